This is an optimization exercise on Yosys and OpenROAD, whose aim is small area, a short achievable clock period and few clock cycles per item, not a production implementation.
RTL that was checked went through simulation tests only; none was proved equivalent to the original.
Order is by start time. A run may have started before the one above it ended, and the first run may already hold edits.
Some runs may be left out. An edit can pass the tests and still lose a function that they never use.
No functional check of the RTL was part of runs 1, 3 to 9 and 15.

`config.mk`:
```
export PLATFORM = sky130hd
export DESIGN_NAME = JAM
export DESIGN_NICKNAME = JAM
export VERILOG_FILES = /design/flow/design.v
export SDC_FILE = /design/flow/constraint.sdc
export NUM_CORES = 4
export LEC_CHECK = 0
export CAP_MARGIN = 20
export CORE_MARGIN = 2
export CORE_UTILIZATION = 40
export SLEW_MARGIN = 20
```
`design.v`:
```
module JAM (
input CLK,
input RST,
output reg [2:0] W,
output reg [2:0] J,
input [6:0] Cost,
output reg [3:0] MatchCount,
output reg [9:0] MinCost,
output reg Valid );
reg [2:0] n_state;
reg [2:0] c_state;
reg [2:0] max_index;
reg [2:0] max;
reg [2:0] sortlist [0:7];
reg directions [0:7];
reg sortable;
reg [2:0] list_index;
reg [9:0] cost_sum;
reg [9:0] cost_min;
parameter IDLE          = 3'd0,
          CAL_COST      = 3'd1,
          MIN_CONFIRM   = 3'd2,
          MOVE          = 3'd3,
          FIN           = 3'd4
;
always@(posedge CLK or posedge RST) begin
    if (RST) c_state <= IDLE;
    else c_state <= n_state;
end
always@(*) begin
    case(c_state)
        IDLE : n_state = CAL_COST;
        CAL_COST : n_state = (W == 3'd7) ? MIN_CONFIRM : c_state;
        MIN_CONFIRM : n_state = MOVE;
        MOVE : n_state = (sortable == 1'b0) ? FIN : CAL_COST;
        default : n_state = c_state;
    endcase
end
always @(posedge CLK or posedge RST) begin
    if(RST) list_index <= 3'd0;
    else if(n_state == CAL_COST) list_index <= list_index + 3'd1;
    else list_index <= 3'd0;
end
always @(posedge CLK or posedge RST) begin
    if(RST)begin
        sortlist[0] <= 3'd0;
        sortlist[1] <= 3'd1;
        sortlist[2] <= 3'd2;
        sortlist[3] <= 3'd3;
        sortlist[4] <= 3'd4;
        sortlist[5] <= 3'd5;
        sortlist[6] <= 3'd6;
        sortlist[7] <= 3'd7;
    end
    else if(c_state == MOVE && sortable == 1'b1)begin
        if(directions[sortlist[max_index]] == 1'b0)begin
            sortlist[max_index] <= sortlist[max_index-1];
            sortlist[max_index-1] <= sortlist[max_index];
        end
        else if(directions[sortlist[max_index]] == 1'b1)begin
            sortlist[max_index] <= sortlist[max_index+1];
            sortlist[max_index+1] <= sortlist[max_index];
        end
    end
end
always @(posedge CLK or posedge RST) begin
    if(RST)begin
        directions[0] <= 1'b0;
        directions[1] <= 1'b0;
        directions[2] <= 1'b0;
        directions[3] <= 1'b0;
        directions[4] <= 1'b0;
        directions[5] <= 1'b0;
        directions[6] <= 1'b0;
        directions[7] <= 1'b0;
    end
    else if(c_state == MOVE && sortable == 1'b1)begin
        directions[sortlist[0]] <= (sortlist[max_index] < sortlist[0]) ? ~directions[sortlist[0]] : directions[sortlist[0]];
        directions[sortlist[1]] <= (sortlist[max_index] < sortlist[1]) ? ~directions[sortlist[1]] : directions[sortlist[1]];
        directions[sortlist[2]] <= (sortlist[max_index] < sortlist[2]) ? ~directions[sortlist[2]] : directions[sortlist[2]];
        directions[sortlist[3]] <= (sortlist[max_index] < sortlist[3]) ? ~directions[sortlist[3]] : directions[sortlist[3]];
        directions[sortlist[4]] <= (sortlist[max_index] < sortlist[4]) ? ~directions[sortlist[4]] : directions[sortlist[4]];
        directions[sortlist[5]] <= (sortlist[max_index] < sortlist[5]) ? ~directions[sortlist[5]] : directions[sortlist[5]];
        directions[sortlist[6]] <= (sortlist[max_index] < sortlist[6]) ? ~directions[sortlist[6]] : directions[sortlist[6]];
        directions[sortlist[7]] <= (sortlist[max_index] < sortlist[7]) ? ~directions[sortlist[7]] : directions[sortlist[7]];
    end
end
always @(*) begin
    begin
        max_index = 3'd0;
        max = 3'd0;
        if(max < sortlist[0] && (directions[sortlist[0]] == 1'b1 && sortlist[0] > sortlist[1]))begin
            max = sortlist[0];
            max_index = 3'd0;
        end
        if(max < sortlist[1] &&((directions[sortlist[1]] == 1'b0 && sortlist[1] > sortlist[0])||(directions[sortlist[1]] == 1'b1 && sortlist[1] > sortlist[2])))begin
            max = sortlist[1];
            max_index = 3'd1;
        end
        if(max < sortlist[2] &&((directions[sortlist[2]] == 1'b0 && sortlist[2] > sortlist[1])||(directions[sortlist[2]] == 1'b1 && sortlist[2] > sortlist[3])))begin
            max = sortlist[2];
            max_index = 3'd2;
        end
        if(max < sortlist[3] &&((directions[sortlist[3]] == 1'b0 && sortlist[3] > sortlist[2])||(directions[sortlist[3]] == 1'b1 && sortlist[3] > sortlist[4])))begin
            max = sortlist[3];
            max_index = 3'd3;
        end
        if(max < sortlist[4] &&((directions[sortlist[4]] == 1'b0 && sortlist[4] > sortlist[3])||(directions[sortlist[4]] == 1'b1 && sortlist[4] > sortlist[5])))begin
            max = sortlist[4];
            max_index = 3'd4;
        end
        if(max < sortlist[5] &&((directions[sortlist[5]] == 1'b0 && sortlist[5] > sortlist[4])||(directions[sortlist[5]] == 1'b1 && sortlist[5] > sortlist[6])))begin
            max = sortlist[5];
            max_index = 3'd5;
        end
        if(max < sortlist[6] &&((directions[sortlist[6]] == 1'b0 && sortlist[6] > sortlist[5])||(directions[sortlist[6]] == 1'b1 && sortlist[6] > sortlist[7])))begin
            max = sortlist[6];
            max_index = 3'd6;
        end
        if(max < sortlist[7] &&((directions[sortlist[7]] == 1'b0 && sortlist[7] > sortlist[6])))begin
            max = sortlist[7];
            max_index = 3'd7;
        end
    end
end
always @(*) begin
    sortable = 1'b0;
    sortable = ( directions[sortlist[0]] == 1'b1 && sortlist[0] > sortlist[1]) ? 1'b1 : sortable;
    sortable = ((directions[sortlist[1]] == 1'b0 && sortlist[1] > sortlist[0])||(directions[sortlist[1]] == 1'b1 && sortlist[1] > sortlist[2])) ? 1'b1 : sortable;
    sortable = ((directions[sortlist[2]] == 1'b0 && sortlist[2] > sortlist[1])||(directions[sortlist[2]] == 1'b1 && sortlist[2] > sortlist[3])) ? 1'b1 : sortable;
    sortable = ((directions[sortlist[3]] == 1'b0 && sortlist[3] > sortlist[2])||(directions[sortlist[3]] == 1'b1 && sortlist[3] > sortlist[4])) ? 1'b1 : sortable;
    sortable = ((directions[sortlist[4]] == 1'b0 && sortlist[4] > sortlist[3])||(directions[sortlist[4]] == 1'b1 && sortlist[4] > sortlist[5])) ? 1'b1 : sortable;
    sortable = ((directions[sortlist[5]] == 1'b0 && sortlist[5] > sortlist[4])||(directions[sortlist[5]] == 1'b1 && sortlist[5] > sortlist[6])) ? 1'b1 : sortable;
    sortable = ((directions[sortlist[6]] == 1'b0 && sortlist[6] > sortlist[5])||(directions[sortlist[6]] == 1'b1 && sortlist[6] > sortlist[7])) ? 1'b1 : sortable;
    sortable = ( directions[sortlist[7]] == 1'b0 && sortlist[7] > sortlist[6]) ? 1'b1 : sortable;
end
always @(posedge CLK or posedge RST) begin
    if(RST) W <= 3'd0;
    else if(c_state == CAL_COST) W <= list_index;
end
always @(*) begin
    J = sortlist[W];
end
always @(posedge CLK or posedge RST) begin
    if(RST) cost_sum <= 10'd0;
    else if(c_state == CAL_COST) cost_sum <= cost_sum + Cost;
    else cost_sum <= 10'd0;
end
always @(posedge CLK or posedge RST) begin
    if(RST) cost_min <= 10'd1023;
    else if(c_state == MIN_CONFIRM) cost_min <= (cost_min > cost_sum) ? cost_sum : cost_min;
end
always @(posedge CLK or posedge RST) begin
    if(RST) MinCost <= 10'd0;
    else if(c_state == FIN) MinCost <= cost_min;
end
always @(posedge CLK or posedge RST) begin
    if(RST) MatchCount <= 4'd0;
    else if(c_state == MIN_CONFIRM)begin
        if(cost_min > cost_sum) MatchCount <= 4'd1;
        else if(cost_min == cost_sum) MatchCount <= MatchCount + 4'd1;
    end
end
always @(posedge CLK or posedge RST) begin
    if(RST) Valid <= 1'b0;
    else if(c_state == FIN) Valid <= 1'b1;
end
endmodule
```
`run.sh`:
```
#!/bin/bash
# synth_recipe.tcl (not shown) runs the flow's synth.tcl, then flattens the netlist and writes it again
# the make line also repeats each setting of config.mk as NAME=value (left out here)
make -C /OpenROAD-flow-scripts/flow DESIGN_CONFIG=/design/flow/config.mk WORK_HOME=/design/flow/orfs CLKGATE_MAP_FILE= SYNTH_SCRIPT=/design/flow/synth_recipe.tcl finish
```
`constraint.sdc`:
```
create_clock -name core_clock -period 16.0 [get_ports {CLK}]
set_input_delay 3.2000 -clock core_clock [delete_from_list [all_inputs] [get_ports {CLK}]]
set_output_delay 3.2000 -clock core_clock [all_outputs]
set_load 0.01 [all_outputs]
```
==> results of run 1 <==
-- Yosys cell counts, drive strengths merged, types with 16 or more instances --
| master | number | area share [%] |
|---|---|---|
| a211oi | 22 | 1.9 |
| a21o | 16 | 1.4 |
| a21oi | 52 | 2.9 |
| a31oi | 18 | 1.3 |
| buf | 29 | 1.7 |
| clkbuf | 32 | 1.4 |
| dfrtp | 54 | 15 |
| dfstp | 22 | 6.5 |
| ha | 71 | 10 |
| inv | 48 | 2.0 |
| mux2 | 32 | 4.2 |
| mux2i | 70 | 7.9 |
| nand2 | 85 | 3.6 |
| nand2b | 26 | 1.8 |
| nand3 | 40 | 2.4 |
| nor2 | 82 | 3.5 |
| nor2b | 22 | 1.5 |
| nor3 | 45 | 2.5 |
| o21ai | 67 | 3.9 |
-- cells in the final DEF (no fill, tap or decap), drive strengths merged, types with 15 or more instances in the layout --
| cell | instances |
|---|---|
| a211oi | 22 |
| a21o | 16 |
| a21oi | 52 |
| a222oi | 15 |
| a31oi | 18 |
| buf | 37 |
| clkdlybuf4s50 | 29 |
| dfrtp | 54 |
| dfstp | 22 |
| ha | 71 |
| inv | 47 |
| mux2 | 32 |
| mux2i | 70 |
| nand2 | 85 |
| nand2b | 26 |
| nand3 | 40 |
| nor2 | 82 |
| nor2b | 22 |
| nor3 | 45 |
| o21ai | 67 |
-- per-layer routing --
layer	up-vias	part of all wire, %	track usage [%]
met5	-	0	0
met4	0	5.2	15.3
met3	133	10	7.06
met2	549	42	43.3
met1	4408	42	38.3
li1	4153	-	-
-- state kept, by name (all words and copies together) (netlist names) --
register and cells:
cost_sum 10, MinCost 10, directions 8, c_state 3
list_index 3, W 3, sortlist 24, cost_min 10
MatchCount 4, Valid 1
-- worst max-delay path: cells and delay by family (launching register included) --
kind / cells / cell delay [ns]
and+or+nand+nor: 18 / 3.38
muxes: 5 / 1.58
adders and majority gates: 9 / 2.71
DFF: 1 / 0.56
AOI/OAI and AO/OA: 29 / 6.18
xor gates and xnor gates: 1 / 0.26
buffers and inverters: 2 / 0.35
-- repair_timing --
item                                    4_1_cts  5_1_grt
pin swaps                                     0        3
cloned                                        0        0
buffers inserted                              2        4
hold buffers                                  0        0
gates resized for setup                       1       19
endpoints found under the setup margin        4       32
-- worst paths after layout --
check,cells past startpoint,from,to
setup / recovery,64,sortlist[0][0]$_DFFE_PP0P_,directions[2]$_DFFE_PP0P_
hold / removal,1,Valid$_DFFE_PP0N_,Valid$_DFFE_PP0N_
setup reg to reg,64,sortlist[0][0]$_DFFE_PP0P_,directions[2]$_DFFE_PP0P_
hold reg to reg,1,Valid$_DFFE_PP0N_,Valid$_DFFE_PP0N_
max in group asynchronous,3,RST,sortlist[0][2]$_DFFE_PP0P_
min in group asynchronous,2,RST,sortlist[2][0]$_DFFE_PP0P_
-- through the flow --
step | setup slack (ns) | setup TNS [ns] | cell area, µm²
2_1_floorplan | 1.24 | 0 | 8890
3_3_place_gp | 0.174 | 0 | 9490
3_5_place_dp | -0.0353 | -0.0470 | 9490
4_1_cts | 0.137 | 0 | 9840
5_1_grt | 0.0482 | 0 | 9950
6_report | 0.844 | 0 | 9950
-- kinds of logic after synthesis --
kind of cell	after synthesis	synth area share (%)
fa+ha+maj	72	10.2
buf+inv	110	5.11
simple gates	390	22.6
mux	104	12.6
compound gates	313	26.0
xor+xnor	18	1.77
flops	76	21.7
-- final cells by class --
class / instances / area, µm² / area share, %
clock buffer: 11 / 243 / 2.44
clock inverter: 5 / 83.8 / 0.843
inverter: 49 / 189 / 1.90
multi-input combinational: 897 / 6580 / 66.2
sequential: 76 / 1930 / 19.4
tap: 280 / 350 / 3.52
timing repair buffer: 66 / 568 / 5.71
==> results.py, run 1 <==
metrics = {
    "timing": {
        "period_needed_ns": 15.16,
        "fin_crit_sh_pct": 94.7,
        "hold_ws_ns": 0.465,
        "rsz0062_at_grt": "no",
        "fmax_mhz": 66.0,
        "skew_ns": 0.00952,
        "setup_viol": 0,
        "slew_viol_final": 0,
        "hold_viol": 0,
        "tightest_slew_ns": 1.03,
        "slew_headroom_pct": 31.0,
    },
    "clock_network": {
        "clkTransAtPathRegs_ns": 0.07,
        "cts_buffers": 9,
        "cts_tree": "built",
        "cts_root_buf": "clkbuf_16",
        "clk_path_buf_depth": 2,
        "cts.sinks": 76,
        "clk_latency_ns": 0.35,
        "htree_levels": 3,
    },
    "global_route": {
        "grt_pass1_vias": 8829,
        "overflow": 0,
        "grt_max_degree": 66,
        "antenna_found_initial": 0,
        "grt_usage_pct": 28.8,
        "grt_pass1_wl_um": 52200,
    },
    "finish": {
        "drive_above_1_share_pct": 13.8,
        "fillers": 2181,
        "post-route-util_pct": 45.6,
        "layout.nets": 1180,
        "stdcell_count": 1384,
        "area_delta_synth_final_pct": 11.9,
        "n_antenna_cell": 0,
    },
    "yosys": {
        "synth_area_per_cell_um2": 8.21,
        "synth-async-reset-ratio_pct": 100,
        "netlist_area_um2": 8890,
        "synth_edf_count": 0,
        "synthCells": 1083,
        "netlist-cell-type-count": 99,
        "ys.flop_type": "dfrtp_1",
        "yosysWarnings": 3,
        "ys_seq_elements": 76,
        "ys_seq_area_share_pct": 21.7,
    },
    "critical_path": {
        "required_ns": 16.24,
        "cpMostUsedCell": "ha_1",
        "endpoint_kind": "flip-flop",
        "worst_setup_path_start_kind": "flip-flop",
        "r2r_slack_ns": 0.84,
        "worstSetupPathType": "flip-flop to flip-flop",
        "arrival_ns": 15.39,
        "crit_slowest_cell": "dfrtp_2",
        "cpPeakStageDelay_ns": 0.56,
        "path_max_fanout": 16,
    },
    "floorplan": {
        "core_um2": 21800,
        "rows": 54,
        "die_h_um": 153,
        "initial_core_util_pct": 40.7,
        "die-width_um": 153,
        "ioPinCount": 30,
        "dieArea_um2": 23400,
    },
    "run_status": {
        "outcome": "complete, no violations",
    },
    "placed_design": {
        "dpl.hpwl_um": 24700,
        "dp_cells": 1362,
        "io_buffers": 29,
        "gp_congestion": 1.01,
    },
    "detailed_routing": {
        "drt_first_pass_iters": 5,
        "wl_per_cell_um": 25.2,
        "ant_nets": 0,
        "drc": 0,
        "drtIter0Drc": 1114,
        "vias": 9243,
        "wl_um": 34800,
        "vias_per_cell": 6.68,
    },
    "job": {
        "drv_cap": 0,
    },
    "min_path": {
        "hold_class": "flip-flop to flip-flop",
    },
}
Power of run 1 is not shown: the default activity estimate is doubtful for this run.
==> inputs of run 2 (changes only) <==
==> design.v (replaced) <==
module JAM (
input CLK,
input RST,
output reg [2:0] W,
output reg [2:0] J,
input [6:0] Cost,
output reg [3:0] MatchCount,
output reg [9:0] MinCost,
output reg Valid );
localparam [6:0] LAST = 7'd73;
reg [6:0] step;
reg [2:0] yr, xr;           
reg [1:0] sF, sG;           
reg [111:0] Fm, Gm;         
reg [9:0] rom;              
always @(*) begin
    case (step)
        7'd0: rom = {3'd1, 3'd5, 2'd1, 2'd1};
        7'd1: rom = {3'd2, 3'd6, 2'd2, 2'd2};
        7'd2: rom = {3'd3, 3'd7, 2'd3, 2'd3};
        7'd3: rom = {3'd4, 3'd0, 2'd0, 2'd0};
        7'd4: rom = {3'd0, 3'd1, 2'd1, 2'd0};
        7'd5: rom = {3'd1, 3'd2, 2'd2, 2'd0};
        7'd6: rom = {3'd2, 3'd3, 2'd3, 2'd0};
        7'd7: rom = {3'd5, 3'd0, 2'd1, 2'd1};
        7'd8: rom = {3'd0, 3'd1, 2'd2, 2'd1};
        7'd9: rom = {3'd3, 3'd0, 2'd2, 2'd0};
        7'd10: rom = {3'd0, 3'd2, 2'd3, 2'd0};
        7'd11: rom = {3'd1, 3'd0, 2'd3, 2'd1};
        7'd12: rom = {3'd0, 3'd3, 2'd2, 2'd1};
        7'd13: rom = {3'd2, 3'd4, 2'd0, 2'd0};
        7'd14: rom = {3'd3, 3'd0, 2'd2, 2'd1};
        7'd15: rom = {3'd0, 3'd1, 2'd3, 2'd1};
        7'd16: rom = {3'd1, 3'd2, 2'd0, 2'd1};
        7'd17: rom = {3'd6, 3'd0, 2'd3, 2'd2};
        7'd18: rom = {3'd0, 3'd1, 2'd0, 2'd2};
        7'd19: rom = {3'd2, 3'd0, 2'd0, 2'd1};
        7'd20: rom = {3'd4, 3'd2, 2'd0, 2'd0};
        7'd21: rom = {3'd0, 3'd3, 2'd2, 2'd1};
        7'd22: rom = {3'd1, 3'd0, 2'd2, 2'd2};
        7'd23: rom = {3'd2, 3'd1, 2'd2, 2'd0};
        7'd24: rom = {3'd0, 3'd4, 2'd0, 2'd2};
        7'd25: rom = {3'd1, 3'd0, 2'd0, 2'd0};
        7'd26: rom = {3'd0, 3'd2, 2'd2, 2'd0};
        7'd27: rom = {3'd2, 3'd5, 2'd1, 2'd0};
        7'd28: rom = {3'd3, 3'd0, 2'd2, 2'd1};
        7'd29: rom = {3'd0, 3'd1, 2'd0, 2'd1};
        7'd30: rom = {3'd1, 3'd2, 2'd1, 2'd1};
        7'd31: rom = {3'd4, 3'd0, 2'd0, 2'd2};
        7'd32: rom = {3'd0, 3'd1, 2'd1, 2'd2};
        7'd33: rom = {3'd2, 3'd0, 2'd1, 2'd1};
        7'd34: rom = {3'd0, 3'd3, 2'd2, 2'd1};
        7'd35: rom = {3'd1, 3'd0, 2'd2, 2'd2};
        7'd36: rom = {3'd0, 3'd2, 2'd1, 2'd2};
        7'd37: rom = {3'd7, 3'd0, 2'd1, 2'd3};
        7'd38: rom = {3'd0, 3'd1, 2'd2, 2'd3};
        7'd39: rom = {3'd2, 3'd0, 2'd2, 2'd2};
        7'd40: rom = {3'd3, 3'd2, 2'd2, 2'd1};
        7'd41: rom = {3'd5, 3'd3, 2'd2, 2'd0};
        7'd42: rom = {3'd0, 3'd4, 2'd0, 2'd2};
        7'd43: rom = {3'd1, 3'd0, 2'd0, 2'd3};
        7'd44: rom = {3'd2, 3'd1, 2'd0, 2'd1};
        7'd45: rom = {3'd3, 3'd2, 2'd0, 2'd0};
        7'd46: rom = {3'd0, 3'd5, 2'd2, 2'd3};
        7'd47: rom = {3'd1, 3'd0, 2'd2, 2'd1};
        7'd48: rom = {3'd2, 3'd1, 2'd2, 2'd0};
        7'd49: rom = {3'd0, 3'd3, 2'd0, 2'd1};
        7'd50: rom = {3'd1, 3'd0, 2'd0, 2'd0};
        7'd51: rom = {3'd0, 3'd2, 2'd2, 2'd0};
        7'd52: rom = {3'd2, 3'd6, 2'd3, 2'd0};
        7'd53: rom = {3'd3, 3'd0, 2'd2, 2'd1};
        7'd54: rom = {3'd0, 3'd1, 2'd0, 2'd1};
        7'd55: rom = {3'd1, 3'd2, 2'd3, 2'd1};
        7'd56: rom = {3'd4, 3'd0, 2'd0, 2'd2};
        7'd57: rom = {3'd0, 3'd1, 2'd3, 2'd2};
        7'd58: rom = {3'd2, 3'd0, 2'd3, 2'd1};
        7'd59: rom = {3'd0, 3'd3, 2'd2, 2'd1};
        7'd60: rom = {3'd1, 3'd0, 2'd2, 2'd2};
        7'd61: rom = {3'd0, 3'd2, 2'd3, 2'd2};
        7'd62: rom = {3'd5, 3'd0, 2'd3, 2'd3};
        7'd63: rom = {3'd0, 3'd1, 2'd2, 2'd3};
        7'd64: rom = {3'd2, 3'd0, 2'd2, 2'd2};
        7'd65: rom = {3'd3, 3'd2, 2'd2, 2'd1};
        7'd66: rom = {3'd0, 3'd4, 2'd0, 2'd2};
        7'd67: rom = {3'd1, 3'd0, 2'd0, 2'd3};
        7'd68: rom = {3'd2, 3'd1, 2'd0, 2'd1};
        7'd69: rom = {3'd0, 3'd3, 2'd2, 2'd3};
        7'd70: rom = {3'd1, 3'd0, 2'd2, 2'd1};
        7'd71: rom = {3'd0, 3'd2, 2'd0, 2'd1};
        default: rom = 10'd0;
    endcase
end
always @(posedge CLK or posedge RST) begin
    if (RST) begin
        W <= 3'd0;
        J <= 3'd0;
        step <= 7'd0;
        yr <= 3'd0;
        xr <= 3'd4;
        sF <= 2'd0;
        sG <= 2'd0;
    end else begin
        W <= W + 3'd1;
        if (W == 3'd3) J <= xr;
        if (W == 3'd7) begin
            J <= rom[9:7];
            {yr, xr, sF, sG} <= rom;
            if (!Valid) step <= step + 7'd1;
        end
    end
end
integer s, r;
always @(posedge CLK) begin
    for (s = 0; s < 4; s = s + 1)
        for (r = 0; r < 4; r = r + 1) begin
            if (!W[2] && sF == s && W[1:0] == r) Fm[(s*4+r)*7 +: 7] <= Cost;
            if ( W[2] && sG == s && W[1:0] == r) Gm[(s*4+r)*7 +: 7] <= Cost;
        end
end
wire [111:0] M = W[2] ? Fm : Gm;
wire [1:0] pt = W[1:0];
wire [27:0] cA = M[27:0];
wire [27:0] cB = (pt == 2'd0) ? M[55:28] : (pt == 2'd1) ? M[83:56] : M[111:84];
wire [27:0] cC = (pt == 2'd0) ? M[83:56] : M[55:28];
wire [27:0] cD = (pt == 2'd2) ? M[83:56] : M[111:84];
function [8:0] pmin;        
    input [6:0] a0, b1, b0, a1;
    reg [7:0] u, v;
    begin
        u = a0 + b1;
        v = b0 + a1;
        pmin = {u == v, (u < v) ? u : v};
    end
endfunction
reg [8:0] q01ab, q23cd, q01cd, q23ab;
always @(posedge CLK) begin
    q01ab <= pmin(cA[6:0],   cB[13:7],  cB[6:0],   cA[13:7]);
    q23cd <= pmin(cC[20:14], cD[27:21], cD[20:14], cC[27:21]);
    q01cd <= pmin(cC[6:0],   cD[13:7],  cD[6:0],   cC[13:7]);
    q23ab <= pmin(cA[20:14], cB[27:21], cB[20:14], cA[27:21]);
end
wire [8:0] v1 = q01ab[7:0] + q23cd[7:0];
wire [8:0] v2 = q01cd[7:0] + q23ab[7:0];
wire [3:0] c1 = (q01ab[8] & q23cd[8]) ? 4'd4 : (q01ab[8] | q23cd[8]) ? 4'd2 : 4'd1;
wire [3:0] c2 = (q01cd[8] & q23ab[8]) ? 4'd4 : (q01cd[8] | q23ab[8]) ? 4'd2 : 4'd1;
reg [8:0] pv;
reg [3:0] pc;
always @(posedge CLK) begin
    pv <= (v1 < v2) ? v1 : v2;
    pc <= (v1 < v2) ? c1 : (v2 < v1) ? c2 : c1 + c2;
end
reg [8:0] acc, fs;
reg [3:0] accc, fsc;
always @(posedge CLK) begin
    if (W == 3'd6 || W == 3'd2) begin
        acc <= pv;
        accc <= pc;
    end else if (pv < acc) begin
        acc <= pv;
        accc <= pc;
    end else if (pv == acc) begin
        accc <= accc + pc;
    end
    if (W == 3'd1) begin
        fs <= acc;
        fsc <= accc;
    end
end
wire [9:0] tot = fs + acc;
wire [7:0] cprod = fsc * accc;
always @(posedge CLK or posedge RST) begin
    if (RST) begin
        MinCost <= 10'h3ff;
        MatchCount <= 4'd0;
        Valid <= 1'b0;
    end else if (W == 3'd5 && step >= 7'd4 && !Valid) begin
        if (tot < MinCost) begin
            MinCost <= tot;
            MatchCount <= cprod[3:0];
        end else if (tot == MinCost) begin
            MatchCount <= MatchCount + cprod[3:0];
        end
        if (step == LAST) Valid <= 1'b1;
    end
end
endmodule
==> results.py, run 2 <==
metrics = {
    "clock_network": {
        "cts_buffers": 40,
        "clkTransAtPathRegs_ns": 0.06,
        "cts.sinks": 334,
        "cts_root_buf": "clkbuf_16",
        "clk_latency_ns": 0.59,
        "clk_path_buf_depth": 3,
        "cts_hold_buf": 0,
        "post_cts_buffers": 0,
        "htree_levels": 2,
        "cts-resized-gates": 0,
        "cts_tree": "built",
    },
    "detailed_routing": {
        "drc": 0,
        "drtIter0Drc": 829,
        "ant_nets": 0,
        "wl_per_cell_um": 20.1,
        "drt_first_pass_iters": 5,
        "vias": 12620,
        "vias_per_cell": 5.46,
        "wl_um": 46400,
    },
    "timing": {
        "hold_ws_ns": 0.435,
        "period_needed_ns": 5.74,
        "hold_viol": 0,
        "tightest_slew_ns": 1.04,
        "setup_viol": 0,
        "fin_crit_sh_pct": 35.9,
        "skew_ns": 0.0450,
        "layout_setup_ws_ns": 10.26,
        "slew_headroom_pct": 29.9,
        "slew_viol_final": 0,
        "rsz0062_at_grt": "no",
        "fmax_mhz": 174,
        "tns_ns": 0,
    },
    "placed_design": {
        "dpl.hpwl_um": 33200,
        "gp_congestion": 0.899,
        "dp_slack_ns": 10.24,
        "io_buffers": 29,
    },
    "floorplan": {
        "dieArea_um2": 51600,
        "rows": 81,
        "core_um2": 49100,
        "ioPinCount": 30,
        "die-width_um": 227,
        "die_h_um": 227,
        "initial_core_util_pct": 40.6,
    },
    "global_route": {
        "antenna_found_initial": 1,
        "grt_pass1_wl_um": 73100,
        "overflow": 0,
        "grt_max_degree": 76,
        "grt_usage_pct": 18.6,
        "grt_pass1_vias": 13006,
    },
    "finish": {
        "layout.nets": 1816,
        "final_common_cell": "edfxtp_1",
        "fillers": 4424,
        "regArea_um2": 9380,
        "mostFrequentLayoutCells": "250 x edfxtp_1, 177 x ha_1, 131 x inv_1, 96 x a21oi_1, 95 x nor2_1",
        "area_delta_synth_final_pct": 11.8,
        "drive_above_1_share_pct": 15.9,
        "reg_top3": "Fm: 112 flops, Gm: 112 flops, MinCost: 10 flops",
        "multi_input_area_um2": 9760,
    },
    "critical_path": {
        "path_max_fanout": 52,
        "arrival_ns": 6.19,
        "crit_buf_inv": 2,
        "cp_cell_sequence": "buf_4 > mux4_2 > nor2_1 > a21oi_1 > ha_1 > inv_1 > fa_1 > nor2b_1 > o21a_1 > o21ai_0 > a21oi_1 > a2111oi_1 > ha_1 > nand4_1 > o21ai_2 > mux2_2",
        "cpPeakStageDelay_ns": 1.00,
        "crit_slowest_cell": "dfrtp_4",
        "required_ns": 16.45,
        "critical-path-top-delay-family": "compound AO/OA/AOI/OAI gates",
        "endpoint_kind": "flip-flop",
        "worstSetupPathType": "flip-flop to flip-flop",
        "worst_setup_path_start_kind": "flip-flop",
    },
    "yosys": {
        "ys.flop_type": "edfxtp_1",
        "synth_area_per_cell_um2": 12.6,
        "synth_common_cells": "250 x edfxtp_1, 179 x ha_1, 132 x inv_1",
        "synth_top_cell_by_area": "edfxtp_1",
        "synth_top_area_share_pct": 37.7,
        "synthCells": 1584,
        "synth_edf_count": 250,
        "ys_seq_area_share_pct": 47.1,
        "synth-async-reset-ratio_pct": 10.5,
        "netlist_area_um2": 19900,
        "synth_area_leaders": "edfxtp_1 38%, ha_1 11%, mux4_2 10%",
        "netlist-cell-type-count": 71,
        "synth.most_common_cell": "edfxtp_1",
        "ys_seq_elements": 334,
        "yosysWarnings": 1,
    },
    "run_status": {
        "outcome": "complete, no violations",
    },
    "min_path": {
        "hold_class": "flip-flop to flip-flop",
    },
    "job": {
        "drv_cap": 0,
    },
}
[run 2: cells by family after synthesis]
kind of cell	share of synthesized area [%]
xor+xnor	2.84
fa+ha+maj	12.7
mux	16.5
simple gates	7.13
compound gates	9.85
flops	47.1
buf+inv	3.88
[run 2: layout make-up]
type,count,area share [%]
Multi-Input combinational cell,1057,43.9
Sequential cell,334,42.1
Clock buffer,46,4.60
Tap cell,664,3.73
Inverter,134,2.26
Timing Repair Buffer,47,1.89
Clock inverter,28,1.51
Antenna cell,1,0.0112
[run 2: worst paths after layout]
kind	startpoint	endpoint	slack [ns]	cells past startpoint
worst max-delay path	W[2]$_DFF_PP0_	q23ab[0]$_DFF_P_	10.26	16
worst min-delay path	pv[4]$_DFF_P_	acc[4]$_DFFE_PP_	0.44	0
worst max register to register	W[2]$_DFF_PP0_	q23ab[0]$_DFF_P_	10.26	16
worst min register to register	pv[4]$_DFF_P_	acc[4]$_DFFE_PP_	0.44	0
max in group asynchronous	RST	W[2]$_DFF_PP0_	12.50	3
min in group asynchronous	RST	W[2]$_DFF_PP0_	3.08	3
[run 2: routing by layer]
layer / track usage (%) / routed length, µm / vias up
met5: 0 / 0 / -
met4: 6.75 / 1480 / 0
met3: 3.27 / 2500 / 84
met2: 31.4 / 22100 / 325
met1: 24.1 / 20400 / 6205
li1: - / - / 6006
[run 2: metrics by stage]
step | area (µm²) | cells | util [%]
6_report | 22300 | 2311 | 45.4
3_3_place_gp | 20900 | 2236 | 42.6
5_1_grt | 22300 | 2310 | 45.4
3_5_place_dp | 20900 | 2236 | 42.6
4_1_cts | 22300 | 2310 | 45.4
2_1_floorplan | 19900 | 1584 | -
Testbench counts for the RTL of run 2, summed over its fixed seeds: cycles 10,620, tables 18.
Power of run 2 is not shown: the default activity estimate is doubtful for this run.
==> inputs of run 3 (changes only) <==
--- a/design.v
+++ b/design.v
@@ -90,9 +90,14 @@
         default: rom = 10'd0;
     endcase
 end
+reg [2:0] ph;
+wire [2:0] phn = ph + 3'd1;
+wire [1:0] sn = (ph == 3'd7) ? rom[3:2] : phn[2] ? sG : sF;
+wire [1:0] rn = sn - phn[1:0] - 2'd1;
 always @(posedge CLK or posedge RST) begin
     if (RST) begin
-        W <= 3'd0;
+        ph <= 3'd0;
+        W <= 3'd3;
         J <= 3'd0;
         step <= 7'd0;
         yr <= 3'd0;
@@ -100,29 +105,30 @@
         sF <= 2'd0;
         sG <= 2'd0;
     end else begin
-        W <= W + 3'd1;
-        if (W == 3'd3) J <= xr;
-        if (W == 3'd7) begin
+        ph <= phn;
+        W <= {phn[2], rn};
+        if (ph == 3'd3) J <= xr;
+        if (ph == 3'd7) begin
             J <= rom[9:7];
             {yr, xr, sF, sG} <= rom;
             if (!Valid) step <= step + 7'd1;
         end
     end
 end
-integer s, r;
+integer r, k;
 always @(posedge CLK) begin
-    for (s = 0; s < 4; s = s + 1)
-        for (r = 0; r < 4; r = r + 1) begin
-            if (!W[2] && sF == s && W[1:0] == r) Fm[(s*4+r)*7 +: 7] <= Cost;
-            if ( W[2] && sG == s && W[1:0] == r) Gm[(s*4+r)*7 +: 7] <= Cost;
+    for (r = 0; r < 4; r = r + 1)
+        for (k = 0; k < 4; k = k + 1) begin
+            Fm[(k*4+r)*7 +: 7] <= (k == r && !W[2] && W[1:0] == r) ? Cost : Fm[(((k+1)%4)*4+r)*7 +: 7];
+            Gm[(k*4+r)*7 +: 7] <= (k == r &&  W[2] && W[1:0] == r) ? Cost : Gm[(((k+1)%4)*4+r)*7 +: 7];
         end
 end
-wire [111:0] M = W[2] ? Fm : Gm;
-wire [1:0] pt = W[1:0];
+wire [111:0] M = ph[2] ? Fm : Gm;
+wire swap = (ph[1:0] == 2'd2);
 wire [27:0] cA = M[27:0];
-wire [27:0] cB = (pt == 2'd0) ? M[55:28] : (pt == 2'd1) ? M[83:56] : M[111:84];
-wire [27:0] cC = (pt == 2'd0) ? M[83:56] : M[55:28];
-wire [27:0] cD = (pt == 2'd2) ? M[83:56] : M[111:84];
+wire [27:0] cB = swap ? M[83:56] : M[55:28];
+wire [27:0] cC = swap ? M[55:28] : M[83:56];
+wire [27:0] cD = M[111:84];
 function [8:0] pmin;        
     input [6:0] a0, b1, b0, a1;
     reg [7:0] u, v;
@@ -152,7 +158,7 @@
 reg [8:0] acc, fs;
 reg [3:0] accc, fsc;
 always @(posedge CLK) begin
-    if (W == 3'd6 || W == 3'd2) begin
+    if (ph == 3'd6 || ph == 3'd2) begin
         acc <= pv;
         accc <= pc;
     end else if (pv < acc) begin
@@ -161,7 +167,7 @@
     end else if (pv == acc) begin
         accc <= accc + pc;
     end
-    if (W == 3'd1) begin
+    if (ph == 3'd1) begin
         fs <= acc;
         fsc <= accc;
     end
@@ -173,7 +179,7 @@
         MinCost <= 10'h3ff;
         MatchCount <= 4'd0;
         Valid <= 1'b0;
-    end else if (W == 3'd5 && step >= 7'd4 && !Valid) begin
+    end else if (ph == 3'd5 && step >= 7'd4 && !Valid) begin
         if (tot < MinCost) begin
             MinCost <= tot;
             MatchCount <= cprod[3:0];
==> results.py, run 3 <==
metrics = {
    "detailed_routing": {
        "drc": 0,
        "drtIter0Drc": 684,
        "route.met3.wl_um": 1680,
        "met2_length_um": 17100,
        "routed.top_layer": "met4",
        "vias": 11084,
        "m1WireLength_um": 17700,
        "drt_first_pass_iters": 5,
        "vias_per_cell": 5.30,
        "ant_nets": 0,
        "wl_per_cell_um": 17.9,
        "wl_um": 37400,
    },
    "finish": {
        "reg_top3": "Fm: 112 flops, Gm: 112 flops, MinCost: 10 flops",
        "n_antenna_cell": 0,
        "layout.nets": 1728,
        "final_common_cell": "dfxtp_1",
        "fin_area_um2": 19100,
        "drive_above_1_share_pct": 18.8,
        "post-route-util_pct": 45.5,
        "area_delta_synth_final_pct": 12.2,
        "mostFrequentLayoutCells": "273 x dfxtp_1, 177 x ha_1, 127 x mux2_2, 110 x inv_1, 105 x a21oi_1",
    },
    "placed_design": {
        "dpl.hpwl_um": 27300,
        "postPlaceCellArea_um2": 17800,
        "io_buffers": 29,
        "gp_congestion": 0.880,
    },
    "critical_path": {
        "worst_setup_path_start_kind": "flip-flop",
        "crit_slowest_cell": "dfrtp_4",
        "cpPeakStageDelay_ns": 0.99,
        "critical-path-top-delay-family": "flip-flops",
        "path_max_fanout": 58,
        "required_ns": 12.80,
        "crit_buf_inv": 1,
        "cp_cell_sequence": "clkdlybuf4s50_1",
        "endpoint_kind": "primary output",
        "worstSetupPathType": "flip-flop to primary output",
        "arrival_ns": 2.31,
    },
    "yosys": {
        "synth_area_leaders": "dfxtp_1 32%, ha_1 13%, mux2_2 8.4%",
        "synth-simple-area-share_pct": 6.68,
        "ys_seq_elements": 336,
        "synth_compound_area_share_pct": 10.3,
        "synth_edf_count": 26,
        "synth_top_area_share_pct": 32.1,
        "synth-async-reset-ratio_pct": 11.0,
        "synth_top_family_by_area": "multiplexers",
        "synth_area_per_cell_um2": 11.4,
        "synth.most_common_cell": "dfxtp_1",
        "ys.flop_type": "dfxtp_1",
        "netlist-cell-type-count": 64,
        "synth_top_cell_by_area": "dfxtp_1",
        "yosysWarnings": 1,
        "synthCells": 1501,
        "ys_seq_area_share_pct": 42.2,
        "synth_xor_area_share_pct": 4.04,
        "synth_fa_ha_area_share_pct": 14.7,
        "synth_mux_area_share_pct": 17.8,
        "synth_common_cells": "273 x dfxtp_1, 178 x ha_1, 127 x mux2_2",
        "netlist_area_um2": 17000,
    },
    "clock_network": {
        "cts_root_buf": "clkbuf_16",
        "cts-resized-gates": 0,
        "clkTransAtPathRegs_ns": 0.06,
        "cts.sinks": 336,
        "post_cts_buffers": 0,
        "clk_path_buf_depth": 3,
        "cts_tree": "built",
        "cts_buffers": 38,
        "clk_latency_ns": 0.56,
        "cts_hold_buf": 0,
        "htree_levels": 2,
    },
    "timing": {
        "tightest_slew_ns": 0.922,
        "fin_crit_sh_pct": 34.4,
        "skew_ns": 0.0326,
        "period_needed_ns": 5.51,
        "slew_viol_final": 0,
        "rsz0062_at_grt": "no",
        "hold_viol": 0,
        "tns_ns": 0,
        "setup_viol": 0,
        "slew_headroom_pct": 38.5,
        "fmax_mhz": 182,
    },
    "min_path": {
        "hold_class": "flip-flop to flip-flop",
    },
    "global_route": {
        "grt_usage_pct": 17.3,
        "grt_pass1_vias": 11224,
        "grt_pass1_wl_um": 60600,
        "overflow": 0,
        "antenna_found_initial": 1,
        "grt_max_degree": 59,
    },
    "floorplan": {
        "dieArea_um2": 44300,
        "die_h_um": 210,
        "rows": 75,
        "ioPinCount": 30,
        "initial_core_util_pct": 40.5,
        "die-width_um": 210,
        "core_um2": 42000,
    },
    "run_status": {
        "outcome": "complete, no violations",
    },
    "job": {
        "drv_cap": 0,
    },
}
## run 3: cell types whose count changed after synthesis, sizes merged, moves of 13 or more
| cell | change |
|---|---|
| dfxtp | +224 |
| edfxtp | -224 |
| mux2 | +69 |
| nor2 | -47 |
| mux2i | -35 |
| mux4 | -30 |
| inv | -22 |
| nand2 | +22 |
| and2 | -19 |
| xor2 | +13 |
## run 3: metrics by stage
stage | worst slack [ns] | hold WS, ns | instances
finish | 10.49 | 0.340 | 2091
global route | 10.22 | 0.349 | 2091
CTS | 10.42 | 0.343 | 2091
detailed placement | 10.62 | 0.331 | 2026
global placement | 10.66 | 0.329 | 2025
floorplan | 11.68 | 0.326 | 1501
## run 3: path summary, 6_finish.rpt
check	from	end	slack [ns]	cells past startpoint
max reg2reg	W[2]$_DFF_PP0_	q01cd[2]$_DFF_P_	10.65	15
min	Gm[7]$_DFF_P_	Gm[91]$_DFF_P_	0.34	0
min in group asynchronous	RST	J[2]$_DFFE_PP0P_	3.08	3
max in group asynchronous	RST	W[2]$_DFF_PP0_	12.53	3
max	W[2]$_DFF_PP0_	W[2]	10.49	1
min reg2reg	Gm[7]$_DFF_P_	Gm[91]$_DFF_P_	0.34	0
## run 3: final cells by class
| cell class | instances | area [µm²] |
|---|---|---|
| Clock buffer | 48 | 1090 |
| Clock inverter | 17 | 193 |
| Fill cell | 3855 | 22900 |
| Inverter | 112 | 420 |
| Multi-Input combinational cell | 995 | 9140 |
| Sequential cell | 336 | 7190 |
| Tap cell | 539 | 674 |
| Timing Repair Buffer | 44 | 403 |
## run 3: routing by layer
metal  vias to the layer above  GRT usage [%]
met3                        62           2.89
met2                       223           28.2
met1                      5375           23.6
li1                       5424              -
met5                         -              0
met4                         0           5.44
## run 3: cells by family (layout without fill, tap and decap cells)
family | after synthesis | in the layout
flops | 336 | 336
mux | 214 | 214
compound gates | 286 | 286
xor+xnor | 77 | 77
fa+ha+maj | 192 | 192
simple gates | 226 | 226
buf+inv | 170 | 221
Power of run 3 is not shown: the default activity estimate is doubtful for this run.
==> inputs of run 4 (changes only) <==
--- a/design.v
+++ b/design.v
@@ -91,6 +91,9 @@
     endcase
 end
 reg [2:0] ph;
+reg [3:0] ldF, ldG;           
+reg selA, selB, selC, selD;   
+reg swB, swC;                 
 wire [2:0] phn = ph + 3'd1;
 wire [1:0] sn = (ph == 3'd7) ? rom[3:2] : phn[2] ? sG : sF;
 wire [1:0] rn = sn - phn[1:0] - 2'd1;
@@ -98,6 +101,14 @@
     if (RST) begin
         ph <= 3'd0;
         W <= 3'd3;
+        ldF <= 4'd8;
+        ldG <= 4'd0;
+        selA <= 1'b0;
+        selB <= 1'b0;
+        selC <= 1'b0;
+        selD <= 1'b0;
+        swB <= 1'b0;
+        swC <= 1'b0;
         J <= 3'd0;
         step <= 7'd0;
         yr <= 3'd0;
@@ -107,6 +118,14 @@
     end else begin
         ph <= phn;
         W <= {phn[2], rn};
+        ldF <= phn[2] ? 4'd0 : (4'd1 << rn);
+        ldG <= phn[2] ? (4'd1 << rn) : 4'd0;
+        selA <= phn[2];
+        selB <= phn[2] & (phn[1:0] != 2'd3);
+        selC <= (phn >= 3'd3) & (phn <= 3'd6);
+        selD <= (phn >= 3'd3);
+        swB <= (phn[1:0] == 2'd2);
+        swC <= phn[1];
         if (ph == 3'd3) J <= xr;
         if (ph == 3'd7) begin
             J <= rom[9:7];
@@ -119,16 +138,14 @@
 always @(posedge CLK) begin
     for (r = 0; r < 4; r = r + 1)
         for (k = 0; k < 4; k = k + 1) begin
-            Fm[(k*4+r)*7 +: 7] <= (k == r && !W[2] && W[1:0] == r) ? Cost : Fm[(((k+1)%4)*4+r)*7 +: 7];
-            Gm[(k*4+r)*7 +: 7] <= (k == r &&  W[2] && W[1:0] == r) ? Cost : Gm[(((k+1)%4)*4+r)*7 +: 7];
+            Fm[(k*4+r)*7 +: 7] <= (k == r && ldF[r]) ? Cost : Fm[(((k+1)%4)*4+r)*7 +: 7];
+            Gm[(k*4+r)*7 +: 7] <= (k == r && ldG[r]) ? Cost : Gm[(((k+1)%4)*4+r)*7 +: 7];
         end
 end
-wire [111:0] M = ph[2] ? Fm : Gm;
-wire swap = (ph[1:0] == 2'd2);
-wire [27:0] cA = M[27:0];
-wire [27:0] cB = swap ? M[83:56] : M[55:28];
-wire [27:0] cC = swap ? M[55:28] : M[83:56];
-wire [27:0] cD = M[111:84];
+wire [27:0] cA = selA ? Fm[27:0] : Gm[27:0];
+wire [27:0] cB = selB ? (swB ? Fm[83:56] : Fm[55:28]) : (swB ? Gm[83:56] : Gm[55:28]);
+wire [27:0] cC = selC ? (swC ? Fm[55:28] : Fm[83:56]) : (swC ? Gm[55:28] : Gm[83:56]);
+wire [27:0] cD = selD ? Fm[111:84] : Gm[111:84];
 function [8:0] pmin;        
     input [6:0] a0, b1, b0, a1;
     reg [7:0] u, v;
==> results.py, run 4 <==
metrics = {
    "run_status": {
        "outcome": "complete, no violations",
    },
    "timing": {
        "skew_ns": 0.0219,
        "slew_viol_final": 0,
        "slew_headroom_pct": 40.0,
        "setup_viol": 0,
        "fin_crit_sh_pct": 33.8,
        "tightest_slew_ns": 0.897,
        "rsz0062_at_grt": "no",
        "hold_viol": 0,
        "tns_ns": 0,
        "period_needed_ns": 5.41,
        "fmax_mhz": 185,
        "hold_ws_ns": 0.345,
    },
    "global_route": {
        "gr-usage-met3_pct": 2.57,
        "grt_max_degree": 51,
        "antenna_found_initial": 0,
        "met2_usage_pct": 28.3,
        "overflow": 0,
        "grt_usage_pct": 17.7,
        "grt.busiest_layer": "met2",
        "grt_pass1_vias": 11784,
        "grt_pass1_wl_um": 65200,
        "gr-usage-met1_pct": 25.0,
    },
    "yosys": {
        "synth-async-reset-ratio_pct": 14.1,
        "ys_seq_area_share_pct": 41.8,
        "ys.flop_type": "dfxtp_1",
        "netlist_area_um2": 17900,
        "synth_edf_count": 26,
        "ys_seq_elements": 348,
        "synth_top_cell_by_area": "dfxtp_1",
        "yosysWarnings": 1,
        "synth_area_leaders": "dfxtp_1 31%, ha_1 13%, mux2_2 8.6%",
        "netlist-cell-type-count": 73,
        "synth_top_area_share_pct": 30.5,
        "synthCells": 1596,
        "synth_area_per_cell_um2": 11.2,
        "synth.most_common_cell": "dfxtp_1",
        "synth_common_cells": "273 x dfxtp_1, 179 x ha_1, 143 x inv_1",
    },
    "min_path": {
        "hold_class": "flip-flop to flip-flop",
    },
    "finish": {
        "fillers": 4006,
        "mostFrequentLayoutCells": "273 x dfxtp_1, 179 x ha_1, 142 x inv_1, 137 x mux2_2, 70 x nor2_1",
        "reg_top3": "Fm: 112 flops, Gm: 112 flops, MinCost: 10 flops",
        "layout.nets": 1818,
        "drive_above_1_share_pct": 18.8,
        "stdcell_count": 2238,
        "n_antenna_cell": 0,
        "final_common_cell": "dfxtp_1",
        "area_delta_synth_final_pct": 12.1,
    },
    "critical_path": {
        "worstSetupPathType": "flip-flop to primary output",
        "endpoint_kind": "primary output",
        "cpPeakStageDelay_ns": 0.63,
        "path_max_fanout": 23,
        "required_ns": 12.80,
        "worst_setup_path_start_kind": "flip-flop",
        "cp_cell_sequence": "buf_4 > clkdlybuf4s50_1",
        "arrival_ns": 2.21,
        "crit_slowest_cell": "clkdlybuf4s50_1",
    },
    "clock_network": {
        "post_cts_buffers": 0,
        "cts-resized-gates": 0,
        "cts_root_buf": "clkbuf_16",
        "cts_buffers": 39,
        "cts_hold_buf": 0,
        "htree_levels": 2,
        "clk_latency_ns": 0.54,
        "clkTransAtPathRegs_ns": 0.06,
        "clk_path_buf_depth": 3,
        "cts.sinks": 348,
        "cts_tree": "built",
    },
    "floorplan": {
        "rows": 77,
        "ioPinCount": 30,
        "die_h_um": 216,
        "core_um2": 44200,
        "dieArea_um2": 46500,
        "initial_core_util_pct": 40.5,
        "die-width_um": 216,
    },
    "detailed_routing": {
        "vias": 11800,
        "drc": 0,
        "drt_first_pass_iters": 5,
        "wl_per_cell_um": 18.4,
        "wl_um": 41100,
        "drtIter0Drc": 845,
        "ant_nets": 0,
        "vias_per_cell": 5.27,
    },
    "placed_design": {
        "dp_cells": 2167,
        "gp_congestion": 0.832,
        "io_buffers": 29,
        "dpl.hpwl_um": 29800,
    },
    "job": {
        "drv_cap": 0,
    },
}
run 4: cell count changes in the layout (fill, tap and decap cells not counted), sizes merged, moves of 12 or more:
cell / change
a21oi: -40
inv: +32
mux2i: +25
nand2: -12
nand2b: -12
nor2: +22
nor2b: +12
run 4: cell type report:
type	instances	area, µm²	share of cell area (%)
clock buffers	59	1160	5.79
clock inverters	12	133	0.661
inverters	143	537	2.67
multi-input cells	1044	9630	48.0
flip-flops and latches	348	7500	37.3
well taps	592	741	3.69
repair buffers	40	373	1.86
run 4: worst max-delay path, delay by kind of cell, from the launching register on:
family / cells / cell delay (ns)
buffers and inverters: 2 / 1.09
flip-flops: 1 / 0.56
run 4: stage by stage:
stage,setup WS (ns),area (µm²),utilization [%]
5_1_grt,10.53,20100,45.4
4_1_cts,10.57,20100,45.4
6_report,10.59,20100,45.4
2_1_floorplan,11.53,17900,-
3_3_place_gp,11.16,18800,42.5
3_5_place_dp,11.13,18800,42.5
run 4: logic make-up (layout without fill, tap and decap cells):
family / after synthesis / count (layout) / synth area share, %
mux: 249 / 249 / 19.0
xor+xnor: 62 / 62 / 3.11
flops: 348 / 348 / 41.8
compound gates: 282 / 282 / 10.4
buf+inv: 204 / 254 / 4.43
fa+ha+maj: 193 / 193 / 14.1
simple gates: 258 / 258 / 7.25
run 4: final timing paths:
path	from	cells past startpoint	end	slack [ns]
min in group asynchronous	RST	3	MatchCount[0]$_DFFE_PP0P_	3.18
max in group asynchronous	RST	3	selB$_DFF_PP0_	12.35
setup reg to reg	selC$_DFF_PP0_	15	q23cd[4]$_DFF_P_	11.07
setup / recovery	W[2]$_DFF_PP0_	2	W[2]	10.59
hold / removal	Gm[108]$_DFF_P_	0	Gm[80]$_DFF_P_	0.35
hold reg to reg	Gm[108]$_DFF_P_	0	Gm[80]$_DFF_P_	0.35
run 4: routing by layer:
metal | share of wire, % | wire length, µm
met1 | 49 | 20000
met2 | 45 | 18700
met3 | 3.7 | 1540
met4 | 2.2 | 915
met5 | 0 | 0
Power of run 4 is not shown: the default activity estimate is doubtful for this run.
==> inputs of run 5 (changes only) <==
--- a/design.v
+++ b/design.v
@@ -8,6 +8,7 @@
 output reg [9:0] MinCost,
 output reg Valid );
 localparam [6:0] LAST = 7'd73;
+reg [2:0] ph;
 reg [6:0] step;
 reg [2:0] yr, xr;           
 reg [1:0] sF, sG;           
@@ -87,51 +88,38 @@
         7'd69: rom = {3'd0, 3'd3, 2'd2, 2'd3};
         7'd70: rom = {3'd1, 3'd0, 2'd2, 2'd1};
         7'd71: rom = {3'd0, 3'd2, 2'd0, 2'd1};
-        default: rom = 10'd0;
+        default: rom = {3'd0, 3'd4, 2'd0, 2'd0};
     endcase
 end
-reg [2:0] ph;
-reg [3:0] ldF, ldG;           
-reg selA, selB, selC, selD;   
-reg swB, swC;                 
 wire [2:0] phn = ph + 3'd1;
 wire [1:0] sn = (ph == 3'd7) ? rom[3:2] : phn[2] ? sG : sF;
 wire [1:0] rn = sn - phn[1:0] - 2'd1;
+reg [3:0] ldF, ldG;         
+reg selA, selB, selC, selD;  
+reg swB, swC;               
 always @(posedge CLK or posedge RST) begin
     if (RST) begin
-        ph <= 3'd0;
-        W <= 3'd3;
-        ldF <= 4'd8;
-        ldG <= 4'd0;
-        selA <= 1'b0;
-        selB <= 1'b0;
-        selC <= 1'b0;
-        selD <= 1'b0;
-        swB <= 1'b0;
-        swC <= 1'b0;
-        J <= 3'd0;
-        step <= 7'd0;
-        yr <= 3'd0;
-        xr <= 3'd4;
-        sF <= 2'd0;
-        sG <= 2'd0;
+        ph <= 3'd7;
+        step <= 7'h7f;
     end else begin
         ph <= phn;
-        W <= {phn[2], rn};
-        ldF <= phn[2] ? 4'd0 : (4'd1 << rn);
-        ldG <= phn[2] ? (4'd1 << rn) : 4'd0;
-        selA <= phn[2];
-        selB <= phn[2] & (phn[1:0] != 2'd3);
-        selC <= (phn >= 3'd3) & (phn <= 3'd6);
-        selD <= (phn >= 3'd3);
-        swB <= (phn[1:0] == 2'd2);
-        swC <= phn[1];
-        if (ph == 3'd3) J <= xr;
-        if (ph == 3'd7) begin
-            J <= rom[9:7];
-            {yr, xr, sF, sG} <= rom;
-            if (!Valid) step <= step + 7'd1;
-        end
+        if (ph == 3'd7 && !Valid) step <= step + 7'd1;
+    end
+end
+always @(posedge CLK) begin
+    W <= {phn[2], rn};
+    ldF <= phn[2] ? 4'd0 : (4'd1 << rn);
+    ldG <= phn[2] ? (4'd1 << rn) : 4'd0;
+    selA <= (phn <= 3'd2);
+    selB <= (phn >= 3'd4) & (phn <= 3'd6);
+    selC <= (phn >= 3'd3) & (phn <= 3'd6);
+    selD <= (phn >= 3'd3);
+    swB <= (phn[1:0] == 2'd2);
+    swC <= phn[1];
+    if (ph == 3'd3) J <= xr;
+    if (ph == 3'd7) begin
+        J <= rom[9:7];
+        {yr, xr, sF, sG} <= rom;
     end
 end
 integer r, k;
@@ -142,7 +130,7 @@
             Gm[(k*4+r)*7 +: 7] <= (k == r && ldG[r]) ? Cost : Gm[(((k+1)%4)*4+r)*7 +: 7];
         end
 end
-wire [27:0] cA = selA ? Fm[27:0] : Gm[27:0];
+wire [27:0] cA = selA ? Gm[27:0] : Fm[27:0];
 wire [27:0] cB = selB ? (swB ? Fm[83:56] : Fm[55:28]) : (swB ? Gm[83:56] : Gm[55:28]);
 wire [27:0] cC = selC ? (swC ? Fm[55:28] : Fm[83:56]) : (swC ? Gm[55:28] : Gm[83:56]);
 wire [27:0] cD = selD ? Fm[111:84] : Gm[111:84];
@@ -191,19 +179,19 @@
 end
 wire [9:0] tot = fs + acc;
 wire [7:0] cprod = fsc * accc;
-always @(posedge CLK or posedge RST) begin
-    if (RST) begin
-        MinCost <= 10'h3ff;
-        MatchCount <= 4'd0;
-        Valid <= 1'b0;
-    end else if (ph == 3'd5 && step >= 7'd4 && !Valid) begin
-        if (tot < MinCost) begin
+wire merge = (ph == 3'd5) && (step >= 7'd4) && (step <= LAST) && !Valid;
+always @(posedge CLK) begin
+    if (merge) begin
+        if (step == 7'd4 || tot < MinCost) begin
             MinCost <= tot;
             MatchCount <= cprod[3:0];
         end else if (tot == MinCost) begin
             MatchCount <= MatchCount + cprod[3:0];
         end
-        if (step == LAST) Valid <= 1'b1;
     end
 end
+always @(posedge CLK or posedge RST) begin
+    if (RST) Valid <= 1'b0;
+    else if (merge && step == LAST) Valid <= 1'b1;
+end
 endmodule
==> results.py, run 5 <==
metrics = {
    "finish": {
        "n_antenna_cell": 0,
        "layout.nets": 1741,
        "area_delta_synth_final_pct": 11.6,
        "mostFrequentLayoutCells": "286 x dfxtp_1, 179 x ha_1, 128 x mux2_2, 112 x inv_1, 89 x a21oi_1",
        "drive_above_1_share_pct": 18.0,
        "fillers": 3984,
        "regArea_um2": 7600,
        "reg_top3": "Fm: 112 flops, Gm: 112 flops, MinCost: 10 flops",
        "final_common_cell": "dfxtp_1",
        "multi_input_area_um2": 9250,
    },
    "detailed_routing": {
        "vias": 11321,
        "wl_per_cell_um": 18.9,
        "drtIter0Drc": 758,
        "drt_first_pass_iters": 5,
        "ant_nets": 0,
        "wl_um": 40600,
        "drc": 0,
        "vias_per_cell": 5.26,
    },
    "global_route": {
        "grt_pass1_wl_um": 64800,
        "antenna_found_initial": 0,
        "overflow": 0,
        "grt_max_degree": 49,
        "grt_usage_pct": 18.4,
        "grt_pass1_vias": 11615,
    },
    "yosys": {
        "ys_seq_elements": 351,
        "synthCells": 1520,
        "synth_common_cells": "290 x dfxtp_1, 179 x ha_1, 128 x mux2_2",
        "ys.flop_type": "dfxtp_1",
        "synth_top_area_share_pct": 33.1,
        "synth_area_leaders": "dfxtp_1 33%, ha_1 13%, edfxtp_1 8.6%",
        "yosysWarnings": 1,
        "netlist_area_um2": 17500,
        "synth_top_cell_by_area": "dfxtp_1",
        "synth_area_per_cell_um2": 11.5,
        "synth_edf_count": 50,
        "netlist-cell-type-count": 71,
        "synth-async-reset-ratio_pct": 3.13,
        "ys_seq_area_share_pct": 43.3,
        "synth.most_common_cell": "dfxtp_1",
    },
    "placed_design": {
        "gp_congestion": 0.862,
        "io_buffers": 29,
        "dpl.hpwl_um": 29000,
    },
    "critical_path": {
        "startpoint": "Valid$_DFFE_PP0P_",
        "endpoint_kind": "primary output",
        "cpPeakStageDelay_ns": 0.57,
        "arrival_ns": 1.53,
        "worstSetupPathType": "flip-flop to primary output",
        "crit_slowest_cell": "clkdlybuf4s50_1",
        "worst_setup_path_start_kind": "flip-flop",
        "reg2reg_from": "selC$_DFF_P_",
        "critical-path-top-delay-family": "buffers and inverters",
        "path_max_fanout": 5,
        "crit_buf_inv": 1,
        "required_ns": 12.80,
        "cp_cell_sequence": "clkdlybuf4s50_1",
    },
    "floorplan": {
        "die_h_um": 213,
        "dieArea_um2": 45500,
        "initial_core_util_pct": 40.6,
        "ioPinCount": 30,
        "rows": 76,
        "die-width_um": 213,
        "core_um2": 43200,
    },
    "job": {
        "drv_cap": 0,
    },
    "timing": {
        "fin_crit_sh_pct": 29.5,
        "hold_viol": 0,
        "tightest_slew_ns": 0.994,
        "period_needed_ns": 4.73,
        "tns_ns": 0,
        "skew_ns": 0.0187,
        "slew_headroom_pct": 32.9,
        "setup_viol": 0,
        "rsz0062_at_grt": "no",
        "fmax_mhz": 212,
        "slew_viol_final": 0,
    },
    "min_path": {
        "hp-start": "Gm[17]$_DFF_P_",
        "hold_class": "flip-flop to flip-flop",
    },
    "clock_network": {
        "htree_levels": 2,
        "clk_path_buf_depth": 3,
        "cts_hold_buf": 0,
        "clkTransAtPathRegs_ns": 0.06,
        "cts_root_buf": "clkbuf_16",
        "cts_buffers": 38,
        "cts_tree": "built",
        "clk_latency_ns": 0.54,
        "post_cts_buffers": 0,
        "cts.sinks": 351,
        "cts-resized-gates": 0,
    },
    "run_status": {
        "outcome": "complete, no violations",
    },
}
run 5: cell count changes after synthesis, sizes merged, moves of 10 or more:
cell / delta
dfrtp: -34
buf: +11
inv: -30
clkbuf: -16
mux2i: -18
dfxtp: +17
edfxtp: +24
a21oi: +24
o21a: -10
xnor2: +11
run 5: area by class of cell:
| class | instances | area share [%] |
|---|---|---|
| Tap cell | 585 | 3.74 |
| Timing Repair Buffer | 35 | 1.71 |
| Multi-Input combinational cell | 1000 | 47.3 |
| Clock buffer | 53 | 5.57 |
| Clock inverter | 15 | 0.640 |
| Inverter | 113 | 2.17 |
| Sequential cell | 351 | 38.9 |
run 5: final timing paths:
check / to / cells past startpoint / slack, ns
max: Valid / 1 / 11.27
min: Gm[101]$_DFF_P_ / 0 / 0.34
max reg2reg: q23cd[0]$_DFF_P_ / 15 / 11.42
min reg2reg: Gm[101]$_DFF_P_ / 0 / 0.34
max in group asynchronous: step[0]$_DFFE_PP1P_ / 2 / 12.62
min in group asynchronous: Valid$_DFFE_PP0P_ / 2 / 3.02
run 5: routing by layer:
metal	vias up	track usage (%)	part of all wire [%]
met5	-	0	0
met4	0	4.17	1.8
met3	56	2.87	4.0
met2	221	30.3	46
met1	5506	25.5	48
li1	5538	-	-
run 5: cells by family (layout without fill, tap and decap cells):
kind of cell / after synthesis / in the layout / share of synthesized area, %
compound gates: 271 / 271 / 9.76
buf+inv: 169 / 216 / 3.89
xor+xnor: 73 / 73 / 3.76
mux: 224 / 224 / 18.1
simple gates: 239 / 239 / 6.78
flops: 351 / 351 / 43.3
fa+ha+maj: 193 / 193 / 14.4
run 5: metrics by stage:
step | setup WS, ns | hold slack (ns) | util, % | cell area (µm²) | cells
floorplan | 11.87 | 0.326 | - | 17500 | 1520
global placement | 11.48 | 0.328 | 42.5 | 18300 | 2084
detailed placement | 11.48 | 0.331 | 42.5 | 18300 | 2084
CTS | 11.25 | 0.343 | 45.3 | 19600 | 2152
global route | 11.16 | 0.348 | 45.3 | 19600 | 2152
finish | 11.27 | 0.341 | 45.3 | 19600 | 2152
Power of run 5 is not shown: the default activity estimate is doubtful for this run.
==> inputs of run 6 (changes only) <==
--- a/config.mk
+++ b/config.mk
@@ -7,5 +7,6 @@
 export LEC_CHECK = 0
 export CAP_MARGIN = 20
 export CORE_MARGIN = 2
-export CORE_UTILIZATION = 40
+export CORE_UTILIZATION = 60
+export CTS_BUF_LIST = sky130_fd_sc_hd__clkbuf_4 sky130_fd_sc_hd__clkbuf_8
 export SLEW_MARGIN = 20
==> results.py, run 6 <==
metrics = {
    "yosys": {
        "synth.most_common_cell": "dfxtp_1",
        "synth_top_family_by_area": "multiplexers",
        "synth_compound_area_share_pct": 9.76,
        "netlist_area_um2": 17500,
        "synth_fa_ha_area_share_pct": 14.4,
        "synth-simple-area-share_pct": 6.78,
        "yosysWarnings": 1,
        "synth-async-reset-ratio_pct": 3.13,
        "synth_common_cells": "290 x dfxtp_1, 179 x ha_1, 128 x mux2_2",
        "ys.flop_type": "dfxtp_1",
        "ys_seq_elements": 351,
        "synth_top_area_share_pct": 33.1,
        "synth_xor_area_share_pct": 3.76,
        "ys_seq_area_share_pct": 43.3,
        "synthCells": 1520,
        "synth_area_leaders": "dfxtp_1 33%, ha_1 13%, edfxtp_1 8.6%",
        "synth_area_per_cell_um2": 11.5,
        "synth_mux_area_share_pct": 18.1,
        "netlist-cell-type-count": 71,
        "synth_top_cell_by_area": "dfxtp_1",
        "synth_edf_count": 50,
    },
    "finish": {
        "multi_input_area_um2": 9260,
        "reg_top3": "Fm: 112 flops, Gm: 112 flops, MinCost: 10 flops",
        "stdcell_count": 1984,
        "n_antenna_cell": 0,
        "post-route-util_pct": 67.2,
        "layout.nets": 1757,
        "mostFrequentLayoutCells": "286 x dfxtp_1, 179 x ha_1, 128 x mux2_2, 112 x inv_1, 89 x a21oi_1",
        "final_common_cell": "dfxtp_1",
        "fillers": 2235,
        "area_delta_synth_final_pct": 10.1,
        "regArea_um2": 7600,
        "drive_above_1_share_pct": 20.2,
    },
    "critical_path": {
        "path_max_fanout": 5,
        "worstSetupPathType": "flip-flop to primary output",
        "crit_buf_inv": 1,
        "rr_worst_depth": 16,
        "timing.rr.end": "q23ab[0]$_DFF_P_",
        "worst_setup_path_start_kind": "flip-flop",
        "endpoint_kind": "primary output",
        "arrival_ns": 1.57,
        "reg2reg_from": "swB$_DFF_P_",
        "crit_slowest_cell": "clkdlybuf4s50_1",
        "r2r_slack_ns": 11.51,
        "required_ns": 12.80,
        "cp_cell_sequence": "clkdlybuf4s50_1",
        "cpPeakStageDelay_ns": 0.56,
        "critical-path-top-delay-family": "buffers and inverters",
    },
    "detailed_routing": {
        "drt_first_pass_iters": 5,
        "wl_per_cell_um": 19.4,
        "drc": 0,
        "vias_per_cell": 5.76,
        "vias": 11421,
        "ant_nets": 0,
        "wl_um": 38600,
        "drtIter0Drc": 707,
    },
    "clock_network": {
        "cts.sinks": 351,
        "clk_latency_ns": 0.59,
        "cts-resized-gates": 0,
        "cts_buffers": 54,
        "post_cts_buffers": 0,
        "cts_root_buf": "clkbuf_8",
        "clkTransAtPathRegs_ns": 0.06,
        "clk_path_buf_depth": 3,
        "cts_hold_buf": 0,
        "cts_tree": "built",
        "htree_levels": 2,
    },
    "floorplan": {
        "dieArea_um2": 30600,
        "die_h_um": 175,
        "initial_core_util_pct": 61.0,
        "ioPinCount": 30,
        "die-width_um": 175,
        "rows": 62,
        "core_um2": 28700,
    },
    "global_route": {
        "grt_pass1_vias": 11447,
        "grt_pass1_wl_um": 61300,
        "grt_max_degree": 49,
        "grt_usage_pct": 25.6,
        "antenna_found_initial": 0,
        "overflow": 0,
    },
    "min_path": {
        "hold-path-endpoint": "Gm[79]$_DFF_P_",
        "hp-start": "Gm[107]$_DFF_P_",
        "hold_class": "flip-flop to flip-flop",
        "min_path_cells": 0,
    },
    "placed_design": {
        "gp_congestion": 0.885,
        "io_buffers": 29,
        "dpl.hpwl_um": 27900,
        "dp_cells": 1883,
    },
    "timing": {
        "slew_headroom_pct": 40.2,
        "slew_viol_final": 0,
        "tightest_slew_ns": 0.898,
        "rsz0062_at_grt": "no",
        "setup_viol": 0,
        "period_needed_ns": 4.77,
        "fin_crit_sh_pct": 29.8,
        "fmax_mhz": 210,
        "hold_viol": 0,
        "skew_ns": 0.0194,
        "tns_ns": 0,
    },
    "run_status": {
        "outcome": "complete, no violations",
    },
    "job": {
        "drv_cap": 0,
    },
}
-- run 6: logic make-up (layout without fill, tap and decap cells) --
family,after synthesis,count (layout)
multiplexers,224,224
XOR/XNOR,73,73
AO/OA/AOI/OAI,271,271
buffers and inverters,169,249
AND/OR/NAND/NOR,239,239
flip-flops,351,351
adder cells (fa/ha/maj),193,193
-- run 6: layer usage --
layer | vias to the layer above | wire length (µm) | track usage (%)
met5 | - | 0 | 0
met4 | 0 | 1190 | 8.65
met3 | 72 | 1870 | 3.85
met2 | 262 | 17900 | 42.2
met1 | 5517 | 17600 | 34.8
li1 | 5570 | - | -
-- run 6: how the worst max path moves through the flow --
stage / startpoint / end / slack (ns) / depth (start not counted)
global route: Valid$_DFFE_PP0P_ / Valid / 11.16 / 1
CTS: Valid$_DFFE_PP0P_ / Valid / 11.22 / 1
global placement: swC$_DFF_P_ / q23cd[3]$_DFF_P_ / 11.61 / 15
finish: Valid$_DFFE_PP0P_ / Valid / 11.23 / 1
floorplan: selC$_DFF_P_ / q01cd[0]$_DFF_P_ / 11.87 / 18
detailed placement: selB$_DFF_P_ / q23ab[0]$_DFF_P_ / 11.54 / 16
-- run 6: final cells by class --
type / count / area share [%]
multi-input combinational: 1000 / 48.0
sequential: 351 / 39.4
clock buffer: 76 / 5.10
tap: 384 / 2.49
inverter: 113 / 2.20
timing repair buffer: 35 / 1.74
clock inverter: 25 / 1.10
-- run 6: through the flow --
stage	setup WS [ns]	hold WS, ns	instance area, µm²
after floorplan	11.87	0.326	17500
after global placement	11.61	0.329	18100
after detailed placement	11.54	0.332	18100
after CTS	11.22	0.344	19300
after global routing	11.16	0.351	19300
final	11.23	0.344	19300
Power of run 6 is not shown: the default activity estimate is doubtful for this run.
==> inputs of run 7 (changes only) <==
==> flow/run.sh (new file) <==
#!/bin/bash
# Standard layout, with repair_timing aiming for more setup slack than the
# clock period needs (the SDC and the clock period are the design's).
set -euo pipefail
bash standard.sh SETUP_SLACK_MARGIN=11.5 finish > standard_make.log 2>&1
==> standard.sh (new file) <==
#!/bin/bash
# synth_recipe.tcl (not shown) runs the flow's synth.tcl, then flattens the netlist and writes it again
# the make line also repeats each setting of config.mk as NAME=value (left out here)
make -C /OpenROAD-flow-scripts/flow DESIGN_CONFIG=/design/flow/config.mk WORK_HOME=/design/flow/orfs CLKGATE_MAP_FILE= SYNTH_SCRIPT=/design/flow/synth_recipe.tcl "${@:-finish}"
--- a/config.mk
+++ b/config.mk
@@ -7,6 +7,5 @@
 export LEC_CHECK = 0
 export CAP_MARGIN = 20
 export CORE_MARGIN = 2
-export CORE_UTILIZATION = 60
-export CTS_BUF_LIST = sky130_fd_sc_hd__clkbuf_4 sky130_fd_sc_hd__clkbuf_8
+export CORE_UTILIZATION = 40
 export SLEW_MARGIN = 20
removed: run.sh
==> results.py, run 7 <==
metrics = {
    "yosys": {
        "synth_common_cells": "290 x dfxtp_1, 179 x ha_1, 128 x mux2_2",
        "synth_top_area_share_pct": 33.1,
        "yosysWarnings": 1,
        "netlist-cell-type-count": 71,
        "synth-async-reset-ratio_pct": 3.13,
        "synth_top_cell_by_area": "dfxtp_1",
        "synth_edf_count": 50,
        "ys_seq_elements": 351,
        "synth.most_common_cell": "dfxtp_1",
        "synth_area_per_cell_um2": 11.5,
        "ys.flop_type": "dfxtp_1",
        "netlist_area_um2": 17500,
        "ys_seq_area_share_pct": 43.3,
        "synth_area_leaders": "dfxtp_1 33%, ha_1 13%, edfxtp_1 8.6%",
        "synthCells": 1520,
    },
    "critical_path": {
        "crit_buf_inv": 1,
        "cp_cell_sequence": "dlygate4sd2_1",
        "worstSetupPathType": "flip-flop to primary output",
        "r2r_slack_ns": 11.74,
        "cpPeakStageDelay_ns": 0.41,
        "worst_setup_path_start_kind": "flip-flop",
        "reg2reg_from": "selC$_DFF_P_",
        "arrival_ns": 1.23,
        "critical-path-top-delay-family": "flip-flops",
        "crit_slowest_cell": "edfxtp_1",
        "path_max_fanout": 2,
        "timing.rr.end": "q23cd[0]$_DFF_P_",
        "required_ns": 12.80,
        "rr_worst_depth": 15,
        "endpoint_kind": "primary output",
    },
    "detailed_routing": {
        "drc": 0,
        "wl_um": 40800,
        "drtIter0Drc": 767,
        "wl_per_cell_um": 18.9,
        "ant_nets": 0,
        "vias_per_cell": 5.26,
        "vias": 11327,
        "drt_first_pass_iters": 5,
    },
    "floorplan": {
        "die_h_um": 213,
        "dieArea_um2": 45500,
        "rows": 76,
        "ioPinCount": 30,
        "die-width_um": 213,
        "core_um2": 43200,
        "initial_core_util_pct": 40.6,
    },
    "timing": {
        "slew_headroom_pct": 32.9,
        "setup_viol": 0,
        "hold_viol": 0,
        "period_needed_ns": 4.43,
        "fin_crit_sh_pct": 27.7,
        "tns_ns": 0,
        "fmax_mhz": 226,
        "skew_ns": 0.0188,
        "rsz0062_at_grt": "yes",
        "slew_viol_final": 0,
        "tightest_slew_ns": 0.994,
    },
    "clock_network": {
        "cts_tree": "built",
        "htree_levels": 2,
        "clk_path_buf_depth": 3,
        "cts_buffers": 38,
        "cts_hold_buf": 0,
        "clkTransAtPathRegs_ns": 0.06,
        "cts.sinks": 351,
        "cts_root_buf": "clkbuf_16",
        "clk_latency_ns": 0.54,
    },
    "run_status": {
        "outcome": "complete, no violations",
    },
    "finish": {
        "n_antenna_cell": 0,
        "reg_top3": "Fm: 112 flops, Gm: 112 flops, MinCost: 10 flops",
        "mostFrequentLayoutCells": "286 x dfxtp_1, 179 x ha_1, 128 x mux2_2, 112 x inv_1, 89 x a21oi_1",
        "area_delta_synth_final_pct": 11.7,
        "final_common_cell": "dfxtp_1",
        "drive_above_1_share_pct": 18.4,
        "post-route-util_pct": 45.4,
        "layout.nets": 1743,
    },
    "global_route": {
        "grt_pass1_vias": 11627,
        "overflow": 0,
        "grt_max_degree": 49,
        "antenna_found_initial": 0,
        "grt_usage_pct": 18.4,
        "grt_pass1_wl_um": 64800,
    },
    "placed_design": {
        "io_buffers": 29,
        "gp_congestion": 0.862,
        "dpl.hpwl_um": 29000,
    },
    "job": {
        "drv_cap": 0,
    },
    "min_path": {
        "hp-start": "Gm[17]$_DFF_P_",
        "hold_class": "flip-flop to flip-flop",
        "min_path_cells": 0,
        "hold-path-endpoint": "Gm[101]$_DFF_P_",
    },
}
==> run 7: cell counts after synthesis <==
No cell type changed its count.
==> run 7: cells by family after synthesis <==
group	after synthesis	share of synthesized area (%)
and+or+nand+nor	239	6.78
DFF	351	43.3
adders and majority gates	193	14.4
muxes	224	18.1
AOI/OAI and AO/OA	271	9.76
buffers and inverters	169	3.89
xor gates and xnor gates	73	3.76
==> run 7: routing by layer <==
metal | global-route usage, % | up-vias | wire, µm
li1 | - | 5545 | -
met1 | 25.5 | 5507 | 19600
met2 | 30.1 | 217 | 18600
met3 | 2.93 | 58 | 1680
met4 | 4.55 | 0 | 893
met5 | 0 | - | 0
==> run 7: how the worst max path moves through the flow <==
stage	start	endpoint	depth (start not counted)
floorplan	selC$_DFF_P_	q01cd[0]$_DFF_P_	18
global placement	selC$_DFF_P_	q23cd[0]$_DFF_P_	15
detailed placement	selC$_DFF_P_	q23cd[0]$_DFF_P_	15
CTS	Valid$_DFFE_PP0P_	Valid	1
global route	selC$_DFF_P_	q23cd[0]$_DFF_P_	15
finish	MinCost[7]$_DFFE_PP_	MinCost[7]	1
==> run 7: timing repair <==
action | in CTS | in global routing
hold endpoints to repair | 0 | 0
buffers inserted | 1 | 1
resized for setup | 22 | 11
setup endpoints to repair | 27 | 34
==> run 7: layout make-up <==
type / instances / area [µm²]
Tap cell: 585 / 732
Sequential cell: 351 / 7600
Inverter: 113 / 424
Clock buffer: 53 / 1090
Clock inverter: 15 / 125
Multi-Input combinational cell: 1000 / 9260
Timing Repair Buffer: 37 / 352
Fill cell: 3990 / 23600
==> run 7: through the flow <==
step,cell area [µm²],hold WS (ns),worst slack (ns),std cells
after floorplan,17500,0.326,11.87,1520
after global placement,18300,0.328,11.48,2084
after detailed placement,18300,0.331,11.48,2084
after CTS,19500,0.343,11.37,2153
after global routing,19600,0.348,11.48,2154
final,19600,0.341,11.57,2154
Power of run 7 is not shown: the default activity estimate is doubtful for this run.
==> inputs of run 8 (changes only) <==
==> flow/run.sh (replaced) <==
#!/bin/bash
# Standard layout, with repair_timing aiming for more setup slack than the
# clock period needs (the SDC and the clock period are the design's), and
# plain buffers on the ports.
set -euo pipefail
bash standard.sh SETUP_SLACK_MARGIN=11.8 "BUFFER_PORTS_ARGS=-buffer_cell sky130_fd_sc_hd__buf_2" finish > standard_make.log 2>&1
==> results.py, run 8 <==
metrics = {
    "run_status": {
        "outcome": "complete, no violations",
    },
    "floorplan": {
        "die-width_um": 213,
        "rows": 76,
        "ioPinCount": 30,
        "die_h_um": 213,
        "core_um2": 43200,
        "dieArea_um2": 45500,
        "initial_core_util_pct": 40.6,
    },
    "critical_path": {
        "crit_buf_inv": 1,
        "cpPeakStageDelay_ns": 0.41,
        "endpoint_kind": "primary output",
        "r2r_slack_ns": 12.01,
        "arrival_ns": 1.11,
        "worst_setup_path_start_kind": "flip-flop",
        "cp_cell_sequence": "buf_6",
        "critical-path-top-delay-family": "flip-flops",
        "worstSetupPathType": "flip-flop to primary output",
        "crit_slowest_cell": "edfxtp_1",
        "path_max_fanout": 2,
        "required_ns": 12.80,
    },
    "global_route": {
        "met2_usage_pct": 28.7,
        "gr-usage-met1_pct": 25.5,
        "antenna_found_initial": 0,
        "grt_pass1_wl_um": 64000,
        "overflow": 0,
        "gr-usage-met3_pct": 2.77,
        "grt_usage_pct": 18.3,
        "grt_max_degree": 49,
        "grt.busiest_layer": "met2",
        "grt_pass1_vias": 11573,
    },
    "detailed_routing": {
        "wl_per_cell_um": 18.7,
        "ant_nets": 0,
        "vias": 11444,
        "drtIter0Drc": 625,
        "vias_per_cell": 5.25,
        "wl_um": 40800,
        "drt_first_pass_iters": 7,
        "drc": 0,
    },
    "placed_design": {
        "io_buffers": 29,
        "gp_congestion": 0.846,
        "dp_slack_ns": 11.47,
        "dpl.hpwl_um": 29000,
        "postPlaceCellArea_um2": 18200,
    },
    "finish": {
        "mostFrequentLayoutCells": "285 x dfxtp_1, 179 x ha_1, 128 x mux2_2, 112 x inv_1, 86 x a21oi_1",
        "n_antenna_cell": 0,
        "reg_top3": "Fm: 112 flops, Gm: 112 flops, MinCost: 10 flops",
        "drive_above_1_share_pct": 22.3,
        "area_delta_synth_final_pct": 13.3,
        "fin_area_um2": 19900,
        "final_common_cell": "dfxtp_1",
        "layout.nets": 1769,
    },
    "clock_network": {
        "cts.sinks": 351,
        "htree_levels": 2,
        "clk_path_buf_depth": 3,
        "cts_hold_buf": 0,
        "cts_buffers": 38,
        "cts_root_buf": "clkbuf_16",
        "cts_tree": "built",
        "clkTransAtPathRegs_ns": 0.06,
        "clk_latency_ns": 0.56,
    },
    "yosys": {
        "synth_area_per_cell_um2": 11.5,
        "synth_common_cells": "290 x dfxtp_1, 179 x ha_1, 128 x mux2_2",
        "synth_top_cell_by_area": "dfxtp_1",
        "synth_top_area_share_pct": 33.1,
        "netlist_area_um2": 17500,
        "ys_seq_area_share_pct": 43.3,
        "ys_seq_elements": 351,
        "synth_area_leaders": "dfxtp_1 33%, ha_1 13%, edfxtp_1 8.6%",
        "synth_edf_count": 50,
        "yosysWarnings": 1,
        "synth.most_common_cell": "dfxtp_1",
        "ys.flop_type": "dfxtp_1",
        "netlist-cell-type-count": 71,
        "synthCells": 1520,
        "synth-async-reset-ratio_pct": 3.13,
    },
    "timing": {
        "hold_ws_ns": 0.343,
        "slew_headroom_pct": 33.0,
        "hold_viol": 0,
        "tns_ns": 0,
        "rsz0062_at_grt": "yes",
        "slew_viol_final": 0,
        "tightest_slew_ns": 0.992,
        "layout_setup_ws_ns": 11.69,
        "period_needed_ns": 4.31,
        "fmax_mhz": 232,
        "skew_ns": 0.0302,
        "setup_viol": 0,
        "fin_crit_sh_pct": 26.9,
    },
    "min_path": {
        "hold_class": "flip-flop to flip-flop",
    },
    "job": {
        "drv_cap": 0,
    },
}
[run 8: cell counts after synthesis]
No cell type changed its count.
[run 8: path summary, 6_finish.rpt]
check,from,to,depth (start not counted)
max reg2reg,selA$_DFF_P_,q23ab[0]$_DFF_P_,16
min in group asynchronous,RST,Valid$_DFFE_PP0P_,2
max in group asynchronous,RST,step[5]$_DFFE_PP1P_,2
max,MinCost[3]$_DFFE_PP_,MinCost[3],1
min reg2reg,Fm[5]$_DFF_P_,Fm[89]$_DFF_P_,0
min,Fm[5]$_DFF_P_,Fm[89]$_DFF_P_,0
[run 8: what timing repair did]
action | CTS | global route
buffers inserted | 13 | 13
resized for setup | 14 | 18
hold endpoints to repair | 0 | 0
pin swaps | 0 | 0
setup endpoints to repair | 44 | 72
gates cloned | 0 | 2
[run 8: through the flow]
stage / instances / util [%]
5_1_grt: 2180 / 46.0
6_report: 2180 / 46.0
4_1_cts: 2165 / 45.5
3_3_place_gp: 2084 / 42.1
3_5_place_dp: 2084 / 42.1
2_1_floorplan: 1520 / -
[run 8: metal layers]
| layer | share of wire (%) | wire, µm | vias to the layer above |
|---|---|---|---|
| li1 | - | - | 5587 |
| met3 | 4.4 | 1800 | 67 |
| met1 | 48 | 19400 | 5540 |
| met2 | 45 | 18300 | 250 |
| met5 | 0 | 0 | - |
| met4 | 3.1 | 1270 | 0 |
[run 8: area by class of cell]
class	count	area [µm²]
clock buffers	49	1100
flip-flops and latches	351	7610
multi-input cells	1000	9290
well taps	585	732
inverters	113	424
clock inverters	19	204
fillers	3996	23300
repair buffers	63	505
[run 8: kinds of logic (layout without fill, tap and decap cells)]
group | after synthesis | in the layout | share of synthesized area, %
AO/OA/AOI/OAI | 271 | 271 | 9.76
XOR/XNOR | 73 | 73 | 3.76
adder cells (fa/ha/maj) | 193 | 193 | 14.4
buffers and inverters | 169 | 244 | 3.89
flip-flops | 351 | 351 | 43.3
multiplexers | 224 | 224 | 18.1
AND/OR/NAND/NOR | 239 | 239 | 6.78
Power of run 8 is not shown: the default activity estimate is doubtful for this run.
==> inputs of run 9 (changes only) <==
--- a/config.mk
+++ b/config.mk
@@ -8,4 +8,6 @@
 export CAP_MARGIN = 20
 export CORE_MARGIN = 2
 export CORE_UTILIZATION = 40
+export CTS_CLUSTER_DIAMETER = 80
+export CTS_CLUSTER_SIZE = 40
 export SLEW_MARGIN = 20
==> results.py, run 9 <==
metrics = {
    "yosys": {
        "netlist-cell-type-count": 71,
        "synth.most_common_cell": "dfxtp_1",
        "synth-async-reset-ratio_pct": 3.13,
        "synth_edf_count": 50,
        "synth_area_leaders": "dfxtp_1 33%, ha_1 13%, edfxtp_1 8.6%",
        "synth_common_cells": "290 x dfxtp_1, 179 x ha_1, 128 x mux2_2",
        "yosysWarnings": 1,
        "synth_top_cell_by_area": "dfxtp_1",
        "synth_top_area_share_pct": 33.1,
        "ys_seq_elements": 351,
        "synthCells": 1520,
        "ys_seq_area_share_pct": 43.3,
        "synth_area_per_cell_um2": 11.5,
        "netlist_area_um2": 17500,
        "ys.flop_type": "dfxtp_1",
    },
    "clock_network": {
        "cts_buffers": 20,
        "clk_path_buf_depth": 3,
        "cts_tree": "built",
        "clkTransAtPathRegs_ns": 0.10,
        "clk_latency_ns": 0.57,
        "cts.sinks": 351,
        "htree_levels": 1,
        "cts_root_buf": "clkbuf_16",
    },
    "global_route": {
        "grt_max_degree": 49,
        "antenna_found_initial": 0,
        "overflow": 0,
        "grt_usage_pct": 17.9,
        "grt_pass1_vias": 11346,
        "grt_pass1_wl_um": 63400,
    },
    "finish": {
        "reg_top3": "Fm: 112 flops, Gm: 112 flops, MinCost: 10 flops",
        "n_antenna_cell": 0,
        "area_delta_synth_final_pct": 10.6,
        "final_common_cell": "dfxtp_1",
        "drive_above_1_share_pct": 21.3,
        "mostFrequentLayoutCells": "285 x dfxtp_1, 179 x ha_1, 128 x mux2_2, 112 x inv_1, 85 x a21oi_1",
        "layout.nets": 1758,
    },
    "critical_path": {
        "worst_setup_path_start_kind": "flip-flop",
        "rr_worst_depth": 15,
        "cp_cell_sequence": "buf_6",
        "crit_buf_inv": 1,
        "crit_cells": 1,
        "path_max_fanout": 2,
        "required_ns": 12.80,
        "endpoint_kind": "primary output",
        "arrival_ns": 1.11,
        "cpPeakStageDelay_ns": 0.43,
        "critical-path-top-delay-family": "flip-flops",
        "crit_slowest_cell": "edfxtp_1",
        "worstSetupPathType": "flip-flop to primary output",
    },
    "min_path": {
        "hold_class": "flip-flop to flip-flop",
        "min_path_cells": 0,
    },
    "floorplan": {
        "die_h_um": 213,
        "initial_core_util_pct": 40.6,
        "rows": 76,
        "core_um2": 43200,
        "dieArea_um2": 45500,
        "ioPinCount": 30,
        "die-width_um": 213,
    },
    "placed_design": {
        "gp_congestion": 0.846,
        "io_buffers": 29,
        "dpl.hpwl_um": 29000,
    },
    "timing": {
        "fin_crit_sh_pct": 26.9,
        "rsz0062_at_grt": "yes",
        "tns_ns": 0,
        "fmax_mhz": 232,
        "setup_viol": 0,
        "skew_ns": 0.0379,
        "tightest_slew_ns": 0.987,
        "slew_viol_final": 0,
        "hold_viol": 0,
        "period_needed_ns": 4.31,
        "slew_headroom_pct": 33.3,
    },
    "detailed_routing": {
        "drt_first_pass_iters": 5,
        "wl_per_cell_um": 18.7,
        "drtIter0Drc": 660,
        "vias": 11366,
        "ant_nets": 0,
        "drc": 0,
        "wl_um": 40200,
        "vias_per_cell": 5.27,
    },
    "job": {
        "drv_cap": 0,
    },
    "run_status": {
        "outcome": "complete, no violations",
    },
}
## run 9: layout make-up
cell class	count	area, µm²
fillers	4022	23800
inverters	113	424
repair buffers	70	562
flip-flops and latches	351	7610
well taps	585	732
clock inverters	14	221
multi-input cells	1000	9290
clock buffers	22	539
## run 9: cells by family (layout without fill, tap and decap cells)
kind of cell               Yosys count  count (layout)  share of synthesized area (%)
AOI/OAI and AO/OA                  271             271                           9.76
xor gates and xnor gates            73              73                           3.76
adders and majority gates          193             193                           14.4
buffers and inverters              169             219                           3.89
DFF                                351             351                           43.3
muxes                              224             224                           18.1
and+or+nand+nor                    239             239                           6.78
## run 9: worst paths after layout
check                                     startpoint  slack, ns             endpoint
min in group asynchronous                        RST       2.67    Valid$_DFFE_PP0P_
worst min-delay path                  Fm[97]$_DFF_P_       0.33       Fm[69]$_DFF_P_
worst max-delay path            MinCost[3]$_DFFE_PP_      11.69           MinCost[3]
worst max register to register          selC$_DFF_P_      12.00     q23cd[0]$_DFF_P_
worst min register to register        Fm[97]$_DFF_P_       0.33       Fm[69]$_DFF_P_
max in group asynchronous                        RST      12.98  step[6]$_DFFE_PP1P_
## run 9: repair_timing
item                       CTS  global route
pin swaps                    0             0
cloned                       0             2
setup endpoints to repair   46            74
buffers inserted            13            20
gates resized for setup     16            21
hold buffers                 0             0
## run 9: metal layers
layer,global-route usage (%),wire length [µm]
met4,4.89,1110
met2,28.4,18100
met3,2.19,1480
met5,0,0
met1,25.7,19500
## run 9: stage by stage
| step | utilization, % | setup WS (ns) | hold slack (ns) | cells | instance area (µm²) |
|---|---|---|---|---|---|
| floorplan | - | 11.87 | 0.326 | 1520 | 17500 |
| global placement | 42.1 | 11.54 | 0.327 | 2084 | 18200 |
| detailed placement | 42.1 | 11.47 | 0.332 | 2084 | 18200 |
| CTS | 44.2 | 11.67 | 0.328 | 2133 | 19100 |
| global route | 44.9 | 11.64 | 0.334 | 2155 | 19400 |
| finish | 44.9 | 11.69 | 0.333 | 2155 | 19400 |
Power of run 9 is not shown: the default activity estimate is doubtful for this run.
==> inputs of run 10 (changes only) <==
--- a/design.v
+++ b/design.v
@@ -160,29 +160,28 @@
     pv <= (v1 < v2) ? v1 : v2;
     pc <= (v1 < v2) ? c1 : (v2 < v1) ? c2 : c1 + c2;
 end
-reg [8:0] acc, fs;
-reg [3:0] accc, fsc;
+reg [8:0] acc;
+reg [3:0] accc;
 always @(posedge CLK) begin
-    if (ph == 3'd6 || ph == 3'd2) begin
+    if (ph == 3'd6) begin
         acc <= pv;
         accc <= pc;
-    end else if (pv < acc) begin
-        acc <= pv;
-        accc <= pc;
-    end else if (pv == acc) begin
-        accc <= accc + pc;
-    end
-    if (ph == 3'd1) begin
-        fs <= acc;
-        fsc <= accc;
+    end else if (ph == 3'd7 || ph == 3'd0) begin
+        if (pv < acc) begin
+            acc <= pv;
+            accc <= pc;
+        end else if (pv == acc) begin
+            accc <= accc + pc;
+        end
     end
 end
-wire [9:0] tot = fs + acc;
-wire [7:0] cprod = fsc * accc;
-wire merge = (ph == 3'd5) && (step >= 7'd4) && (step <= LAST) && !Valid;
+wire [9:0] tot = acc + pv;
+wire [7:0] cprod = accc * pc;
+wire merge = (ph >= 3'd2) && (ph <= 3'd4) && (step >= 7'd4) && (step <= LAST) && !Valid;
+wire first = (step == 7'd4) && (ph == 3'd2);
 always @(posedge CLK) begin
     if (merge) begin
-        if (step == 7'd4 || tot < MinCost) begin
+        if (first || tot < MinCost) begin
             MinCost <= tot;
             MatchCount <= cprod[3:0];
         end else if (tot == MinCost) begin
@@ -192,6 +191,6 @@
 end
 always @(posedge CLK or posedge RST) begin
     if (RST) Valid <= 1'b0;
-    else if (merge && step == LAST) Valid <= 1'b1;
+    else if (merge && step == LAST && ph == 3'd4) Valid <= 1'b1;
 end
 endmodule
--- a/config.mk
+++ b/config.mk
@@ -8,6 +8,6 @@
 export CAP_MARGIN = 20
 export CORE_MARGIN = 2
 export CORE_UTILIZATION = 40
-export CTS_CLUSTER_DIAMETER = 80
+export CTS_CLUSTER_DIAMETER = 50
 export CTS_CLUSTER_SIZE = 40
 export SLEW_MARGIN = 20
==> results.py, run 10 <==
metrics = {
    "finish": {
        "area_delta_synth_final_pct": 11.9,
        "layout.nets": 1758,
        "mostFrequentLayoutCells": "285 x dfxtp_1, 179 x ha_1, 122 x inv_1, 119 x mux2_2, 80 x a21oi_1",
        "drive_above_1_share_pct": 21.3,
        "reg_top3": "Fm: 112 flops, Gm: 112 flops, MinCost: 10 flops",
        "final_common_cell": "dfxtp_1",
        "n_antenna_cell": 0,
    },
    "critical_path": {
        "r2r_slack_ns": 11.98,
        "cpPeakStageDelay_ns": 0.40,
        "crit_buf_inv": 1,
        "endpoint_kind": "primary output",
        "arrival_ns": 1.14,
        "critical-path-top-delay-family": "flip-flops",
        "path_max_fanout": 2,
        "cp_cell_sequence": "buf_2",
        "crit_slowest_cell": "edfxtp_1",
        "reg2reg_from": "selA$_DFF_P_",
        "required_ns": 12.80,
        "timing.rr.end": "q01ab[0]$_DFF_P_",
        "rr_worst_depth": 14,
        "worstSetupPathType": "flip-flop to primary output",
        "worst_setup_path_start_kind": "flip-flop",
    },
    "run_status": {
        "outcome": "complete, no violations",
    },
    "yosys": {
        "netlist_area_um2": 17300,
        "netlist-cell-type-count": 83,
        "synth_area_leaders": "dfxtp_1 34%, ha_1 13%, mux2_2 7.7%",
        "synth.most_common_cell": "dfxtp_1",
        "yosysWarnings": 1,
        "synth_area_per_cell_um2": 11.3,
        "ys_seq_elements": 338,
        "synth_top_cell_by_area": "dfxtp_1",
        "ys_seq_area_share_pct": 41.6,
        "synth-async-reset-ratio_pct": 3.25,
        "synth_common_cells": "290 x dfxtp_1, 179 x ha_1, 122 x inv_1",
        "synth_top_area_share_pct": 33.6,
        "ys.flop_type": "dfxtp_1",
        "synthCells": 1525,
        "synth_edf_count": 37,
    },
    "global_route": {
        "antenna_found_initial": 0,
        "grt_pass1_vias": 11372,
        "grt_max_degree": 51,
        "overflow": 0,
        "grt_pass1_wl_um": 63700,
        "grt_usage_pct": 18.1,
    },
    "detailed_routing": {
        "vias_per_cell": 5.29,
        "drtIter0Drc": 773,
        "drc": 0,
        "wl_um": 40500,
        "ant_nets": 0,
        "wl_per_cell_um": 18.7,
        "drt_first_pass_iters": 7,
        "vias": 11457,
    },
    "floorplan": {
        "die_h_um": 212,
        "initial_core_util_pct": 40.3,
        "ioPinCount": 30,
        "rows": 76,
        "die-width_um": 212,
        "dieArea_um2": 44900,
        "core_um2": 42900,
    },
    "clock_network": {
        "cts_hold_buf": 0,
        "cts_tree": "built",
        "cts_buffers": 31,
        "clk_latency_ns": 0.59,
        "cts.sinks": 338,
        "cts_root_buf": "clkbuf_16",
        "clkTransAtPathRegs_ns": 0.08,
        "htree_levels": 1,
        "clk_path_buf_depth": 3,
    },
    "min_path": {
        "hold_class": "flip-flop to flip-flop",
        "min_path_cells": 0,
        "hold-path-endpoint": "Fm[85]$_DFF_P_",
        "hp-start": "Fm[1]$_DFF_P_",
    },
    "job": {
        "drv_cap": 0,
    },
    "timing": {
        "tns_ns": 0,
        "tightest_slew_ns": 0.856,
        "slew_headroom_pct": 42.9,
        "setup_viol": 0,
        "slew_viol_final": 0,
        "rsz0062_at_grt": "yes",
        "period_needed_ns": 4.34,
        "skew_ns": 0.0262,
        "fin_crit_sh_pct": 27.1,
        "layout_setup_ws_ns": 11.66,
        "fmax_mhz": 231,
        "hold_viol": 0,
    },
    "placed_design": {
        "dpl.hpwl_um": 29200,
        "gp_congestion": 0.881,
        "dp_slack_ns": 11.31,
        "io_buffers": 29,
    },
}
run 10: changes by cell type after synthesis, moves of 8 or more:
| cell | change |
|---|---|
| nand2_1 | -8 |
| mux2_2 | -9 |
| nor3_1 | +14 |
| inv_1 | +10 |
| a211oi_1 | -8 |
| o21ai_0 | -9 |
| edfxtp_1 | -13 |
| nor2_1 | -12 |
| a31oi_1 | -10 |
run 10: timing repair:
| action | in CTS | in global routing |
|---|---|---|
| resized for setup | 18 | 17 |
| setup endpoints to repair | 62 | 65 |
| buffers inserted | 12 | 3 |
| gates cloned | 0 | 2 |
| pin swaps | 2 | 2 |
run 10: logic make-up (layout without fill, tap and decap cells):
family,after synthesis,count (layout),share of synthesized area [%]
flops,338,338,41.6
buf+inv,179,234,4.29
xor+xnor,77,77,3.90
compound gates,280,280,10.7
simple gates,240,240,7.22
fa+ha+maj,193,193,14.6
mux,218,218,17.7
run 10: worst max path at each step:
| stage | from | slack, ns | depth (start not counted) | endpoint |
|---|---|---|---|---|
| final | MatchCount[0]$_DFFE_PP_ | 11.66 | 1 | MatchCount[0] |
| after detailed placement | selC$_DFF_P_ | 11.31 | 14 | q23cd[0]$_DFF_P_ |
| after floorplan | selC$_DFF_P_ | 11.85 | 16 | q01cd[0]$_DFF_P_ |
| after global placement | selC$_DFF_P_ | 11.36 | 14 | q23cd[0]$_DFF_P_ |
| after global routing | MinCost[4]$_DFFE_PP_ | 11.61 | 1 | MinCost[4] |
| after CTS | MatchCount[0]$_DFFE_PP_ | 11.63 | 1 | MatchCount[0] |
run 10: area by class of cell:
cell class	instances	area, µm²
Fill cell	3918	23500
Multi-Input combinational cell	1008	9420
Sequential cell	338	7210
Clock buffer	35	832
Tap cell	585	732
Inverter	124	465
Timing Repair Buffer	53	430
Clock inverter	22	267
run 10: worst reg2reg max path, cell delays in order, from the launching register on:
cell	delay, ns
dfxtp_1	0.33
buf_6	0.35
mux2_2	0.44
ha_1	0.23
fa_1	0.41
a21o_1	0.20
a21oi_2	0.20
o21bai_1	0.08
a21oi_1	0.19
xor2_1	0.21
inv_1	0.06
ha_1	0.31
nand4_1	0.16
o21ai_4	0.36
mux2_2	0.39
run 10: per-stage QoR:
| stage | std cells | utilization, % | hold slack, ns | area, µm² |
|---|---|---|---|---|
| after floorplan | 1525 | - | 0.326 | 17300 |
| after global placement | 2091 | 41.9 | 0.328 | 18000 |
| after detailed placement | 2091 | 41.9 | 0.331 | 18000 |
| after CTS | 2160 | 44.8 | 0.348 | 19200 |
| after global routing | 2165 | 45.1 | 0.352 | 19400 |
| final | 2165 | 45.1 | 0.344 | 19400 |
run 10: layer usage:
| metal | wire, µm | track usage [%] |
|---|---|---|
| met1 | 19600 | 26.1 |
| met2 | 18400 | 29.1 |
| met3 | 1650 | 1.96 |
| met4 | 871 | 4.15 |
| met5 | 0 | 0 |
Testbench counts for the RTL of run 10, summed over its fixed seeds: cycles 10,620, tables 18.
Power of run 10 is not shown: the default activity estimate is doubtful for this run.
==> inputs of run 11 (changes only) <==
--- a/config.mk
+++ b/config.mk
@@ -8,6 +8,6 @@
 export CAP_MARGIN = 20
 export CORE_MARGIN = 2
 export CORE_UTILIZATION = 40
-export CTS_CLUSTER_DIAMETER = 50
-export CTS_CLUSTER_SIZE = 40
+export CTS_CLUSTER_DIAMETER = 60
+export CTS_CLUSTER_SIZE = 30
 export SLEW_MARGIN = 20
==> results.py, run 11 <==
metrics = {
    "timing": {
        "tns_ns": 0,
        "fin_crit_sh_pct": 27.0,
        "tightest_slew_ns": 0.844,
        "setup_viol": 0,
        "period_needed_ns": 4.32,
        "hold_viol": 0,
        "fmax_mhz": 231,
        "hold_ws_ns": 0.347,
        "slew_viol_final": 0,
        "rsz0062_at_grt": "yes",
        "skew_ns": 0.0138,
        "slew_headroom_pct": 43.7,
        "layout_setup_ws_ns": 11.68,
    },
    "critical_path": {
        "critical-path-top-delay-family": "flip-flops",
        "worst_setup_path_start_kind": "flip-flop",
        "rr_worst_depth": 14,
        "crit_cells": 1,
        "arrival_ns": 1.12,
        "crit_buf_inv": 1,
        "crit_slowest_cell": "edfxtp_1",
        "cp_cell_sequence": "buf_2",
        "path_max_fanout": 2,
        "cpPeakStageDelay_ns": 0.40,
        "endpoint_kind": "primary output",
        "worstSetupPathType": "flip-flop to primary output",
        "required_ns": 12.80,
    },
    "clock_network": {
        "clk_path_buf_depth": 3,
        "cts_tree": "built",
        "clkTransAtPathRegs_ns": 0.08,
        "htree_levels": 1,
        "cts_root_buf": "clkbuf_16",
        "cts_buffers": 28,
        "clk_latency_ns": 0.58,
        "cts.sinks": 338,
        "cts_hold_buf": 0,
    },
    "yosys": {
        "synth_common_cells": "290 x dfxtp_1, 179 x ha_1, 122 x inv_1",
        "synth_top_cell_by_area": "dfxtp_1",
        "yosysWarnings": 1,
        "ys.flop_type": "dfxtp_1",
        "synth.most_common_cell": "dfxtp_1",
        "synth_area_leaders": "dfxtp_1 34%, ha_1 13%, mux2_2 7.7%",
        "synth_edf_count": 37,
        "netlist_area_um2": 17300,
        "netlist-cell-type-count": 83,
        "synth_top_area_share_pct": 33.6,
        "synth-async-reset-ratio_pct": 3.25,
        "ys_seq_area_share_pct": 41.6,
        "ys_seq_elements": 338,
        "synthCells": 1525,
        "synth_area_per_cell_um2": 11.3,
    },
    "global_route": {
        "overflow": 0,
        "grt_usage_pct": 18.1,
        "antenna_found_initial": 0,
        "grt_max_degree": 51,
        "grt_pass1_vias": 11373,
        "grt_pass1_wl_um": 63900,
    },
    "floorplan": {
        "ioPinCount": 30,
        "die-width_um": 212,
        "rows": 76,
        "die_h_um": 212,
        "initial_core_util_pct": 40.3,
        "dieArea_um2": 44900,
        "core_um2": 42900,
    },
    "detailed_routing": {
        "drtIter0Drc": 662,
        "wl_per_cell_um": 18.8,
        "wl_um": 40500,
        "vias_per_cell": 5.28,
        "vias": 11409,
        "ant_nets": 0,
        "drt_first_pass_iters": 5,
        "drc": 0,
    },
    "min_path": {
        "min_path_cells": 0,
        "hold_class": "flip-flop to flip-flop",
    },
    "finish": {
        "mostFrequentLayoutCells": "285 x dfxtp_1, 179 x ha_1, 122 x inv_1, 119 x mux2_2, 79 x a21oi_1",
        "reg_top3": "Fm: 112 flops, Gm: 112 flops, MinCost: 10 flops",
        "area_delta_synth_final_pct": 11.7,
        "layout.nets": 1755,
        "n_antenna_cell": 0,
        "fillers": 3917,
        "regArea_um2": 7210,
        "multi_input_area_um2": 9420,
        "final_common_cell": "dfxtp_1",
        "post-route-util_pct": 45.0,
        "drive_above_1_share_pct": 21.0,
    },
    "placed_design": {
        "dp_slack_ns": 11.31,
        "dpl.hpwl_um": 29200,
        "gp_congestion": 0.881,
        "io_buffers": 29,
    },
    "job": {
        "drv_cap": 0,
    },
    "run_status": {
        "outcome": "complete, no violations",
    },
}
## run 11: repair_timing
item,CTS,global route
cloned,0,2
resized for setup,18,18
buffers inserted,12,3
setup endpoints to repair,63,65
pin swaps,2,2
endpoints found under the hold margin,0,0
## run 11: kinds of logic after synthesis
logic type / after synthesis / synth area share [%]
mux: 218 / 17.7
fa+ha+maj: 193 / 14.6
flops: 338 / 41.6
xor+xnor: 77 / 3.90
compound gates: 280 / 10.7
simple gates: 240 / 7.22
buf+inv: 179 / 4.29
## run 11: per-layer routing
layer / routed length (µm) / GRT usage (%) / part of all wire (%)
met1: 19800 / 26.0 / 49
met2: 18500 / 29.4 / 46
met3: 1430 / 1.92 / 3.5
met4: 816 / 4.08 / 2.0
met5: 0 / 0 / 0
## run 11: path summary, 6_finish.rpt
kind / start / endpoint / slack [ns]
worst max-delay path: MatchCount[0]$_DFFE_PP_ / MatchCount[0] / 11.68
worst min-delay path: Fm[93]$_DFF_P_ / Fm[65]$_DFF_P_ / 0.35
worst max register to register: selA$_DFF_P_ / q01ab[0]$_DFF_P_ / 11.95
worst min register to register: Fm[93]$_DFF_P_ / Fm[65]$_DFF_P_ / 0.35
max in group asynchronous: RST / Valid$_DFFE_PP0P_ / 12.95
min in group asynchronous: RST / Valid$_DFFE_PP0P_ / 2.67
## run 11: metrics by stage
step           std cells  instance area (µm²)
4_1_cts             2155                19200
3_3_place_gp        2091                18000
5_1_grt             2160                19300
3_5_place_dp        2091                18000
6_report            2160                19300
2_1_floorplan       1525                17300
## run 11: cell type report
| class | instances | share of cell area, % |
|---|---|---|
| clock buffers | 32 | 3.92 |
| clock inverters | 20 | 1.52 |
| inverters | 124 | 2.41 |
| multi-input cells | 1008 | 48.8 |
| flip-flops and latches | 338 | 37.3 |
| well taps | 585 | 3.79 |
| repair buffers | 53 | 2.24 |
Power of run 11 is not shown: the default activity estimate is doubtful for this run.
==> inputs of run 12 (changes only) <==
==> flow/run.sh (replaced) <==
#!/bin/bash
# Standard layout, with repair_timing aiming for more setup slack than the
# clock period needs (the SDC and the clock period are the design's), and
# plain buffers on the ports.
set -euo pipefail
bash standard.sh SETUP_SLACK_MARGIN=12.2 "BUFFER_PORTS_ARGS=-buffer_cell sky130_fd_sc_hd__buf_2" finish > standard_make.log 2>&1
--- a/config.mk
+++ b/config.mk
@@ -5,6 +5,7 @@
 export SDC_FILE = /design/flow/constraint.sdc
 export NUM_CORES = 4
 export LEC_CHECK = 0
+export ABC_AREA = 1
 export CAP_MARGIN = 20
 export CORE_MARGIN = 2
 export CORE_UTILIZATION = 40
==> results.py, run 12 <==
metrics = {
    "placed_design": {
        "io_buffers": 29,
        "gp_congestion": 0.914,
        "dpl.hpwl_um": 31600,
        "postPlaceCellArea_um2": 17500,
    },
    "detailed_routing": {
        "vias_per_cell": 5.31,
        "wl_per_cell_um": 17.9,
        "vias": 13576,
        "wl_um": 45800,
        "drc": 0,
        "drtIter0Drc": 1145,
        "ant_nets": 0,
        "drt_first_pass_iters": 5,
    },
    "yosys": {
        "ys_seq_area_share_pct": 42.7,
        "netlist_area_um2": 16900,
        "ys_seq_elements": 338,
        "synth_top_area_share_pct": 34.4,
        "synth_edf_count": 37,
        "synthCells": 1960,
        "synth_area_per_cell_um2": 8.61,
        "synth_common_cells": "317 x nand2_1, 290 x dfxtp_1, 245 x o21ai_0",
        "synth_area_leaders": "dfxtp_1 34%, ha_1 13%, o21ai_0 7.3%",
        "ys.flop_type": "dfxtp_1",
        "netlist-cell-type-count": 51,
        "synth-async-reset-ratio_pct": 3.25,
        "synth.most_common_cell": "nand2_1",
        "synth_top_cell_by_area": "dfxtp_1",
        "yosysWarnings": 1,
    },
    "critical_path": {
        "cpPeakStageDelay_ns": 0.42,
        "cp_cell_sequence": "buf_6",
        "arrival_ns": 1.10,
        "required_ns": 12.80,
        "worstSetupPathType": "flip-flop to primary output",
        "endpoint_kind": "primary output",
        "worst_setup_path_start_kind": "flip-flop",
        "crit_buf_inv": 1,
        "path_max_fanout": 2,
        "crit_slowest_cell": "dfrtp_2",
        "critical-path-top-delay-family": "flip-flops",
    },
    "timing": {
        "setup_viol": 0,
        "period_needed_ns": 4.30,
        "fin_crit_sh_pct": 26.9,
        "fmax_mhz": 233,
        "skew_ns": 0.0587,
        "rsz0062_at_grt": "yes",
        "slew_viol_final": 0,
        "hold_viol": 0,
        "slew_headroom_pct": 46.4,
        "tns_ns": 0,
        "tightest_slew_ns": 0.804,
    },
    "floorplan": {
        "die-width_um": 209,
        "dieArea_um2": 43900,
        "initial_core_util_pct": 40.4,
        "core_um2": 41800,
        "rows": 75,
        "die_h_um": 209,
        "ioPinCount": 30,
    },
    "finish": {
        "multi_input_area_um2": 8750,
        "drive_above_1_share_pct": 12.2,
        "reg_top3": "Fm: 112 flops, Gm: 112 flops, MinCost: 10 flops",
        "layout.nets": 2198,
        "mostFrequentLayoutCells": "312 x nand2_1, 284 x dfxtp_1, 237 x o21ai_0, 198 x inv_1, 175 x ha_1",
        "final_common_cell": "nand2_1",
        "fin_area_um2": 19300,
        "area_delta_synth_final_pct": 14.3,
        "fillers": 3953,
        "regArea_um2": 7220,
        "n_antenna_cell": 0,
    },
    "clock_network": {
        "cts_hold_buf": 0,
        "cts.sinks": 338,
        "clkTransAtPathRegs_ns": 0.08,
        "clk_path_buf_depth": 3,
        "cts_tree": "built",
        "cts_root_buf": "clkbuf_16",
        "clk_latency_ns": 0.61,
        "htree_levels": 1,
        "cts_buffers": 28,
    },
    "global_route": {
        "overflow": 0,
        "antenna_found_initial": 0,
        "grt_pass1_vias": 12756,
        "grt_max_degree": 69,
        "grt_pass1_wl_um": 68700,
        "grt_usage_pct": 19.6,
    },
    "run_status": {
        "outcome": "complete, no violations",
    },
    "min_path": {
        "hold_class": "flip-flop to flip-flop",
    },
    "job": {
        "drv_cap": 0,
    },
}
run 12: cell types whose count changed after synthesis, moves of 35 or more:
cell / before / now
mux2_2: 119 / 56
nand2_1: 45 / 317
mux4_2: 57 / 0
inv_1: 122 / 207
nor2_1: 61 / 120
mux2i_1: 38 / 0
a21oi_1: 86 / 162
nand3_1: 10 / 50
o21ai_0: 49 / 245
clkbuf_1: 22 / 57
run 12: final timing paths:
| kind | depth (start not counted) | endpoint | slack, ns | from |
|---|---|---|---|---|
| worst max-delay path | 1 | Valid | 11.70 | Valid$_DFFE_PP0P_ |
| worst min-delay path | 0 | Fm[90]$_DFF_P_ | 0.34 | Fm[6]$_DFF_P_ |
| worst max register to register | 21 | q01cd[2]$_DFF_P_ | 12.32 | selC$_DFF_P_ |
| worst min register to register | 0 | Fm[90]$_DFF_P_ | 0.34 | Fm[6]$_DFF_P_ |
| max in group asynchronous | 2 | step[2]$_DFFE_PP1P_ | 13.00 | RST |
| min in group asynchronous | 2 | Valid$_DFFE_PP0P_ | 2.65 | RST |
run 12: metal layers:
metal  vias to the layer above  GRT usage (%)  part of all wire (%)
met4                         0           3.99                   2.3
met5                         -              0                     0
met3                        73           2.32                   6.0
met1                      6356           27.5                    46
met2                       445           32.7                    46
li1                       6702              -                     -
run 12: final cells by class:
cell class	instances	area share, %
clock buffers	32	3.87
clock inverters	20	1.67
inverters	212	4.47
multi-input cells	1343	45.3
flip-flops and latches	338	37.4
well taps	539	3.49
repair buffers	67	3.46
repair inverters	6	0.253
run 12: cell families (layout without fill, tap and decap cells):
family | count (synthesis) | count (layout) | synth area share (%)
xor+xnor | 70 | 70 | 3.63
compound gates | 492 | 492 | 15.8
fa+ha+maj | 193 | 193 | 14.9
buf+inv | 279 | 337 | 6.34
mux | 56 | 56 | 3.73
simple gates | 532 | 532 | 12.9
flops | 338 | 338 | 42.7
run 12: what timing repair did:
action | CTS | global route
pin swaps | 0 | 9
cloned | 0 | 13
resized for setup | 30 | 67
endpoints found under the setup margin | 57 | 78
buffers inserted | 10 | 14
run 12: metrics by stage:
step	setup slack (ns)	instances	util [%]	hold WS [ns]
floorplan	12.33	1960	-	0.326
global placement	11.55	2468	41.9	0.328
detailed placement	11.46	2468	41.9	0.331
CTS	11.66	2530	44.8	0.342
global route	11.64	2557	46.2	0.339
finish	11.70	2557	46.2	0.338
Power of run 12 is not shown: the default activity estimate is doubtful for this run.
==> inputs of run 13 (changes only) <==
==> flow/run.sh (replaced) <==
#!/bin/bash
# Standard layout, with repair_timing aiming for more setup slack than the
# clock period needs (the SDC and the clock period are the design's), and
# plain buffers on the ports.
set -euo pipefail
bash standard.sh SETUP_SLACK_MARGIN=11.8 "BUFFER_PORTS_ARGS=-buffer_cell sky130_fd_sc_hd__buf_2" finish > standard_make.log 2>&1
--- a/config.mk
+++ b/config.mk
@@ -8,7 +8,7 @@
 export ABC_AREA = 1
 export CAP_MARGIN = 20
 export CORE_MARGIN = 2
-export CORE_UTILIZATION = 40
+export CORE_UTILIZATION = 65
 export CTS_CLUSTER_DIAMETER = 60
 export CTS_CLUSTER_SIZE = 30
 export SLEW_MARGIN = 20
==> results.py, run 13 <==
metrics = {
    "yosys": {
        "synth-async-reset-ratio_pct": 3.25,
        "synth_top_area_share_pct": 34.4,
        "synth.most_common_cell": "nand2_1",
        "synth_common_cells": "317 x nand2_1, 290 x dfxtp_1, 245 x o21ai_0",
        "yosysWarnings": 1,
        "ys.flop_type": "dfxtp_1",
        "netlist-cell-type-count": 51,
        "ys_seq_elements": 338,
        "synthCells": 1960,
        "synth_area_per_cell_um2": 8.61,
        "netlist_area_um2": 16900,
        "synth_edf_count": 37,
        "synth_area_leaders": "dfxtp_1 34%, ha_1 13%, o21ai_0 7.3%",
        "synth_top_cell_by_area": "dfxtp_1",
        "ys_seq_area_share_pct": 42.7,
    },
    "critical_path": {
        "cp-endpoint": "MinCost[5]",
        "cp_cell_sequence": "buf_6",
        "r2r_slack_ns": 12.05,
        "reg2reg_from": "swC$_DFF_P_",
        "critical-path-top-delay-family": "flip-flops",
        "crit_buf_inv": 1,
        "startpoint": "MinCost[5]$_DFFE_PP_",
        "rr_worst_depth": 21,
        "crit_cells": 1,
        "worst_setup_path_start_kind": "flip-flop",
        "arrival_ns": 1.09,
        "path_max_fanout": 2,
        "crit_slowest_cell": "edfxtp_1",
        "timing.rr.end": "q23cd[5]$_DFF_P_",
        "endpoint_kind": "primary output",
        "worstSetupPathType": "flip-flop to primary output",
        "cpPeakStageDelay_ns": 0.42,
        "required_ns": 12.80,
    },
    "detailed_routing": {
        "wl_um": 43700,
        "drtIter0Drc": 1378,
        "drc": 0,
        "wl_per_cell_um": 18.8,
        "vias_per_cell": 5.87,
        "drt_first_pass_iters": 5,
        "ant_nets": 0,
        "vias": 13633,
    },
    "timing": {
        "hold_ws_ns": 0.332,
        "tns_ns": 0,
        "period_needed_ns": 4.29,
        "setup_viol": 0,
        "hold_viol": 0,
        "slew_headroom_pct": 47.5,
        "slew_viol_final": 0,
        "skew_ns": 0.0372,
        "fin_crit_sh_pct": 26.8,
        "fmax_mhz": 233,
        "tightest_slew_ns": 0.786,
        "rsz0062_at_grt": "yes",
    },
    "finish": {
        "area_delta_synth_final_pct": 9.15,
        "reg_top3": "Fm: 112 flops, Gm: 112 flops, MinCost: 10 flops",
        "layout.nets": 2180,
        "multi_input_area_um2": 8620,
        "n_antenna_cell": 0,
        "fillers": 1931,
        "final_common_cell": "nand2_1",
        "drive_above_1_share_pct": 10.0,
        "fin_area_um2": 18400,
        "mostFrequentLayoutCells": "317 x nand2_1, 286 x dfxtp_1, 244 x o21ai_0, 199 x inv_1, 179 x ha_1",
        "regArea_um2": 7220,
    },
    "min_path": {
        "min_path_cells": 0,
        "hold_class": "flip-flop to flip-flop",
    },
    "clock_network": {
        "htree_levels": 1,
        "clk_path_buf_depth": 3,
        "clk_latency_ns": 0.56,
        "cts_buffers": 23,
        "cts_hold_buf": 0,
        "cts_root_buf": "clkbuf_16",
        "cts_tree": "built",
        "clkTransAtPathRegs_ns": 0.10,
        "cts.sinks": 338,
    },
    "global_route": {
        "antenna_found_initial": 0,
        "grt_usage_pct": 32.1,
        "grt_pass1_vias": 12999,
        "grt_pass1_wl_um": 68100,
        "overflow": 0,
        "grt_max_degree": 69,
    },
    "floorplan": {
        "dieArea_um2": 27300,
        "initial_core_util_pct": 66.7,
        "core_um2": 25300,
        "die-width_um": 165,
        "die_h_um": 165,
        "ioPinCount": 30,
        "rows": 58,
    },
    "placed_design": {
        "io_buffers": 29,
        "gp_congestion": 0.944,
        "dpl.hpwl_um": 31200,
        "postPlaceCellArea_um2": 17200,
    },
    "job": {
        "drv_cap": 0,
    },
    "run_status": {
        "outcome": "complete, no violations",
    },
}
[run 13: cell type report]
| cell class | count | share of cell area [%] |
|---|---|---|
| multi-input cells | 1343 | 46.8 |
| clock inverters | 17 | 1.70 |
| repair inverters | 1 | 0.0272 |
| clock buffers | 24 | 3.20 |
| well taps | 330 | 2.24 |
| repair buffers | 59 | 2.35 |
| flip-flops and latches | 338 | 39.2 |
| inverters | 212 | 4.57 |
[run 13: worst min path at each step]
stage / startpoint / endpoint / slack, ns
floorplan: Fm[84]$_DFF_P_ / Fm[56]$_DFF_P_ / 0.33
global placement: Gm[14]$_DFF_P_ / Gm[98]$_DFF_P_ / 0.33
detailed placement: Gm[20]$_DFF_P_ / Gm[104]$_DFF_P_ / 0.33
CTS: Fm[108]$_DFF_P_ / Fm[80]$_DFF_P_ / 0.33
global route: Fm[108]$_DFF_P_ / Fm[80]$_DFF_P_ / 0.32
finish: Fm[108]$_DFF_P_ / Fm[80]$_DFF_P_ / 0.33
[run 13: metal layers]
metal,track usage [%],part of all wire [%],up-vias
li1,-,-,6642
met1,43.3,42,6301
met2,52.5,46,573
met3,4.17,7.4,117
met4,12.8,4.2,0
met5,0,0,-
[run 13: logic make-up (layout without fill, tap and decap cells)]
| kind of cell | after synthesis | after routing | synth area share [%] |
|---|---|---|---|
| AND/OR/NAND/NOR | 532 | 532 | 12.9 |
| AO/OA/AOI/OAI | 492 | 492 | 15.8 |
| flip-flops | 338 | 338 | 42.7 |
| buffers and inverters | 279 | 313 | 6.34 |
| adder cells (fa/ha/maj) | 193 | 193 | 14.9 |
| XOR/XNOR | 70 | 70 | 3.63 |
| multiplexers | 56 | 56 | 3.73 |
[run 13: through the flow]
stage	std cells	setup WS (ns)	utilization (%)
2_1_floorplan	1960	12.33	-
4_1_cts	2309	11.70	71.9
6_report	2324	11.71	72.8
5_1_grt	2324	11.64	72.8
3_5_place_dp	2258	11.59	68.0
3_3_place_gp	2258	11.77	68.0
[run 13: timing repair]
| item | in CTS | in global routing |
|---|---|---|
| setup endpoints to repair | 49 | 51 |
| buffers inserted | 9 | 15 |
| endpoints found under the hold margin | 0 | 0 |
| pin swaps | 0 | 1 |
| resized for setup | 8 | 28 |
| gates cloned | 1 | 0 |
Power of run 13 is not shown: the default activity estimate is doubtful for this run.
==> inputs of run 14 (changes only) <==
--- a/config.mk
+++ b/config.mk
@@ -8,7 +8,7 @@
 export ABC_AREA = 1
 export CAP_MARGIN = 20
 export CORE_MARGIN = 2
-export CORE_UTILIZATION = 65
+export CORE_UTILIZATION = 40
 export CTS_CLUSTER_DIAMETER = 60
 export CTS_CLUSTER_SIZE = 30
 export SLEW_MARGIN = 20
==> results.py, run 14 <==
metrics = {
    "yosys": {
        "synth_area_leaders": "dfxtp_1 34%, ha_1 13%, o21ai_0 7.3%",
        "netlist_area_um2": 16900,
        "yosysWarnings": 1,
        "synth_area_per_cell_um2": 8.61,
        "synth_edf_count": 37,
        "synth.most_common_cell": "nand2_1",
        "ys.flop_type": "dfxtp_1",
        "netlist-cell-type-count": 51,
        "synth_top_area_share_pct": 34.4,
        "synth_common_cells": "317 x nand2_1, 290 x dfxtp_1, 245 x o21ai_0",
        "synthCells": 1960,
        "synth_top_cell_by_area": "dfxtp_1",
        "synth-async-reset-ratio_pct": 3.25,
        "ys_seq_area_share_pct": 42.7,
        "ys_seq_elements": 338,
    },
    "min_path": {
        "hold_class": "flip-flop to flip-flop",
        "min_path_cells": 0,
        "hold-path-endpoint": "Gm[48]$_DFF_P_",
        "hp-start": "Gm[76]$_DFF_P_",
    },
    "floorplan": {
        "ioPinCount": 30,
        "rows": 75,
        "die-width_um": 209,
        "initial_core_util_pct": 40.4,
        "die_h_um": 209,
        "core_um2": 41800,
        "dieArea_um2": 43900,
    },
    "finish": {
        "n_antenna_cell": 0,
        "layout.nets": 2175,
        "mostFrequentLayoutCells": "317 x nand2_1, 285 x dfxtp_1, 244 x o21ai_0, 201 x inv_1, 179 x ha_1",
        "drive_above_1_share_pct": 9.97,
        "area_delta_synth_final_pct": 11.3,
        "final_common_cell": "nand2_1",
        "reg_top3": "Fm: 112 flops, Gm: 112 flops, MinCost: 10 flops",
        "post-route-util_pct": 45.0,
    },
    "detailed_routing": {
        "drtIter0Drc": 1118,
        "drc": 0,
        "vias": 13294,
        "vias_per_cell": 5.25,
        "wl_per_cell_um": 17.0,
        "drt_first_pass_iters": 6,
        "ant_nets": 0,
        "wl_um": 43200,
    },
    "placed_design": {
        "dp_slack_ns": 11.46,
        "dpl.hpwl_um": 31600,
        "io_buffers": 29,
        "gp_congestion": 0.914,
    },
    "critical_path": {
        "endpoint_kind": "primary output",
        "path_max_fanout": 2,
        "crit_slowest_cell": "dfrtp_2",
        "reg2reg_from": "swC$_DFF_P_",
        "worst_setup_path_start_kind": "flip-flop",
        "critical-path-top-delay-family": "flip-flops",
        "r2r_slack_ns": 12.10,
        "crit_buf_inv": 1,
        "arrival_ns": 1.10,
        "required_ns": 12.80,
        "rr_worst_depth": 22,
        "cp_cell_sequence": "buf_6",
        "crit_cells": 1,
        "cpPeakStageDelay_ns": 0.42,
        "worstSetupPathType": "flip-flop to primary output",
        "timing.rr.end": "q01cd[6]$_DFF_P_",
    },
    "run_status": {
        "outcome": "complete, no violations",
    },
    "clock_network": {
        "clk_path_buf_depth": 3,
        "clk_latency_ns": 0.60,
        "cts_buffers": 28,
        "cts_tree": "built",
        "htree_levels": 1,
        "clkTransAtPathRegs_ns": 0.09,
        "cts.sinks": 338,
        "cts_root_buf": "clkbuf_16",
    },
    "timing": {
        "setup_viol": 0,
        "skew_ns": 0.0566,
        "period_needed_ns": 4.30,
        "fmax_mhz": 233,
        "rsz0062_at_grt": "yes",
        "tightest_slew_ns": 0.795,
        "slew_viol_final": 0,
        "layout_setup_ws_ns": 11.70,
        "fin_crit_sh_pct": 26.9,
        "tns_ns": 0,
        "hold_viol": 0,
        "slew_headroom_pct": 47.0,
    },
    "global_route": {
        "gr-usage-met1_pct": 27.5,
        "gr-usage-met3_pct": 2.32,
        "grt_pass1_wl_um": 68800,
        "grt.busiest_layer": "met2",
        "antenna_found_initial": 0,
        "overflow": 0,
        "grt_max_degree": 69,
        "grt_usage_pct": 19.6,
        "grt_pass1_vias": 12722,
        "met2_usage_pct": 32.8,
    },
    "job": {
        "drv_cap": 0,
    },
}
## run 14: changes by cell type in the layout (fill, tap and decap cells not counted), moves of 2 or more
cell,change
clkbuf_16,+7
clkbuf_1,+2
inv_2,-2
buf_8,+2
inv_8,+2
buf_2,+3
buf_4,-12
inv_1,+2
clkinv_2,+2
buf_6,-3
## run 14: worst max path at each step
stage                             endpoint                  from
after CTS                            Valid     Valid$_DFFE_PP0P_
after floorplan           q23ab[1]$_DFF_P_          selA$_DFF_P_
after global placement    q01cd[4]$_DFF_P_           swC$_DFF_P_
after detailed placement  q01cd[6]$_DFF_P_           swC$_DFF_P_
final                                Valid     Valid$_DFFE_PP0P_
after global routing            MinCost[1]  MinCost[1]$_DFFE_PP_
## run 14: kinds of logic (layout without fill, tap and decap cells)
group	Yosys count	after routing	share of synthesized area (%)
AOI/OAI and AO/OA	492	492	15.8
xor gates and xnor gates	70	70	3.63
adders and majority gates	193	193	14.9
buffers and inverters	279	314	6.34
DFF	338	338	42.7
muxes	56	56	3.73
and+or+nand+nor	532	532	12.9
## run 14: per-stage QoR
step                      hold slack, ns  instance area (µm²)  std cells
after floorplan                    0.326                16900       1960
after global placement             0.328                17500       2468
after detailed placement           0.331                17500       2468
after CTS                          0.342                18700       2529
after global routing               0.344                18800       2534
final                              0.341                18800       2534
## run 14: cell type report
cell class / instances / area (µm²)
clock buffer: 32 / 747
clock inverter: 20 / 322
fill: 3984 / 23000
inverter: 212 / 833
multi-input combinational: 1343 / 8620
sequential: 338 / 7220
tap: 539 / 674
timing repair buffer: 50 / 385
## run 14: metal layers
metal	part of all wire (%)	vias to the layer above
li1	-	6650
met1	48	6247
met2	46	349
met3	4.5	48
met4	1.6	0
met5	0	-
## run 14: repair_timing
| item | CTS | global route |
|---|---|---|
| gates resized for setup | 10 | 29 |
| endpoints found under the setup margin | 52 | 52 |
| setup buffers | 9 | 4 |
| cloned | 0 | 1 |
| hold buffers | 0 | 0 |
Power of run 14 is not shown: the default activity estimate is doubtful for this run.
==> inputs of run 15 (changes only) <==
==> design.v (replaced) <==
module JAM (
input CLK,
input RST,
output reg [2:0] W,
output reg [2:0] J,
input [6:0] Cost,
output reg [3:0] MatchCount,
output reg [9:0] MinCost,
output reg Valid );
localparam [6:0] FIRST = 7'd10;
localparam [6:0] LAST = 7'd79;
reg [1:0] ph;
reg [6:0] step;
reg tgt;                    
reg [2:0] exF, exG;         
reg [139:0] Fm, Gm;         
reg [9:0] rom;              
always @(*) begin
    case (step)
        7'd0: rom = {1'b0, 3'd1, 3'd1, 3'd4};
        7'd1: rom = {1'b0, 3'd2, 3'd2, 3'd4};
        7'd2: rom = {1'b0, 3'd3, 3'd3, 3'd4};
        7'd3: rom = {1'b0, 3'd4, 3'd4, 3'd4};
        7'd4: rom = {1'b1, 3'd4, 3'd4, 3'd0};
        7'd5: rom = {1'b1, 3'd5, 3'd4, 3'd1};
        7'd6: rom = {1'b1, 3'd6, 3'd4, 3'd2};
        7'd7: rom = {1'b1, 3'd7, 3'd4, 3'd3};
        7'd8: rom = {1'b1, 3'd0, 3'd4, 3'd4};
        7'd9: rom = {1'b1, 3'd1, 3'd0, 3'd0};
        7'd10: rom = {1'b1, 3'd2, 3'd1, 3'd4};
        7'd11: rom = {1'b1, 3'd3, 3'd2, 3'd0};
        7'd12: rom = {1'b0, 3'd5, 3'd3, 3'd4};
        7'd13: rom = {1'b0, 3'd6, 3'd2, 3'd1};
        7'd14: rom = {1'b0, 3'd7, 3'd3, 3'd2};
        7'd15: rom = {1'b1, 3'd0, 3'd2, 3'd3};
        7'd16: rom = {1'b1, 3'd4, 3'd0, 3'd2};
        7'd17: rom = {1'b1, 3'd1, 3'd4, 3'd3};
        7'd18: rom = {1'b0, 3'd3, 3'd1, 3'd2};
        7'd19: rom = {1'b0, 3'd5, 3'd4, 3'd0};
        7'd20: rom = {1'b0, 3'd2, 3'd1, 3'd1};
        7'd21: rom = {1'b1, 3'd6, 3'd4, 3'd4};
        7'd22: rom = {1'b1, 3'd0, 3'd2, 3'd1};
        7'd23: rom = {1'b1, 3'd7, 3'd0, 3'd4};
        7'd24: rom = {1'b0, 3'd4, 3'd3, 3'd1};
        7'd25: rom = {1'b0, 3'd3, 3'd0, 3'd2};
        7'd26: rom = {1'b0, 3'd1, 3'd3, 3'd0};
        7'd27: rom = {1'b1, 3'd2, 3'd0, 3'd3};
        7'd28: rom = {1'b1, 3'd6, 3'd1, 3'd0};
        7'd29: rom = {1'b1, 3'd5, 3'd2, 3'd3};
        7'd30: rom = {1'b0, 3'd7, 3'd4, 3'd0};
        7'd31: rom = {1'b1, 3'd2, 3'd2, 3'd4};
        7'd32: rom = {1'b1, 3'd3, 3'd1, 3'd0};
        7'd33: rom = {1'b1, 3'd1, 3'd0, 3'd4};
        7'd34: rom = {1'b0, 3'd4, 3'd3, 3'd0};
        7'd35: rom = {1'b1, 3'd2, 3'd0, 3'd2};
        7'd36: rom = {1'b0, 3'd5, 3'd1, 3'd0};
        7'd37: rom = {1'b1, 3'd4, 3'd0, 3'd3};
        7'd38: rom = {1'b0, 3'd1, 3'd3, 3'd0};
        7'd39: rom = {1'b1, 3'd6, 3'd0, 3'd4};
        7'd40: rom = {1'b0, 3'd2, 3'd2, 3'd0};
        7'd41: rom = {1'b1, 3'd1, 3'd0, 3'd2};
        7'd42: rom = {1'b0, 3'd4, 3'd3, 3'd0};
        7'd43: rom = {1'b1, 3'd7, 3'd0, 3'd3};
        7'd44: rom = {1'b1, 3'd5, 3'd4, 3'd0};
        7'd45: rom = {1'b1, 3'd2, 3'd1, 3'd3};
        7'd46: rom = {1'b0, 3'd1, 3'd2, 3'd0};
        7'd47: rom = {1'b1, 3'd3, 3'd1, 3'd2};
        7'd48: rom = {1'b0, 3'd2, 3'd0, 3'd0};
        7'd49: rom = {1'b1, 3'd7, 3'd1, 3'd3};
        7'd50: rom = {1'b0, 3'd6, 3'd4, 3'd0};
        7'd51: rom = {1'b1, 3'd2, 3'd1, 3'd4};
        7'd52: rom = {1'b0, 3'd3, 3'd0, 3'd0};
        7'd53: rom = {1'b1, 3'd1, 3'd1, 3'd2};
        7'd54: rom = {1'b0, 3'd2, 3'd2, 3'd0};
        7'd55: rom = {1'b0, 3'd0, 3'd1, 3'd4};
        7'd56: rom = {1'b1, 3'd3, 3'd2, 3'd1};
        7'd57: rom = {1'b0, 3'd5, 3'd0, 3'd4};
        7'd58: rom = {1'b1, 3'd6, 3'd2, 3'd0};
        7'd59: rom = {1'b0, 3'd7, 3'd4, 3'd4};
        7'd60: rom = {1'b1, 3'd5, 3'd2, 3'd3};
        7'd61: rom = {1'b0, 3'd3, 3'd0, 3'd4};
        7'd62: rom = {1'b1, 3'd4, 3'd2, 3'd1};
        7'd63: rom = {1'b0, 3'd1, 3'd3, 3'd4};
        7'd64: rom = {1'b1, 3'd3, 3'd2, 3'd2};
        7'd65: rom = {1'b0, 3'd5, 3'd0, 3'd4};
        7'd66: rom = {1'b1, 3'd7, 3'd2, 3'd3};
        7'd67: rom = {1'b0, 3'd6, 3'd4, 3'd4};
        7'd68: rom = {1'b1, 3'd5, 3'd2, 3'd0};
        7'd69: rom = {1'b0, 3'd3, 3'd0, 3'd4};
        7'd70: rom = {1'b1, 3'd1, 3'd2, 3'd2};
        7'd71: rom = {1'b0, 3'd5, 3'd3, 3'd4};
        7'd72: rom = {1'b1, 3'd6, 3'd2, 3'd0};
        7'd73: rom = {1'b0, 3'd7, 3'd4, 3'd4};
        7'd74: rom = {1'b0, 3'd4, 3'd2, 3'd3};
        7'd75: rom = {1'b0, 3'd1, 3'd4, 3'd1};
        7'd76: rom = {1'b1, 3'd0, 3'd2, 3'd2};
        7'd77: rom = {1'b0, 3'd0, 3'd1, 3'd1};
        default: rom = {1'b0, 3'd0, 3'd0, 3'd4};
    endcase
end
wire [1:0] phn = ph + 2'd1;
wire endstep = (ph == 2'd3);
wire tgtn = endstep ? rom[9] : tgt;
wire [2:0] exFn = endstep ? rom[5:3] : exF;
wire [2:0] exGn = endstep ? rom[2:0] : exG;
function [10:0] sels;
    input [2:0] e;
    input [1:0] p;
    reg a;
    reg [3:0] b;
    reg [2:0] c, d;
    begin
        a = (e == 3'd0);
        case (p)
            2'd0:    b = (e >= 3'd2) ? 4'b0001 : 4'b0010;
            2'd1:    b = (e >= 3'd3) ? 4'b0010 : 4'b0100;
            default: b = (e == 3'd4) ? 4'b0100 : 4'b1000;
        endcase
        if (p == 2'd0) c = (e >= 3'd3) ? 3'b010 : 3'b100;
        else           c = (e >= 3'd2) ? 3'b001 : 3'b010;
        if (p == 2'd2) d = (e >= 3'd3) ? 3'b001 : 3'b010;
        else           d = (e == 3'd4) ? 3'b010 : 3'b100;
        sels = {a, b, c, d};
    end
endfunction
reg [10:0] sF, sG;
always @(posedge CLK or posedge RST) begin
    if (RST) begin
        ph <= 2'd3;
        step <= 7'h7f;
    end else begin
        ph <= phn;
        if (endstep && !Valid) step <= step + 7'd1;
    end
end
always @(posedge CLK) begin
    W <= {tgtn, phn};
    if (endstep) begin
        J <= rom[8:6];
        tgt <= rom[9];
        exF <= rom[5:3];
        exG <= rom[2:0];
    end
    sF <= sels(exFn, phn);
    sG <= sels(exGn, phn);
end
integer s, r;
always @(posedge CLK) begin
    for (s = 0; s < 5; s = s + 1)
        for (r = 0; r < 4; r = r + 1) begin
            if (!tgt && exF == s && ph == r) Fm[(s*4+r)*7 +: 7] <= Cost;
            if ( tgt && exG == s && ph == r) Gm[(s*4+r)*7 +: 7] <= Cost;
        end
end
function [8:0] pmin;        
    input [6:0] a0, b1, b0, a1;
    reg [7:0] u, v;
    begin
        u = a0 + b1;
        v = b0 + a1;
        pmin = {u == v, (u < v) ? u : v};
    end
endfunction
function [27:0] pick4;      
    input [3:0] o;
    input [139:0] m;
    begin
        pick4 = ({28{o[0]}} & m[55:28]) | ({28{o[1]}} & m[83:56]) |
                ({28{o[2]}} & m[111:84]) | ({28{o[3]}} & m[139:112]);
    end
endfunction
function [111:0] cols;
    input [10:0] q;
    input [139:0] m;
    begin
        cols[27:0]   = q[10] ? m[55:28] : m[27:0];
        cols[55:28]  = pick4(q[9:6], m);
        cols[83:56]  = pick4({1'b0, q[5:3]}, m);
        cols[111:84] = pick4({q[2:0], 1'b0}, m);
    end
endfunction
wire [111:0] uF = cols(sF, Fm);
wire [111:0] uG = cols(sG, Gm);
reg [8:0] qF01ab, qF23cd, qF01cd, qF23ab;
reg [8:0] qG01ab, qG23cd, qG01cd, qG23ab;
always @(posedge CLK) begin
    qF01ab <= pmin(uF[6:0],    uF[41:35],  uF[34:28],  uF[13:7]);
    qF23cd <= pmin(uF[76:70],  uF[111:105], uF[104:98], uF[83:77]);
    qF01cd <= pmin(uF[62:56],  uF[97:91],  uF[90:84],  uF[69:63]);
    qF23ab <= pmin(uF[20:14],  uF[55:49],  uF[48:42],  uF[27:21]);
    qG01ab <= pmin(uG[6:0],    uG[41:35],  uG[34:28],  uG[13:7]);
    qG23cd <= pmin(uG[76:70],  uG[111:105], uG[104:98], uG[83:77]);
    qG01cd <= pmin(uG[62:56],  uG[97:91],  uG[90:84],  uG[69:63]);
    qG23ab <= pmin(uG[20:14],  uG[55:49],  uG[48:42],  uG[27:21]);
end
function [12:0] part;
    input [8:0] q01ab, q23cd, q01cd, q23ab;
    reg [8:0] v1, v2;
    reg [3:0] c1, c2;
    begin
        v1 = q01ab[7:0] + q23cd[7:0];
        v2 = q01cd[7:0] + q23ab[7:0];
        c1 = (q01ab[8] & q23cd[8]) ? 4'd4 : (q01ab[8] | q23cd[8]) ? 4'd2 : 4'd1;
        c2 = (q01cd[8] & q23ab[8]) ? 4'd4 : (q01cd[8] | q23ab[8]) ? 4'd2 : 4'd1;
        part = (v1 < v2) ? {v1, c1} : (v2 < v1) ? {v2, c2} : {v1, c1 + c2};
    end
endfunction
reg [12:0] pF, pG;          
always @(posedge CLK) begin
    pF <= part(qF01ab, qF23cd, qF01cd, qF23ab);
    pG <= part(qG01ab, qG23cd, qG01cd, qG23ab);
end
function [12:0] accum;
    input [12:0] acc, p;
    begin
        if (p[12:4] < acc[12:4]) accum = p;
        else if (p[12:4] == acc[12:4]) accum = {acc[12:4], acc[3:0] + p[3:0]};
        else accum = acc;
    end
endfunction
reg [12:0] aF, aG;
always @(posedge CLK) begin
    aF <= (ph == 2'd2) ? pF : accum(aF, pF);
    aG <= (ph == 2'd2) ? pG : accum(aG, pG);
end
wire [9:0] tot = aF[12:4] + aG[12:4];
wire [7:0] cprod = aF[3:0] * aG[3:0];
wire merge = (ph == 2'd1) && (step >= FIRST) && (step <= LAST) && !Valid;
always @(posedge CLK) begin
    if (merge) begin
        if (step == FIRST || tot < MinCost) begin
            MinCost <= tot;
            MatchCount <= cprod[3:0];
        end else if (tot == MinCost) begin
            MatchCount <= MatchCount + cprod[3:0];
        end
    end
end
always @(posedge CLK or posedge RST) begin
    if (RST) Valid <= 1'b0;
    else if (merge && step == LAST) Valid <= 1'b1;
end
endmodule
--- a/config.mk
+++ b/config.mk
@@ -8,7 +8,7 @@
 export ABC_AREA = 1
 export CAP_MARGIN = 20
 export CORE_MARGIN = 2
-export CORE_UTILIZATION = 40
+export CORE_UTILIZATION = 65
 export CTS_CLUSTER_DIAMETER = 60
 export CTS_CLUSTER_SIZE = 30
 export SLEW_MARGIN = 20
==> results.py, run 15 <==
metrics = {
    "run_status": {
        "outcome": "complete, no violations",
    },
    "yosys": {
        "ys_seq_elements": 462,
        "synth.most_common_cell": "nand2_1",
        "ys.flop_type": "edfxtp_1",
        "netlist-cell-type-count": 47,
        "synth_area_per_cell_um2": 8.54,
        "synth_common_cells": "960 x nand2_1, 377 x inv_1, 324 x edfxtp_1",
        "synthCells": 3376,
        "synth_edf_count": 324,
        "synth-async-reset-ratio_pct": 2.16,
        "synth_top_cell_by_area": "edfxtp_1",
        "netlist_area_um2": 28800,
        "yosysWarnings": 1,
        "synth_area_leaders": "edfxtp_1 34%, ha_1 13%, nand2_1 12%",
        "ys_seq_area_share_pct": 43.5,
        "synth_top_area_share_pct": 33.7,
    },
    "timing": {
        "fmax_mhz": 227,
        "hold_ws_ns": 0.546,
        "fin_crit_sh_pct": 27.5,
        "slew_headroom_pct": 29.4,
        "setup_viol": 0,
        "rsz0062_at_grt": "yes",
        "hold_viol": 0,
        "slew_viol_final": 0,
        "skew_ns": 0.0469,
        "tns_ns": 0,
        "tightest_slew_ns": 1.05,
        "period_needed_ns": 4.41,
    },
    "global_route": {
        "grt_usage_pct": 34.4,
        "grt_pass1_wl_um": 124000,
        "overflow": 0,
        "antenna_found_initial": 2,
        "grt_pass1_vias": 23349,
        "grt_max_degree": 47,
    },
    "placed_design": {
        "dpl.hpwl_um": 57700,
        "io_buffers": 29,
        "gp_congestion": 0.961,
    },
    "finish": {
        "mostFrequentLayoutCells": "960 x nand2_1, 374 x inv_1, 324 x edfxtp_1, 306 x ha_1, 233 x a21oi_1",
        "area_delta_synth_final_pct": 7.54,
        "reg_top3": "Fm: 140 flops, Gm: 140 flops",
        "post-route-util_pct": 70.4,
        "final_common_cell": "nand2_1",
        "n_antenna_cell": 0,
        "drive_above_1_share_pct": 5.97,
        "layout.nets": 3727,
        "fillers": 3430,
    },
    "critical_path": {
        "critical-path-top-delay-family": "flip-flops",
        "worst_setup_path_start_kind": "flip-flop",
        "crit_slowest_cell": "edfxtp_1",
        "required_ns": 12.80,
        "arrival_ns": 1.21,
        "worstSetupPathType": "flip-flop to primary output",
        "endpoint_kind": "primary output",
        "cpPeakStageDelay_ns": 0.44,
        "path_max_fanout": 2,
        "crit_buf_inv": 1,
        "cp_cell_sequence": "buf_6",
    },
    "clock_network": {
        "cts_root_buf": "clkbuf_16",
        "htree_levels": 2,
        "cts.sinks": 462,
        "clkTransAtPathRegs_ns": 0.09,
        "cts_buffers": 38,
        "clk_path_buf_depth": 3,
        "cts_tree": "built",
        "clk_latency_ns": 0.61,
    },
    "floorplan": {
        "rows": 77,
        "ioPinCount": 30,
        "core_um2": 44000,
        "die-width_um": 215,
        "die_h_um": 215,
        "dieArea_um2": 46100,
        "initial_core_util_pct": 65.5,
    },
    "detailed_routing": {
        "drtIter0Drc": 2495,
        "wl_um": 78900,
        "drc": 0,
        "ant_nets": 0,
        "vias_per_cell": 5.95,
        "vias": 23849,
        "wl_per_cell_um": 19.7,
        "drt_first_pass_iters": 6,
    },
    "job": {
        "drv_cap": 0,
    },
    "min_path": {
        "hold_class": "flip-flop to flip-flop",
    },
}
[run 15: cell count changes after synthesis, moves of 48 or more]
cell | previous run | this run
a21oi_1 | 162 | 233
xor2_1 | 41 | 89
nand2_1 | 317 | 960
o21ai_0 | 245 | 174
ha_1 | 179 | 306
edfxtp_1 | 37 | 324
inv_1 | 207 | 377
dfxtp_1 | 290 | 128
nand3_1 | 50 | 203
nor2_1 | 120 | 186
[run 15: logic make-up (layout without fill, tap and decap cells)]
logic type	after synthesis	after routing	synth area share, %
AOI/OAI and AO/OA	505	505	9.80
xor gates and xnor gates	125	125	3.80
adders and majority gates	332	332	15.1
buffers and inverters	487	526	6.50
DFF	462	462	43.5
muxes	21	21	0.820
and+or+nand+nor	1444	1444	20.5
[run 15: per-stage QoR]
stage | area [µm²] | instances | setup WS, ns
4_1_cts | 30900 | 3999 | 11.56
3_3_place_gp | 29400 | 3914 | 11.68
3_5_place_dp | 29400 | 3914 | 11.53
6_report | 31000 | 4007 | 11.59
5_1_grt | 31000 | 4007 | 11.56
2_1_floorplan | 28800 | 3376 | 12.25
[run 15: repair_timing]
item | in CTS | in global routing
buffers inserted | 16 | 8
resized for setup | 3 | 23
hold buffers | 0 | 0
endpoints found under the setup margin | 47 | 64
[run 15: path summary, 6_finish.rpt]
check / start / cells past startpoint / endpoint / slack [ns]
min in group asynchronous: RST / 2 / Valid$_DFFE_PP0P_ / 2.58
hold reg to reg: pF[3]$_SDFF_PN0_ / 1 / aF[3]$_DFFE_PP_ / 0.55
setup reg to reg: sF[4]$_DFF_P_ / 20 / qF23cd[5]$_DFF_P_ / 11.87
max in group asynchronous: RST / 2 / step[1]$_DFFE_PP1P_ / 13.08
hold / removal: pF[3]$_SDFF_PN0_ / 1 / aF[3]$_DFFE_PP_ / 0.55
setup / recovery: W[2]$_DFFE_PP_ / 1 / W[2] / 11.59
[run 15: layout make-up]
cell class	instances	area, µm²	share of cell area (%)
inverters	385	1460	4.70
well taps	592	741	2.39
repair buffers	72	504	1.63
clock buffers	40	980	3.16
multi-input cells	2427	14400	46.5
flip-flops and latches	462	12600	40.5
clock inverters	29	353	1.14
[run 15: metal layers]
metal | vias to the layer above | share of wire, % | global-route usage [%]
li1 | 11369 | - | -
met1 | 11089 | 40 | 44.8
met2 | 1173 | 46 | 56.7
met3 | 216 | 10 | 7.67
met4 | 2 | 3.4 | 12.1
met5 | - | 0.023 | 0
Power of run 15 is not shown: the default activity estimate is doubtful for this run.
==> inputs of run 16 (changes only) <==
--- a/design.v
+++ b/design.v
@@ -12,97 +12,109 @@
 reg [1:0] ph;
 reg [6:0] step;
 reg tgt;                    
-reg [2:0] exF, exG;         
+reg [2:0] xF0, xG0;         
+reg [2:0] lpos;             
 reg [139:0] Fm, Gm;         
 reg [9:0] rom;              
 always @(*) begin
     case (step)
-        7'd0: rom = {1'b0, 3'd1, 3'd1, 3'd4};
-        7'd1: rom = {1'b0, 3'd2, 3'd2, 3'd4};
-        7'd2: rom = {1'b0, 3'd3, 3'd3, 3'd4};
-        7'd3: rom = {1'b0, 3'd4, 3'd4, 3'd4};
+        7'd0: rom = {1'b0, 3'd1, 3'd2, 3'd0};
+        7'd1: rom = {1'b0, 3'd2, 3'd4, 3'd1};
+        7'd2: rom = {1'b0, 3'd3, 3'd1, 3'd2};
+        7'd3: rom = {1'b0, 3'd4, 3'd3, 3'd3};
         7'd4: rom = {1'b1, 3'd4, 3'd4, 3'd0};
-        7'd5: rom = {1'b1, 3'd5, 3'd4, 3'd1};
-        7'd6: rom = {1'b1, 3'd6, 3'd4, 3'd2};
-        7'd7: rom = {1'b1, 3'd7, 3'd4, 3'd3};
-        7'd8: rom = {1'b1, 3'd0, 3'd4, 3'd4};
+        7'd5: rom = {1'b1, 3'd5, 3'd0, 3'd2};
+        7'd6: rom = {1'b1, 3'd6, 3'd1, 3'd4};
+        7'd7: rom = {1'b1, 3'd7, 3'd2, 3'd1};
+        7'd8: rom = {1'b1, 3'd0, 3'd3, 3'd3};
         7'd9: rom = {1'b1, 3'd1, 3'd0, 3'd0};
-        7'd10: rom = {1'b1, 3'd2, 3'd1, 3'd4};
-        7'd11: rom = {1'b1, 3'd3, 3'd2, 3'd0};
-        7'd12: rom = {1'b0, 3'd5, 3'd3, 3'd4};
-        7'd13: rom = {1'b0, 3'd6, 3'd2, 3'd1};
+        7'd10: rom = {1'b1, 3'd2, 3'd2, 3'd0};
+        7'd11: rom = {1'b1, 3'd3, 3'd4, 3'd2};
+        7'd12: rom = {1'b0, 3'd5, 3'd1, 3'd2};
+        7'd13: rom = {1'b0, 3'd6, 3'd1, 3'd0};
         7'd14: rom = {1'b0, 3'd7, 3'd3, 3'd2};
-        7'd15: rom = {1'b1, 3'd0, 3'd2, 3'd3};
-        7'd16: rom = {1'b1, 3'd4, 3'd0, 3'd2};
-        7'd17: rom = {1'b1, 3'd1, 3'd4, 3'd3};
-        7'd18: rom = {1'b0, 3'd3, 3'd1, 3'd2};
+        7'd15: rom = {1'b1, 3'd0, 3'd3, 3'd4};
+        7'd16: rom = {1'b1, 3'd4, 3'd2, 3'd4};
+        7'd17: rom = {1'b1, 3'd1, 3'd2, 3'd1};
+        7'd18: rom = {1'b0, 3'd3, 3'd0, 3'd1};
         7'd19: rom = {1'b0, 3'd5, 3'd4, 3'd0};
-        7'd20: rom = {1'b0, 3'd2, 3'd1, 3'd1};
-        7'd21: rom = {1'b1, 3'd6, 3'd4, 3'd4};
-        7'd22: rom = {1'b1, 3'd0, 3'd2, 3'd1};
-        7'd23: rom = {1'b1, 3'd7, 3'd0, 3'd4};
+        7'd20: rom = {1'b0, 3'd2, 3'd2, 3'd2};
+        7'd21: rom = {1'b1, 3'd6, 3'd1, 3'd1};
+        7'd22: rom = {1'b1, 3'd0, 3'd0, 3'd4};
+        7'd23: rom = {1'b1, 3'd7, 3'd4, 3'd3};
         7'd24: rom = {1'b0, 3'd4, 3'd3, 3'd1};
-        7'd25: rom = {1'b0, 3'd3, 3'd0, 3'd2};
-        7'd26: rom = {1'b0, 3'd1, 3'd3, 3'd0};
-        7'd27: rom = {1'b1, 3'd2, 3'd0, 3'd3};
-        7'd28: rom = {1'b1, 3'd6, 3'd1, 3'd0};
+        7'd25: rom = {1'b0, 3'd3, 3'd1, 3'd3};
+        7'd26: rom = {1'b0, 3'd1, 3'd0, 3'd2};
+        7'd27: rom = {1'b1, 3'd2, 3'd3, 3'd1};
+        7'd28: rom = {1'b1, 3'd6, 3'd0, 3'd4};
         7'd29: rom = {1'b1, 3'd5, 3'd2, 3'd3};
-        7'd30: rom = {1'b0, 3'd7, 3'd4, 3'd0};
-        7'd31: rom = {1'b1, 3'd2, 3'd2, 3'd4};
-        7'd32: rom = {1'b1, 3'd3, 3'd1, 3'd0};
-        7'd33: rom = {1'b1, 3'd1, 3'd0, 3'd4};
+        7'd30: rom = {1'b0, 3'd7, 3'd0, 3'd1};
+        7'd31: rom = {1'b1, 3'd2, 3'd4, 3'd1};
+        7'd32: rom = {1'b1, 3'd3, 3'd4, 3'd3};
+        7'd33: rom = {1'b1, 3'd1, 3'd4, 3'd3};
         7'd34: rom = {1'b0, 3'd4, 3'd3, 3'd0};
-        7'd35: rom = {1'b1, 3'd2, 3'd0, 3'd2};
-        7'd36: rom = {1'b0, 3'd5, 3'd1, 3'd0};
-        7'd37: rom = {1'b1, 3'd4, 3'd0, 3'd3};
-        7'd38: rom = {1'b0, 3'd1, 3'd3, 3'd0};
+        7'd35: rom = {1'b1, 3'd2, 3'd1, 3'd3};
+        7'd36: rom = {1'b0, 3'd5, 3'd3, 3'd2};
+        7'd37: rom = {1'b1, 3'd4, 3'd3, 3'd1};
+        7'd38: rom = {1'b0, 3'd1, 3'd2, 3'd4};
         7'd39: rom = {1'b1, 3'd6, 3'd0, 3'd4};
-        7'd40: rom = {1'b0, 3'd2, 3'd2, 3'd0};
-        7'd41: rom = {1'b1, 3'd1, 3'd0, 3'd2};
-        7'd42: rom = {1'b0, 3'd4, 3'd3, 3'd0};
-        7'd43: rom = {1'b1, 3'd7, 3'd0, 3'd3};
+        7'd40: rom = {1'b0, 3'd2, 3'd3, 3'd1};
+        7'd41: rom = {1'b1, 3'd1, 3'd2, 3'd4};
+        7'd42: rom = {1'b0, 3'd4, 3'd1, 3'd3};
+        7'd43: rom = {1'b1, 3'd7, 3'd4, 3'd2};
         7'd44: rom = {1'b1, 3'd5, 3'd4, 3'd0};
-        7'd45: rom = {1'b1, 3'd2, 3'd1, 3'd3};
-        7'd46: rom = {1'b0, 3'd1, 3'd2, 3'd0};
-        7'd47: rom = {1'b1, 3'd3, 3'd1, 3'd2};
-        7'd48: rom = {1'b0, 3'd2, 3'd0, 3'd0};
+        7'd45: rom = {1'b1, 3'd2, 3'd2, 3'd4};
+        7'd46: rom = {1'b0, 3'd1, 3'd4, 3'd2};
+        7'd47: rom = {1'b1, 3'd3, 3'd4, 3'd0};
+        7'd48: rom = {1'b0, 3'd2, 3'd4, 3'd4};
         7'd49: rom = {1'b1, 3'd7, 3'd1, 3'd3};
-        7'd50: rom = {1'b0, 3'd6, 3'd4, 3'd0};
-        7'd51: rom = {1'b1, 3'd2, 3'd1, 3'd4};
-        7'd52: rom = {1'b0, 3'd3, 3'd0, 3'd0};
-        7'd53: rom = {1'b1, 3'd1, 3'd1, 3'd2};
+        7'd50: rom = {1'b0, 3'd6, 3'd0, 3'd1};
+        7'd51: rom = {1'b1, 3'd2, 3'd3, 3'd1};
+        7'd52: rom = {1'b0, 3'd3, 3'd3, 3'd3};
+        7'd53: rom = {1'b1, 3'd1, 3'd0, 3'd1};
         7'd54: rom = {1'b0, 3'd2, 3'd2, 3'd0};
-        7'd55: rom = {1'b0, 3'd0, 3'd1, 3'd4};
-        7'd56: rom = {1'b1, 3'd3, 3'd2, 3'd1};
-        7'd57: rom = {1'b0, 3'd5, 3'd0, 3'd4};
-        7'd58: rom = {1'b1, 3'd6, 3'd2, 3'd0};
+        7'd55: rom = {1'b0, 3'd0, 3'd2, 3'd0};
+        7'd56: rom = {1'b1, 3'd3, 3'd4, 3'd3};
+        7'd57: rom = {1'b0, 3'd5, 3'd3, 3'd2};
+        7'd58: rom = {1'b1, 3'd6, 3'd1, 3'd4};
         7'd59: rom = {1'b0, 3'd7, 3'd4, 3'd4};
-        7'd60: rom = {1'b1, 3'd5, 3'd2, 3'd3};
-        7'd61: rom = {1'b0, 3'd3, 3'd0, 3'd4};
-        7'd62: rom = {1'b1, 3'd4, 3'd2, 3'd1};
-        7'd63: rom = {1'b0, 3'd1, 3'd3, 3'd4};
+        7'd60: rom = {1'b1, 3'd5, 3'd3, 3'd4};
+        7'd61: rom = {1'b0, 3'd3, 3'd2, 3'd1};
+        7'd62: rom = {1'b1, 3'd4, 3'd0, 3'd4};
+        7'd63: rom = {1'b0, 3'd1, 3'd2, 3'd3};
         7'd64: rom = {1'b1, 3'd3, 3'd2, 3'd2};
-        7'd65: rom = {1'b0, 3'd5, 3'd0, 3'd4};
-        7'd66: rom = {1'b1, 3'd7, 3'd2, 3'd3};
-        7'd67: rom = {1'b0, 3'd6, 3'd4, 3'd4};
-        7'd68: rom = {1'b1, 3'd5, 3'd2, 3'd0};
+        7'd65: rom = {1'b0, 3'd5, 3'd1, 3'd0};
+        7'd66: rom = {1'b1, 3'd7, 3'd4, 3'd0};
+        7'd67: rom = {1'b0, 3'd6, 3'd2, 3'd2};
+        7'd68: rom = {1'b1, 3'd5, 3'd1, 3'd4};
         7'd69: rom = {1'b0, 3'd3, 3'd0, 3'd4};
-        7'd70: rom = {1'b1, 3'd1, 3'd2, 3'd2};
-        7'd71: rom = {1'b0, 3'd5, 3'd3, 3'd4};
-        7'd72: rom = {1'b1, 3'd6, 3'd2, 3'd0};
-        7'd73: rom = {1'b0, 3'd7, 3'd4, 3'd4};
+        7'd70: rom = {1'b1, 3'd1, 3'd3, 3'd3};
+        7'd71: rom = {1'b0, 3'd5, 3'd0, 3'd1};
+        7'd72: rom = {1'b1, 3'd6, 3'd0, 3'd3};
+        7'd73: rom = {1'b0, 3'd7, 3'd3, 3'd3};
         7'd74: rom = {1'b0, 3'd4, 3'd2, 3'd3};
-        7'd75: rom = {1'b0, 3'd1, 3'd4, 3'd1};
-        7'd76: rom = {1'b1, 3'd0, 3'd2, 3'd2};
-        7'd77: rom = {1'b0, 3'd0, 3'd1, 3'd1};
+        7'd75: rom = {1'b0, 3'd1, 3'd0, 3'd2};
+        7'd76: rom = {1'b1, 3'd0, 3'd4, 3'd4};
+        7'd77: rom = {1'b0, 3'd0, 3'd4, 3'd4};
         default: rom = {1'b0, 3'd0, 3'd0, 3'd4};
     endcase
 end
+function [2:0] sub5;        
+    input [2:0] a, b;
+    begin
+        sub5 = (a >= b) ? a - b : a + 3'd5 - b;
+    end
+endfunction
 wire [1:0] phn = ph + 2'd1;
 wire endstep = (ph == 2'd3);
 wire tgtn = endstep ? rom[9] : tgt;
-wire [2:0] exFn = endstep ? rom[5:3] : exF;
-wire [2:0] exGn = endstep ? rom[2:0] : exG;
+wire [2:0] xF0n = endstep ? rom[5:3] : xF0;
+wire [2:0] xG0n = endstep ? rom[2:0] : xG0;
+wire [2:0] mn = tgtn ? xG0n : xF0n;
+wire [2:0] pn = sub5(mn, {1'b0, phn} + 3'd1);    
+wire [1:0] rn = mn[1:0] - phn - 2'd1;            
+wire [2:0] xpFn = sub5(xF0n, {1'b0, phn});       
+wire [2:0] xpGn = sub5(xG0n, {1'b0, phn});
 function [10:0] sels;
     input [2:0] e;
     input [1:0] p;
@@ -123,6 +135,13 @@
         sels = {a, b, c, d};
     end
 endfunction
+function [1:0] qsel;
+    input [2:0] xp;         
+    input [1:0] p;
+    begin
+        qsel = (p == 2'd0) ? 2'd1 : (p == 2'd2 && xp == 3'd4) ? 2'd2 : 2'd0;
+    end
+endfunction
 reg [10:0] sF, sG;
 always @(posedge CLK or posedge RST) begin
     if (RST) begin
@@ -134,22 +153,25 @@
     end
 end
 always @(posedge CLK) begin
-    W <= {tgtn, phn};
+    W <= {tgtn, rn};
+    lpos <= pn;
     if (endstep) begin
         J <= rom[8:6];
         tgt <= rom[9];
-        exF <= rom[5:3];
-        exG <= rom[2:0];
-    end
-    sF <= sels(exFn, phn);
-    sG <= sels(exGn, phn);
-end
-integer s, r;
-always @(posedge CLK) begin
-    for (s = 0; s < 5; s = s + 1)
+        xF0 <= rom[5:3];
+        xG0 <= rom[2:0];
+    end
+    sF <= sels(xpFn, qsel(xpFn, phn));
+    sG <= sels(xpGn, qsel(xpGn, phn));
+end
+integer k, r;
+always @(posedge CLK) begin
+    for (k = 0; k < 5; k = k + 1)
         for (r = 0; r < 4; r = r + 1) begin
-            if (!tgt && exF == s && ph == r) Fm[(s*4+r)*7 +: 7] <= Cost;
-            if ( tgt && exG == s && ph == r) Gm[(s*4+r)*7 +: 7] <= Cost;
+            Fm[(k*4+r)*7 +: 7] <= ((k == r || k == r + 1) && !tgt && W[1:0] == r && lpos == k) ?
+                                  Cost : Fm[(((k+1)%5)*4+r)*7 +: 7];
+            Gm[(k*4+r)*7 +: 7] <= ((k == r || k == r + 1) &&  tgt && W[1:0] == r && lpos == k) ?
+                                  Cost : Gm[(((k+1)%5)*4+r)*7 +: 7];
         end
 end
 function [8:0] pmin;        
--- a/config.mk
+++ b/config.mk
@@ -5,7 +5,6 @@
 export SDC_FILE = /design/flow/constraint.sdc
 export NUM_CORES = 4
 export LEC_CHECK = 0
-export ABC_AREA = 1
 export CAP_MARGIN = 20
 export CORE_MARGIN = 2
 export CORE_UTILIZATION = 65
==> results.py, run 16 <==
metrics = {
    "global_route": {
        "grt_pass1_vias": 21066,
        "grt_usage_pct": 32.3,
        "grt_pass1_wl_um": 113000,
        "overflow": 0,
        "antenna_found_initial": 3,
        "grt_max_degree": 63,
    },
    "finish": {
        "area_delta_synth_final_pct": 9.81,
        "reg_top3": "Fm: 140 flops, Gm: 140 flops",
        "layout.nets": 3177,
        "final_common_cell": "dfxtp_1",
        "n_antenna_cell": 0,
        "mostFrequentLayoutCells": "408 x dfxtp_1, 330 x inv_1, 326 x ha_1, 184 x mux2_2, 140 x a21oi_1",
        "drive_above_1_share_pct": 16.1,
    },
    "detailed_routing": {
        "vias": 21291,
        "drtIter0Drc": 2190,
        "drc": 0,
        "vias_per_cell": 6.31,
        "drt_first_pass_iters": 10,
        "wl_um": 72200,
        "wl_per_cell_um": 21.4,
        "ant_nets": 0,
    },
    "timing": {
        "hold_viol": 0,
        "fin_crit_sh_pct": 27.1,
        "tns_ns": 0,
        "rsz0062_at_grt": "yes",
        "fmax_mhz": 231,
        "slew_viol_final": 0,
        "skew_ns": 0.0254,
        "tightest_slew_ns": 1.17,
        "slew_headroom_pct": 22.0,
        "setup_viol": 0,
        "period_needed_ns": 4.33,
    },
    "critical_path": {
        "reg2reg_from": "sF[10]$_DFF_P_",
        "startpoint": "MinCost[0]$_DFFE_PP_",
        "required_ns": 12.80,
        "path_max_fanout": 2,
        "endpoint_kind": "primary output",
        "crit_slowest_cell": "edfxtp_1",
        "r2r_slack_ns": 11.87,
        "critical-path-top-delay-family": "flip-flops",
        "cp-endpoint": "MinCost[0]",
        "cpPeakStageDelay_ns": 0.40,
        "worst_setup_path_start_kind": "flip-flop",
        "crit_buf_inv": 1,
        "timing.rr.end": "qF23ab[7]$_DFF_P_",
        "crit_cells": 1,
        "rr_worst_depth": 16,
        "worstSetupPathType": "flip-flop to primary output",
        "arrival_ns": 1.13,
        "cp_cell_sequence": "buf_2",
    },
    "clock_network": {
        "htree_levels": 2,
        "clkTransAtPathRegs_ns": 0.08,
        "cts_root_buf": "clkbuf_16",
        "clk_path_buf_depth": 3,
        "cts_tree": "built",
        "cts.sinks": 465,
        "clk_latency_ns": 0.59,
        "cts_hold_buf": 0,
        "cts_buffers": 36,
    },
    "yosys": {
        "ys_seq_elements": 465,
        "synth_edf_count": 43,
        "synth.most_common_cell": "dfxtp_1",
        "ys.flop_type": "dfxtp_1",
        "synthCells": 2780,
        "synth_top_area_share_pct": 30.0,
        "synth_common_cells": "412 x dfxtp_1, 334 x inv_1, 330 x ha_1",
        "synth-async-reset-ratio_pct": 2.15,
        "synth_area_leaders": "dfxtp_1 30%, ha_1 15%, mux2_2 7.6%",
        "synth_top_cell_by_area": "dfxtp_1",
        "netlist-cell-type-count": 97,
        "synth_area_per_cell_um2": 9.89,
        "ys_seq_area_share_pct": 35.7,
        "netlist_area_um2": 27500,
        "yosysWarnings": 1,
    },
    "placed_design": {
        "dpl.hpwl_um": 51800,
        "gp_congestion": 0.920,
        "io_buffers": 29,
    },
    "floorplan": {
        "dieArea_um2": 43900,
        "ioPinCount": 30,
        "die_h_um": 210,
        "core_um2": 41900,
        "initial_core_util_pct": 65.7,
        "die-width_um": 210,
        "rows": 75,
    },
    "min_path": {
        "hold_class": "flip-flop to flip-flop",
    },
    "run_status": {
        "outcome": "complete, no violations",
    },
    "job": {
        "drv_cap": 0,
    },
}
==> run 16: cell count changes after synthesis, moves of 50 or more <==
| cell | change |
|---|---|
| a21o_1 | +70 |
| a21oi_1 | -81 |
| a222oi_1 | +112 |
| a22oi_1 | +119 |
| dfxtp_1 | +284 |
| edfxtp_1 | -281 |
| mux2_2 | +164 |
| mux2i_1 | +62 |
| nand2_1 | -839 |
| nand3_1 | -179 |
| nor2_1 | -94 |
| nor2b_1 | +50 |
| o21ai_0 | -108 |
==> run 16: cells by family after synthesis <==
logic type | share of synthesized area [%]
and+or+nand+nor | 7.77
buffers and inverters | 6.57
xor gates and xnor gates | 4.56
AOI/OAI and AO/OA | 17.8
muxes | 10.5
adders and majority gates | 17.1
DFF | 35.7
other | 0.0136
==> run 16: layout make-up <==
| cell class | count | area [µm²] |
|---|---|---|
| tap | 539 | 674 |
| sequential | 465 | 9820 |
| timing repair buffer | 114 | 898 |
| inverter | 336 | 1270 |
| clock inverter | 26 | 428 |
| multi-input combinational | 1856 | 16200 |
| clock buffer | 38 | 940 |
| fill | 3097 | 11700 |
==> run 16: how the worst min path moves through the flow <==
stage	depth (start not counted)	slack (ns)	end	startpoint
3_5_place_dp	0	0.33	Fm[112]$_DFF_P_	Fm[0]$_DFF_P_
3_3_place_gp	0	0.33	Gm[124]$_DFF_P_	Gm[12]$_DFF_P_
5_1_grt	0	0.34	Fm[114]$_DFF_P_	Fm[2]$_DFF_P_
2_1_floorplan	0	0.33	Fm[112]$_DFF_P_	Fm[0]$_DFF_P_
6_report	0	0.33	Fm[114]$_DFF_P_	Fm[2]$_DFF_P_
4_1_cts	0	0.33	Fm[114]$_DFF_P_	Fm[2]$_DFF_P_
==> run 16: metal layers <==
layer	up-vias	routed length, µm	track usage [%]
met3	173	6170	5.40
li1	10041	-	-
met1	10139	30900	43.6
met2	936	32600	52.4
met5	-	13	0
met4	2	2490	12.0
==> run 16: worst reg2reg max path, delay by kind of cell (launching register included) <==
kind	cells	cell delay, ns
AO/OA/AOI/OAI	9	1.85
XOR/XNOR	1	0.23
adder cells (fa/ha/maj)	2	0.62
buffers and inverters	3	0.50
flip-flops	1	0.41
multiplexers	1	0.41
==> run 16: what timing repair did <==
item                       in CTS  in global routing
gates cloned                    1                  1
pin swaps                       2                 26
gates resized for setup        30                 58
buffers inserted               20                 28
setup endpoints to repair      84                117
==> run 16: metrics by stage <==
| step | hold slack, ns | utilization [%] | setup WS [ns] | std cells | cell area, µm² |
|---|---|---|---|---|---|
| 2_1_floorplan | 0.327 | - | 11.81 | 2781 | 27500 |
| 3_3_place_gp | 0.330 | 67.0 | 11.33 | 3260 | 28000 |
| 3_5_place_dp | 0.333 | 67.0 | 11.23 | 3260 | 28000 |
| 4_1_cts | 0.335 | 71.0 | 11.65 | 3345 | 29700 |
| 5_1_grt | 0.340 | 72.1 | 11.63 | 3374 | 30200 |
| 6_report | 0.334 | 72.1 | 11.67 | 3374 | 30200 |
Testbench counts for the RTL of run 16, summed over its fixed seeds: cycles 5,742, tables 18.
Power of run 16 is not shown: the default activity estimate is doubtful for this run.
==> inputs of run 17 (changes only) <==
--- a/config.mk
+++ b/config.mk
@@ -5,6 +5,7 @@
 export SDC_FILE = /design/flow/constraint.sdc
 export NUM_CORES = 4
 export LEC_CHECK = 0
+export ABC_AREA = 1
 export CAP_MARGIN = 20
 export CORE_MARGIN = 2
 export CORE_UTILIZATION = 65
==> results.py, run 17 <==
metrics = {
    "run_status": {
        "outcome": "complete, no violations",
    },
    "timing": {
        "slew_viol_final": 0,
        "tns_ns": 0,
        "layout_setup_ws_ns": 11.62,
        "skew_ns": 0.0244,
        "setup_viol": 0,
        "hold_viol": 0,
        "hold_ws_ns": 0.346,
        "tightest_slew_ns": 1.07,
        "fmax_mhz": 228,
        "period_needed_ns": 4.38,
        "rsz0062_at_grt": "yes",
        "slew_headroom_pct": 27.7,
        "fin_crit_sh_pct": 27.4,
    },
    "floorplan": {
        "ioPinCount": 30,
        "dieArea_um2": 43900,
        "initial_core_util_pct": 65.6,
        "rows": 75,
        "die_h_um": 210,
        "core_um2": 41900,
        "die-width_um": 210,
    },
    "yosys": {
        "ys.flop_type": "dfxtp_1",
        "synth_xor_area_share_pct": 4.43,
        "ys_seq_elements": 465,
        "synth_edf_count": 43,
        "yosysWarnings": 1,
        "synth_compound_area_share_pct": 12.4,
        "synth.most_common_cell": "nand2_1",
        "synth_mux_area_share_pct": 0.897,
        "synth_top_family_by_area": "simple AND/OR/NAND/NOR gates",
        "netlist_area_um2": 27500,
        "ys_seq_area_share_pct": 35.7,
        "synth_area_per_cell_um2": 7.67,
        "synth-simple-area-share_pct": 21.9,
        "netlist-cell-type-count": 55,
        "synth_fa_ha_area_share_pct": 17.1,
        "synthCells": 3581,
        "synth_common_cells": "1035 x nand2_1, 412 x dfxtp_1, 396 x inv_1",
        "synth_area_leaders": "dfxtp_1 30%, ha_1 15%, nand2_1 14%",
        "synth_top_area_share_pct": 30.0,
        "synth-async-reset-ratio_pct": 2.15,
        "synth_top_cell_by_area": "dfxtp_1",
    },
    "detailed_routing": {
        "drt_first_pass_iters": 6,
        "drtIter0Drc": 1964,
        "drc": 0,
        "vias": 24321,
        "wl_per_cell_um": 18.7,
        "ant_nets": 0,
        "wl_um": 77400,
        "vias_per_cell": 5.86,
    },
    "critical_path": {
        "arrival_ns": 1.18,
        "crit_cells": 1,
        "reg2reg_from": "sG[6]$_DFF_P_",
        "crit_buf_inv": 1,
        "startpoint": "MinCost[7]$_DFFE_PP_",
        "cp_cell_sequence": "buf_2",
        "rr_worst_depth": 18,
        "cp-endpoint": "MinCost[7]",
        "crit_slowest_cell": "edfxtp_1",
        "worst_setup_path_start_kind": "flip-flop",
        "cpPeakStageDelay_ns": 0.42,
        "endpoint_kind": "primary output",
        "timing.rr.end": "qG01ab[3]$_DFF_P_",
        "worstSetupPathType": "flip-flop to primary output",
        "r2r_slack_ns": 12.09,
        "path_max_fanout": 2,
        "critical-path-top-delay-family": "flip-flops",
        "required_ns": 12.80,
    },
    "finish": {
        "area_delta_synth_final_pct": 7.96,
        "regArea_um2": 9820,
        "layout.nets": 3947,
        "drive_above_1_share_pct": 6.51,
        "n_antenna_cell": 0,
        "final_common_cell": "nand2_1",
        "mostFrequentLayoutCells": "1034 x nand2_1, 408 x dfxtp_1, 391 x inv_1, 330 x ha_1, 269 x o21ai_0",
        "reg_top3": "Fm: 140 flops, Gm: 140 flops",
        "multi_input_area_um2": 15700,
        "fillers": 3345,
    },
    "global_route": {
        "antenna_found_initial": 0,
        "grt_pass1_wl_um": 123000,
        "overflow": 0,
        "grt_usage_pct": 35.4,
        "grt_max_degree": 56,
        "grt_pass1_vias": 23926,
    },
    "min_path": {
        "hold_class": "flip-flop to flip-flop",
        "hp-start": "Fm[13]$_DFF_P_",
    },
    "clock_network": {
        "cts_buffers": 37,
        "clk_latency_ns": 0.59,
        "clk_path_buf_depth": 3,
        "cts_tree": "built",
        "htree_levels": 2,
        "cts.sinks": 465,
        "cts_root_buf": "clkbuf_16",
        "clkTransAtPathRegs_ns": 0.09,
    },
    "job": {
        "drv_cap": 0,
    },
    "placed_design": {
        "io_buffers": 29,
        "gp_congestion": 0.978,
        "dpl.hpwl_um": 56800,
        "dp_slack_ns": 11.30,
    },
}
[run 17: timing repair]
action | 4_1_cts | 5_1_grt
gates cloned | 0 | 0
resized for setup | 15 | 15
hold buffers | 0 | 0
pin swaps | 0 | 1
buffers inserted | 14 | 11
setup endpoints to repair | 35 | 77
[run 17: stage by stage]
stage | utilization (%) | area, µm² | cells
floorplan | - | 27500 | 3582
global placement | 66.8 | 28000 | 4054
detailed placement | 66.8 | 28000 | 4054
CTS | 70.5 | 29500 | 4136
global route | 70.9 | 29700 | 4147
finish | 70.9 | 29700 | 4147
[run 17: how the worst min path moves through the flow]
stage                            endpoint  cells past startpoint
after CTS                 Fm[125]$_DFF_P_                      0
after floorplan           Fm[120]$_DFF_P_                      0
after detailed placement  Fm[114]$_DFF_P_                      0
after global routing      Gm[126]$_DFF_P_                      0
final                     Fm[125]$_DFF_P_                      0
after global placement    Fm[118]$_DFF_P_                      0
[run 17: metal layers]
layer | vias to the layer above | global-route usage (%) | routed length [µm] | part of all wire, %
li1 | 11748 | - | - | -
met1 | 11292 | 42.5 | 31100 | 40
met2 | 1009 | 59.4 | 35600 | 46
met3 | 272 | 6.33 | 5820 | 7.5
met4 | 0 | 21.2 | 4810 | 6.2
met5 | - | 0 | 0 | 0
[run 17: cell type report]
class	instances	area share, %
tap	539	2.27
multi-input combinational	2588	52.8
inverter	411	5.31
timing repair buffer	76	1.81
clock inverter	25	1.30
sequential	465	33.1
clock buffer	43	3.41
[run 17: cells by family (layout without fill, tap and decap cells)]
family / after synthesis / count (layout)
buffers and inverters: 529 / 555
xor gates and xnor gates: 139 / 139
DFF: 465 / 465
and+or+nand+nor: 1461 / 1461
muxes: 22 / 22
AOI/OAI and AO/OA: 605 / 605
other: 1 / 2
adders and majority gates: 359 / 359
Power of run 17 is not shown: the default activity estimate is doubtful for this run.
==> inputs of run 18 (changes only) <==
==> flow/run.sh (replaced) <==
#!/bin/bash
# Standard layout, with repair_timing aiming for more setup slack than the
# clock period needs (the SDC and the clock period are the design's), plain
# buffers on the ports, and adders left to ABC (no half/full-adder cell mapping).
set -euo pipefail
bash standard.sh SETUP_SLACK_MARGIN=11.8 "BUFFER_PORTS_ARGS=-buffer_cell sky130_fd_sc_hd__buf_2" ADDER_MAP_FILE= finish > standard_make.log 2>&1
==> config.mk (replaced) <==
export PLATFORM = sky130hd
export DESIGN_NAME = JAM
export DESIGN_NICKNAME = JAM
export VERILOG_FILES = /design/flow/design.v
export SDC_FILE = /design/flow/constraint.sdc
export NUM_CORES = 4
export LEC_CHECK = 0
export CAP_MARGIN = 20
export CORE_MARGIN = 2
export CORE_UTILIZATION = 65
export CTS_CLUSTER_DIAMETER = 70
export CTS_CLUSTER_SIZE = 32
export SLEW_MARGIN = 20
==> results.py, run 18 <==
metrics = {
    "global_route": {
        "gr-usage-met3_pct": 5.44,
        "grt_pass1_wl_um": 111000,
        "met2_usage_pct": 53.6,
        "grt.busiest_layer": "met2",
        "overflow": 0,
        "grt_pass1_vias": 20592,
        "antenna_found_initial": 0,
        "grt_max_degree": 47,
        "gr-usage-met1_pct": 45.1,
        "grt_usage_pct": 33.4,
    },
    "min_path": {
        "hp-start": "Fm[20]$_DFF_P_",
        "hold_class": "flip-flop to flip-flop",
    },
    "critical_path": {
        "crit_slowest_cell": "edfxtp_1",
        "critical-path-top-delay-family": "flip-flops",
        "arrival_ns": 1.18,
        "cp_cell_sequence": "buf_2",
        "required_ns": 12.80,
        "endpoint_kind": "primary output",
        "path_max_fanout": 2,
        "crit_buf_inv": 1,
        "cpPeakStageDelay_ns": 0.41,
        "reg2reg_from": "sG[3]$_SDFF_PN0_",
        "worst_setup_path_start_kind": "flip-flop",
        "worstSetupPathType": "flip-flop to primary output",
        "startpoint": "MinCost[3]$_DFFE_PP_",
    },
    "detailed_routing": {
        "vias_per_cell": 6.58,
        "drc": 0,
        "vias": 21686,
        "wl_per_cell_um": 22.2,
        "drt_first_pass_iters": 12,
        "wl_um": 73000,
        "ant_nets": 0,
        "drtIter0Drc": 2830,
    },
    "clock_network": {
        "cts_root_buf": "clkbuf_16",
        "clkTransAtPathRegs_ns": 0.10,
        "cts_tree": "built",
        "cts.sinks": 465,
        "clk_path_buf_depth": 3,
        "htree_levels": 1,
        "clk_latency_ns": 0.63,
        "cts_buffers": 30,
    },
    "yosys": {
        "synth-async-reset-ratio_pct": 2.15,
        "synth.most_common_cell": "dfxtp_1",
        "netlist-cell-type-count": 93,
        "netlist_area_um2": 26000,
        "synth_area_per_cell_um2": 9.45,
        "yosysWarnings": 1,
        "synth_top_area_share_pct": 31.7,
        "synth_edf_count": 43,
        "ys.flop_type": "dfxtp_1",
        "synth_common_cells": "412 x dfxtp_1, 283 x xnor2_1, 205 x nand2_1",
        "synth_top_cell_by_area": "dfxtp_1",
        "synthCells": 2749,
        "synth_area_leaders": "dfxtp_1 32%, xnor2_1 9.5%, mux2_2 5.9%",
        "ys_seq_area_share_pct": 37.7,
        "ys_seq_elements": 465,
    },
    "timing": {
        "skew_ns": 0.0341,
        "slew_headroom_pct": 18.8,
        "fmax_mhz": 228,
        "period_needed_ns": 4.38,
        "fin_crit_sh_pct": 27.4,
        "tightest_slew_ns": 1.21,
        "slew_viol_final": 0,
        "hold_viol": 0,
        "hold_ws_ns": 0.347,
        "rsz0062_at_grt": "yes",
        "tns_ns": 0,
        "setup_viol": 0,
    },
    "floorplan": {
        "die_h_um": 204,
        "initial_core_util_pct": 65.7,
        "ioPinCount": 30,
        "die-width_um": 204,
        "rows": 73,
        "core_um2": 39500,
        "dieArea_um2": 41600,
    },
    "finish": {
        "n_antenna_cell": 0,
        "drive_above_1_share_pct": 15.0,
        "mostFrequentLayoutCells": "404 x dfxtp_1, 282 x xnor2_1, 205 x nand2_1, 178 x nor2_1, 136 x mux2_2",
        "regArea_um2": 9840,
        "final_common_cell": "dfxtp_1",
        "fillers": 2913,
        "layout.nets": 2756,
        "reg_top3": "Fm: 140 flops, Gm: 140 flops",
        "multi_input_area_um2": 15500,
        "area_delta_synth_final_pct": 10.1,
    },
    "placed_design": {
        "gp_congestion": 0.932,
        "io_buffers": 29,
        "dpl.hpwl_um": 50300,
    },
    "job": {
        "drv_cap": 0,
    },
    "run_status": {
        "outcome": "complete, no violations",
    },
}
==> run 18: cell count changes after synthesis, sizes merged, moves of 89 or more <==
cell / before / now
a21oi: 194 / 104
mux2: 21 / 138
xnor2: 50 / 286
inv: 409 / 91
maj3: 0 / 123
mux2i: 1 / 90
nand2: 1049 / 205
a222oi: 0 / 110
ha: 330 / 0
nand3: 199 / 36
a22oi: 0 / 105
o21ai: 280 / 105
==> run 18: routing by layer <==
layer,share of wire (%),wire length [µm],vias to the layer above
li1,-,-,10079
met1,42,31000,10384
met2,45,32900,1054
met3,9.3,6820,169
met4,3.2,2320,0
met5,0,0,-
==> run 18: cell families (layout without fill, tap and decap cells) <==
logic type               count (synthesis)  after routing  synth area share (%)
AO/OA/AOI/OAI                          657            657                  18.5
XOR/XNOR                               410            410                  14.3
adder cells (fa/ha/maj)                123            123                  4.88
buffers and inverters                  236            256                  3.61
flip-flops                             465            465                  37.7
multiplexers                           229            229                  9.55
other                                    1              2                0.0144
AND/OR/NAND/NOR                        628            628                  11.4
==> run 18: final cells by class <==
type                            count  share of cell area, %
Clock buffer                       30                   2.62
Clock inverter                     25                   1.57
Inverter                           93                   1.22
Multi-Input combinational cell   2049                   54.2
Sequential cell                   465                   34.4
Tap cell                          525                   2.30
Timing Repair Buffer              108                   3.67
==> run 18: final timing paths <==
| check | endpoint | slack [ns] | cells past startpoint |
|---|---|---|---|
| hold reg to reg | Fm[132]$_DFF_P_ | 0.35 | 0 |
| min in group asynchronous | Valid$_DFFE_PP0P_ | 2.59 | 2 |
| hold / removal | Fm[132]$_DFF_P_ | 0.35 | 0 |
| max in group asynchronous | step[6]$_DFFE_PP1P_ | 13.07 | 2 |
| setup / recovery | MinCost[3] | 11.62 | 1 |
| setup reg to reg | qG23cd[4]$_DFF_P_ | 11.81 | 14 |
==> run 18: through the flow <==
step                cells  util, %  worst slack (ns)  cell area [µm²]
floorplan            2750        -             12.21            26000
global placement     3187     66.8             11.68            26400
detailed placement   3187     66.8             11.61            26400
CTS                  3263     70.5             11.60            27900
global route         3295     72.3             11.58            28600
finish               3295     72.3             11.62            28600
==> run 18: what timing repair did <==
action	in CTS	in global routing
gates cloned	0	5
hold buffers	0	0
endpoints found under the setup margin	75	95
gates resized for setup	30	88
pin swaps	2	16
setup buffers	21	27
hold endpoints to repair	0	0
Power of run 18 is not shown: the default activity estimate is doubtful for this run.
==> inputs of run 19 (changes only) <==
--- a/config.mk
+++ b/config.mk
@@ -8,6 +8,6 @@
 export CAP_MARGIN = 20
 export CORE_MARGIN = 2
 export CORE_UTILIZATION = 65
-export CTS_CLUSTER_DIAMETER = 70
-export CTS_CLUSTER_SIZE = 32
+export CTS_CLUSTER_DIAMETER = 60
+export CTS_CLUSTER_SIZE = 30
 export SLEW_MARGIN = 20
==> results.py, run 19 <==
metrics = {
    "run_status": {
        "outcome": "complete, no violations",
    },
    "detailed_routing": {
        "drc": 0,
        "drtIter0Drc": 2832,
        "routed.top_layer": "met5",
        "vias_per_cell": 6.57,
        "wl_um": 72800,
        "m1WireLength_um": 31000,
        "ant_nets": 0,
        "route.met3.wl_um": 6770,
        "drt_first_pass_iters": 10,
        "wl_per_cell_um": 22.0,
        "vias": 21715,
        "met2_length_um": 32300,
    },
    "finish": {
        "drive_above_1_share_pct": 15.1,
        "reg_top3": "Fm: 140 flops, Gm: 140 flops",
        "fillers": 2928,
        "mostFrequentLayoutCells": "405 x dfxtp_1, 280 x xnor2_1, 205 x nand2_1, 179 x nor2_1, 136 x mux2_2",
        "final_common_cell": "dfxtp_1",
        "n_antenna_cell": 0,
        "layout.nets": 2760,
        "area_delta_synth_final_pct": 10.1,
    },
    "yosys": {
        "ys.flop_type": "dfxtp_1",
        "synth.most_common_cell": "dfxtp_1",
        "synth-async-reset-ratio_pct": 2.15,
        "synth_top_area_share_pct": 31.7,
        "ys_seq_area_share_pct": 37.7,
        "synth_area_leaders": "dfxtp_1 32%, xnor2_1 9.5%, mux2_2 5.9%",
        "synth_top_cell_by_area": "dfxtp_1",
        "ys_seq_elements": 465,
        "synth_common_cells": "412 x dfxtp_1, 283 x xnor2_1, 205 x nand2_1",
        "synthCells": 2749,
        "netlist-cell-type-count": 93,
        "synth_edf_count": 43,
        "netlist_area_um2": 26000,
        "synth_area_per_cell_um2": 9.45,
        "yosysWarnings": 1,
    },
    "floorplan": {
        "rows": 73,
        "die_h_um": 204,
        "ioPinCount": 30,
        "initial_core_util_pct": 65.7,
        "dieArea_um2": 41600,
        "die-width_um": 204,
        "core_um2": 39500,
    },
    "clock_network": {
        "cts_tree": "built",
        "cts_hold_buf": 0,
        "clk_path_buf_depth": 3,
        "cts_buffers": 36,
        "cts_root_buf": "clkbuf_16",
        "htree_levels": 2,
        "clk_latency_ns": 0.59,
        "clkTransAtPathRegs_ns": 0.08,
        "cts.sinks": 465,
    },
    "min_path": {
        "hold_class": "flip-flop to flip-flop",
        "hold-path-endpoint": "Fm[125]$_DFF_P_",
        "hp-start": "Fm[13]$_DFF_P_",
        "min_path_cells": 0,
    },
    "critical_path": {
        "cpPeakStageDelay_ns": 0.40,
        "r2r_slack_ns": 11.88,
        "worst_setup_path_start_kind": "flip-flop",
        "critical-path-top-delay-family": "flip-flops",
        "reg2reg_from": "step[0]$_DFFE_PP1P_",
        "cp_cell_sequence": "buf_2",
        "worstSetupPathType": "flip-flop to primary output",
        "path_max_fanout": 2,
        "crit_buf_inv": 1,
        "crit_cells": 1,
        "rr_worst_depth": 12,
        "endpoint_kind": "primary output",
        "crit_slowest_cell": "edfxtp_1",
        "required_ns": 12.80,
        "arrival_ns": 1.12,
        "timing.rr.end": "lpos[2]$_DFF_P_",
    },
    "timing": {
        "slew_headroom_pct": 24.4,
        "rsz0062_at_grt": "yes",
        "setup_viol": 0,
        "skew_ns": 0.0428,
        "fin_crit_sh_pct": 27.0,
        "tns_ns": 0,
        "tightest_slew_ns": 1.12,
        "hold_viol": 0,
        "period_needed_ns": 4.32,
        "fmax_mhz": 231,
        "slew_viol_final": 0,
        "hold_ws_ns": 0.343,
    },
    "global_route": {
        "grt_max_degree": 47,
        "grt_pass1_vias": 20633,
        "overflow": 0,
        "grt_pass1_wl_um": 110000,
        "grt_usage_pct": 33.6,
        "antenna_found_initial": 1,
    },
    "placed_design": {
        "gp_congestion": 0.932,
        "dpl.hpwl_um": 50300,
        "io_buffers": 29,
    },
    "job": {
        "drv_cap": 0,
    },
}
run 19: per-stage QoR:
| step | instance area, µm² | util, % | setup slack [ns] | instances |
|---|---|---|---|---|
| 6_report | 28600 | 72.3 | 11.68 | 3304 |
| 5_1_grt | 28600 | 72.3 | 11.63 | 3304 |
| 4_1_cts | 27900 | 70.6 | 11.65 | 3274 |
| 3_5_place_dp | 26400 | 66.8 | 11.61 | 3187 |
| 3_3_place_gp | 26400 | 66.8 | 11.68 | 3187 |
| 2_1_floorplan | 26000 | - | 12.21 | 2750 |
run 19: worst max-delay path by stage:
stage                       startpoint                   end  slack [ns]
3_5_place_dp            sG[10]$_DFF_P_     qG23ab[4]$_DFF_P_       11.61
5_1_grt        MatchCount[3]$_DFFE_PP_         MatchCount[3]       11.63
3_3_place_gp            sG[10]$_DFF_P_     qG23ab[0]$_DFF_P_       11.68
2_1_floorplan          aF[4]$_DFFE_PP_  MinCost[0]$_DFFE_PP_       12.21
6_report          MinCost[5]$_DFFE_PP_            MinCost[5]       11.68
4_1_cts        MatchCount[3]$_DFFE_PP_         MatchCount[3]       11.65
run 19: cells by family (layout without fill, tap and decap cells):
logic type      after synthesis  after routing  share of synthesized area [%]
compound gates              657            657                           18.5
xor+xnor                    410            410                           14.3
fa+ha+maj                   123            123                           4.88
buf+inv                     236            265                           3.61
flops                       465            465                           37.7
mux                         229            229                           9.55
other cells                   1              2                         0.0144
simple gates                628            628                           11.4
run 19: cell type report:
| cell class | count | area, µm² | share of cell area (%) |
|---|---|---|---|
| clock buffers | 38 | 951 | 3.32 |
| clock inverters | 28 | 303 | 1.06 |
| inverters | 93 | 349 | 1.22 |
| multi-input cells | 2049 | 15500 | 54.2 |
| flip-flops and latches | 465 | 9830 | 34.4 |
| well taps | 525 | 657 | 2.30 |
| repair buffers | 106 | 1010 | 3.54 |
run 19: metal layers:
layer,GRT usage (%),up-vias
met5,0,-
met4,14.6,2
met3,5.99,175
met2,53.3,1009
met1,44.9,10412
li1,-,10117
run 19: what timing repair did:
item,in CTS,in global routing
setup buffers,21,26
gates cloned,0,4
pin swaps,2,14
resized for setup,27,86
endpoints found under the setup margin,74,96
Power of run 19 is not shown: the default activity estimate is doubtful for this run.
==> inputs of run 20 (changes only) <==
==> flow/run.sh (replaced) <==
#!/bin/bash
# Standard layout, with repair_timing aiming for more setup slack than the
# clock period needs (the SDC and the clock period are the design's), plain
# buffers on the ports, and adders left to ABC (no half/full-adder cell mapping).
set -euo pipefail
bash standard.sh SETUP_SLACK_MARGIN=11.6 "BUFFER_PORTS_ARGS=-buffer_cell sky130_fd_sc_hd__buf_2" ADDER_MAP_FILE= finish > standard_make.log 2>&1
==> results.py, run 20 <==
metrics = {
    "floorplan": {
        "core_um2": 39500,
        "die-width_um": 204,
        "initial_core_util_pct": 65.7,
        "rows": 73,
        "die_h_um": 204,
        "dieArea_um2": 41600,
        "ioPinCount": 30,
    },
    "job": {
        "drv_cap": 0,
    },
    "global_route": {
        "grt_pass1_wl_um": 110000,
        "grt_usage_pct": 33.4,
        "grt_pass1_vias": 20503,
        "antenna_found_initial": 1,
        "grt_max_degree": 47,
        "overflow": 0,
    },
    "timing": {
        "skew_ns": 0.0428,
        "rsz0062_at_grt": "no",
        "slew_headroom_pct": 28.1,
        "period_needed_ns": 4.37,
        "fmax_mhz": 229,
        "tightest_slew_ns": 1.08,
        "slew_viol_final": 0,
        "hold_viol": 0,
        "setup_viol": 0,
        "fin_crit_sh_pct": 27.3,
        "tns_ns": 0,
    },
    "clock_network": {
        "clkTransAtPathRegs_ns": 0.08,
        "cts.sinks": 465,
        "cts_hold_buf": 0,
        "clk_path_buf_depth": 3,
        "clk_latency_ns": 0.59,
        "cts_buffers": 36,
        "cts_root_buf": "clkbuf_16",
        "htree_levels": 2,
        "cts_tree": "built",
    },
    "detailed_routing": {
        "wl_um": 71000,
        "vias_per_cell": 6.56,
        "met2_length_um": 31600,
        "vias": 21463,
        "route.met3.wl_um": 6460,
        "routed.top_layer": "met5",
        "m1WireLength_um": 30400,
        "wl_per_cell_um": 21.7,
        "drc": 0,
        "drt_first_pass_iters": 11,
        "drtIter0Drc": 2674,
        "ant_nets": 0,
    },
    "critical_path": {
        "arrival_ns": 1.17,
        "cp_cell_sequence": "buf_2",
        "path_max_fanout": 5,
        "critical-path-top-delay-family": "flip-flops",
        "required_ns": 12.80,
        "worstSetupPathType": "flip-flop to primary output",
        "cpPeakStageDelay_ns": 0.44,
        "worst_setup_path_start_kind": "flip-flop",
        "crit_slowest_cell": "dfxtp_2",
        "crit_buf_inv": 1,
        "endpoint_kind": "primary output",
    },
    "finish": {
        "layout.nets": 2726,
        "fin_area_um2": 27900,
        "mostFrequentLayoutCells": "408 x dfxtp_1, 283 x xnor2_1, 205 x nand2_1, 179 x nor2_1, 136 x mux2_2",
        "drive_above_1_share_pct": 13.0,
        "fillers": 3024,
        "area_delta_synth_final_pct": 7.43,
        "final_common_cell": "dfxtp_1",
        "reg_top3": "Fm: 140 flops, Gm: 140 flops",
        "n_antenna_cell": 0,
    },
    "placed_design": {
        "dpl.hpwl_um": 50300,
        "io_buffers": 29,
        "postPlaceCellArea_um2": 26400,
        "gp_congestion": 0.932,
    },
    "run_status": {
        "outcome": "complete, no violations",
    },
    "yosys": {
        "synth_common_cells": "412 x dfxtp_1, 283 x xnor2_1, 205 x nand2_1",
        "ys_seq_elements": 465,
        "synth_top_area_share_pct": 31.7,
        "synth_top_cell_by_area": "dfxtp_1",
        "synth.most_common_cell": "dfxtp_1",
        "netlist-cell-type-count": 93,
        "netlist_area_um2": 26000,
        "yosysWarnings": 1,
        "synth_area_per_cell_um2": 9.45,
        "synth-async-reset-ratio_pct": 2.15,
        "synthCells": 2749,
        "synth_area_leaders": "dfxtp_1 32%, xnor2_1 9.5%, mux2_2 5.9%",
        "synth_edf_count": 43,
        "ys_seq_area_share_pct": 37.7,
        "ys.flop_type": "dfxtp_1",
    },
    "min_path": {
        "hold_class": "flip-flop to flip-flop",
    },
}
run 20: cell counts after synthesis:
No cell type changed its count.
run 20: worst register-to-register path: stages (launching register included):
cell and delay [ns]:
dfxtp_1 0.32, buf_4 0.38, a22oi_1 0.23, a21oi_1 0.34
xnor3_1 0.33, maj3_1 0.39, maj3_2 0.31, maj3_2 0.31
maj3_1 0.41, maj3_1 0.38, nor2_1 0.09, nor2_1 0.06
maj3_2 0.41, mux2i_1 0.17
run 20: metrics by stage:
step	utilization, %	hold WS, ns	setup slack [ns]	std cells
after floorplan	-	0.324	12.21	2750
after global placement	66.8	0.330	11.68	3187
after detailed placement	66.8	0.334	11.61	3187
after CTS	70.1	0.338	11.57	3259
after global routing	70.6	0.345	11.59	3270
final	70.6	0.335	11.63	3270
run 20: routing by layer:
layer	track usage, %	vias to the layer above
met2	53.2	1025
li1	-	10047
met5	0	-
met4	14.1	2
met3	5.92	167
met1	44.8	10222
run 20: layout make-up:
class                   instances  area [µm²]  share of cell area (%)
flip-flops and latches        465        9810                    35.2
clock inverters                28         303                    1.08
well taps                     525         657                    2.35
clock buffers                  38         951                    3.41
inverters                      93         349                    1.25
multi-input cells            2049       15300                    54.9
repair buffers                 72         515                    1.85
run 20: path summary, 6_finish.rpt:
check | slack [ns] | startpoint | cells past startpoint | end
setup / recovery | 11.63 | W[1]$_DFF_P_ | 1 | W[1]
hold / removal | 0.34 | Fm[13]$_DFF_P_ | 0 | Fm[125]$_DFF_P_
max in group asynchronous | 13.04 | RST | 2 | step[6]$_DFFE_PP1P_
hold reg to reg | 0.34 | Fm[13]$_DFF_P_ | 0 | Fm[125]$_DFF_P_
setup reg to reg | 11.74 | sF[7]$_DFF_P_ | 13 | qF01ab[3]$_DFF_P_
min in group asynchronous | 2.63 | RST | 2 | Valid$_DFFE_PP0P_
run 20: cells by family (layout without fill, tap and decap cells):
group | count (synthesis) | count (layout) | synth area share, %
flip-flops | 465 | 465 | 37.7
adder cells (fa/ha/maj) | 123 | 123 | 4.88
XOR/XNOR | 410 | 410 | 14.3
AO/OA/AOI/OAI | 657 | 657 | 18.5
other | 1 | 2 | 0.0144
buffers and inverters | 236 | 231 | 3.61
multiplexers | 229 | 229 | 9.55
AND/OR/NAND/NOR | 628 | 628 | 11.4
run 20: repair_timing:
action | 4_1_cts | 5_1_grt
cloned | 0 | 0
endpoints found under the setup margin | 12 | 63
setup buffers | 6 | 11
resized for setup | 5 | 24
pin swaps | 0 | 4
Power of run 20 is not shown: the default activity estimate is doubtful for this run.

-- re-timing with driven ports --
No port has a modelled driver above. Below, the same layouts with a new extraction and two added sets of constraints. Step 1, drivers: a clkbuf_16 drives CLK and a buf_2 each remaining input, both assumed. Step 2, shift: input delay + t, output delay - t, t = (earliest + latest rising clock arrival at the registers) / 2. This alone moves slack from input paths to output paths. a / b / c = ideal / step 1 / step 2; a / b = the first two.
run | t, ns | setup slack, ns | worst hold slack (ns) | worst data-port slew with drivers (ns) | pins driven straight from the clock port
run 1 | 0.391 | 0.844 / 0.844 / 0.844 | 0.465 / 0.465 / 0.465 | 0.03 | 1
run 2 | 0.629 | 10.258 / 10.258 / 10.258 | 0.435 / 0.435 / 0.435 | 0.03 | 1
run 3 | 0.596 | 10.495 / 10.443 / 10.645 | 0.340 / 0.340 / 0.340 | 0.03 | 1
run 4 | 0.584 | 10.588 / 10.533 / 11.067 | 0.345 / 0.345 / 0.345 | 0.04 | 1
run 5 | 0.583 | 11.274 / 11.220 / 11.423 | 0.341 / 0.341 / 0.341 | 0.04 | 1
run 6 | 0.628 | 11.230 / 11.182 / 11.515 | 0.344 / 0.344 / 0.344 | 0.03 | 1
run 7 | 0.581 | 11.566 / 11.511 / 11.586 | 0.341 / 0.341 / 0.341 | 0.04 | 1
run 8 | 0.605 | 11.694 / 11.637 / 12.006 | 0.343 / 0.343 / 0.343 | 0.03 | 1
run 9 | 0.600 | 11.694 / 11.640 / 12.004 | 0.333 / 0.333 / 0.333 | 0.03 | 1
run 10 | 0.631 | 11.664 / 11.616 / 11.984 | 0.344 / 0.344 / 0.344 | 0.04 | 1
run 11 | 0.619 | 11.675 / 11.627 / 11.947 | 0.347 / 0.347 / 0.347 | 0.04 | 1
run 12 | 0.633 | 11.699 / 11.646 / 12.156 | 0.338 / 0.338 / 0.338 | 0.03 | 1
run 13 | 0.586 | 11.710 / 11.661 / 12.045 | 0.332 / 0.332 / 0.332 | 0.03 | 1
run 14 | 0.629 | 11.703 / 11.649 / 12.104 | 0.341 / 0.341 / 0.341 | 0.03 | 1
run 15 | 0.647 | 11.594 / 11.533 / 11.750 | 0.546 / 0.546 / 0.546 | 0.03 | 1
run 16 | 0.629 | 11.667 / 11.612 / 11.873 | 0.334 / 0.334 / 0.334 | 0.07 | 1
run 17 | 0.635 | 11.623 / 11.567 / 11.738 | 0.346 / 0.346 / 0.346 | 0.04 | 1
run 18 | 0.671 | 11.618 / 11.562 / 11.812 | 0.347 / 0.347 / 0.347 | 0.03 | 1
run 19 | 0.627 | 11.676 / 11.620 / 11.879 | 0.343 / 0.343 / 0.343 | 0.03 | 1
run 20 | 0.627 | 11.631 / 11.575 / 11.741 | 0.335 / 0.335 / 0.335 | 0.03 | 1
After both steps every run listed still meets setup and hold.
